This is an optimization exercise on Yosys and OpenROAD, whose aim is small area, not a production implementation.
At most, simulation tests tie the RTL to the original design; equivalence was not proved.
The runs stand in the order in which they began. Some may have run side by side, so a run need not build on the results above it, and the first need not be the original design.
Not every run is shown, and edits may drop behaviour that the tests do not exercise.
Function not checked in run 1: the RTL went through the layout flow alone.
No activity file was given, so power comes from the tool's default toggle rates.

==> flow/config.mk <==
export PLATFORM = sky130hd
export DESIGN_NAME = Tile_PECore
export DESIGN_NICKNAME = Tile_PECore
export VERILOG_FILES = /design/flow/design.v
export SDC_FILE = /design/flow/constraint.sdc
export NUM_CORES = 4
export LEC_CHECK = 0
export CAP_MARGIN = 20
export CORE_MARGIN = 2
export CORE_UTILIZATION = 40
export SLEW_MARGIN = 20
==> flow/constraint.sdc <==
create_clock -name core_clock -period 25.0 [get_ports {clk}]
set_input_delay 5.0000 -clock core_clock [delete_from_list [all_inputs] [get_ports {clk}]]
set_output_delay 5.0000 -clock core_clock [all_outputs]
set_load 0.01 [all_outputs]
==> flow/design.v <==
module Tile_PECore (
  input [15:0] SB_T0_EAST_SB_IN_B16_0,
  input [0:0] SB_T0_EAST_SB_IN_B1_0,
  output [0:0] SB_T0_EAST_SB_OUT_B1,
  output [15:0] SB_T0_EAST_SB_OUT_B16,
  input [15:0] SB_T0_NORTH_SB_IN_B16_0,
  input [0:0] SB_T0_NORTH_SB_IN_B1_0,
  output [0:0] SB_T0_NORTH_SB_OUT_B1,
  output [15:0] SB_T0_NORTH_SB_OUT_B16,
  input [15:0] SB_T0_SOUTH_SB_IN_B16_0,
  input [0:0] SB_T0_SOUTH_SB_IN_B1_0,
  output [0:0] SB_T0_SOUTH_SB_OUT_B1,
  output [15:0] SB_T0_SOUTH_SB_OUT_B16,
  input [15:0] SB_T0_WEST_SB_IN_B16_0,
  input [0:0] SB_T0_WEST_SB_IN_B1_0,
  output [0:0] SB_T0_WEST_SB_OUT_B1,
  output [15:0] SB_T0_WEST_SB_OUT_B16,
  input [15:0] SB_T1_EAST_SB_IN_B16_0,
  input [0:0] SB_T1_EAST_SB_IN_B1_0,
  output [0:0] SB_T1_EAST_SB_OUT_B1,
  output [15:0] SB_T1_EAST_SB_OUT_B16,
  input [15:0] SB_T1_NORTH_SB_IN_B16_0,
  input [0:0] SB_T1_NORTH_SB_IN_B1_0,
  output [0:0] SB_T1_NORTH_SB_OUT_B1,
  output [15:0] SB_T1_NORTH_SB_OUT_B16,
  input [15:0] SB_T1_SOUTH_SB_IN_B16_0,
  input [0:0] SB_T1_SOUTH_SB_IN_B1_0,
  output [0:0] SB_T1_SOUTH_SB_OUT_B1,
  output [15:0] SB_T1_SOUTH_SB_OUT_B16,
  input [15:0] SB_T1_WEST_SB_IN_B16_0,
  input [0:0] SB_T1_WEST_SB_IN_B1_0,
  output [0:0] SB_T1_WEST_SB_OUT_B1,
  output [15:0] SB_T1_WEST_SB_OUT_B16,
  input [15:0] SB_T2_EAST_SB_IN_B16_0,
  input [0:0] SB_T2_EAST_SB_IN_B1_0,
  output [0:0] SB_T2_EAST_SB_OUT_B1,
  output [15:0] SB_T2_EAST_SB_OUT_B16,
  input [15:0] SB_T2_NORTH_SB_IN_B16_0,
  input [0:0] SB_T2_NORTH_SB_IN_B1_0,
  output [0:0] SB_T2_NORTH_SB_OUT_B1,
  output [15:0] SB_T2_NORTH_SB_OUT_B16,
  input [15:0] SB_T2_SOUTH_SB_IN_B16_0,
  input [0:0] SB_T2_SOUTH_SB_IN_B1_0,
  output [0:0] SB_T2_SOUTH_SB_OUT_B1,
  output [15:0] SB_T2_SOUTH_SB_OUT_B16,
  input [15:0] SB_T2_WEST_SB_IN_B16_0,
  input [0:0] SB_T2_WEST_SB_IN_B1_0,
  output [0:0] SB_T2_WEST_SB_OUT_B1,
  output [15:0] SB_T2_WEST_SB_OUT_B16,
  input [15:0] SB_T3_EAST_SB_IN_B16_0,
  input [0:0] SB_T3_EAST_SB_IN_B1_0,
  output [0:0] SB_T3_EAST_SB_OUT_B1,
  output [15:0] SB_T3_EAST_SB_OUT_B16,
  input [15:0] SB_T3_NORTH_SB_IN_B16_0,
  input [0:0] SB_T3_NORTH_SB_IN_B1_0,
  output [0:0] SB_T3_NORTH_SB_OUT_B1,
  output [15:0] SB_T3_NORTH_SB_OUT_B16,
  input [15:0] SB_T3_SOUTH_SB_IN_B16_0,
  input [0:0] SB_T3_SOUTH_SB_IN_B1_0,
  output [0:0] SB_T3_SOUTH_SB_OUT_B1,
  output [15:0] SB_T3_SOUTH_SB_OUT_B16,
  input [15:0] SB_T3_WEST_SB_IN_B16_0,
  input [0:0] SB_T3_WEST_SB_IN_B1_0,
  output [0:0] SB_T3_WEST_SB_OUT_B1,
  output [15:0] SB_T3_WEST_SB_OUT_B16,
  input [15:0] SB_T4_EAST_SB_IN_B16_0,
  input [0:0] SB_T4_EAST_SB_IN_B1_0,
  output [0:0] SB_T4_EAST_SB_OUT_B1,
  output [15:0] SB_T4_EAST_SB_OUT_B16,
  input [15:0] SB_T4_NORTH_SB_IN_B16_0,
  input [0:0] SB_T4_NORTH_SB_IN_B1_0,
  output [0:0] SB_T4_NORTH_SB_OUT_B1,
  output [15:0] SB_T4_NORTH_SB_OUT_B16,
  input [15:0] SB_T4_SOUTH_SB_IN_B16_0,
  input [0:0] SB_T4_SOUTH_SB_IN_B1_0,
  output [0:0] SB_T4_SOUTH_SB_OUT_B1,
  output [15:0] SB_T4_SOUTH_SB_OUT_B16,
  input [15:0] SB_T4_WEST_SB_IN_B16_0,
  input [0:0] SB_T4_WEST_SB_IN_B1_0,
  output [0:0] SB_T4_WEST_SB_OUT_B1,
  output [15:0] SB_T4_WEST_SB_OUT_B16,
  input  clk,
  input [31:0] config_config_addr,
  input [31:0] config_config_data,
  output [31:0] config_out_config_addr,
  output [31:0] config_out_config_data,
  output [0:0] config_out_read,
  output [0:0] config_out_write,
  input [0:0] config_read,
  input [0:0] config_write,
  output [31:0] read_config_data,
  input [31:0] read_config_data_in,
  input  reset,
  output  reset_out,
  input [3:0] stall,
  output [3:0] stall_out,
  input [15:0] tile_id
);
  assign config_out_config_addr = config_config_addr;
  assign config_out_config_data = config_config_data;
  assign config_out_read        = config_read;
  assign config_out_write       = config_write;
  assign reset_out              = reset;
  assign stall_out              = stall;
  wire [7:0]  cfg_reg  = config_config_addr[31:24];
  wire [7:0]  cfg_feat = config_config_addr[23:16];
  wire        tile_hit = (config_config_addr[15:0] == tile_id);
  wire        wr       = config_write[0] & tile_hit;
  wire [31:0] cd       = config_config_data;
  wire wr_pe   = wr & (cfg_feat == 8'd0);
  wire wr_sb1  = wr & (cfg_feat == 8'd6);
  wire wr_sb16 = wr & (cfg_feat == 8'd7);
  wire cb_reg0 = (cfg_reg == 8'd0);
  wire [15:0] in16 [0:19];
  wire        in1  [0:19];
  assign in16[0]  = SB_T0_NORTH_SB_IN_B16_0; assign in16[1]  = SB_T0_SOUTH_SB_IN_B16_0;
  assign in16[2]  = SB_T0_EAST_SB_IN_B16_0;  assign in16[3]  = SB_T0_WEST_SB_IN_B16_0;
  assign in16[4]  = SB_T1_NORTH_SB_IN_B16_0; assign in16[5]  = SB_T1_SOUTH_SB_IN_B16_0;
  assign in16[6]  = SB_T1_EAST_SB_IN_B16_0;  assign in16[7]  = SB_T1_WEST_SB_IN_B16_0;
  assign in16[8]  = SB_T2_NORTH_SB_IN_B16_0; assign in16[9]  = SB_T2_SOUTH_SB_IN_B16_0;
  assign in16[10] = SB_T2_EAST_SB_IN_B16_0;  assign in16[11] = SB_T2_WEST_SB_IN_B16_0;
  assign in16[12] = SB_T3_NORTH_SB_IN_B16_0; assign in16[13] = SB_T3_SOUTH_SB_IN_B16_0;
  assign in16[14] = SB_T3_EAST_SB_IN_B16_0;  assign in16[15] = SB_T3_WEST_SB_IN_B16_0;
  assign in16[16] = SB_T4_NORTH_SB_IN_B16_0; assign in16[17] = SB_T4_SOUTH_SB_IN_B16_0;
  assign in16[18] = SB_T4_EAST_SB_IN_B16_0;  assign in16[19] = SB_T4_WEST_SB_IN_B16_0;
  assign in1[0]  = SB_T0_NORTH_SB_IN_B1_0; assign in1[1]  = SB_T0_SOUTH_SB_IN_B1_0;
  assign in1[2]  = SB_T0_EAST_SB_IN_B1_0;  assign in1[3]  = SB_T0_WEST_SB_IN_B1_0;
  assign in1[4]  = SB_T1_NORTH_SB_IN_B1_0; assign in1[5]  = SB_T1_SOUTH_SB_IN_B1_0;
  assign in1[6]  = SB_T1_EAST_SB_IN_B1_0;  assign in1[7]  = SB_T1_WEST_SB_IN_B1_0;
  assign in1[8]  = SB_T2_NORTH_SB_IN_B1_0; assign in1[9]  = SB_T2_SOUTH_SB_IN_B1_0;
  assign in1[10] = SB_T2_EAST_SB_IN_B1_0;  assign in1[11] = SB_T2_WEST_SB_IN_B1_0;
  assign in1[12] = SB_T3_NORTH_SB_IN_B1_0; assign in1[13] = SB_T3_SOUTH_SB_IN_B1_0;
  assign in1[14] = SB_T3_EAST_SB_IN_B1_0;  assign in1[15] = SB_T3_WEST_SB_IN_B1_0;
  assign in1[16] = SB_T4_NORTH_SB_IN_B1_0; assign in1[17] = SB_T4_SOUTH_SB_IN_B1_0;
  assign in1[18] = SB_T4_EAST_SB_IN_B1_0;  assign in1[19] = SB_T4_WEST_SB_IN_B1_0;
  reg  [39:0] sb16_sel;
  reg  [39:0] sb1_sel;
  wire [15:0] out16    [0:19];
  wire        out1     [0:19];
  wire [15:0] res;
  wire        res_p;
  genvar gt, gs;
  generate
    for (gt = 0; gt < 5; gt = gt + 1) begin : g_track
      for (gs = 0; gs < 4; gs = gs + 1) begin : g_side
        localparam integer OS = (gs == 0) ? 2 : (gs == 1) ? 0 : (gs == 2) ? 1 : 3;
        localparam integer A0 = (OS == 0) ? 1 : 0;
        localparam integer A1 = (OS <= 1) ? 2 : 1;
        localparam integer A2 = (OS <= 2) ? 3 : 2;
        localparam integer K  = gt * 4 + gs;
        always @(posedge clk or posedge reset) begin
          if (reset) begin
            sb16_sel[2*K +: 2] <= 2'd0;
            sb1_sel[2*K +: 2]  <= 2'd0;
          end else begin
            if (wr_sb16 && cfg_reg == K) sb16_sel[2*K +: 2] <= cd[1:0];
            if (wr_sb1  && cfg_reg == K) sb1_sel[2*K +: 2]  <= cd[1:0];
          end
        end
        assign out16[K] = (sb16_sel[2*K +: 2] == 2'd0) ? in16[gt*4+A0] :
                          (sb16_sel[2*K +: 2] == 2'd1) ? in16[gt*4+A1] :
                          (sb16_sel[2*K +: 2] == 2'd2) ? in16[gt*4+A2] : res;
        assign out1[K]  = (sb1_sel[2*K +: 2] == 2'd0) ? in1[gt*4+A0] :
                          (sb1_sel[2*K +: 2] == 2'd1) ? in1[gt*4+A1] :
                          (sb1_sel[2*K +: 2] == 2'd2) ? in1[gt*4+A2] : res_p;
      end
    end
  endgenerate
  assign SB_T0_EAST_SB_OUT_B16  = out16[0];  assign SB_T0_NORTH_SB_OUT_B16 = out16[1];
  assign SB_T0_SOUTH_SB_OUT_B16 = out16[2];  assign SB_T0_WEST_SB_OUT_B16  = out16[3];
  assign SB_T1_EAST_SB_OUT_B16  = out16[4];  assign SB_T1_NORTH_SB_OUT_B16 = out16[5];
  assign SB_T1_SOUTH_SB_OUT_B16 = out16[6];  assign SB_T1_WEST_SB_OUT_B16  = out16[7];
  assign SB_T2_EAST_SB_OUT_B16  = out16[8];  assign SB_T2_NORTH_SB_OUT_B16 = out16[9];
  assign SB_T2_SOUTH_SB_OUT_B16 = out16[10]; assign SB_T2_WEST_SB_OUT_B16  = out16[11];
  assign SB_T3_EAST_SB_OUT_B16  = out16[12]; assign SB_T3_NORTH_SB_OUT_B16 = out16[13];
  assign SB_T3_SOUTH_SB_OUT_B16 = out16[14]; assign SB_T3_WEST_SB_OUT_B16  = out16[15];
  assign SB_T4_EAST_SB_OUT_B16  = out16[16]; assign SB_T4_NORTH_SB_OUT_B16 = out16[17];
  assign SB_T4_SOUTH_SB_OUT_B16 = out16[18]; assign SB_T4_WEST_SB_OUT_B16  = out16[19];
  assign SB_T0_EAST_SB_OUT_B1  = out1[0];  assign SB_T0_NORTH_SB_OUT_B1 = out1[1];
  assign SB_T0_SOUTH_SB_OUT_B1 = out1[2];  assign SB_T0_WEST_SB_OUT_B1  = out1[3];
  assign SB_T1_EAST_SB_OUT_B1  = out1[4];  assign SB_T1_NORTH_SB_OUT_B1 = out1[5];
  assign SB_T1_SOUTH_SB_OUT_B1 = out1[6];  assign SB_T1_WEST_SB_OUT_B1  = out1[7];
  assign SB_T2_EAST_SB_OUT_B1  = out1[8];  assign SB_T2_NORTH_SB_OUT_B1 = out1[9];
  assign SB_T2_SOUTH_SB_OUT_B1 = out1[10]; assign SB_T2_WEST_SB_OUT_B1  = out1[11];
  assign SB_T3_EAST_SB_OUT_B1  = out1[12]; assign SB_T3_NORTH_SB_OUT_B1 = out1[13];
  assign SB_T3_SOUTH_SB_OUT_B1 = out1[14]; assign SB_T3_WEST_SB_OUT_B1  = out1[15];
  assign SB_T4_EAST_SB_OUT_B1  = out1[16]; assign SB_T4_NORTH_SB_OUT_B1 = out1[17];
  assign SB_T4_SOUTH_SB_OUT_B1 = out1[18]; assign SB_T4_WEST_SB_OUT_B1  = out1[19];
  reg [24:0] cb_sel;    
  generate
    for (gt = 1; gt <= 5; gt = gt + 1) begin : g_cb
      always @(posedge clk or posedge reset) begin
        if (reset)
          cb_sel[5*(gt-1) +: 5] <= 5'd0;
        else if (wr && cfg_feat == gt && cb_reg0)
          cb_sel[5*(gt-1) +: 5] <= cd[4:0];
      end
    end
  endgenerate
  function [4:0] cb_idx(input [4:0] s);
    cb_idx = s[4] ? {3'b100, s[1:0]} : {1'b0, s[3:0]};
  endfunction
  wire [4:0]  cbi_bit0  = cb_idx(cb_sel[0 +: 5]);
  wire [4:0]  cbi_bit1  = cb_idx(cb_sel[5 +: 5]);
  wire [4:0]  cbi_bit2  = cb_idx(cb_sel[10 +: 5]);
  wire [4:0]  cbi_data0 = cb_idx(cb_sel[15 +: 5]);
  wire [4:0]  cbi_data1 = cb_idx(cb_sel[20 +: 5]);
  wire        bit0  = in1[cbi_bit0];
  wire        bit1  = in1[cbi_bit1];
  wire        bit2  = in1[cbi_bit2];
  wire [15:0] data0 = in16[cbi_data0];
  wire [15:0] data1 = in16[cbi_data1];
  wire clk_en = ~stall[0];
  reg  [15:0] inp_code;
  reg  [15:0] op_code;
  reg  [15:0] op_a_reg;
  reg  [15:0] op_b_reg;
  reg         op_d_reg, op_e_reg, op_f_reg;
  reg  [7:0]  lut;
  reg  [15:0] dbg_data;
  reg         dbg_bit;
  wire ld_ff  = wr_pe & (cfg_reg == 8'hFF);
  wire ld_a   = wr_pe & (cfg_reg == 8'hF0);
  wire ld_b   = wr_pe & (cfg_reg == 8'hF1);
  wire ld_d   = wr_pe & (cfg_reg == 8'hF3);
  wire ld_e   = wr_pe & (cfg_reg == 8'hF4);
  wire ld_f   = wr_pe & (cfg_reg == 8'hF5);
  wire ld_lut = wr_pe & (cfg_reg == 8'h00);
  wire ld_e0  = wr_pe & (cfg_reg == 8'hE0);
  wire ld_e1  = wr_pe & (cfg_reg == 8'hE1);
  wire [1:0] mode_a = inp_code[1:0];
  wire [2:0] mode_b = inp_code[4:2];
  wire [1:0] mode_d = inp_code[9:8];
  wire [1:0] mode_e = inp_code[11:10];
  wire [1:0] mode_f = inp_code[13:12];
  wire       en_acc = op_code[9];
  wire [15:0] op_a = (mode_a == 2'd2) ? data0 : op_a_reg;
  wire [15:0] op_b = (mode_b == 3'd2) ? data1 : op_b_reg;
  wire        op_d = (mode_d == 2'd2) ? bit0  : op_d_reg;
  wire        op_e = (mode_e == 2'd2) ? bit1  : op_e_reg;
  wire        op_f = (mode_f == 2'd2) ? bit2  : op_f_reg;
  wire [15:0] comp_res;
  wire        comp_res_p;
  wire        C, V;
  wire le_a = ld_a | (mode_a == 2'd3) | ((mode_a == 2'd1) & clk_en);
  wire ld_b_any = ld_b | (clk_en & en_acc);
  wire le_b = ld_b_any | (mode_b == 3'd3) | ((mode_b == 3'd1) & clk_en);
  wire le_d = ld_d | (mode_d == 2'd3) | ((mode_d == 2'd1) & clk_en);
  wire le_e = ld_e | (mode_e == 2'd3) | ((mode_e == 2'd1) & clk_en);
  wire le_f = ld_f | (mode_f == 2'd3) | ((mode_f == 2'd1) & clk_en);
  wire [15:0] val_b = ld_b ? cd[15:0] : ((en_acc & op_d) ? 16'd0 : comp_res);
  always @(posedge clk or posedge reset) begin
    if (reset) begin
      inp_code <= 16'd0;
      op_code  <= 16'd0;
      op_a_reg <= 16'd0;
      op_b_reg <= 16'd0;
      op_d_reg <= 1'b0;
      op_e_reg <= 1'b0;
      op_f_reg <= 1'b0;
      lut      <= 8'd0;
      dbg_data <= 16'd0;
      dbg_bit  <= 1'b0;
    end else begin
      if (ld_ff) begin
        inp_code <= cd[31:16];
        op_code  <= cd[15:0];
      end
      if (le_a)   op_a_reg <= ld_a ? cd[15:0] : data0;
      if (le_b)   op_b_reg <= ld_b_any ? val_b : data1;
      if (le_d)   op_d_reg <= ld_d ? cd[0] : bit0;
      if (le_e)   op_e_reg <= ld_e ? cd[0] : bit1;
      if (le_f)   op_f_reg <= ld_f ? cd[0] : bit2;
      if (ld_lut) lut      <= cd[7:0];
      if (ld_e0)  dbg_data <= cd[15:0];
      if (ld_e1)  dbg_bit  <= cd[0];
    end
  end
  wire [5:0] op        = op_code[5:0];
  wire       is_signed = op_code[6];
  reg  [15:0] add_a, add_b;
  reg         add_ci;
  wire [16:0] add_s = {1'b0, add_a} + {1'b0, add_b} + {16'd0, add_ci};
  wire [15:0] sum   = add_s[15:0];
  assign C = add_s[16];
  always @(*) begin
    add_a  = op_a;
    add_b  = op_b;
    add_ci = 1'b0;
    case (op)
      6'h00: add_ci = op_d;
      6'h01, 6'h04, 6'h05: begin add_b = ~op_b; add_ci = 1'b1; end
      6'h03: begin add_a = ~op_a; add_b = 16'd0; add_ci = 1'b1; end
      default: ;
    endcase
  end
  wire a15 = op_a[15];
  wire b15 = op_b[15];
  wire s15 = sum[15];
  wire eq  = (op_a == op_b);
  wire same_sign = ~(a15 ^ b15);
  wire lte = (same_sign & s15) | (is_signed ? (a15 & ~b15) : (~a15 & b15)) | eq;
  wire gte = (same_sign & ~s15) | (is_signed ? (~a15 & b15) : (a15 & ~b15));
  wire signed [16:0] m_a = {is_signed & a15, op_a};
  wire signed [16:0] m_b = {is_signed & b15, op_b};
  wire signed [33:0] m_full = m_a * m_b;
  wire [31:0] m = m_full[31:0];
  wire [15:0] shr_s = $signed(op_a) >>> op_b[3:0];
  wire [15:0] shr_u = op_a >> op_b[3:0];
  wire [15:0] shr = is_signed ? shr_s : shr_u;
  wire [15:0] shl = op_a << op_b[3:0];
  wire [15:0] abs_res = (s15 | ~is_signed) ? op_a : sum;
  wire mult_sovf = (a15 == b15) ? m[15] : (~m[15] & |{op_a, op_b});
  reg [15:0] res_w;
  reg        res_p_w;
  reg        ovfl;
  always @(*) begin
    res_w   = sum;
    res_p_w = C;
    ovfl    = 1'b0;
    case (op)
      6'h00: ovfl = is_signed ? (same_sign & (a15 != s15)) : C;
      6'h01: ovfl = is_signed & (~same_sign & (a15 != s15));
      6'h03: begin res_p_w = a15; res_w = abs_res; ovfl = abs_res[15]; end
      6'h04: begin res_p_w = gte; res_w = gte ? op_a : op_b; end
      6'h05: begin res_p_w = lte; res_w = lte ? op_a : op_b; end
      6'h08: res_w = op_d ? op_a : op_b;
      6'h0F: res_w = shr;
      6'h11: res_w = shl;
      6'h0B: begin res_w = m[15:0];  res_p_w = 1'b0; ovfl = is_signed ? mult_sovf : |m[31:16]; end
      6'h0C: begin res_w = m[23:8];  res_p_w = 1'b0; ovfl = is_signed ? mult_sovf : |m[31:24]; end
      6'h0D: begin res_w = m[31:16]; res_p_w = 1'b0; end
      6'h12: res_w = op_a | op_b;
      6'h13: res_w = op_a & op_b;
      6'h14: res_w = op_a ^ op_b;
      default: begin res_w = op_a; res_p_w = op_d; end
    endcase
  end
  assign comp_res   = res_w;
  assign comp_res_p = res_p_w;
  assign V = ovfl;
  wire Z = ~|comp_res;
  wire N = comp_res[15];
  wire res_lut = lut[{op_f, op_e, op_d}];
  reg  flag;
  always @(*) begin
    case (op_code[15:12])
      4'h0: flag = Z;
      4'h1: flag = ~Z;
      4'h2: flag = C;
      4'h3: flag = ~C;
      4'h4: flag = N;
      4'h5: flag = ~N;
      4'h6: flag = V;
      4'h7: flag = ~V;
      4'h8: flag = C & ~Z;
      4'h9: flag = ~C | Z;
      4'hA: flag = (N == V);
      4'hB: flag = (N != V);
      4'hC: flag = ~Z & (N == V);
      4'hD: flag = Z | (N != V);
      4'hE: flag = res_lut;
      default: flag = comp_res_p;
    endcase
  end
  assign res   = en_acc ? op_b : comp_res;
  assign res_p = flag;
  reg [31:0] pe_rd;
  always @(*) begin
    case (cfg_reg)
      8'h00: pe_rd = {24'd0, lut};
      8'hE0: pe_rd = {16'd0, dbg_data};
      8'hE1: pe_rd = {31'd0, dbg_bit};
      8'hF0: pe_rd = {16'd0, op_a_reg};
      8'hF1: pe_rd = {16'd0, op_b_reg};
      8'hF3: pe_rd = {31'd0, op_d_reg};
      8'hF4: pe_rd = {31'd0, op_e_reg};
      8'hF5: pe_rd = {31'd0, op_f_reg};
      8'hFF: pe_rd = {inp_code, op_code};
      default: pe_rd = 32'd0;
    endcase
  end
  wire [4:0] sb_ri = cb_idx(cfg_reg[4:0]);
  wire [1:0] sb16_rd = sb16_sel[2*sb_ri +: 2];
  wire [1:0] sb1_rd  = sb1_sel[2*sb_ri +: 2];
  reg [31:0] rd;
  always @(*) begin
    case (cfg_feat[2:0])
      3'd0: rd = pe_rd;
      3'd1: rd = {27'd0, cb_sel[0 +: 5]};
      3'd2: rd = {27'd0, cb_sel[5 +: 5]};
      3'd3: rd = {27'd0, cb_sel[10 +: 5]};
      3'd4: rd = {27'd0, cb_sel[15 +: 5]};
      3'd5: rd = {27'd0, cb_sel[20 +: 5]};
      3'd6: rd = {30'd0, sb1_rd};
      default: rd = {30'd0, sb16_rd};
    endcase
  end
  wire rd_en = config_read[0] & tile_hit & (cfg_feat < 8'd8);
  assign read_config_data = (rd_en ? rd : 32'd0) | read_config_data_in;
endmodule
==> flow/flow/run.sh <==
#!/bin/bash
set -euo pipefail
bash standard.sh "BUFFER_PORTS_ARGS=-buffer_cell sky130_fd_sc_hd__buf_1" finish > make_finish.log 2>&1
==> flow/standard.sh <==
#!/bin/bash
# synth_recipe.tcl (not shown) runs the flow's synth.tcl, then flattens the netlist and writes it again
# the make line also repeats each setting of config.mk as NAME=value (left out here)
make -C /OpenROAD-flow-scripts/flow DESIGN_CONFIG=/design/flow/config.mk WORK_HOME=/design/flow/orfs CLKGATE_MAP_FILE= SYNTH_SCRIPT=/design/flow/synth_recipe.tcl "${@:-finish}"
==> run notes, run 1 <==
- The number of vias per cell is about 7.2.
- The number of failing hold endpoints at the final stage is 0.
- The number of buffers added on ports is 896.
- The leading area contributor after synthesis is sky130_fd_sc_hd__mux4_2.
- The number of antenna violations at the first check in global routing is 48.
- The finished cells cover 47110 sq um.
- Sequential cells were found to cover roughly an eighth of the synthesized design area.
- The post-detailed-route count of antenna-violating nets is 0.
- The post-synthesis cell area is 41760 sq um.
- Setup repair after global routing left no endpoint under its margin.
- The placed instances occupy a cell area of 46350 sq um.
- The global-route wire length before repair is 377800 um.
- The signed area change from the synthesized netlist to the final layout is 12.81%.
- The HPWL after detailed placement is 222300 um.
- The die covers 107000 sq um.
- The library cell contributing the largest single delay on the critical path is sky130_fd_sc_hd__a221oi_1.
- The buffer type at the clock tree root is sky130_fd_sc_hd__clkbuf_16.
- The final setup skew is a little over 0.01 ns.
- Counting I/O delays and the setup requirement, the final critical path takes 22.34 ns.
- The total via count in the routed design is 47170.
- The path class of the tightest hold or removal check is reg -> reg.
- The post-route netlist has 18.48% of its cells at a drive strength greater than 1.
- After synthesis the netlist holds a flip-flop and latch count of 197.
- The total CTS buffers is 17.
- The routed wire length per instance is 43.14 um.
- The H-tree was split into 4 levels.
- The number of global-route vias before repair is 44480.
- The post-detailed-routing wire length is 282200 um.
- The clock latency on the worst-skew pair is 0.48 ns.
- The CTS tree is built.
- After synthesis, the cell types taking the most area are sky130_fd_sc_hd__mux4_2 (20%), sky130_fd_sc_hd__fa_1 (14%), sky130_fd_sc_hd__dfrtp_1 (12%).
- The total DRC errors in the routed layout is 0.
- Entering global routing, the biggest net connects 123 pins.
- The tool flagged a number of max-cap violations equal to 0.
- In the post-route analysis, the smallest setup slack over all paths is 2.658 ns.
- The kind of end point of the critical path is an output pin.
- The post-CTS setup repair buffer count is 0.
- For this configuration, the core starts out at a cell density of 40.35%.
- The placeable core region is 103500 sq um.
- The biggest cell delay along the critical path is 0.91 ns.
- The number of flops mapped to enable cells by yosys is 0.
- The count of cells resized by post-cts repair is 0.
- Adding up every negative setup slack in the final design gives 0 ns.
- The transition at the pin with the smallest max-transition slack is ~1.4 ns.
- The net count reported at finish is 5998.
- Averaged over all synthesized cells, the footprint is 9.319 sq um.
- At the worst endpoint, the required time is around 20 ns.
- For this run, the share of the core covered by cells in the final layout is 45.52%.
- The power density relative to cell area is 22.63 nW/um^2.
- The largest registers in the layout are sb16_sel: 40 flops, sb1_sel: 40 flops, cb_sel: 25 flops.
- The longest clock path from root to sink contains 2 buffers.
- The layout filler cell count is 10310.
- Pin placement for this block handled 903 I/O pins.
- The flow ran to the end and the layout has no timing, DRC or antenna violations.
- The number of rows in the core area is 118.
- The completed layout was analyzed and its total power is about 1.1 mW.
- The headroom to the max-slew limit is 6.576%.
- The final global-route overflow total is 0.
- The count of warnings emitted by yosys is 1.
- The minimum hold slack is 0.5178 ns.
- From bottom edge to top edge, the die measures 327.1 um.
- At the end of routability-driven placement, the weighted congestion stood at approximately 1.1.
- The post-synthesis cell count is 4481.
- Of all flip-flops after synthesis, the portion carrying an async set or reset was 100.0%.
- The total clock sinks is 197.
- The number of violations reported at the end of detailed-routing iteration 0 is 7547.
- The fmax is 0.04476 GHz.
- The leakage power of the design is 18.46 nW.
- The pre-CTS setup slack is 3.091 ns.
- The final count of pins violating max slew is 0.
- Buffers inserted to repair hold after CTS numbered 0.
- For the worst setup path, the data arrival time is 17.34 ns.
- The area share of the largest cell type after synthesis is 19.68%.
- Global routing consumed, over all layers together, 51.14% of the routing resources.
- The final period utilization is 89.37%.
- The floorplan step set the die width to 327.1 um.
- The number of cells in the design after placement is 6480.
- Clock-pin slew was measured on the worst setup and hold paths at 0.08 ns.
- Setup violations remaining at the end of the flow were counted as 0.
- The count of TritonRoute iterations in the first routing pass is 6.
- The number of standard cells in the layout, taps in and fillers out is roughly 6500.
- The number of distinct library cells after synthesis is 106.
- The startpoint-to-endpoint class of the critical path is in -> out.
- VDD sags by at most 48.00 uV.
- The flip-flop cell with the highest count after synthesis is sky130_fd_sc_hd__dfrtp_1.
- In this run the worst path has a maximum fanout of 21.
- The kind of launch point of the worst setup path is an input port.
## per-layer routing
layer | GRT usage (%) | share of wire [%] | vias up
li1 | - | - | 17830
met1 | 66.07 | 37 | 23910
met2 | 71.67 | 40 | 4431
met3 | 20.73 | 15 | 972
met4 | 29.81 | 7.6 | 28
met5 | 1.065 | 0.11 | -
## worst paths after layout
path / startpoint / end / slack (ns) / depth (start not counted)
worst max-delay path: SB_T3_SOUTH_SB_IN_B16_0[15] / SB_T3_SOUTH_SB_OUT_B1[0] / 2.66 / 39
worst min-delay path: op_code[7] / op_code[7] / 0.52 / 1
worst max register to register: cb_sel[17] / op_b_reg[15] / 11.60 / 35
worst min register to register: op_code[7] / op_code[7] / 0.52 / 1
max in group asynchronous: reset / sb16_sel[4] / 18.60 / 3
min in group asynchronous: reset / inp_code[14] / 4.70 / 2
## placed cells by master, fill, tap and decap left out, types with 85 or more instances in the layout
cell                        n
sky130_fd_sc_hd__a21oi_1  140
sky130_fd_sc_hd__buf_1    892
sky130_fd_sc_hd__buf_4    192
sky130_fd_sc_hd__dfrtp_1  187
sky130_fd_sc_hd__fa_1     284
sky130_fd_sc_hd__ha_1     133
sky130_fd_sc_hd__inv_1    374
sky130_fd_sc_hd__mux2_2   210
sky130_fd_sc_hd__mux2i_1  140
sky130_fd_sc_hd__mux4_2   365
sky130_fd_sc_hd__nand2_1  369
sky130_fd_sc_hd__nand3_1  110
sky130_fd_sc_hd__nor2_1   332
sky130_fd_sc_hd__nor3_1    85
sky130_fd_sc_hd__o21ai_0  155
## synthesized netlist by cell type (30+ instances only)
library cell,number
sky130_fd_sc_hd__nand2b_1,44
sky130_fd_sc_hd__mux2i_1,144
sky130_fd_sc_hd__a21oi_1,151
sky130_fd_sc_hd__a211oi_1,31
sky130_fd_sc_hd__fa_1,284
sky130_fd_sc_hd__inv_1,375
sky130_fd_sc_hd__buf_4,81
sky130_fd_sc_hd__mux4_2,365
sky130_fd_sc_hd__a22oi_1,82
sky130_fd_sc_hd__o21ai_0,155
sky130_fd_sc_hd__nand3_1,110
sky130_fd_sc_hd__buf_1,70
sky130_fd_sc_hd__buf_2,56
sky130_fd_sc_hd__clkbuf_1,251
sky130_fd_sc_hd__nand4_1,54
sky130_fd_sc_hd__nor2_1,336
sky130_fd_sc_hd__nand2_1,369
sky130_fd_sc_hd__ha_1,133
sky130_fd_sc_hd__nor3_1,88
sky130_fd_sc_hd__o22ai_1,48
sky130_fd_sc_hd__mux2_2,210
sky130_fd_sc_hd__nor4_1,38
sky130_fd_sc_hd__a21o_1,32
sky130_fd_sc_hd__and3_1,84
sky130_fd_sc_hd__dfrtp_1,197
sky130_fd_sc_hd__xnor2_1,55
sky130_fd_sc_hd__o211ai_1,30
sky130_fd_sc_hd__a221oi_1,49
## report_power, final
| group | internal (mW) | switching (mW) |
|---|---|---|
| clock network | 0.145 | 0.169 |
| registers | 0.321 | 0.00464 |
| logic | 0.117 | 0.310 |
| total | 0.583 | 0.483 |
## cell type report
class | count | area (sq um) | area share, %
clock buffers | 17 | 425.4 | 0.9030
diodes | 28 | 70.07 | 0.1487
well taps | 1380 | 1727 | 3.665
clock inverters | 15 | 241.5 | 0.5126
flip-flops and latches | 197 | 4945 | 10.50
inverters | 391 | 1478 | 3.137
multi-input cells | 3422 | 33380 | 70.85
repair buffers | 1092 | 4848 | 10.29
## cell families after synthesis
kind of cell,count (synthesis),share of synthesized area [%]
compound gates,881,15.32
flops,197,11.80
buf+inv,862,8.839
simple gates,1311,15.55
xor+xnor,84,1.762
mux,729,29.13
fa+ha+maj,417,17.60
## critical path: cells and delay by family
kind,cells,cell delay (ns)
buf+inv,10,2.30
mux,3,0.84
simple gates,7,2.07
compound gates,11,3.55
xor+xnor,1,0.29
fa+ha+maj,7,3.22
==> inputs of run 2 (changes only) <==
--- a/flow/design.v
+++ b/flow/design.v
@@ -141,2 +141,3 @@
   wire        res_p;
+  wire [15:0] nres = ~res;
   genvar gt, gs;
@@ -159,5 +160,9 @@
         end
-        assign out16[K] = (sb16_sel[2*K +: 2] == 2'd0) ? in16[gt*4+A0] :
-                          (sb16_sel[2*K +: 2] == 2'd1) ? in16[gt*4+A1] :
-                          (sb16_sel[2*K +: 2] == 2'd2) ? in16[gt*4+A2] : res;
+        wire [1:0] s16 = sb16_sel[2*K +: 2];
+        wire h0 = (s16 == 2'd0), h1 = (s16 == 2'd1), h2 = (s16 == 2'd2), nh3 = ~(s16 == 2'd3);
+        genvar gb;
+        for (gb = 0; gb < 16; gb = gb + 1) begin : g_bit
+          sb_mux_bit u_m (.a0(in16[gt*4+A0][gb]), .a1(in16[gt*4+A1][gb]), .a2(in16[gt*4+A2][gb]),
+                          .h0(h0), .h1(h1), .h2(h2), .nh3(nh3), .nr(nres[gb]), .y(out16[K][gb]));
+        end
         assign out1[K]  = (sb1_sel[2*K +: 2] == 2'd0) ? in1[gt*4+A0] :
@@ -210,4 +215,18 @@
   wire        bit2  = in1[cbi_bit2];
-  wire [15:0] data0 = in16[cbi_data0];
-  wire [15:0] data1 = in16[cbi_data1];
+  wire [15:0] data0, data1;
+  wire [19:0] oh_data0, oh_data1;
+  generate
+    for (gt = 0; gt < 20; gt = gt + 1) begin : g_cbdec
+      assign oh_data0[gt] = (cbi_data0 == gt);
+      assign oh_data1[gt] = (cbi_data1 == gt);
+    end
+    for (gt = 0; gt < 16; gt = gt + 1) begin : g_cbbit
+      wire [19:0] col;
+      for (gs = 0; gs < 20; gs = gs + 1) begin : g_col
+        assign col[gs] = in16[gs][gt];
+      end
+      cb_mux_bit u_d0 (.a(col), .h(oh_data0), .y(data0[gt]));
+      cb_mux_bit u_d1 (.a(col), .h(oh_data1), .y(data1[gt]));
+    end
+  endgenerate
   wire clk_en = ~stall[0];
@@ -303,6 +322,4 @@
   wire gte = (same_sign & ~s15) | (is_signed ? (~a15 & b15) : (a15 & ~b15));
-  wire signed [16:0] m_a = {is_signed & a15, op_a};
-  wire signed [16:0] m_b = {is_signed & b15, op_b};
-  wire signed [33:0] m_full = m_a * m_b;
-  wire [31:0] m = m_full[31:0];
+  wire [31:0] m;
+  booth_mul u_mul (.a(op_a), .b(op_b), .s(is_signed), .m(m));
   wire [15:0] shr_s = $signed(op_a) >>> op_b[3:0];
@@ -401 +418,821 @@
 endmodule
+module sb_mux_bit (
+  input  a0, a1, a2,
+  input  h0, h1, h2, nh3,
+  input  nr,
+  output y
+);
+  wire x;
+  cell_aoi222 u_x (.a1(h0), .a2(a0), .b1(h1), .b2(a1), .c1(h2), .c2(a2), .y(x));
+  cell_oai21  u_y (.a1(nh3), .a2(nr), .b1(x), .y(y));
+endmodule
+module cell_aoi222 (input a1, a2, b1, b2, c1, c2, output y);
+  assign y = ~((a1 & a2) | (b1 & b2) | (c1 & c2));
+endmodule
+module cell_oai21 (input a1, a2, b1, output y);
+  assign y = ~((a1 | a2) & b1);
+endmodule
+module cb_mux_bit (
+  input  [19:0] a,
+  input  [19:0] h,
+  output y
+);
+  wire [6:0] x;
+  wire       x03;
+  cell_aoi222 u_x0 (.a1(h[0]),  .a2(a[0]),  .b1(h[1]),  .b2(a[1]),  .c1(h[2]),  .c2(a[2]),  .y(x[0]));
+  cell_aoi222 u_x1 (.a1(h[3]),  .a2(a[3]),  .b1(h[4]),  .b2(a[4]),  .c1(h[5]),  .c2(a[5]),  .y(x[1]));
+  cell_aoi222 u_x2 (.a1(h[6]),  .a2(a[6]),  .b1(h[7]),  .b2(a[7]),  .c1(h[8]),  .c2(a[8]),  .y(x[2]));
+  cell_aoi222 u_x3 (.a1(h[9]),  .a2(a[9]),  .b1(h[10]), .b2(a[10]), .c1(h[11]), .c2(a[11]), .y(x[3]));
+  cell_aoi222 u_x4 (.a1(h[12]), .a2(a[12]), .b1(h[13]), .b2(a[13]), .c1(h[14]), .c2(a[14]), .y(x[4]));
+  cell_aoi222 u_x5 (.a1(h[15]), .a2(a[15]), .b1(h[16]), .b2(a[16]), .c1(h[17]), .c2(a[17]), .y(x[5]));
+  cell_aoi22  u_x6 (.a1(h[18]), .a2(a[18]), .b1(h[19]), .b2(a[19]), .y(x[6]));
+  cell_and4   u_a  (.a(x[0]), .b(x[1]), .c(x[2]), .d(x[3]), .y(x03));
+  cell_nand4  u_y  (.a(x03), .b(x[4]), .c(x[5]), .d(x[6]), .y(y));
+endmodule
+module cell_aoi22 (input a1, a2, b1, b2, output y);
+  assign y = ~((a1 & a2) | (b1 & b2));
+endmodule
+module cell_and4 (input a, b, c, d, output y);
+  assign y = a & b & c & d;
+endmodule
+module cell_nand4 (input a, b, c, d, output y);
+  assign y = ~(a & b & c & d);
+endmodule
+module cell_fa (input a, b, ci, output s, co);
+  assign s  = a ^ b ^ ci;
+  assign co = (a & b) | (a & ci) | (b & ci);
+endmodule
+module cell_ha (input a, b, output s, co);
+  assign s  = a ^ b;
+  assign co = a & b;
+endmodule
+module booth_enc (input b2, b1, b0,
+                  output pos1, neg1, pos2, neg2, nneg2, nz, neg, negc);
+  wire one = b1 ^ b0;
+  wire two = (b2 & ~b1 & ~b0) | (~b2 & b1 & b0);
+  assign pos1  = one & ~b2;
+  assign neg1  = one & b2;
+  assign pos2  = two & ~b2;
+  assign neg2  = two & b2;
+  assign nneg2 = ~neg2;
+  assign nz    = one | two;
+  assign neg   = b2;
+  assign negc  = b2 & (one | two);
+endmodule
+module booth_sel (input pos1, neg1, pos2, nneg2, aj, naj, ajm1, output p);
+  wire x;
+  cell_aoi222 u_x (.a1(pos1), .a2(aj), .b1(neg1), .b2(naj), .c1(pos2), .c2(ajm1), .y(x));
+  cell_oai21  u_p (.a1(nneg2), .a2(ajm1), .b1(x), .y(p));
+endmodule
+module booth_sel0 (input pos1, neg1, neg2, aj, naj, output p);
+  assign p = (pos1 & aj) | (neg1 & naj) | neg2;
+endmodule
+module booth_seln (input nz, neg, a16, output p);
+  assign p = ~(nz & (a16 ^ neg));
+endmodule
+module booth_mul (
+  input  [15:0] a,
+  input  [15:0] b,
+  input         s,
+  output [31:0] m
+);
+  wire sa = s & a[15];
+  wire sb = s & b[15];
+  wire [16:0] A = {sa, a};
+  wire [17:0] B = {sb, sb, b};
+  wire [16:0] nA = ~A;
+  wire pos1_0, neg1_0, pos2_0, neg2_0, nneg2_0, nz0, neg0, negc0;
+  booth_enc u_enc0 (.b2(B[1]), .b1(B[0]), .b0(1'b0), .pos1(pos1_0), .neg1(neg1_0), .pos2(pos2_0), .neg2(neg2_0), .nneg2(nneg2_0), .nz(nz0), .neg(neg0), .negc(negc0));
+  wire pos1_1, neg1_1, pos2_1, neg2_1, nneg2_1, nz1, neg1, negc1;
+  booth_enc u_enc1 (.b2(B[3]), .b1(B[2]), .b0(B[1]), .pos1(pos1_1), .neg1(neg1_1), .pos2(pos2_1), .neg2(neg2_1), .nneg2(nneg2_1), .nz(nz1), .neg(neg1), .negc(negc1));
+  wire pos1_2, neg1_2, pos2_2, neg2_2, nneg2_2, nz2, neg2, negc2;
+  booth_enc u_enc2 (.b2(B[5]), .b1(B[4]), .b0(B[3]), .pos1(pos1_2), .neg1(neg1_2), .pos2(pos2_2), .neg2(neg2_2), .nneg2(nneg2_2), .nz(nz2), .neg(neg2), .negc(negc2));
+  wire pos1_3, neg1_3, pos2_3, neg2_3, nneg2_3, nz3, neg3, negc3;
+  booth_enc u_enc3 (.b2(B[7]), .b1(B[6]), .b0(B[5]), .pos1(pos1_3), .neg1(neg1_3), .pos2(pos2_3), .neg2(neg2_3), .nneg2(nneg2_3), .nz(nz3), .neg(neg3), .negc(negc3));
+  wire pos1_4, neg1_4, pos2_4, neg2_4, nneg2_4, nz4, neg4, negc4;
+  booth_enc u_enc4 (.b2(B[9]), .b1(B[8]), .b0(B[7]), .pos1(pos1_4), .neg1(neg1_4), .pos2(pos2_4), .neg2(neg2_4), .nneg2(nneg2_4), .nz(nz4), .neg(neg4), .negc(negc4));
+  wire pos1_5, neg1_5, pos2_5, neg2_5, nneg2_5, nz5, neg5, negc5;
+  booth_enc u_enc5 (.b2(B[11]), .b1(B[10]), .b0(B[9]), .pos1(pos1_5), .neg1(neg1_5), .pos2(pos2_5), .neg2(neg2_5), .nneg2(nneg2_5), .nz(nz5), .neg(neg5), .negc(negc5));
+  wire pos1_6, neg1_6, pos2_6, neg2_6, nneg2_6, nz6, neg6, negc6;
+  booth_enc u_enc6 (.b2(B[13]), .b1(B[12]), .b0(B[11]), .pos1(pos1_6), .neg1(neg1_6), .pos2(pos2_6), .neg2(neg2_6), .nneg2(nneg2_6), .nz(nz6), .neg(neg6), .negc(negc6));
+  wire pos1_7, neg1_7, pos2_7, neg2_7, nneg2_7, nz7, neg7, negc7;
+  booth_enc u_enc7 (.b2(B[15]), .b1(B[14]), .b0(B[13]), .pos1(pos1_7), .neg1(neg1_7), .pos2(pos2_7), .neg2(neg2_7), .nneg2(nneg2_7), .nz(nz7), .neg(neg7), .negc(negc7));
+  wire pos1_8, neg1_8, pos2_8, neg2_8, nneg2_8, nz8, neg8, negc8;
+  booth_enc u_enc8 (.b2(B[17]), .b1(B[16]), .b0(B[15]), .pos1(pos1_8), .neg1(neg1_8), .pos2(pos2_8), .neg2(neg2_8), .nneg2(nneg2_8), .nz(nz8), .neg(neg8), .negc(negc8));
+  wire p1;
+  booth_sel0 u_p1 (.pos1(pos1_0), .neg1(neg1_0), .neg2(neg2_0), .aj(A[0]), .naj(nA[0]), .p(p1));
+  wire p2;
+  booth_sel u_p2 (.pos1(pos1_0), .neg1(neg1_0), .pos2(pos2_0), .nneg2(nneg2_0), .aj(A[1]), .naj(nA[1]), .ajm1(A[0]), .p(p2));
+  wire p3;
+  booth_sel u_p3 (.pos1(pos1_0), .neg1(neg1_0), .pos2(pos2_0), .nneg2(nneg2_0), .aj(A[2]), .naj(nA[2]), .ajm1(A[1]), .p(p3));
+  wire p4;
+  booth_sel u_p4 (.pos1(pos1_0), .neg1(neg1_0), .pos2(pos2_0), .nneg2(nneg2_0), .aj(A[3]), .naj(nA[3]), .ajm1(A[2]), .p(p4));
+  wire p5;
+  booth_sel u_p5 (.pos1(pos1_0), .neg1(neg1_0), .pos2(pos2_0), .nneg2(nneg2_0), .aj(A[4]), .naj(nA[4]), .ajm1(A[3]), .p(p5));
+  wire p6;
+  booth_sel u_p6 (.pos1(pos1_0), .neg1(neg1_0), .pos2(pos2_0), .nneg2(nneg2_0), .aj(A[5]), .naj(nA[5]), .ajm1(A[4]), .p(p6));
+  wire p7;
+  booth_sel u_p7 (.pos1(pos1_0), .neg1(neg1_0), .pos2(pos2_0), .nneg2(nneg2_0), .aj(A[6]), .naj(nA[6]), .ajm1(A[5]), .p(p7));
+  wire p8;
+  booth_sel u_p8 (.pos1(pos1_0), .neg1(neg1_0), .pos2(pos2_0), .nneg2(nneg2_0), .aj(A[7]), .naj(nA[7]), .ajm1(A[6]), .p(p8));
+  wire p9;
+  booth_sel u_p9 (.pos1(pos1_0), .neg1(neg1_0), .pos2(pos2_0), .nneg2(nneg2_0), .aj(A[8]), .naj(nA[8]), .ajm1(A[7]), .p(p9));
+  wire p10;
+  booth_sel u_p10 (.pos1(pos1_0), .neg1(neg1_0), .pos2(pos2_0), .nneg2(nneg2_0), .aj(A[9]), .naj(nA[9]), .ajm1(A[8]), .p(p10));
+  wire p11;
+  booth_sel u_p11 (.pos1(pos1_0), .neg1(neg1_0), .pos2(pos2_0), .nneg2(nneg2_0), .aj(A[10]), .naj(nA[10]), .ajm1(A[9]), .p(p11));
+  wire p12;
+  booth_sel u_p12 (.pos1(pos1_0), .neg1(neg1_0), .pos2(pos2_0), .nneg2(nneg2_0), .aj(A[11]), .naj(nA[11]), .ajm1(A[10]), .p(p12));
+  wire p13;
+  booth_sel u_p13 (.pos1(pos1_0), .neg1(neg1_0), .pos2(pos2_0), .nneg2(nneg2_0), .aj(A[12]), .naj(nA[12]), .ajm1(A[11]), .p(p13));
+  wire p14;
+  booth_sel u_p14 (.pos1(pos1_0), .neg1(neg1_0), .pos2(pos2_0), .nneg2(nneg2_0), .aj(A[13]), .naj(nA[13]), .ajm1(A[12]), .p(p14));
+  wire p15;
+  booth_sel u_p15 (.pos1(pos1_0), .neg1(neg1_0), .pos2(pos2_0), .nneg2(nneg2_0), .aj(A[14]), .naj(nA[14]), .ajm1(A[13]), .p(p15));
+  wire p16;
+  booth_sel u_p16 (.pos1(pos1_0), .neg1(neg1_0), .pos2(pos2_0), .nneg2(nneg2_0), .aj(A[15]), .naj(nA[15]), .ajm1(A[14]), .p(p16));
+  wire p17;
+  booth_sel u_p17 (.pos1(pos1_0), .neg1(neg1_0), .pos2(pos2_0), .nneg2(nneg2_0), .aj(A[16]), .naj(nA[16]), .ajm1(A[15]), .p(p17));
+  wire p18;
+  booth_seln u_p18 (.nz(nz0), .neg(neg0), .a16(A[16]), .p(p18));
+  wire p19;
+  booth_sel0 u_p19 (.pos1(pos1_1), .neg1(neg1_1), .neg2(neg2_1), .aj(A[0]), .naj(nA[0]), .p(p19));
+  wire p20;
+  booth_sel u_p20 (.pos1(pos1_1), .neg1(neg1_1), .pos2(pos2_1), .nneg2(nneg2_1), .aj(A[1]), .naj(nA[1]), .ajm1(A[0]), .p(p20));
+  wire p21;
+  booth_sel u_p21 (.pos1(pos1_1), .neg1(neg1_1), .pos2(pos2_1), .nneg2(nneg2_1), .aj(A[2]), .naj(nA[2]), .ajm1(A[1]), .p(p21));
+  wire p22;
+  booth_sel u_p22 (.pos1(pos1_1), .neg1(neg1_1), .pos2(pos2_1), .nneg2(nneg2_1), .aj(A[3]), .naj(nA[3]), .ajm1(A[2]), .p(p22));
+  wire p23;
+  booth_sel u_p23 (.pos1(pos1_1), .neg1(neg1_1), .pos2(pos2_1), .nneg2(nneg2_1), .aj(A[4]), .naj(nA[4]), .ajm1(A[3]), .p(p23));
+  wire p24;
+  booth_sel u_p24 (.pos1(pos1_1), .neg1(neg1_1), .pos2(pos2_1), .nneg2(nneg2_1), .aj(A[5]), .naj(nA[5]), .ajm1(A[4]), .p(p24));
+  wire p25;
+  booth_sel u_p25 (.pos1(pos1_1), .neg1(neg1_1), .pos2(pos2_1), .nneg2(nneg2_1), .aj(A[6]), .naj(nA[6]), .ajm1(A[5]), .p(p25));
+  wire p26;
+  booth_sel u_p26 (.pos1(pos1_1), .neg1(neg1_1), .pos2(pos2_1), .nneg2(nneg2_1), .aj(A[7]), .naj(nA[7]), .ajm1(A[6]), .p(p26));
+  wire p27;
+  booth_sel u_p27 (.pos1(pos1_1), .neg1(neg1_1), .pos2(pos2_1), .nneg2(nneg2_1), .aj(A[8]), .naj(nA[8]), .ajm1(A[7]), .p(p27));
+  wire p28;
+  booth_sel u_p28 (.pos1(pos1_1), .neg1(neg1_1), .pos2(pos2_1), .nneg2(nneg2_1), .aj(A[9]), .naj(nA[9]), .ajm1(A[8]), .p(p28));
+  wire p29;
+  booth_sel u_p29 (.pos1(pos1_1), .neg1(neg1_1), .pos2(pos2_1), .nneg2(nneg2_1), .aj(A[10]), .naj(nA[10]), .ajm1(A[9]), .p(p29));
+  wire p30;
+  booth_sel u_p30 (.pos1(pos1_1), .neg1(neg1_1), .pos2(pos2_1), .nneg2(nneg2_1), .aj(A[11]), .naj(nA[11]), .ajm1(A[10]), .p(p30));
+  wire p31;
+  booth_sel u_p31 (.pos1(pos1_1), .neg1(neg1_1), .pos2(pos2_1), .nneg2(nneg2_1), .aj(A[12]), .naj(nA[12]), .ajm1(A[11]), .p(p31));
+  wire p32;
+  booth_sel u_p32 (.pos1(pos1_1), .neg1(neg1_1), .pos2(pos2_1), .nneg2(nneg2_1), .aj(A[13]), .naj(nA[13]), .ajm1(A[12]), .p(p32));
+  wire p33;
+  booth_sel u_p33 (.pos1(pos1_1), .neg1(neg1_1), .pos2(pos2_1), .nneg2(nneg2_1), .aj(A[14]), .naj(nA[14]), .ajm1(A[13]), .p(p33));
+  wire p34;
+  booth_sel u_p34 (.pos1(pos1_1), .neg1(neg1_1), .pos2(pos2_1), .nneg2(nneg2_1), .aj(A[15]), .naj(nA[15]), .ajm1(A[14]), .p(p34));
+  wire p35;
+  booth_sel u_p35 (.pos1(pos1_1), .neg1(neg1_1), .pos2(pos2_1), .nneg2(nneg2_1), .aj(A[16]), .naj(nA[16]), .ajm1(A[15]), .p(p35));
+  wire p36;
+  booth_seln u_p36 (.nz(nz1), .neg(neg1), .a16(A[16]), .p(p36));
+  wire p37;
+  booth_sel0 u_p37 (.pos1(pos1_2), .neg1(neg1_2), .neg2(neg2_2), .aj(A[0]), .naj(nA[0]), .p(p37));
+  wire p38;
+  booth_sel u_p38 (.pos1(pos1_2), .neg1(neg1_2), .pos2(pos2_2), .nneg2(nneg2_2), .aj(A[1]), .naj(nA[1]), .ajm1(A[0]), .p(p38));
+  wire p39;
+  booth_sel u_p39 (.pos1(pos1_2), .neg1(neg1_2), .pos2(pos2_2), .nneg2(nneg2_2), .aj(A[2]), .naj(nA[2]), .ajm1(A[1]), .p(p39));
+  wire p40;
+  booth_sel u_p40 (.pos1(pos1_2), .neg1(neg1_2), .pos2(pos2_2), .nneg2(nneg2_2), .aj(A[3]), .naj(nA[3]), .ajm1(A[2]), .p(p40));
+  wire p41;
+  booth_sel u_p41 (.pos1(pos1_2), .neg1(neg1_2), .pos2(pos2_2), .nneg2(nneg2_2), .aj(A[4]), .naj(nA[4]), .ajm1(A[3]), .p(p41));
+  wire p42;
+  booth_sel u_p42 (.pos1(pos1_2), .neg1(neg1_2), .pos2(pos2_2), .nneg2(nneg2_2), .aj(A[5]), .naj(nA[5]), .ajm1(A[4]), .p(p42));
+  wire p43;
+  booth_sel u_p43 (.pos1(pos1_2), .neg1(neg1_2), .pos2(pos2_2), .nneg2(nneg2_2), .aj(A[6]), .naj(nA[6]), .ajm1(A[5]), .p(p43));
+  wire p44;
+  booth_sel u_p44 (.pos1(pos1_2), .neg1(neg1_2), .pos2(pos2_2), .nneg2(nneg2_2), .aj(A[7]), .naj(nA[7]), .ajm1(A[6]), .p(p44));
+  wire p45;
+  booth_sel u_p45 (.pos1(pos1_2), .neg1(neg1_2), .pos2(pos2_2), .nneg2(nneg2_2), .aj(A[8]), .naj(nA[8]), .ajm1(A[7]), .p(p45));
+  wire p46;
+  booth_sel u_p46 (.pos1(pos1_2), .neg1(neg1_2), .pos2(pos2_2), .nneg2(nneg2_2), .aj(A[9]), .naj(nA[9]), .ajm1(A[8]), .p(p46));
+  wire p47;
+  booth_sel u_p47 (.pos1(pos1_2), .neg1(neg1_2), .pos2(pos2_2), .nneg2(nneg2_2), .aj(A[10]), .naj(nA[10]), .ajm1(A[9]), .p(p47));
+  wire p48;
+  booth_sel u_p48 (.pos1(pos1_2), .neg1(neg1_2), .pos2(pos2_2), .nneg2(nneg2_2), .aj(A[11]), .naj(nA[11]), .ajm1(A[10]), .p(p48));
+  wire p49;
+  booth_sel u_p49 (.pos1(pos1_2), .neg1(neg1_2), .pos2(pos2_2), .nneg2(nneg2_2), .aj(A[12]), .naj(nA[12]), .ajm1(A[11]), .p(p49));
+  wire p50;
+  booth_sel u_p50 (.pos1(pos1_2), .neg1(neg1_2), .pos2(pos2_2), .nneg2(nneg2_2), .aj(A[13]), .naj(nA[13]), .ajm1(A[12]), .p(p50));
+  wire p51;
+  booth_sel u_p51 (.pos1(pos1_2), .neg1(neg1_2), .pos2(pos2_2), .nneg2(nneg2_2), .aj(A[14]), .naj(nA[14]), .ajm1(A[13]), .p(p51));
+  wire p52;
+  booth_sel u_p52 (.pos1(pos1_2), .neg1(neg1_2), .pos2(pos2_2), .nneg2(nneg2_2), .aj(A[15]), .naj(nA[15]), .ajm1(A[14]), .p(p52));
+  wire p53;
+  booth_sel u_p53 (.pos1(pos1_2), .neg1(neg1_2), .pos2(pos2_2), .nneg2(nneg2_2), .aj(A[16]), .naj(nA[16]), .ajm1(A[15]), .p(p53));
+  wire p54;
+  booth_seln u_p54 (.nz(nz2), .neg(neg2), .a16(A[16]), .p(p54));
+  wire p55;
+  booth_sel0 u_p55 (.pos1(pos1_3), .neg1(neg1_3), .neg2(neg2_3), .aj(A[0]), .naj(nA[0]), .p(p55));
+  wire p56;
+  booth_sel u_p56 (.pos1(pos1_3), .neg1(neg1_3), .pos2(pos2_3), .nneg2(nneg2_3), .aj(A[1]), .naj(nA[1]), .ajm1(A[0]), .p(p56));
+  wire p57;
+  booth_sel u_p57 (.pos1(pos1_3), .neg1(neg1_3), .pos2(pos2_3), .nneg2(nneg2_3), .aj(A[2]), .naj(nA[2]), .ajm1(A[1]), .p(p57));
+  wire p58;
+  booth_sel u_p58 (.pos1(pos1_3), .neg1(neg1_3), .pos2(pos2_3), .nneg2(nneg2_3), .aj(A[3]), .naj(nA[3]), .ajm1(A[2]), .p(p58));
+  wire p59;
+  booth_sel u_p59 (.pos1(pos1_3), .neg1(neg1_3), .pos2(pos2_3), .nneg2(nneg2_3), .aj(A[4]), .naj(nA[4]), .ajm1(A[3]), .p(p59));
+  wire p60;
+  booth_sel u_p60 (.pos1(pos1_3), .neg1(neg1_3), .pos2(pos2_3), .nneg2(nneg2_3), .aj(A[5]), .naj(nA[5]), .ajm1(A[4]), .p(p60));
+  wire p61;
+  booth_sel u_p61 (.pos1(pos1_3), .neg1(neg1_3), .pos2(pos2_3), .nneg2(nneg2_3), .aj(A[6]), .naj(nA[6]), .ajm1(A[5]), .p(p61));
+  wire p62;
+  booth_sel u_p62 (.pos1(pos1_3), .neg1(neg1_3), .pos2(pos2_3), .nneg2(nneg2_3), .aj(A[7]), .naj(nA[7]), .ajm1(A[6]), .p(p62));
+  wire p63;
+  booth_sel u_p63 (.pos1(pos1_3), .neg1(neg1_3), .pos2(pos2_3), .nneg2(nneg2_3), .aj(A[8]), .naj(nA[8]), .ajm1(A[7]), .p(p63));
+  wire p64;
+  booth_sel u_p64 (.pos1(pos1_3), .neg1(neg1_3), .pos2(pos2_3), .nneg2(nneg2_3), .aj(A[9]), .naj(nA[9]), .ajm1(A[8]), .p(p64));
+  wire p65;
+  booth_sel u_p65 (.pos1(pos1_3), .neg1(neg1_3), .pos2(pos2_3), .nneg2(nneg2_3), .aj(A[10]), .naj(nA[10]), .ajm1(A[9]), .p(p65));
+  wire p66;
+  booth_sel u_p66 (.pos1(pos1_3), .neg1(neg1_3), .pos2(pos2_3), .nneg2(nneg2_3), .aj(A[11]), .naj(nA[11]), .ajm1(A[10]), .p(p66));
+  wire p67;
+  booth_sel u_p67 (.pos1(pos1_3), .neg1(neg1_3), .pos2(pos2_3), .nneg2(nneg2_3), .aj(A[12]), .naj(nA[12]), .ajm1(A[11]), .p(p67));
+  wire p68;
+  booth_sel u_p68 (.pos1(pos1_3), .neg1(neg1_3), .pos2(pos2_3), .nneg2(nneg2_3), .aj(A[13]), .naj(nA[13]), .ajm1(A[12]), .p(p68));
+  wire p69;
+  booth_sel u_p69 (.pos1(pos1_3), .neg1(neg1_3), .pos2(pos2_3), .nneg2(nneg2_3), .aj(A[14]), .naj(nA[14]), .ajm1(A[13]), .p(p69));
+  wire p70;
+  booth_sel u_p70 (.pos1(pos1_3), .neg1(neg1_3), .pos2(pos2_3), .nneg2(nneg2_3), .aj(A[15]), .naj(nA[15]), .ajm1(A[14]), .p(p70));
+  wire p71;
+  booth_sel u_p71 (.pos1(pos1_3), .neg1(neg1_3), .pos2(pos2_3), .nneg2(nneg2_3), .aj(A[16]), .naj(nA[16]), .ajm1(A[15]), .p(p71));
+  wire p72;
+  booth_seln u_p72 (.nz(nz3), .neg(neg3), .a16(A[16]), .p(p72));
+  wire p73;
+  booth_sel0 u_p73 (.pos1(pos1_4), .neg1(neg1_4), .neg2(neg2_4), .aj(A[0]), .naj(nA[0]), .p(p73));
+  wire p74;
+  booth_sel u_p74 (.pos1(pos1_4), .neg1(neg1_4), .pos2(pos2_4), .nneg2(nneg2_4), .aj(A[1]), .naj(nA[1]), .ajm1(A[0]), .p(p74));
+  wire p75;
+  booth_sel u_p75 (.pos1(pos1_4), .neg1(neg1_4), .pos2(pos2_4), .nneg2(nneg2_4), .aj(A[2]), .naj(nA[2]), .ajm1(A[1]), .p(p75));
+  wire p76;
+  booth_sel u_p76 (.pos1(pos1_4), .neg1(neg1_4), .pos2(pos2_4), .nneg2(nneg2_4), .aj(A[3]), .naj(nA[3]), .ajm1(A[2]), .p(p76));
+  wire p77;
+  booth_sel u_p77 (.pos1(pos1_4), .neg1(neg1_4), .pos2(pos2_4), .nneg2(nneg2_4), .aj(A[4]), .naj(nA[4]), .ajm1(A[3]), .p(p77));
+  wire p78;
+  booth_sel u_p78 (.pos1(pos1_4), .neg1(neg1_4), .pos2(pos2_4), .nneg2(nneg2_4), .aj(A[5]), .naj(nA[5]), .ajm1(A[4]), .p(p78));
+  wire p79;
+  booth_sel u_p79 (.pos1(pos1_4), .neg1(neg1_4), .pos2(pos2_4), .nneg2(nneg2_4), .aj(A[6]), .naj(nA[6]), .ajm1(A[5]), .p(p79));
+  wire p80;
+  booth_sel u_p80 (.pos1(pos1_4), .neg1(neg1_4), .pos2(pos2_4), .nneg2(nneg2_4), .aj(A[7]), .naj(nA[7]), .ajm1(A[6]), .p(p80));
+  wire p81;
+  booth_sel u_p81 (.pos1(pos1_4), .neg1(neg1_4), .pos2(pos2_4), .nneg2(nneg2_4), .aj(A[8]), .naj(nA[8]), .ajm1(A[7]), .p(p81));
+  wire p82;
+  booth_sel u_p82 (.pos1(pos1_4), .neg1(neg1_4), .pos2(pos2_4), .nneg2(nneg2_4), .aj(A[9]), .naj(nA[9]), .ajm1(A[8]), .p(p82));
+  wire p83;
+  booth_sel u_p83 (.pos1(pos1_4), .neg1(neg1_4), .pos2(pos2_4), .nneg2(nneg2_4), .aj(A[10]), .naj(nA[10]), .ajm1(A[9]), .p(p83));
+  wire p84;
+  booth_sel u_p84 (.pos1(pos1_4), .neg1(neg1_4), .pos2(pos2_4), .nneg2(nneg2_4), .aj(A[11]), .naj(nA[11]), .ajm1(A[10]), .p(p84));
+  wire p85;
+  booth_sel u_p85 (.pos1(pos1_4), .neg1(neg1_4), .pos2(pos2_4), .nneg2(nneg2_4), .aj(A[12]), .naj(nA[12]), .ajm1(A[11]), .p(p85));
+  wire p86;
+  booth_sel u_p86 (.pos1(pos1_4), .neg1(neg1_4), .pos2(pos2_4), .nneg2(nneg2_4), .aj(A[13]), .naj(nA[13]), .ajm1(A[12]), .p(p86));
+  wire p87;
+  booth_sel u_p87 (.pos1(pos1_4), .neg1(neg1_4), .pos2(pos2_4), .nneg2(nneg2_4), .aj(A[14]), .naj(nA[14]), .ajm1(A[13]), .p(p87));
+  wire p88;
+  booth_sel u_p88 (.pos1(pos1_4), .neg1(neg1_4), .pos2(pos2_4), .nneg2(nneg2_4), .aj(A[15]), .naj(nA[15]), .ajm1(A[14]), .p(p88));
+  wire p89;
+  booth_sel u_p89 (.pos1(pos1_4), .neg1(neg1_4), .pos2(pos2_4), .nneg2(nneg2_4), .aj(A[16]), .naj(nA[16]), .ajm1(A[15]), .p(p89));
+  wire p90;
+  booth_seln u_p90 (.nz(nz4), .neg(neg4), .a16(A[16]), .p(p90));
+  wire p91;
+  booth_sel0 u_p91 (.pos1(pos1_5), .neg1(neg1_5), .neg2(neg2_5), .aj(A[0]), .naj(nA[0]), .p(p91));
+  wire p92;
+  booth_sel u_p92 (.pos1(pos1_5), .neg1(neg1_5), .pos2(pos2_5), .nneg2(nneg2_5), .aj(A[1]), .naj(nA[1]), .ajm1(A[0]), .p(p92));
+  wire p93;
+  booth_sel u_p93 (.pos1(pos1_5), .neg1(neg1_5), .pos2(pos2_5), .nneg2(nneg2_5), .aj(A[2]), .naj(nA[2]), .ajm1(A[1]), .p(p93));
+  wire p94;
+  booth_sel u_p94 (.pos1(pos1_5), .neg1(neg1_5), .pos2(pos2_5), .nneg2(nneg2_5), .aj(A[3]), .naj(nA[3]), .ajm1(A[2]), .p(p94));
+  wire p95;
+  booth_sel u_p95 (.pos1(pos1_5), .neg1(neg1_5), .pos2(pos2_5), .nneg2(nneg2_5), .aj(A[4]), .naj(nA[4]), .ajm1(A[3]), .p(p95));
+  wire p96;
+  booth_sel u_p96 (.pos1(pos1_5), .neg1(neg1_5), .pos2(pos2_5), .nneg2(nneg2_5), .aj(A[5]), .naj(nA[5]), .ajm1(A[4]), .p(p96));
+  wire p97;
+  booth_sel u_p97 (.pos1(pos1_5), .neg1(neg1_5), .pos2(pos2_5), .nneg2(nneg2_5), .aj(A[6]), .naj(nA[6]), .ajm1(A[5]), .p(p97));
+  wire p98;
+  booth_sel u_p98 (.pos1(pos1_5), .neg1(neg1_5), .pos2(pos2_5), .nneg2(nneg2_5), .aj(A[7]), .naj(nA[7]), .ajm1(A[6]), .p(p98));
+  wire p99;
+  booth_sel u_p99 (.pos1(pos1_5), .neg1(neg1_5), .pos2(pos2_5), .nneg2(nneg2_5), .aj(A[8]), .naj(nA[8]), .ajm1(A[7]), .p(p99));
+  wire p100;
+  booth_sel u_p100 (.pos1(pos1_5), .neg1(neg1_5), .pos2(pos2_5), .nneg2(nneg2_5), .aj(A[9]), .naj(nA[9]), .ajm1(A[8]), .p(p100));
+  wire p101;
+  booth_sel u_p101 (.pos1(pos1_5), .neg1(neg1_5), .pos2(pos2_5), .nneg2(nneg2_5), .aj(A[10]), .naj(nA[10]), .ajm1(A[9]), .p(p101));
+  wire p102;
+  booth_sel u_p102 (.pos1(pos1_5), .neg1(neg1_5), .pos2(pos2_5), .nneg2(nneg2_5), .aj(A[11]), .naj(nA[11]), .ajm1(A[10]), .p(p102));
+  wire p103;
+  booth_sel u_p103 (.pos1(pos1_5), .neg1(neg1_5), .pos2(pos2_5), .nneg2(nneg2_5), .aj(A[12]), .naj(nA[12]), .ajm1(A[11]), .p(p103));
+  wire p104;
+  booth_sel u_p104 (.pos1(pos1_5), .neg1(neg1_5), .pos2(pos2_5), .nneg2(nneg2_5), .aj(A[13]), .naj(nA[13]), .ajm1(A[12]), .p(p104));
+  wire p105;
+  booth_sel u_p105 (.pos1(pos1_5), .neg1(neg1_5), .pos2(pos2_5), .nneg2(nneg2_5), .aj(A[14]), .naj(nA[14]), .ajm1(A[13]), .p(p105));
+  wire p106;
+  booth_sel u_p106 (.pos1(pos1_5), .neg1(neg1_5), .pos2(pos2_5), .nneg2(nneg2_5), .aj(A[15]), .naj(nA[15]), .ajm1(A[14]), .p(p106));
+  wire p107;
+  booth_sel u_p107 (.pos1(pos1_5), .neg1(neg1_5), .pos2(pos2_5), .nneg2(nneg2_5), .aj(A[16]), .naj(nA[16]), .ajm1(A[15]), .p(p107));
+  wire p108;
+  booth_seln u_p108 (.nz(nz5), .neg(neg5), .a16(A[16]), .p(p108));
+  wire p109;
+  booth_sel0 u_p109 (.pos1(pos1_6), .neg1(neg1_6), .neg2(neg2_6), .aj(A[0]), .naj(nA[0]), .p(p109));
+  wire p110;
+  booth_sel u_p110 (.pos1(pos1_6), .neg1(neg1_6), .pos2(pos2_6), .nneg2(nneg2_6), .aj(A[1]), .naj(nA[1]), .ajm1(A[0]), .p(p110));
+  wire p111;
+  booth_sel u_p111 (.pos1(pos1_6), .neg1(neg1_6), .pos2(pos2_6), .nneg2(nneg2_6), .aj(A[2]), .naj(nA[2]), .ajm1(A[1]), .p(p111));
+  wire p112;
+  booth_sel u_p112 (.pos1(pos1_6), .neg1(neg1_6), .pos2(pos2_6), .nneg2(nneg2_6), .aj(A[3]), .naj(nA[3]), .ajm1(A[2]), .p(p112));
+  wire p113;
+  booth_sel u_p113 (.pos1(pos1_6), .neg1(neg1_6), .pos2(pos2_6), .nneg2(nneg2_6), .aj(A[4]), .naj(nA[4]), .ajm1(A[3]), .p(p113));
+  wire p114;
+  booth_sel u_p114 (.pos1(pos1_6), .neg1(neg1_6), .pos2(pos2_6), .nneg2(nneg2_6), .aj(A[5]), .naj(nA[5]), .ajm1(A[4]), .p(p114));
+  wire p115;
+  booth_sel u_p115 (.pos1(pos1_6), .neg1(neg1_6), .pos2(pos2_6), .nneg2(nneg2_6), .aj(A[6]), .naj(nA[6]), .ajm1(A[5]), .p(p115));
+  wire p116;
+  booth_sel u_p116 (.pos1(pos1_6), .neg1(neg1_6), .pos2(pos2_6), .nneg2(nneg2_6), .aj(A[7]), .naj(nA[7]), .ajm1(A[6]), .p(p116));
+  wire p117;
+  booth_sel u_p117 (.pos1(pos1_6), .neg1(neg1_6), .pos2(pos2_6), .nneg2(nneg2_6), .aj(A[8]), .naj(nA[8]), .ajm1(A[7]), .p(p117));
+  wire p118;
+  booth_sel u_p118 (.pos1(pos1_6), .neg1(neg1_6), .pos2(pos2_6), .nneg2(nneg2_6), .aj(A[9]), .naj(nA[9]), .ajm1(A[8]), .p(p118));
+  wire p119;
+  booth_sel u_p119 (.pos1(pos1_6), .neg1(neg1_6), .pos2(pos2_6), .nneg2(nneg2_6), .aj(A[10]), .naj(nA[10]), .ajm1(A[9]), .p(p119));
+  wire p120;
+  booth_sel u_p120 (.pos1(pos1_6), .neg1(neg1_6), .pos2(pos2_6), .nneg2(nneg2_6), .aj(A[11]), .naj(nA[11]), .ajm1(A[10]), .p(p120));
+  wire p121;
+  booth_sel u_p121 (.pos1(pos1_6), .neg1(neg1_6), .pos2(pos2_6), .nneg2(nneg2_6), .aj(A[12]), .naj(nA[12]), .ajm1(A[11]), .p(p121));
+  wire p122;
+  booth_sel u_p122 (.pos1(pos1_6), .neg1(neg1_6), .pos2(pos2_6), .nneg2(nneg2_6), .aj(A[13]), .naj(nA[13]), .ajm1(A[12]), .p(p122));
+  wire p123;
+  booth_sel u_p123 (.pos1(pos1_6), .neg1(neg1_6), .pos2(pos2_6), .nneg2(nneg2_6), .aj(A[14]), .naj(nA[14]), .ajm1(A[13]), .p(p123));
+  wire p124;
+  booth_sel u_p124 (.pos1(pos1_6), .neg1(neg1_6), .pos2(pos2_6), .nneg2(nneg2_6), .aj(A[15]), .naj(nA[15]), .ajm1(A[14]), .p(p124));
+  wire p125;
+  booth_sel u_p125 (.pos1(pos1_6), .neg1(neg1_6), .pos2(pos2_6), .nneg2(nneg2_6), .aj(A[16]), .naj(nA[16]), .ajm1(A[15]), .p(p125));
+  wire p126;
+  booth_seln u_p126 (.nz(nz6), .neg(neg6), .a16(A[16]), .p(p126));
+  wire p127;
+  booth_sel0 u_p127 (.pos1(pos1_7), .neg1(neg1_7), .neg2(neg2_7), .aj(A[0]), .naj(nA[0]), .p(p127));
+  wire p128;
+  booth_sel u_p128 (.pos1(pos1_7), .neg1(neg1_7), .pos2(pos2_7), .nneg2(nneg2_7), .aj(A[1]), .naj(nA[1]), .ajm1(A[0]), .p(p128));
+  wire p129;
+  booth_sel u_p129 (.pos1(pos1_7), .neg1(neg1_7), .pos2(pos2_7), .nneg2(nneg2_7), .aj(A[2]), .naj(nA[2]), .ajm1(A[1]), .p(p129));
+  wire p130;
+  booth_sel u_p130 (.pos1(pos1_7), .neg1(neg1_7), .pos2(pos2_7), .nneg2(nneg2_7), .aj(A[3]), .naj(nA[3]), .ajm1(A[2]), .p(p130));
+  wire p131;
+  booth_sel u_p131 (.pos1(pos1_7), .neg1(neg1_7), .pos2(pos2_7), .nneg2(nneg2_7), .aj(A[4]), .naj(nA[4]), .ajm1(A[3]), .p(p131));
+  wire p132;
+  booth_sel u_p132 (.pos1(pos1_7), .neg1(neg1_7), .pos2(pos2_7), .nneg2(nneg2_7), .aj(A[5]), .naj(nA[5]), .ajm1(A[4]), .p(p132));
+  wire p133;
+  booth_sel u_p133 (.pos1(pos1_7), .neg1(neg1_7), .pos2(pos2_7), .nneg2(nneg2_7), .aj(A[6]), .naj(nA[6]), .ajm1(A[5]), .p(p133));
+  wire p134;
+  booth_sel u_p134 (.pos1(pos1_7), .neg1(neg1_7), .pos2(pos2_7), .nneg2(nneg2_7), .aj(A[7]), .naj(nA[7]), .ajm1(A[6]), .p(p134));
+  wire p135;
+  booth_sel u_p135 (.pos1(pos1_7), .neg1(neg1_7), .pos2(pos2_7), .nneg2(nneg2_7), .aj(A[8]), .naj(nA[8]), .ajm1(A[7]), .p(p135));
+  wire p136;
+  booth_sel u_p136 (.pos1(pos1_7), .neg1(neg1_7), .pos2(pos2_7), .nneg2(nneg2_7), .aj(A[9]), .naj(nA[9]), .ajm1(A[8]), .p(p136));
+  wire p137;
+  booth_sel u_p137 (.pos1(pos1_7), .neg1(neg1_7), .pos2(pos2_7), .nneg2(nneg2_7), .aj(A[10]), .naj(nA[10]), .ajm1(A[9]), .p(p137));
+  wire p138;
+  booth_sel u_p138 (.pos1(pos1_7), .neg1(neg1_7), .pos2(pos2_7), .nneg2(nneg2_7), .aj(A[11]), .naj(nA[11]), .ajm1(A[10]), .p(p138));
+  wire p139;
+  booth_sel u_p139 (.pos1(pos1_7), .neg1(neg1_7), .pos2(pos2_7), .nneg2(nneg2_7), .aj(A[12]), .naj(nA[12]), .ajm1(A[11]), .p(p139));
+  wire p140;
+  booth_sel u_p140 (.pos1(pos1_7), .neg1(neg1_7), .pos2(pos2_7), .nneg2(nneg2_7), .aj(A[13]), .naj(nA[13]), .ajm1(A[12]), .p(p140));
+  wire p141;
+  booth_sel u_p141 (.pos1(pos1_7), .neg1(neg1_7), .pos2(pos2_7), .nneg2(nneg2_7), .aj(A[14]), .naj(nA[14]), .ajm1(A[13]), .p(p141));
+  wire p142;
+  booth_sel u_p142 (.pos1(pos1_7), .neg1(neg1_7), .pos2(pos2_7), .nneg2(nneg2_7), .aj(A[15]), .naj(nA[15]), .ajm1(A[14]), .p(p142));
+  wire p143;
+  booth_sel u_p143 (.pos1(pos1_7), .neg1(neg1_7), .pos2(pos2_7), .nneg2(nneg2_7), .aj(A[16]), .naj(nA[16]), .ajm1(A[15]), .p(p143));
+  wire p144;
+  booth_seln u_p144 (.nz(nz7), .neg(neg7), .a16(A[16]), .p(p144));
+  wire p145;
+  booth_sel0 u_p145 (.pos1(pos1_8), .neg1(neg1_8), .neg2(neg2_8), .aj(A[0]), .naj(nA[0]), .p(p145));
+  wire p146;
+  booth_sel u_p146 (.pos1(pos1_8), .neg1(neg1_8), .pos2(pos2_8), .nneg2(nneg2_8), .aj(A[1]), .naj(nA[1]), .ajm1(A[0]), .p(p146));
+  wire p147;
+  booth_sel u_p147 (.pos1(pos1_8), .neg1(neg1_8), .pos2(pos2_8), .nneg2(nneg2_8), .aj(A[2]), .naj(nA[2]), .ajm1(A[1]), .p(p147));
+  wire p148;
+  booth_sel u_p148 (.pos1(pos1_8), .neg1(neg1_8), .pos2(pos2_8), .nneg2(nneg2_8), .aj(A[3]), .naj(nA[3]), .ajm1(A[2]), .p(p148));
+  wire p149;
+  booth_sel u_p149 (.pos1(pos1_8), .neg1(neg1_8), .pos2(pos2_8), .nneg2(nneg2_8), .aj(A[4]), .naj(nA[4]), .ajm1(A[3]), .p(p149));
+  wire p150;
+  booth_sel u_p150 (.pos1(pos1_8), .neg1(neg1_8), .pos2(pos2_8), .nneg2(nneg2_8), .aj(A[5]), .naj(nA[5]), .ajm1(A[4]), .p(p150));
+  wire p151;
+  booth_sel u_p151 (.pos1(pos1_8), .neg1(neg1_8), .pos2(pos2_8), .nneg2(nneg2_8), .aj(A[6]), .naj(nA[6]), .ajm1(A[5]), .p(p151));
+  wire p152;
+  booth_sel u_p152 (.pos1(pos1_8), .neg1(neg1_8), .pos2(pos2_8), .nneg2(nneg2_8), .aj(A[7]), .naj(nA[7]), .ajm1(A[6]), .p(p152));
+  wire p153;
+  booth_sel u_p153 (.pos1(pos1_8), .neg1(neg1_8), .pos2(pos2_8), .nneg2(nneg2_8), .aj(A[8]), .naj(nA[8]), .ajm1(A[7]), .p(p153));
+  wire p154;
+  booth_sel u_p154 (.pos1(pos1_8), .neg1(neg1_8), .pos2(pos2_8), .nneg2(nneg2_8), .aj(A[9]), .naj(nA[9]), .ajm1(A[8]), .p(p154));
+  wire p155;
+  booth_sel u_p155 (.pos1(pos1_8), .neg1(neg1_8), .pos2(pos2_8), .nneg2(nneg2_8), .aj(A[10]), .naj(nA[10]), .ajm1(A[9]), .p(p155));
+  wire p156;
+  booth_sel u_p156 (.pos1(pos1_8), .neg1(neg1_8), .pos2(pos2_8), .nneg2(nneg2_8), .aj(A[11]), .naj(nA[11]), .ajm1(A[10]), .p(p156));
+  wire p157;
+  booth_sel u_p157 (.pos1(pos1_8), .neg1(neg1_8), .pos2(pos2_8), .nneg2(nneg2_8), .aj(A[12]), .naj(nA[12]), .ajm1(A[11]), .p(p157));
+  wire p158;
+  booth_sel u_p158 (.pos1(pos1_8), .neg1(neg1_8), .pos2(pos2_8), .nneg2(nneg2_8), .aj(A[13]), .naj(nA[13]), .ajm1(A[12]), .p(p158));
+  wire p159;
+  booth_sel u_p159 (.pos1(pos1_8), .neg1(neg1_8), .pos2(pos2_8), .nneg2(nneg2_8), .aj(A[14]), .naj(nA[14]), .ajm1(A[13]), .p(p159));
+  wire p160;
+  booth_sel u_p160 (.pos1(pos1_8), .neg1(neg1_8), .pos2(pos2_8), .nneg2(nneg2_8), .aj(A[15]), .naj(nA[15]), .ajm1(A[14]), .p(p160));
+  wire s161, c162;
+  cell_ha u_s161 (.a(negc0), .b(p1), .s(s161), .co(c162));
+  wire s163, c164;
+  cell_ha u_s163 (.a(p2), .b(c162), .s(s163), .co(c164));
+  wire s165, c166;
+  cell_fa u_s165 (.a(negc1), .b(p19), .ci(p3), .s(s165), .co(c166));
+  wire s167, c168;
+  cell_ha u_s167 (.a(s165), .b(c164), .s(s167), .co(c168));
+  wire s169, c170;
+  cell_fa u_s169 (.a(p20), .b(p4), .ci(c166), .s(s169), .co(c170));
+  wire s171, c172;
+  cell_ha u_s171 (.a(c168), .b(s169), .s(s171), .co(c172));
+  wire s173, c174;
+  cell_fa u_s173 (.a(negc2), .b(p21), .ci(p37), .s(s173), .co(c174));
+  wire s175, c176;
+  cell_fa u_s175 (.a(p5), .b(s173), .ci(c170), .s(s175), .co(c176));
+  wire s177, c178;
+  cell_ha u_s177 (.a(c172), .b(s175), .s(s177), .co(c178));
+  wire s179, c180;
+  cell_fa u_s179 (.a(p22), .b(p38), .ci(p6), .s(s179), .co(c180));
+  wire s181, c182;
+  cell_fa u_s181 (.a(c174), .b(s179), .ci(c176), .s(s181), .co(c182));
+  wire s183, c184;
+  cell_ha u_s183 (.a(c178), .b(s181), .s(s183), .co(c184));
+  wire s185, c186;
+  cell_fa u_s185 (.a(negc3), .b(p23), .ci(p39), .s(s185), .co(c186));
+  wire s187, c188;
+  cell_fa u_s187 (.a(p55), .b(p7), .ci(c180), .s(s187), .co(c188));
+  wire s189, c190;
+  cell_fa u_s189 (.a(s185), .b(s187), .ci(c182), .s(s189), .co(c190));
+  wire s191, c192;
+  cell_ha u_s191 (.a(c184), .b(s189), .s(s191), .co(c192));
+  wire s193, c194;
+  cell_fa u_s193 (.a(p24), .b(p40), .ci(p56), .s(s193), .co(c194));
+  wire s195, c196;
+  cell_fa u_s195 (.a(p8), .b(c186), .ci(s193), .s(s195), .co(c196));
+  wire s197, c198;
+  cell_fa u_s197 (.a(c188), .b(s195), .ci(c190), .s(s197), .co(c198));
+  wire s199, c200;
+  cell_ha u_s199 (.a(c192), .b(s197), .s(s199), .co(c200));
+  wire s201, c202;
+  cell_fa u_s201 (.a(negc4), .b(p25), .ci(p41), .s(s201), .co(c202));
+  wire s203, c204;
+  cell_fa u_s203 (.a(p57), .b(p73), .ci(p9), .s(s203), .co(c204));
+  wire s205, c206;
+  cell_fa u_s205 (.a(c194), .b(s201), .ci(s203), .s(s205), .co(c206));
+  wire s207, c208;
+  cell_fa u_s207 (.a(c196), .b(s205), .ci(c198), .s(s207), .co(c208));
+  wire s209, c210;
+  cell_ha u_s209 (.a(c200), .b(s207), .s(s209), .co(c210));
+  wire s211, c212;
+  cell_fa u_s211 (.a(p10), .b(p26), .ci(p42), .s(s211), .co(c212));
+  wire s213, c214;
+  cell_fa u_s213 (.a(p58), .b(p74), .ci(c202), .s(s213), .co(c214));
+  wire s215, c216;
+  cell_fa u_s215 (.a(c204), .b(s211), .ci(s213), .s(s215), .co(c216));
+  wire s217, c218;
+  cell_fa u_s217 (.a(c206), .b(s215), .ci(c208), .s(s217), .co(c218));
+  wire s219, c220;
+  cell_ha u_s219 (.a(c210), .b(s217), .s(s219), .co(c220));
+  wire s221, c222;
+  cell_fa u_s221 (.a(negc5), .b(p11), .ci(p27), .s(s221), .co(c222));
+  wire s223, c224;
+  cell_fa u_s223 (.a(p43), .b(p59), .ci(p75), .s(s223), .co(c224));
+  wire s225, c226;
+  cell_fa u_s225 (.a(p91), .b(c212), .ci(s221), .s(s225), .co(c226));
+  wire s227, c228;
+  cell_fa u_s227 (.a(s223), .b(c214), .ci(s225), .s(s227), .co(c228));
+  wire s229, c230;
+  cell_fa u_s229 (.a(c216), .b(s227), .ci(c218), .s(s229), .co(c230));
+  wire s231, c232;
+  cell_ha u_s231 (.a(c220), .b(s229), .s(s231), .co(c232));
+  wire s233, c234;
+  cell_fa u_s233 (.a(p12), .b(p28), .ci(p44), .s(s233), .co(c234));
+  wire s235, c236;
+  cell_fa u_s235 (.a(p60), .b(p76), .ci(p92), .s(s235), .co(c236));
+  wire s237, c238;
+  cell_fa u_s237 (.a(c222), .b(c224), .ci(s233), .s(s237), .co(c238));
+  wire s239, c240;
+  cell_fa u_s239 (.a(s235), .b(c226), .ci(s237), .s(s239), .co(c240));
+  wire s241, c242;
+  cell_fa u_s241 (.a(c228), .b(s239), .ci(c230), .s(s241), .co(c242));
+  wire s243, c244;
+  cell_ha u_s243 (.a(c232), .b(s241), .s(s243), .co(c244));
+  wire s245, c246;
+  cell_fa u_s245 (.a(negc6), .b(p109), .ci(p13), .s(s245), .co(c246));
+  wire s247, c248;
+  cell_fa u_s247 (.a(p29), .b(p45), .ci(p61), .s(s247), .co(c248));
+  wire s249, c250;
+  cell_fa u_s249 (.a(p77), .b(p93), .ci(c234), .s(s249), .co(c250));
+  wire s251, c252;
+  cell_fa u_s251 (.a(c236), .b(s245), .ci(s247), .s(s251), .co(c252));
+  wire s253, c254;
+  cell_fa u_s253 (.a(s249), .b(c238), .ci(s251), .s(s253), .co(c254));
+  wire s255, c256;
+  cell_fa u_s255 (.a(c240), .b(s253), .ci(c242), .s(s255), .co(c256));
+  wire s257, c258;
+  cell_ha u_s257 (.a(c244), .b(s255), .s(s257), .co(c258));
+  wire s259, c260;
+  cell_fa u_s259 (.a(p110), .b(p14), .ci(p30), .s(s259), .co(c260));
+  wire s261, c262;
+  cell_fa u_s261 (.a(p46), .b(p62), .ci(p78), .s(s261), .co(c262));
+  wire s263, c264;
+  cell_fa u_s263 (.a(p94), .b(c246), .ci(c248), .s(s263), .co(c264));
+  wire s265, c266;
+  cell_fa u_s265 (.a(s259), .b(s261), .ci(c250), .s(s265), .co(c266));
+  wire s267, c268;
+  cell_fa u_s267 (.a(s263), .b(c252), .ci(s265), .s(s267), .co(c268));
+  wire s269, c270;
+  cell_fa u_s269 (.a(c254), .b(s267), .ci(c256), .s(s269), .co(c270));
+  wire s271, c272;
+  cell_ha u_s271 (.a(c258), .b(s269), .s(s271), .co(c272));
+  wire s273, c274;
+  cell_fa u_s273 (.a(negc7), .b(p111), .ci(p127), .s(s273), .co(c274));
+  wire s275, c276;
+  cell_fa u_s275 (.a(p15), .b(p31), .ci(p47), .s(s275), .co(c276));
+  wire s277, c278;
+  cell_fa u_s277 (.a(p63), .b(p79), .ci(p95), .s(s277), .co(c278));
+  wire s279, c280;
+  cell_fa u_s279 (.a(c260), .b(c262), .ci(s273), .s(s279), .co(c280));
+  wire s281, c282;
+  cell_fa u_s281 (.a(s275), .b(s277), .ci(c264), .s(s281), .co(c282));
+  wire s283, c284;
+  cell_fa u_s283 (.a(s279), .b(c266), .ci(s281), .s(s283), .co(c284));
+  wire s285, c286;
+  cell_fa u_s285 (.a(c268), .b(s283), .ci(c270), .s(s285), .co(c286));
+  wire s287, c288;
+  cell_ha u_s287 (.a(c272), .b(s285), .s(s287), .co(c288));
+  wire s289, c290;
+  cell_fa u_s289 (.a(p112), .b(p128), .ci(p16), .s(s289), .co(c290));
+  wire s291, c292;
+  cell_fa u_s291 (.a(p32), .b(p48), .ci(p64), .s(s291), .co(c292));
+  wire s293, c294;
+  cell_fa u_s293 (.a(p80), .b(p96), .ci(c274), .s(s293), .co(c294));
+  wire s295, c296;
+  cell_fa u_s295 (.a(c276), .b(c278), .ci(s289), .s(s295), .co(c296));
+  wire s297, c298;
+  cell_fa u_s297 (.a(s291), .b(s293), .ci(c280), .s(s297), .co(c298));
+  wire s299, c300;
+  cell_fa u_s299 (.a(s295), .b(c282), .ci(s297), .s(s299), .co(c300));
+  wire s301, c302;
+  cell_fa u_s301 (.a(c284), .b(s299), .ci(c286), .s(s301), .co(c302));
+  wire s303, c304;
+  cell_ha u_s303 (.a(c288), .b(s301), .s(s303), .co(c304));
+  wire s305, c306;
+  cell_fa u_s305 (.a(negc8), .b(p113), .ci(p129), .s(s305), .co(c306));
+  wire s307, c308;
+  cell_fa u_s307 (.a(p145), .b(p17), .ci(p33), .s(s307), .co(c308));
+  wire s309, c310;
+  cell_fa u_s309 (.a(p49), .b(p65), .ci(p81), .s(s309), .co(c310));
+  wire s311, c312;
+  cell_fa u_s311 (.a(p97), .b(c290), .ci(c292), .s(s311), .co(c312));
+  wire s313, c314;
+  cell_fa u_s313 (.a(s305), .b(s307), .ci(s309), .s(s313), .co(c314));
+  wire s315, c316;
+  cell_fa u_s315 (.a(c294), .b(s311), .ci(c296), .s(s315), .co(c316));
+  wire s317, c318;
+  cell_fa u_s317 (.a(s313), .b(c298), .ci(s315), .s(s317), .co(c318));
+  wire s319, c320;
+  cell_fa u_s319 (.a(c300), .b(s317), .ci(c302), .s(s319), .co(c320));
+  wire s321, c322;
+  cell_ha u_s321 (.a(c304), .b(s319), .s(s321), .co(c322));
+  wire i323;
+  assign i323 = ~p114;
+  wire s324, c325;
+  cell_fa u_s324 (.a(p130), .b(p146), .ci(p18), .s(s324), .co(c325));
+  wire s326, c327;
+  cell_fa u_s326 (.a(p34), .b(p50), .ci(p66), .s(s326), .co(c327));
+  wire s328, c329;
+  cell_fa u_s328 (.a(p82), .b(p98), .ci(i323), .s(s328), .co(c329));
+  wire s330, c331;
+  cell_fa u_s330 (.a(c306), .b(c308), .ci(c310), .s(s330), .co(c331));
+  wire s332, c333;
+  cell_fa u_s332 (.a(s324), .b(s326), .ci(s328), .s(s332), .co(c333));
+  wire s334, c335;
+  cell_fa u_s334 (.a(c312), .b(s330), .ci(c314), .s(s334), .co(c335));
+  wire s336, c337;
+  cell_fa u_s336 (.a(s332), .b(c316), .ci(s334), .s(s336), .co(c337));
+  wire s338, c339;
+  cell_fa u_s338 (.a(c318), .b(s336), .ci(c320), .s(s338), .co(c339));
+  wire s340, c341;
+  cell_ha u_s340 (.a(c322), .b(s338), .s(s340), .co(c341));
+  wire i342;
+  assign i342 = ~p114;
+  wire s343, c344;
+  cell_fa u_s343 (.a(p115), .b(p131), .ci(p147), .s(s343), .co(c344));
+  wire s345, c346;
+  cell_fa u_s345 (.a(p35), .b(p51), .ci(p67), .s(s345), .co(c346));
+  wire s347, c348;
+  cell_fa u_s347 (.a(p83), .b(p99), .ci(i342), .s(s347), .co(c348));
+  wire s349, c350;
+  cell_fa u_s349 (.a(c325), .b(c327), .ci(s343), .s(s349), .co(c350));
+  wire s351, c352;
+  cell_fa u_s351 (.a(s345), .b(c329), .ci(s347), .s(s351), .co(c352));
+  wire s353, c354;
+  cell_fa u_s353 (.a(c331), .b(s349), .ci(c333), .s(s353), .co(c354));
+  wire s355, c356;
+  cell_fa u_s355 (.a(s351), .b(c335), .ci(s353), .s(s355), .co(c356));
+  wire s357, c358;
+  cell_fa u_s357 (.a(c337), .b(s355), .ci(c339), .s(s357), .co(c358));
+  wire s359, c360;
+  cell_ha u_s359 (.a(c341), .b(s357), .s(s359), .co(c360));
+  wire s361, c362;
+  cell_fa u_s361 (.a(p100), .b(p114), .ci(p116), .s(s361), .co(c362));
+  wire s363, c364;
+  cell_fa u_s363 (.a(p132), .b(p148), .ci(p36), .s(s363), .co(c364));
+  wire s365, c366;
+  cell_fa u_s365 (.a(p52), .b(p68), .ci(p84), .s(s365), .co(c366));
+  wire s367, c368;
+  cell_fa u_s367 (.a(c344), .b(c346), .ci(s361), .s(s367), .co(c368));
+  wire s369, c370;
+  cell_fa u_s369 (.a(s363), .b(s365), .ci(c348), .s(s369), .co(c370));
+  wire s371, c372;
+  cell_fa u_s371 (.a(c350), .b(s367), .ci(s369), .s(s371), .co(c372));
+  wire s373, c374;
+  cell_fa u_s373 (.a(c352), .b(c354), .ci(s371), .s(s373), .co(c374));
+  wire s375, c376;
+  cell_fa u_s375 (.a(c356), .b(s373), .ci(c358), .s(s375), .co(c376));
+  wire s377, c378;
+  cell_ha u_s377 (.a(c360), .b(s375), .s(s377), .co(c378));
+  wire i379;
+  assign i379 = ~p101;
+  wire s380, c381;
+  cell_fa u_s380 (.a(p117), .b(p133), .ci(p149), .s(s380), .co(c381));
+  wire s382, c383;
+  cell_fa u_s382 (.a(p53), .b(p69), .ci(p85), .s(s382), .co(c383));
+  wire s384, c385;
+  cell_fa u_s384 (.a(i379), .b(c362), .ci(c364), .s(s384), .co(c385));
+  wire s386, c387;
+  cell_fa u_s386 (.a(c366), .b(s380), .ci(s382), .s(s386), .co(c387));
+  wire s388, c389;
+  cell_fa u_s388 (.a(s384), .b(c368), .ci(c370), .s(s388), .co(c389));
+  wire s390, c391;
+  cell_fa u_s390 (.a(s386), .b(c372), .ci(s388), .s(s390), .co(c391));
+  wire s392, c393;
+  cell_fa u_s392 (.a(c374), .b(s390), .ci(c376), .s(s392), .co(c393));
+  wire s394, c395;
+  cell_ha u_s394 (.a(c378), .b(s392), .s(s394), .co(c395));
+  wire s396, c397;
+  cell_fa u_s396 (.a(p101), .b(p102), .ci(p118), .s(s396), .co(c397));
+  wire s398, c399;
+  cell_fa u_s398 (.a(p134), .b(p150), .ci(p54), .s(s398), .co(c399));
+  wire s400, c401;
+  cell_fa u_s400 (.a(p70), .b(p86), .ci(c381), .s(s400), .co(c401));
+  wire s402, c403;
+  cell_fa u_s402 (.a(c383), .b(s396), .ci(s398), .s(s402), .co(c403));
+  wire s404, c405;
+  cell_fa u_s404 (.a(c385), .b(s400), .ci(c387), .s(s404), .co(c405));
+  wire s406, c407;
+  cell_fa u_s406 (.a(s402), .b(c389), .ci(s404), .s(s406), .co(c407));
+  wire s408, c409;
+  cell_fa u_s408 (.a(c391), .b(s406), .ci(c393), .s(s408), .co(c409));
+  wire s410, c411;
+  cell_ha u_s410 (.a(c395), .b(s408), .s(s410), .co(c411));
+  wire i412;
+  assign i412 = ~p103;
+  wire s413, c414;
+  cell_fa u_s413 (.a(p119), .b(p135), .ci(p151), .s(s413), .co(c414));
+  wire s415, c416;
+  cell_fa u_s415 (.a(p71), .b(p87), .ci(i412), .s(s415), .co(c416));
+  wire s417, c418;
+  cell_fa u_s417 (.a(c397), .b(c399), .ci(s413), .s(s417), .co(c418));
+  wire s419, c420;
+  cell_fa u_s419 (.a(s415), .b(c401), .ci(c403), .s(s419), .co(c420));
+  wire s421, c422;
+  cell_fa u_s421 (.a(s417), .b(c405), .ci(s419), .s(s421), .co(c422));
+  wire s423, c424;
+  cell_fa u_s423 (.a(c407), .b(s421), .ci(c409), .s(s423), .co(c424));
+  wire s425, c426;
+  cell_ha u_s425 (.a(c411), .b(s423), .s(s425), .co(c426));
+  wire s427, c428;
+  cell_fa u_s427 (.a(p103), .b(p104), .ci(p120), .s(s427), .co(c428));
+  wire s429, c430;
+  cell_fa u_s429 (.a(p136), .b(p152), .ci(p72), .s(s429), .co(c430));
+  wire s431, c432;
+  cell_fa u_s431 (.a(p88), .b(c414), .ci(s427), .s(s431), .co(c432));
+  wire s433, c434;
+  cell_fa u_s433 (.a(s429), .b(c416), .ci(c418), .s(s433), .co(c434));
+  wire s435, c436;
+  cell_fa u_s435 (.a(s431), .b(c420), .ci(s433), .s(s435), .co(c436));
+  wire s437, c438;
+  cell_fa u_s437 (.a(c422), .b(s435), .ci(c424), .s(s437), .co(c438));
+  wire s439, c440;
+  cell_ha u_s439 (.a(c426), .b(s437), .s(s439), .co(c440));
+  wire i441;
+  assign i441 = ~p105;
+  wire s442, c443;
+  cell_fa u_s442 (.a(p121), .b(p137), .ci(p153), .s(s442), .co(c443));
+  wire s444, c445;
+  cell_fa u_s444 (.a(p89), .b(i441), .ci(c428), .s(s444), .co(c445));
+  wire s446, c447;
+  cell_fa u_s446 (.a(c430), .b(s442), .ci(s444), .s(s446), .co(c447));
+  wire s448, c449;
+  cell_fa u_s448 (.a(c432), .b(c434), .ci(s446), .s(s448), .co(c449));
+  wire s450, c451;
+  cell_fa u_s450 (.a(c436), .b(s448), .ci(c438), .s(s450), .co(c451));
+  wire s452, c453;
+  cell_ha u_s452 (.a(c440), .b(s450), .s(s452), .co(c453));
+  wire s454, c455;
+  cell_fa u_s454 (.a(p105), .b(p106), .ci(p122), .s(s454), .co(c455));
+  wire s456, c457;
+  cell_fa u_s456 (.a(p138), .b(p154), .ci(p90), .s(s456), .co(c457));
+  wire s458, c459;
+  cell_fa u_s458 (.a(c443), .b(s454), .ci(s456), .s(s458), .co(c459));
+  wire s460, c461;
+  cell_fa u_s460 (.a(c445), .b(s458), .ci(c447), .s(s460), .co(c461));
+  wire s462, c463;
+  cell_fa u_s462 (.a(c449), .b(s460), .ci(c451), .s(s462), .co(c463));
+  wire s464, c465;
+  cell_ha u_s464 (.a(c453), .b(s462), .s(s464), .co(c465));
+  wire i466;
+  assign i466 = ~p107;
+  wire s467, c468;
+  cell_fa u_s467 (.a(p123), .b(p139), .ci(p155), .s(s467), .co(c468));
+  wire s469, c470;
+  cell_fa u_s469 (.a(i466), .b(c455), .ci(c457), .s(s469), .co(c470));
+  wire s471, c472;
+  cell_fa u_s471 (.a(s467), .b(s469), .ci(c459), .s(s471), .co(c472));
+  wire s473, c474;
+  cell_fa u_s473 (.a(s471), .b(c461), .ci(c463), .s(s473), .co(c474));
+  wire s475, c476;
+  cell_ha u_s475 (.a(c465), .b(s473), .s(s475), .co(c476));
+  wire s477, c478;
+  cell_fa u_s477 (.a(p107), .b(p108), .ci(p124), .s(s477), .co(c478));
+  wire s479, c480;
+  cell_fa u_s479 (.a(p140), .b(p156), .ci(c468), .s(s479), .co(c480));
+  wire s481, c482;
+  cell_fa u_s481 (.a(s477), .b(c470), .ci(s479), .s(s481), .co(c482));
+  wire s483, c484;
+  cell_fa u_s483 (.a(c472), .b(s481), .ci(c474), .s(s483), .co(c484));
+  wire s485, c486;
+  cell_ha u_s485 (.a(c476), .b(s483), .s(s485), .co(c486));
+  wire i487;
+  assign i487 = ~p125;
+  wire s488, c489;
+  cell_fa u_s488 (.a(p141), .b(p157), .ci(i487), .s(s488), .co(c489));
+  wire s490, c491;
+  cell_fa u_s490 (.a(c478), .b(s488), .ci(c480), .s(s490), .co(c491));
+  wire s492, c493;
+  cell_fa u_s492 (.a(c482), .b(s490), .ci(c484), .s(s492), .co(c493));
+  wire s494, c495;
+  cell_ha u_s494 (.a(c486), .b(s492), .s(s494), .co(c495));
+  wire s496, c497;
+  cell_fa u_s496 (.a(p125), .b(p126), .ci(p142), .s(s496), .co(c497));
+  wire s498, c499;
+  cell_fa u_s498 (.a(p158), .b(s496), .ci(c489), .s(s498), .co(c499));
+  wire s500, c501;
+  cell_fa u_s500 (.a(s498), .b(c491), .ci(c493), .s(s500), .co(c501));
+  wire s502, c503;
+  cell_ha u_s502 (.a(c495), .b(s500), .s(s502), .co(c503));
+  wire i504;
+  assign i504 = ~p143;
+  wire s505, c506;
+  cell_fa u_s505 (.a(p159), .b(i504), .ci(c497), .s(s505), .co(c506));
+  wire s507, c508;
+  cell_fa u_s507 (.a(s505), .b(c499), .ci(c501), .s(s507), .co(c508));
+  wire s509, c510;
+  cell_ha u_s509 (.a(c503), .b(s507), .s(s509), .co(c510));
+  wire s511, c512;
+  cell_fa u_s511 (.a(p143), .b(p144), .ci(p160), .s(s511), .co(c512));
+  wire s513, c514;
+  cell_fa u_s513 (.a(s511), .b(c506), .ci(c508), .s(s513), .co(c514));
+  wire s515, c516;
+  cell_ha u_s515 (.a(c510), .b(s513), .s(s515), .co(c516));
+  assign m[0] = s161;   
+  assign m[1] = s163;   
+  assign m[2] = s167;   
+  assign m[3] = s171;   
+  assign m[4] = s177;   
+  assign m[5] = s183;   
+  assign m[6] = s191;   
+  assign m[7] = s199;   
+  assign m[8] = s209;   
+  assign m[9] = s219;   
+  assign m[10] = s231;   
+  assign m[11] = s243;   
+  assign m[12] = s257;   
+  assign m[13] = s271;   
+  assign m[14] = s287;   
+  assign m[15] = s303;   
+  assign m[16] = s321;   
+  assign m[17] = s340;   
+  assign m[18] = s359;   
+  assign m[19] = s377;   
+  assign m[20] = s394;   
+  assign m[21] = s410;   
+  assign m[22] = s425;   
+  assign m[23] = s439;   
+  assign m[24] = s452;   
+  assign m[25] = s464;   
+  assign m[26] = s475;   
+  assign m[27] = s485;   
+  assign m[28] = s494;   
+  assign m[29] = s502;   
+  assign m[30] = s509;   
+  assign m[31] = s515;   
+endmodule
--- a/flow/config.mk
+++ b/flow/config.mk
@@ -11 +11,3 @@
 export SLEW_MARGIN = 20
+export SYNTH_HIERARCHICAL = 1
+export SYNTH_MINIMUM_KEEP_SIZE = 0
==> run 2 against run 1 <==
Compared with the run above: the run now fails in global routing (5_1_grt); synthesized area is 22% lower; synthesized cell count is 18% lower.
==> run notes, run 2 <==
- The flow did not finish.
- The flow halted during global routing (5_1_grt).
- The tool reported: "[ERROR GRT-0116] Global routing finished with congestion. Check the congestion regions in the DRC Viewer".
- The post-synthesis average cell area is 8.915 sq um (-4.3%).
- The final global-route overflow total is 92.
- The number of buffers added to fix hold violations after cts is 0 (unchanged).
- The number of global-route vias before repair is 49870.
- The total cell area at the placement stage came to 41700 sq um (-10%).
- The final weighted congestion in routability-driven placement is 1.180 (+8.5%).
- The effective utilization at floorplan came to 40.43% (+0.084 points).
- The first global-routing pass estimated 402500 um of wire.
- The pre-CTS setup slack came to -1.716 ns (-4.807 ns).
- The floorplan die height is 289.3 um (-12%).
- The number of buffers on the longest clock path is 2 (unchanged).
- The die width is 289.3 um (-12%).
- The total number of H-tree levels is 4 (unchanged).
- The total clock sinks is 197 (unchanged).
- In the global route stage, overall resource usage came out at 68.69%.
- The largest net degree at the start of global routing is 144.
- The number of cells in the design after placement was 6068 (-6.4%).
- The post-synthesis cell area is 32570 sq um (-22%).
- The count of warnings emitted by yosys is 7 (+6).
- The total CTS buffers is 17 (unchanged).
- The number of buffers added on ports came to 896 (unchanged).
- The top-level I/O count came to 903 (unchanged).
- The post-synthesis cell count is 3653 (-18%).
- The HPWL after detailed placement was 215100 um (-3.2%).
- The buffer type at the clock tree root is sky130_fd_sc_hd__clkbuf_16.
- The number of rows in the core area was 104 (-12%).
==> run 2: worst max path at each step <==
| stage | start | end | slack, ns | cells past startpoint |
|---|---|---|---|---|
| after CTS | SB_T0_NORTH_SB_IN_B16_0[0] | SB_T2_WEST_SB_OUT_B1[0] | -1.38 | 59 |
| after global placement | SB_T0_WEST_SB_IN_B16_0[2] | SB_T4_NORTH_SB_OUT_B1[0] | -1.34 | 55 |
| after floorplan | SB_T0_WEST_SB_IN_B16_0[1] | SB_T0_EAST_SB_OUT_B1[0] | -0.45 | 56 |
| after detailed placement | SB_T0_EAST_SB_IN_B16_0[1] | SB_T2_WEST_SB_OUT_B1[0] | -1.72 | 56 |
==> run 2: metrics by stage <==
step	hold slack (ns)	TNS, ns
CTS	0.5162	-40.14
detailed placement	0.4967	-54.09
global placement	0.4900	-33.62
floorplan	0.4800	-9.009
==> run 2: power groups by stage <==
stage	registers, mW	logic [mW]	clock network, mW
after CTS	0.319	0.321	0.295
after detailed placement	0.325	0.315	0
after global placement	0.325	0.315	0
after floorplan	0.325	0.101	0
==> run 2: what timing repair did <==
action	4_1_cts
cloned	2
gates resized for setup	120
buffers inserted	20
endpoints found under the setup margin	80
pin swaps	22
==> run 2: per-layer routing <==
metal	track usage [%]	overflow
met1	73.37	12
met2	84.73	46
met4	55.44	29
met5	21.59	1
met3	54.65	4
==> inputs of run 3 (changes only) <==
--- a/flow/design.v
+++ b/flow/design.v
@@ -301,5 +301,23 @@
   reg         add_ci;
-  wire [16:0] add_s = {1'b0, add_a} + {1'b0, add_b} + {16'd0, add_ci};
-  wire [15:0] sum   = add_s[15:0];
-  assign C = add_s[16];
+  wire [15:0] sum;
+  wire [8:0]  add_c;
+  wire [7:0]  hs0, hs1;
+  wire [8:0]  hc0, hc1;
+  assign add_c[0] = add_ci;
+  genvar ga;
+  generate
+    for (ga = 0; ga < 8; ga = ga + 1) begin : g_add
+      cell_fa u_fa (.a(add_a[ga]), .b(add_b[ga]), .ci(add_c[ga]), .s(sum[ga]), .co(add_c[ga+1]));
+    end
+    assign hs0[0] = add_a[8] ^ add_b[8];
+    assign hc0[1] = add_a[8] & add_b[8];
+    assign hs1[0] = ~(add_a[8] ^ add_b[8]);
+    assign hc1[1] = add_a[8] | add_b[8];
+    for (ga = 1; ga < 8; ga = ga + 1) begin : g_addh
+      cell_fa u_fa0 (.a(add_a[8+ga]), .b(add_b[8+ga]), .ci(hc0[ga]), .s(hs0[ga]), .co(hc0[ga+1]));
+      cell_fa u_fa1 (.a(add_a[8+ga]), .b(add_b[8+ga]), .ci(hc1[ga]), .s(hs1[ga]), .co(hc1[ga+1]));
+    end
+  endgenerate
+  assign sum[15:8] = add_c[8] ? hs1 : hs0;
+  assign C = add_c[8] ? hc1[8] : hc0[8];
   always @(*) begin
@@ -322,8 +340,13 @@
   wire gte = (same_sign & ~s15) | (is_signed ? (~a15 & b15) : (a15 & ~b15));
+  wire        sh_left  = (op == 6'h11);
+  wire        shift_op = (op == 6'h0F) | sh_left;
+  wire [3:0]  sh_k     = op_b[3:0] ^ {4{~sh_left}};
+  wire [15:0] mb;
+  generate
+    for (ga = 0; ga < 16; ga = ga + 1) begin : g_mb
+      assign mb[ga] = shift_op ? (sh_k == ga) : op_b[ga];
+    end
+  endgenerate
   wire [31:0] m;
-  booth_mul u_mul (.a(op_a), .b(op_b), .s(is_signed), .m(m));
-  wire [15:0] shr_s = $signed(op_a) >>> op_b[3:0];
-  wire [15:0] shr_u = op_a >> op_b[3:0];
-  wire [15:0] shr = is_signed ? shr_s : shr_u;
-  wire [15:0] shl = op_a << op_b[3:0];
+  booth_mul u_mul (.a(op_a), .b(mb), .sa_en(is_signed), .sb_en(is_signed & ~shift_op), .m(m));
   wire [15:0] abs_res = (s15 | ~is_signed) ? op_a : sum;
@@ -344,4 +367,4 @@
       6'h08: res_w = op_d ? op_a : op_b;
-      6'h0F: res_w = shr;
-      6'h11: res_w = shl;
+      6'h0F: res_w = m[30:15];
+      6'h11: res_w = m[15:0];
       6'h0B: begin res_w = m[15:0];  res_p_w = 1'b0; ovfl = is_signed ? mult_sovf : |m[31:16]; end
@@ -384,35 +407,52 @@
   assign res_p = flag;
-  reg [31:0] pe_rd;
-  always @(*) begin
-    case (cfg_reg)
-      8'h00: pe_rd = {24'd0, lut};
-      8'hE0: pe_rd = {16'd0, dbg_data};
-      8'hE1: pe_rd = {31'd0, dbg_bit};
-      8'hF0: pe_rd = {16'd0, op_a_reg};
-      8'hF1: pe_rd = {16'd0, op_b_reg};
-      8'hF3: pe_rd = {31'd0, op_d_reg};
-      8'hF4: pe_rd = {31'd0, op_e_reg};
-      8'hF5: pe_rd = {31'd0, op_f_reg};
-      8'hFF: pe_rd = {inp_code, op_code};
-      default: pe_rd = 32'd0;
-    endcase
-  end
-  wire [4:0] sb_ri = cb_idx(cfg_reg[4:0]);
-  wire [1:0] sb16_rd = sb16_sel[2*sb_ri +: 2];
-  wire [1:0] sb1_rd  = sb1_sel[2*sb_ri +: 2];
-  reg [31:0] rd;
-  always @(*) begin
-    case (cfg_feat[2:0])
-      3'd0: rd = pe_rd;
-      3'd1: rd = {27'd0, cb_sel[0 +: 5]};
-      3'd2: rd = {27'd0, cb_sel[5 +: 5]};
-      3'd3: rd = {27'd0, cb_sel[10 +: 5]};
-      3'd4: rd = {27'd0, cb_sel[15 +: 5]};
-      3'd5: rd = {27'd0, cb_sel[20 +: 5]};
-      3'd6: rd = {30'd0, sb1_rd};
-      default: rd = {30'd0, sb16_rd};
-    endcase
-  end
-  wire rd_en = config_read[0] & tile_hit & (cfg_feat < 8'd8);
-  assign read_config_data = (rd_en ? rd : 32'd0) | read_config_data_in;
+  wire       rd_en = config_read[0] & tile_hit & (cfg_feat[7:3] == 5'd0);
+  wire [7:0] fh;
+  generate
+    for (gt = 0; gt < 8; gt = gt + 1) begin : g_fh
+      assign fh[gt] = rd_en & (cfg_feat[2:0] == gt);
+    end
+  endgenerate
+  wire r_lut = fh[0] & (cfg_reg == 8'h00);
+  wire r_e0  = fh[0] & (cfg_reg == 8'hE0);
+  wire r_e1  = fh[0] & (cfg_reg == 8'hE1);
+  wire r_f0  = fh[0] & (cfg_reg == 8'hF0);
+  wire r_f1  = fh[0] & (cfg_reg == 8'hF1);
+  wire r_f3  = fh[0] & (cfg_reg == 8'hF3);
+  wire r_f4  = fh[0] & (cfg_reg == 8'hF4);
+  wire r_f5  = fh[0] & (cfg_reg == 8'hF5);
+  wire r_ff  = fh[0] & (cfg_reg == 8'hFF);
+  wire [4:0]  sb_ri = cb_idx(cfg_reg[4:0]);
+  wire [19:0] oh_ri;
+  wire [19:0] sbr16_0, sbr16_1, sbr1_0, sbr1_1;
+  wire [1:0]  sb16_rd, sb1_rd;
+  generate
+    for (gt = 0; gt < 20; gt = gt + 1) begin : g_ri
+      assign oh_ri[gt] = (sb_ri == gt);
+      assign sbr16_0[gt] = sb16_sel[2*gt];
+      assign sbr16_1[gt] = sb16_sel[2*gt+1];
+      assign sbr1_0[gt]  = sb1_sel[2*gt];
+      assign sbr1_1[gt]  = sb1_sel[2*gt+1];
+    end
+  endgenerate
+  cb_mux_bit u_rd16_0 (.a(sbr16_0), .h(oh_ri), .y(sb16_rd[0]));
+  cb_mux_bit u_rd16_1 (.a(sbr16_1), .h(oh_ri), .y(sb16_rd[1]));
+  cb_mux_bit u_rd1_0  (.a(sbr1_0),  .h(oh_ri), .y(sb1_rd[0]));
+  cb_mux_bit u_rd1_1  (.a(sbr1_1),  .h(oh_ri), .y(sb1_rd[1]));
+  wire [31:0] rd = {24'd0, {8{r_lut}} & lut}
+                 | {16'd0, {16{r_e0}} & dbg_data}
+                 | {31'd0, r_e1 & dbg_bit}
+                 | {16'd0, {16{r_f0}} & op_a_reg}
+                 | {16'd0, {16{r_f1}} & op_b_reg}
+                 | {31'd0, r_f3 & op_d_reg}
+                 | {31'd0, r_f4 & op_e_reg}
+                 | {31'd0, r_f5 & op_f_reg}
+                 | ({32{r_ff}} & {inp_code, op_code})
+                 | {27'd0, {5{fh[1]}} & cb_sel[0 +: 5]}
+                 | {27'd0, {5{fh[2]}} & cb_sel[5 +: 5]}
+                 | {27'd0, {5{fh[3]}} & cb_sel[10 +: 5]}
+                 | {27'd0, {5{fh[4]}} & cb_sel[15 +: 5]}
+                 | {27'd0, {5{fh[5]}} & cb_sel[20 +: 5]}
+                 | {30'd0, {2{fh[6]}} & sb1_rd}
+                 | {30'd0, {2{fh[7]}} & sb16_rd};
+  assign read_config_data = rd | read_config_data_in;
 endmodule
@@ -495,7 +535,8 @@
   input  [15:0] b,
-  input         s,
+  input         sa_en,
+  input         sb_en,
   output [31:0] m
 );
-  wire sa = s & a[15];
-  wire sb = s & b[15];
+  wire sa = sa_en & a[15];
+  wire sb = sb_en & b[15];
   wire [16:0] A = {sa, a};
@@ -842,397 +883,435 @@
   wire s161, c162;
-  cell_ha u_s161 (.a(negc0), .b(p1), .s(s161), .co(c162));
+  cell_ha u_s161 (.a(negc1), .b(p19), .s(s161), .co(c162));
   wire s163, c164;
-  cell_ha u_s163 (.a(p2), .b(c162), .s(s163), .co(c164));
+  cell_ha u_s163 (.a(p20), .b(p4), .s(s163), .co(c164));
   wire s165, c166;
-  cell_fa u_s165 (.a(negc1), .b(p19), .ci(p3), .s(s165), .co(c166));
+  cell_fa u_s165 (.a(negc2), .b(p21), .ci(p37), .s(s165), .co(c166));
   wire s167, c168;
-  cell_ha u_s167 (.a(s165), .b(c164), .s(s167), .co(c168));
+  cell_ha u_s167 (.a(p5), .b(c164), .s(s167), .co(c168));
   wire s169, c170;
-  cell_fa u_s169 (.a(p20), .b(p4), .ci(c166), .s(s169), .co(c170));
+  cell_fa u_s169 (.a(p22), .b(p38), .ci(p6), .s(s169), .co(c170));
   wire s171, c172;
-  cell_ha u_s171 (.a(c168), .b(s169), .s(s171), .co(c172));
+  cell_ha u_s171 (.a(c166), .b(s169), .s(s171), .co(c172));
   wire s173, c174;
-  cell_fa u_s173 (.a(negc2), .b(p21), .ci(p37), .s(s173), .co(c174));
+  cell_fa u_s173 (.a(negc3), .b(p23), .ci(p39), .s(s173), .co(c174));
   wire s175, c176;
-  cell_fa u_s175 (.a(p5), .b(s173), .ci(c170), .s(s175), .co(c176));
+  cell_fa u_s175 (.a(p55), .b(p7), .ci(c170), .s(s175), .co(c176));
   wire s177, c178;
-  cell_ha u_s177 (.a(c172), .b(s175), .s(s177), .co(c178));
+  cell_ha u_s177 (.a(s173), .b(c172), .s(s177), .co(c178));
   wire s179, c180;
-  cell_fa u_s179 (.a(p22), .b(p38), .ci(p6), .s(s179), .co(c180));
+  cell_fa u_s179 (.a(p24), .b(p40), .ci(p56), .s(s179), .co(c180));
   wire s181, c182;
-  cell_fa u_s181 (.a(c174), .b(s179), .ci(c176), .s(s181), .co(c182));
+  cell_fa u_s181 (.a(p8), .b(c174), .ci(s179), .s(s181), .co(c182));
   wire s183, c184;
-  cell_ha u_s183 (.a(c178), .b(s181), .s(s183), .co(c184));
+  cell_ha u_s183 (.a(c176), .b(s181), .s(s183), .co(c184));
   wire s185, c186;
-  cell_fa u_s185 (.a(negc3), .b(p23), .ci(p39), .s(s185), .co(c186));
+  cell_fa u_s185 (.a(negc4), .b(p25), .ci(p41), .s(s185), .co(c186));
   wire s187, c188;
-  cell_fa u_s187 (.a(p55), .b(p7), .ci(c180), .s(s187), .co(c188));
+  cell_fa u_s187 (.a(p57), .b(p73), .ci(p9), .s(s187), .co(c188));
   wire s189, c190;
-  cell_fa u_s189 (.a(s185), .b(s187), .ci(c182), .s(s189), .co(c190));
+  cell_fa u_s189 (.a(c180), .b(s185), .ci(s187), .s(s189), .co(c190));
   wire s191, c192;
-  cell_ha u_s191 (.a(c184), .b(s189), .s(s191), .co(c192));
+  cell_ha u_s191 (.a(c182), .b(s189), .s(s191), .co(c192));
   wire s193, c194;
-  cell_fa u_s193 (.a(p24), .b(p40), .ci(p56), .s(s193), .co(c194));
+  cell_fa u_s193 (.a(p10), .b(p26), .ci(p42), .s(s193), .co(c194));
   wire s195, c196;
-  cell_fa u_s195 (.a(p8), .b(c186), .ci(s193), .s(s195), .co(c196));
+  cell_fa u_s195 (.a(p58), .b(p74), .ci(c186), .s(s195), .co(c196));
   wire s197, c198;
-  cell_fa u_s197 (.a(c188), .b(s195), .ci(c190), .s(s197), .co(c198));
+  cell_fa u_s197 (.a(c188), .b(s193), .ci(s195), .s(s197), .co(c198));
   wire s199, c200;
-  cell_ha u_s199 (.a(c192), .b(s197), .s(s199), .co(c200));
+  cell_ha u_s199 (.a(c190), .b(c192), .s(s199), .co(c200));
   wire s201, c202;
-  cell_fa u_s201 (.a(negc4), .b(p25), .ci(p41), .s(s201), .co(c202));
+  cell_fa u_s201 (.a(negc5), .b(p11), .ci(p27), .s(s201), .co(c202));
   wire s203, c204;
-  cell_fa u_s203 (.a(p57), .b(p73), .ci(p9), .s(s203), .co(c204));
+  cell_fa u_s203 (.a(p43), .b(p59), .ci(p75), .s(s203), .co(c204));
   wire s205, c206;
-  cell_fa u_s205 (.a(c194), .b(s201), .ci(s203), .s(s205), .co(c206));
+  cell_fa u_s205 (.a(p91), .b(c194), .ci(s201), .s(s205), .co(c206));
   wire s207, c208;
-  cell_fa u_s207 (.a(c196), .b(s205), .ci(c198), .s(s207), .co(c208));
+  cell_fa u_s207 (.a(s203), .b(c196), .ci(s205), .s(s207), .co(c208));
   wire s209, c210;
-  cell_ha u_s209 (.a(c200), .b(s207), .s(s209), .co(c210));
+  cell_ha u_s209 (.a(c198), .b(s207), .s(s209), .co(c210));
   wire s211, c212;
-  cell_fa u_s211 (.a(p10), .b(p26), .ci(p42), .s(s211), .co(c212));
+  cell_fa u_s211 (.a(p12), .b(p28), .ci(p44), .s(s211), .co(c212));
   wire s213, c214;
-  cell_fa u_s213 (.a(p58), .b(p74), .ci(c202), .s(s213), .co(c214));
+  cell_fa u_s213 (.a(p60), .b(p76), .ci(p92), .s(s213), .co(c214));
   wire s215, c216;
-  cell_fa u_s215 (.a(c204), .b(s211), .ci(s213), .s(s215), .co(c216));
+  cell_fa u_s215 (.a(c202), .b(c204), .ci(s211), .s(s215), .co(c216));
   wire s217, c218;
-  cell_fa u_s217 (.a(c206), .b(s215), .ci(c208), .s(s217), .co(c218));
+  cell_fa u_s217 (.a(s213), .b(c206), .ci(s215), .s(s217), .co(c218));
   wire s219, c220;
-  cell_ha u_s219 (.a(c210), .b(s217), .s(s219), .co(c220));
+  cell_ha u_s219 (.a(c208), .b(s217), .s(s219), .co(c220));
   wire s221, c222;
-  cell_fa u_s221 (.a(negc5), .b(p11), .ci(p27), .s(s221), .co(c222));
+  cell_fa u_s221 (.a(negc6), .b(p109), .ci(p13), .s(s221), .co(c222));
   wire s223, c224;
-  cell_fa u_s223 (.a(p43), .b(p59), .ci(p75), .s(s223), .co(c224));
+  cell_fa u_s223 (.a(p29), .b(p45), .ci(p61), .s(s223), .co(c224));
   wire s225, c226;
-  cell_fa u_s225 (.a(p91), .b(c212), .ci(s221), .s(s225), .co(c226));
+  cell_fa u_s225 (.a(p77), .b(p93), .ci(c212), .s(s225), .co(c226));
   wire s227, c228;
-  cell_fa u_s227 (.a(s223), .b(c214), .ci(s225), .s(s227), .co(c228));
+  cell_fa u_s227 (.a(c214), .b(s221), .ci(s223), .s(s227), .co(c228));
   wire s229, c230;
-  cell_fa u_s229 (.a(c216), .b(s227), .ci(c218), .s(s229), .co(c230));
+  cell_fa u_s229 (.a(s225), .b(c216), .ci(s227), .s(s229), .co(c230));
   wire s231, c232;
-  cell_ha u_s231 (.a(c220), .b(s229), .s(s231), .co(c232));
+  cell_ha u_s231 (.a(c218), .b(s229), .s(s231), .co(c232));
   wire s233, c234;
-  cell_fa u_s233 (.a(p12), .b(p28), .ci(p44), .s(s233), .co(c234));
+  cell_fa u_s233 (.a(p110), .b(p14), .ci(p30), .s(s233), .co(c234));
   wire s235, c236;
-  cell_fa u_s235 (.a(p60), .b(p76), .ci(p92), .s(s235), .co(c236));
+  cell_fa u_s235 (.a(p46), .b(p62), .ci(p78), .s(s235), .co(c236));
   wire s237, c238;
-  cell_fa u_s237 (.a(c222), .b(c224), .ci(s233), .s(s237), .co(c238));
+  cell_fa u_s237 (.a(p94), .b(c222), .ci(c224), .s(s237), .co(c238));
   wire s239, c240;
-  cell_fa u_s239 (.a(s235), .b(c226), .ci(s237), .s(s239), .co(c240));
+  cell_fa u_s239 (.a(s233), .b(s235), .ci(c226), .s(s239), .co(c240));
   wire s241, c242;
-  cell_fa u_s241 (.a(c228), .b(s239), .ci(c230), .s(s241), .co(c242));
+  cell_fa u_s241 (.a(s237), .b(c228), .ci(s239), .s(s241), .co(c242));
   wire s243, c244;
-  cell_ha u_s243 (.a(c232), .b(s241), .s(s243), .co(c244));
+  cell_ha u_s243 (.a(c230), .b(c232), .s(s243), .co(c244));
   wire s245, c246;
-  cell_fa u_s245 (.a(negc6), .b(p109), .ci(p13), .s(s245), .co(c246));
+  cell_fa u_s245 (.a(negc7), .b(p111), .ci(p127), .s(s245), .co(c246));
   wire s247, c248;
-  cell_fa u_s247 (.a(p29), .b(p45), .ci(p61), .s(s247), .co(c248));
+  cell_fa u_s247 (.a(p15), .b(p31), .ci(p47), .s(s247), .co(c248));
   wire s249, c250;
-  cell_fa u_s249 (.a(p77), .b(p93), .ci(c234), .s(s249), .co(c250));
+  cell_fa u_s249 (.a(p63), .b(p79), .ci(p95), .s(s249), .co(c250));
   wire s251, c252;
-  cell_fa u_s251 (.a(c236), .b(s245), .ci(s247), .s(s251), .co(c252));
+  cell_fa u_s251 (.a(c234), .b(c236), .ci(s245), .s(s251), .co(c252));
   wire s253, c254;
-  cell_fa u_s253 (.a(s249), .b(c238), .ci(s251), .s(s253), .co(c254));
+  cell_fa u_s253 (.a(s247), .b(s249), .ci(c238), .s(s253), .co(c254));
   wire s255, c256;
-  cell_fa u_s255 (.a(c240), .b(s253), .ci(c242), .s(s255), .co(c256));
+  cell_fa u_s255 (.a(s251), .b(c240), .ci(s253), .s(s255), .co(c256));
   wire s257, c258;
-  cell_ha u_s257 (.a(c244), .b(s255), .s(s257), .co(c258));
+  cell_ha u_s257 (.a(c242), .b(s255), .s(s257), .co(c258));
   wire s259, c260;
-  cell_fa u_s259 (.a(p110), .b(p14), .ci(p30), .s(s259), .co(c260));
+  cell_fa u_s259 (.a(p112), .b(p128), .ci(p16), .s(s259), .co(c260));
   wire s261, c262;
-  cell_fa u_s261 (.a(p46), .b(p62), .ci(p78), .s(s261), .co(c262));
+  cell_fa u_s261 (.a(p32), .b(p48), .ci(p64), .s(s261), .co(c262));
   wire s263, c264;
-  cell_fa u_s263 (.a(p94), .b(c246), .ci(c248), .s(s263), .co(c264));
+  cell_fa u_s263 (.a(p80), .b(p96), .ci(c246), .s(s263), .co(c264));
   wire s265, c266;
-  cell_fa u_s265 (.a(s259), .b(s261), .ci(c250), .s(s265), .co(c266));
+  cell_fa u_s265 (.a(c248), .b(c250), .ci(s259), .s(s265), .co(c266));
   wire s267, c268;
-  cell_fa u_s267 (.a(s263), .b(c252), .ci(s265), .s(s267), .co(c268));
+  cell_fa u_s267 (.a(s261), .b(s263), .ci(c252), .s(s267), .co(c268));
   wire s269, c270;
-  cell_fa u_s269 (.a(c254), .b(s267), .ci(c256), .s(s269), .co(c270));
+  cell_fa u_s269 (.a(s265), .b(c254), .ci(s267), .s(s269), .co(c270));
   wire s271, c272;
-  cell_ha u_s271 (.a(c258), .b(s269), .s(s271), .co(c272));
+  cell_ha u_s271 (.a(c256), .b(s269), .s(s271), .co(c272));
   wire s273, c274;
-  cell_fa u_s273 (.a(negc7), .b(p111), .ci(p127), .s(s273), .co(c274));
+  cell_fa u_s273 (.a(negc8), .b(p113), .ci(p129), .s(s273), .co(c274));
   wire s275, c276;
-  cell_fa u_s275 (.a(p15), .b(p31), .ci(p47), .s(s275), .co(c276));
+  cell_fa u_s275 (.a(p145), .b(p17), .ci(p33), .s(s275), .co(c276));
   wire s277, c278;
-  cell_fa u_s277 (.a(p63), .b(p79), .ci(p95), .s(s277), .co(c278));
+  cell_fa u_s277 (.a(p49), .b(p65), .ci(p81), .s(s277), .co(c278));
   wire s279, c280;
-  cell_fa u_s279 (.a(c260), .b(c262), .ci(s273), .s(s279), .co(c280));
+  cell_fa u_s279 (.a(p97), .b(c260), .ci(c262), .s(s279), .co(c280));
   wire s281, c282;
-  cell_fa u_s281 (.a(s275), .b(s277), .ci(c264), .s(s281), .co(c282));
+  cell_fa u_s281 (.a(s273), .b(s275), .ci(s277), .s(s281), .co(c282));
   wire s283, c284;
-  cell_fa u_s283 (.a(s279), .b(c266), .ci(s281), .s(s283), .co(c284));
+  cell_fa u_s283 (.a(c264), .b(s279), .ci(c266), .s(s283), .co(c284));
   wire s285, c286;
-  cell_fa u_s285 (.a(c268), .b(s283), .ci(c270), .s(s285), .co(c286));
+  cell_fa u_s285 (.a(s281), .b(c268), .ci(s283), .s(s285), .co(c286));
   wire s287, c288;
-  cell_ha u_s287 (.a(c272), .b(s285), .s(s287), .co(c288));
-  wire s289, c290;
-  cell_fa u_s289 (.a(p112), .b(p128), .ci(p16), .s(s289), .co(c290));
-  wire s291, c292;
-  cell_fa u_s291 (.a(p32), .b(p48), .ci(p64), .s(s291), .co(c292));
-  wire s293, c294;
-  cell_fa u_s293 (.a(p80), .b(p96), .ci(c274), .s(s293), .co(c294));
-  wire s295, c296;
-  cell_fa u_s295 (.a(c276), .b(c278), .ci(s289), .s(s295), .co(c296));
-  wire s297, c298;
-  cell_fa u_s297 (.a(s291), .b(s293), .ci(c280), .s(s297), .co(c298));
-  wire s299, c300;
-  cell_fa u_s299 (.a(s295), .b(c282), .ci(s297), .s(s299), .co(c300));
-  wire s301, c302;
-  cell_fa u_s301 (.a(c284), .b(s299), .ci(c286), .s(s301), .co(c302));
-  wire s303, c304;
-  cell_ha u_s303 (.a(c288), .b(s301), .s(s303), .co(c304));
-  wire s305, c306;
-  cell_fa u_s305 (.a(negc8), .b(p113), .ci(p129), .s(s305), .co(c306));
+  cell_ha u_s287 (.a(c270), .b(s285), .s(s287), .co(c288));
+  wire i289 = ~p114;
+  wire s290, c291;
+  cell_fa u_s290 (.a(p130), .b(p146), .ci(p18), .s(s290), .co(c291));
+  wire s292, c293;
+  cell_fa u_s292 (.a(p34), .b(p50), .ci(p66), .s(s292), .co(c293));
+  wire s294, c295;
+  cell_fa u_s294 (.a(p82), .b(p98), .ci(i289), .s(s294), .co(c295));
+  wire s296, c297;
+  cell_fa u_s296 (.a(c274), .b(c276), .ci(c278), .s(s296), .co(c297));
+  wire s298, c299;
+  cell_fa u_s298 (.a(s290), .b(s292), .ci(s294), .s(s298), .co(c299));
+  wire s300, c301;
+  cell_fa u_s300 (.a(c280), .b(s296), .ci(c282), .s(s300), .co(c301));
+  wire s302, c303;
+  cell_fa u_s302 (.a(s298), .b(c284), .ci(s300), .s(s302), .co(c303));
+  wire s304, c305;
+  cell_ha u_s304 (.a(c286), .b(s302), .s(s304), .co(c305));
+  wire i306 = ~p114;
   wire s307, c308;
-  cell_fa u_s307 (.a(p145), .b(p17), .ci(p33), .s(s307), .co(c308));
+  cell_fa u_s307 (.a(p115), .b(p131), .ci(p147), .s(s307), .co(c308));
   wire s309, c310;
-  cell_fa u_s309 (.a(p49), .b(p65), .ci(p81), .s(s309), .co(c310));
+  cell_fa u_s309 (.a(p35), .b(p51), .ci(p67), .s(s309), .co(c310));
   wire s311, c312;
-  cell_fa u_s311 (.a(p97), .b(c290), .ci(c292), .s(s311), .co(c312));
+  cell_fa u_s311 (.a(p83), .b(p99), .ci(i306), .s(s311), .co(c312));
   wire s313, c314;
-  cell_fa u_s313 (.a(s305), .b(s307), .ci(s309), .s(s313), .co(c314));
+  cell_fa u_s313 (.a(c291), .b(c293), .ci(s307), .s(s313), .co(c314));
   wire s315, c316;
-  cell_fa u_s315 (.a(c294), .b(s311), .ci(c296), .s(s315), .co(c316));
+  cell_fa u_s315 (.a(s309), .b(c295), .ci(s311), .s(s315), .co(c316));
   wire s317, c318;
-  cell_fa u_s317 (.a(s313), .b(c298), .ci(s315), .s(s317), .co(c318));
+  cell_fa u_s317 (.a(c297), .b(s313), .ci(c299), .s(s317), .co(c318));
   wire s319, c320;
-  cell_fa u_s319 (.a(c300), .b(s317), .ci(c302), .s(s319), .co(c320));
+  cell_fa u_s319 (.a(s315), .b(c301), .ci(s317), .s(s319), .co(c320));
   wire s321, c322;
-  cell_ha u_s321 (.a(c304), .b(s319), .s(s321), .co(c322));
-  wire i323;
-  assign i323 = ~p114;
-  wire s324, c325;
-  cell_fa u_s324 (.a(p130), .b(p146), .ci(p18), .s(s324), .co(c325));
-  wire s326, c327;
-  cell_fa u_s326 (.a(p34), .b(p50), .ci(p66), .s(s326), .co(c327));
-  wire s328, c329;
-  cell_fa u_s328 (.a(p82), .b(p98), .ci(i323), .s(s328), .co(c329));
-  wire s330, c331;
-  cell_fa u_s330 (.a(c306), .b(c308), .ci(c310), .s(s330), .co(c331));
-  wire s332, c333;
-  cell_fa u_s332 (.a(s324), .b(s326), .ci(s328), .s(s332), .co(c333));
-  wire s334, c335;
-  cell_fa u_s334 (.a(c312), .b(s330), .ci(c314), .s(s334), .co(c335));
-  wire s336, c337;
-  cell_fa u_s336 (.a(s332), .b(c316), .ci(s334), .s(s336), .co(c337));
-  wire s338, c339;
-  cell_fa u_s338 (.a(c318), .b(s336), .ci(c320), .s(s338), .co(c339));
+  cell_ha u_s321 (.a(c303), .b(s319), .s(s321), .co(c322));
+  wire s323, c324;
+  cell_fa u_s323 (.a(p100), .b(p114), .ci(p116), .s(s323), .co(c324));
+  wire s325, c326;
+  cell_fa u_s325 (.a(p132), .b(p148), .ci(p36), .s(s325), .co(c326));
+  wire s327, c328;
+  cell_fa u_s327 (.a(p52), .b(p68), .ci(p84), .s(s327), .co(c328));
+  wire s329, c330;
+  cell_fa u_s329 (.a(c308), .b(c310), .ci(s323), .s(s329), .co(c330));
+  wire s331, c332;
+  cell_fa u_s331 (.a(s325), .b(s327), .ci(c312), .s(s331), .co(c332));
+  wire s333, c334;
+  cell_fa u_s333 (.a(c314), .b(s329), .ci(s331), .s(s333), .co(c334));
+  wire s335, c336;
+  cell_fa u_s335 (.a(c316), .b(c318), .ci(s333), .s(s335), .co(c336));
+  wire s337, c338;
+  cell_ha u_s337 (.a(c320), .b(s335), .s(s337), .co(c338));
+  wire i339 = ~p101;
   wire s340, c341;
-  cell_ha u_s340 (.a(c322), .b(s338), .s(s340), .co(c341));
-  wire i342;
-  assign i342 = ~p114;
-  wire s343, c344;
-  cell_fa u_s343 (.a(p115), .b(p131), .ci(p147), .s(s343), .co(c344));
-  wire s345, c346;
-  cell_fa u_s345 (.a(p35), .b(p51), .ci(p67), .s(s345), .co(c346));
-  wire s347, c348;
-  cell_fa u_s347 (.a(p83), .b(p99), .ci(i342), .s(s347), .co(c348));
-  wire s349, c350;
-  cell_fa u_s349 (.a(c325), .b(c327), .ci(s343), .s(s349), .co(c350));
-  wire s351, c352;
-  cell_fa u_s351 (.a(s345), .b(c329), .ci(s347), .s(s351), .co(c352));
-  wire s353, c354;
-  cell_fa u_s353 (.a(c331), .b(s349), .ci(c333), .s(s353), .co(c354));
-  wire s355, c356;
-  cell_fa u_s355 (.a(s351), .b(c335), .ci(s353), .s(s355), .co(c356));
-  wire s357, c358;
-  cell_fa u_s357 (.a(c337), .b(s355), .ci(c339), .s(s357), .co(c358));
-  wire s359, c360;
-  cell_ha u_s359 (.a(c341), .b(s357), .s(s359), .co(c360));
-  wire s361, c362;
-  cell_fa u_s361 (.a(p100), .b(p114), .ci(p116), .s(s361), .co(c362));
-  wire s363, c364;
-  cell_fa u_s363 (.a(p132), .b(p148), .ci(p36), .s(s363), .co(c364));
-  wire s365, c366;
-  cell_fa u_s365 (.a(p52), .b(p68), .ci(p84), .s(s365), .co(c366));
-  wire s367, c368;
-  cell_fa u_s367 (.a(c344), .b(c346), .ci(s361), .s(s367), .co(c368));
+  cell_fa u_s340 (.a(p117), .b(p133), .ci(p149), .s(s340), .co(c341));
+  wire s342, c343;
+  cell_fa u_s342 (.a(p53), .b(p69), .ci(p85), .s(s342), .co(c343));
+  wire s344, c345;
+  cell_fa u_s344 (.a(i339), .b(c324), .ci(c326), .s(s344), .co(c345));
+  wire s346, c347;
+  cell_fa u_s346 (.a(c328), .b(s340), .ci(s342), .s(s346), .co(c347));
+  wire s348, c349;
+  cell_fa u_s348 (.a(s344), .b(c330), .ci(c332), .s(s348), .co(c349));
+  wire s350, c351;
+  cell_fa u_s350 (.a(s346), .b(c334), .ci(s348), .s(s350), .co(c351));
+  wire s352, c353;
+  cell_ha u_s352 (.a(c336), .b(s350), .s(s352), .co(c353));
+  wire s354, c355;
+  cell_fa u_s354 (.a(p101), .b(p102), .ci(p118), .s(s354), .co(c355));
+  wire s356, c357;
+  cell_fa u_s356 (.a(p134), .b(p150), .ci(p54), .s(s356), .co(c357));
+  wire s358, c359;
+  cell_fa u_s358 (.a(p70), .b(p86), .ci(c341), .s(s358), .co(c359));
+  wire s360, c361;
+  cell_fa u_s360 (.a(c343), .b(s354), .ci(s356), .s(s360), .co(c361));
+  wire s362, c363;
+  cell_fa u_s362 (.a(c345), .b(s358), .ci(c347), .s(s362), .co(c363));
+  wire s364, c365;
+  cell_fa u_s364 (.a(s360), .b(c349), .ci(s362), .s(s364), .co(c365));
+  wire s366, c367;
+  cell_ha u_s366 (.a(c351), .b(s364), .s(s366), .co(c367));
+  wire i368 = ~p103;
   wire s369, c370;
-  cell_fa u_s369 (.a(s363), .b(s365), .ci(c348), .s(s369), .co(c370));
+  cell_fa u_s369 (.a(p119), .b(p135), .ci(p151), .s(s369), .co(c370));
   wire s371, c372;
-  cell_fa u_s371 (.a(c350), .b(s367), .ci(s369), .s(s371), .co(c372));
+  cell_fa u_s371 (.a(p71), .b(p87), .ci(i368), .s(s371), .co(c372));
   wire s373, c374;
-  cell_fa u_s373 (.a(c352), .b(c354), .ci(s371), .s(s373), .co(c374));
+  cell_fa u_s373 (.a(c355), .b(c357), .ci(s369), .s(s373), .co(c374));
   wire s375, c376;
-  cell_fa u_s375 (.a(c356), .b(s373), .ci(c358), .s(s375), .co(c376));
+  cell_fa u_s375 (.a(s371), .b(c359), .ci(c361), .s(s375), .co(c376));
   wire s377, c378;
-  cell_ha u_s377 (.a(c360), .b(s375), .s(s377), .co(c378));
-  wire i379;
-  assign i379 = ~p101;
-  wire s380, c381;
-  cell_fa u_s380 (.a(p117), .b(p133), .ci(p149), .s(s380), .co(c381));
-  wire s382, c383;
-  cell_fa u_s382 (.a(p53), .b(p69), .ci(p85), .s(s382), .co(c383));
-  wire s384, c385;
-  cell_fa u_s384 (.a(i379), .b(c362), .ci(c364), .s(s384), .co(c385));
-  wire s386, c387;
-  cell_fa u_s386 (.a(c366), .b(s380), .ci(s382), .s(s386), .co(c387));
-  wire s388, c389;
-  cell_fa u_s388 (.a(s384), .b(c368), .ci(c370), .s(s388), .co(c389));
-  wire s390, c391;
-  cell_fa u_s390 (.a(s386), .b(c372), .ci(s388), .s(s390), .co(c391));
-  wire s392, c393;
-  cell_fa u_s392 (.a(c374), .b(s390), .ci(c376), .s(s392), .co(c393));
+  cell_fa u_s377 (.a(s373), .b(c363), .ci(s375), .s(s377), .co(c378));
+  wire s379, c380;
+  cell_ha u_s379 (.a(c365), .b(s377), .s(s379), .co(c380));
+  wire s381, c382;
+  cell_fa u_s381 (.a(p103), .b(p104), .ci(p120), .s(s381), .co(c382));
+  wire s383, c384;
+  cell_fa u_s383 (.a(p136), .b(p152), .ci(p72), .s(s383), .co(c384));
+  wire s385, c386;
+  cell_fa u_s385 (.a(p88), .b(c370), .ci(s381), .s(s385), .co(c386));
+  wire s387, c388;
+  cell_fa u_s387 (.a(s383), .b(c372), .ci(c374), .s(s387), .co(c388));
+  wire s389, c390;
+  cell_fa u_s389 (.a(s385), .b(c376), .ci(s387), .s(s389), .co(c390));
+  wire s391, c392;
+  cell_ha u_s391 (.a(c378), .b(s389), .s(s391), .co(c392));
+  wire i393 = ~p105;
   wire s394, c395;
-  cell_ha u_s394 (.a(c378), .b(s392), .s(s394), .co(c395));
+  cell_fa u_s394 (.a(p121), .b(p137), .ci(p153), .s(s394), .co(c395));
   wire s396, c397;
-  cell_fa u_s396 (.a(p101), .b(p102), .ci(p118), .s(s396), .co(c397));
+  cell_fa u_s396 (.a(p89), .b(i393), .ci(c382), .s(s396), .co(c397));
   wire s398, c399;
-  cell_fa u_s398 (.a(p134), .b(p150), .ci(p54), .s(s398), .co(c399));
+  cell_fa u_s398 (.a(c384), .b(s394), .ci(s396), .s(s398), .co(c399));
   wire s400, c401;
-  cell_fa u_s400 (.a(p70), .b(p86), .ci(c381), .s(s400), .co(c401));
+  cell_fa u_s400 (.a(c386), .b(c388), .ci(s398), .s(s400), .co(c401));
   wire s402, c403;
-  cell_fa u_s402 (.a(c383), .b(s396), .ci(s398), .s(s402), .co(c403));
+  cell_ha u_s402 (.a(c390), .b(s400), .s(s402), .co(c403));
   wire s404, c405;
-  cell_fa u_s404 (.a(c385), .b(s400), .ci(c387), .s(s404), .co(c405));
+  cell_fa u_s404 (.a(p105), .b(p106), .ci(p122), .s(s404), .co(c405));
   wire s406, c407;
-  cell_fa u_s406 (.a(s402), .b(c389), .ci(s404), .s(s406), .co(c407));
+  cell_fa u_s406 (.a(p138), .b(p154), .ci(p90), .s(s406), .co(c407));
   wire s408, c409;
-  cell_fa u_s408 (.a(c391), .b(s406), .ci(c393), .s(s408), .co(c409));
+  cell_fa u_s408 (.a(c395), .b(s404), .ci(s406), .s(s408), .co(c409));
   wire s410, c411;
-  cell_ha u_s410 (.a(c395), .b(s408), .s(s410), .co(c411));
-  wire i412;
-  assign i412 = ~p103;
-  wire s413, c414;
-  cell_fa u_s413 (.a(p119), .b(p135), .ci(p151), .s(s413), .co(c414));
+  cell_fa u_s410 (.a(c397), .b(s408), .ci(c399), .s(s410), .co(c411));
+  wire s412, c413;
+  cell_ha u_s412 (.a(c401), .b(s410), .s(s412), .co(c413));
+  wire i414 = ~p107;
   wire s415, c416;
-  cell_fa u_s415 (.a(p71), .b(p87), .ci(i412), .s(s415), .co(c416));
+  cell_fa u_s415 (.a(p123), .b(p139), .ci(p155), .s(s415), .co(c416));
   wire s417, c418;
-  cell_fa u_s417 (.a(c397), .b(c399), .ci(s413), .s(s417), .co(c418));
+  cell_fa u_s417 (.a(i414), .b(c405), .ci(c407), .s(s417), .co(c418));
   wire s419, c420;
-  cell_fa u_s419 (.a(s415), .b(c401), .ci(c403), .s(s419), .co(c420));
+  cell_fa u_s419 (.a(s415), .b(s417), .ci(c409), .s(s419), .co(c420));
   wire s421, c422;
-  cell_fa u_s421 (.a(s417), .b(c405), .ci(s419), .s(s421), .co(c422));
+  cell_ha u_s421 (.a(s419), .b(c411), .s(s421), .co(c422));
   wire s423, c424;
-  cell_fa u_s423 (.a(c407), .b(s421), .ci(c409), .s(s423), .co(c424));
+  cell_fa u_s423 (.a(p107), .b(p108), .ci(p124), .s(s423), .co(c424));
   wire s425, c426;
-  cell_ha u_s425 (.a(c411), .b(s423), .s(s425), .co(c426));
+  cell_fa u_s425 (.a(p140), .b(p156), .ci(c416), .s(s425), .co(c426));
   wire s427, c428;
-  cell_fa u_s427 (.a(p103), .b(p104), .ci(p120), .s(s427), .co(c428));
+  cell_fa u_s427 (.a(s423), .b(c418), .ci(s425), .s(s427), .co(c428));
   wire s429, c430;
-  cell_fa u_s429 (.a(p136), .b(p152), .ci(p72), .s(s429), .co(c430));
-  wire s431, c432;
-  cell_fa u_s431 (.a(p88), .b(c414), .ci(s427), .s(s431), .co(c432));
-  wire s433, c434;
-  cell_fa u_s433 (.a(s429), .b(c416), .ci(c418), .s(s433), .co(c434));
-  wire s435, c436;
-  cell_fa u_s435 (.a(s431), .b(c420), .ci(s433), .s(s435), .co(c436));
-  wire s437, c438;
-  cell_fa u_s437 (.a(c422), .b(s435), .ci(c424), .s(s437), .co(c438));
-  wire s439, c440;
-  cell_ha u_s439 (.a(c426), .b(s437), .s(s439), .co(c440));
-  wire i441;
-  assign i441 = ~p105;
+  cell_ha u_s429 (.a(c420), .b(s427), .s(s429), .co(c430));
+  wire i431 = ~p125;
+  wire s432, c433;
+  cell_fa u_s432 (.a(p141), .b(p157), .ci(i431), .s(s432), .co(c433));
+  wire s434, c435;
+  cell_fa u_s434 (.a(c424), .b(s432), .ci(c426), .s(s434), .co(c435));
+  wire s436, c437;
+  cell_ha u_s436 (.a(c428), .b(s434), .s(s436), .co(c437));
+  wire s438, c439;
+  cell_fa u_s438 (.a(p125), .b(p126), .ci(p142), .s(s438), .co(c439));
+  wire s440, c441;
+  cell_fa u_s440 (.a(p158), .b(s438), .ci(c433), .s(s440), .co(c441));
   wire s442, c443;
-  cell_fa u_s442 (.a(p121), .b(p137), .ci(p153), .s(s442), .co(c443));
-  wire s444, c445;
-  cell_fa u_s444 (.a(p89), .b(i441), .ci(c428), .s(s444), .co(c445));
-  wire s446, c447;
-  cell_fa u_s446 (.a(c430), .b(s442), .ci(s444), .s(s446), .co(c447));
-  wire s448, c449;
-  cell_fa u_s448 (.a(c432), .b(c434), .ci(s446), .s(s448), .co(c449));
-  wire s450, c451;
-  cell_fa u_s450 (.a(c436), .b(s448), .ci(c438), .s(s450), .co(c451));
-  wire s452, c453;
-  cell_ha u_s452 (.a(c440), .b(s450), .s(s452), .co(c453));
-  wire s454, c455;
-  cell_fa u_s454 (.a(p105), .b(p106), .ci(p122), .s(s454), .co(c455));
-  wire s456, c457;
-  cell_fa u_s456 (.a(p138), .b(p154), .ci(p90), .s(s456), .co(c457));
-  wire s458, c459;
-  cell_fa u_s458 (.a(c443), .b(s454), .ci(s456), .s(s458), .co(c459));
-  wire s460, c461;
-  cell_fa u_s460 (.a(c445), .b(s458), .ci(c447), .s(s460), .co(c461));
-  wire s462, c463;
-  cell_fa u_s462 (.a(c449), .b(s460), .ci(c451), .s(s462), .co(c463));
-  wire s464, c465;
-  cell_ha u_s464 (.a(c453), .b(s462), .s(s464), .co(c465));
-  wire i466;
-  assign i466 = ~p107;
+  cell_ha u_s442 (.a(s440), .b(c435), .s(s442), .co(c443));
+  wire i444 = ~p143;
+  wire s445, c446;
+  cell_fa u_s445 (.a(p159), .b(i444), .ci(c439), .s(s445), .co(c446));
+  wire s447, c448;
+  cell_ha u_s447 (.a(s445), .b(c441), .s(s447), .co(c448));
+  wire s449, c450;
+  cell_fa u_s449 (.a(p143), .b(p144), .ci(p160), .s(s449), .co(c450));
+  wire s451, c452;
+  cell_ha u_s451 (.a(s449), .b(c446), .s(s451), .co(c452));
+  wire s453, c454;
+  cell_ha u_s453 (.a(negc0), .b(p1), .s(s453), .co(c454));
+  wire s455, c456;
+  cell_ha u_s455 (.a(p2), .b(c454), .s(s455), .co(c456));
+  wire s457, c458;
+  cell_fa u_s457 (.a(p3), .b(s161), .ci(c456), .s(s457), .co(c458));
+  wire s459, c460;
+  cell_fa u_s459 (.a(c162), .b(s163), .ci(c458), .s(s459), .co(c460));
+  wire s461, c462;
+  cell_fa u_s461 (.a(s165), .b(s167), .ci(c460), .s(s461), .co(c462));
+  wire s463, c464;
+  cell_fa u_s463 (.a(c168), .b(s171), .ci(c462), .s(s463), .co(c464));
+  wire s465, c466;
+  cell_fa u_s465 (.a(s175), .b(s177), .ci(c464), .s(s465), .co(c466));
   wire s467, c468;
-  cell_fa u_s467 (.a(p123), .b(p139), .ci(p155), .s(s467), .co(c468));
+  cell_fa u_s467 (.a(c178), .b(s183), .ci(c466), .s(s467), .co(c468));
   wire s469, c470;
-  cell_fa u_s469 (.a(i466), .b(c455), .ci(c457), .s(s469), .co(c470));
+  cell_fa u_s469 (.a(c184), .b(s191), .ci(c468), .s(s469), .co(c470));
   wire s471, c472;
-  cell_fa u_s471 (.a(s467), .b(s469), .ci(c459), .s(s471), .co(c472));
+  cell_fa u_s471 (.a(s197), .b(s199), .ci(c470), .s(s471), .co(c472));
   wire s473, c474;
-  cell_fa u_s473 (.a(s471), .b(c461), .ci(c463), .s(s473), .co(c474));
+  cell_ha u_s473 (.a(c200), .b(s209), .s(s473), .co(c474));
   wire s475, c476;
-  cell_ha u_s475 (.a(c465), .b(s473), .s(s475), .co(c476));
+  cell_fa u_s475 (.a(c210), .b(s219), .ci(c474), .s(s475), .co(c476));
   wire s477, c478;
-  cell_fa u_s477 (.a(p107), .b(p108), .ci(p124), .s(s477), .co(c478));
+  cell_fa u_s477 (.a(c220), .b(s231), .ci(c476), .s(s477), .co(c478));
   wire s479, c480;
-  cell_fa u_s479 (.a(p140), .b(p156), .ci(c468), .s(s479), .co(c480));
+  cell_fa u_s479 (.a(s241), .b(s243), .ci(c478), .s(s479), .co(c480));
   wire s481, c482;
-  cell_fa u_s481 (.a(s477), .b(c470), .ci(s479), .s(s481), .co(c482));
+  cell_fa u_s481 (.a(c244), .b(s257), .ci(c480), .s(s481), .co(c482));
   wire s483, c484;
-  cell_fa u_s483 (.a(c472), .b(s481), .ci(c474), .s(s483), .co(c484));
+  cell_fa u_s483 (.a(c258), .b(s271), .ci(c482), .s(s483), .co(c484));
   wire s485, c486;
-  cell_ha u_s485 (.a(c476), .b(s483), .s(s485), .co(c486));
-  wire i487;
-  assign i487 = ~p125;
-  wire s488, c489;
-  cell_fa u_s488 (.a(p141), .b(p157), .ci(i487), .s(s488), .co(c489));
-  wire s490, c491;
-  cell_fa u_s490 (.a(c478), .b(s488), .ci(c480), .s(s490), .co(c491));
-  wire s492, c493;
-  cell_fa u_s492 (.a(c482), .b(s490), .ci(c484), .s(s492), .co(c493));
-  wire s494, c495;
-  cell_ha u_s494 (.a(c486), .b(s492), .s(s494), .co(c495));
-  wire s496, c497;
-  cell_fa u_s496 (.a(p125), .b(p126), .ci(p142), .s(s496), .co(c497));
-  wire s498, c499;
-  cell_fa u_s498 (.a(p158), .b(s496), .ci(c489), .s(s498), .co(c499));
-  wire s500, c501;
-  cell_fa u_s500 (.a(s498), .b(c491), .ci(c493), .s(s500), .co(c501));
+  cell_fa u_s485 (.a(c272), .b(s287), .ci(c484), .s(s485), .co(c486));
+  wire s487 = ~(c200 ^ s209);
+  wire c488 = c200 | s209;
+  wire s489, c490;
+  cell_fa u_s489 (.a(c210), .b(s219), .ci(c488), .s(s489), .co(c490));
+  wire s491, c492;
+  cell_fa u_s491 (.a(c220), .b(s231), .ci(c490), .s(s491), .co(c492));
+  wire s493, c494;
+  cell_fa u_s493 (.a(s241), .b(s243), .ci(c492), .s(s493), .co(c494));
+  wire s495, c496;
+  cell_fa u_s495 (.a(c244), .b(s257), .ci(c494), .s(s495), .co(c496));
+  wire s497, c498;
+  cell_fa u_s497 (.a(c258), .b(s271), .ci(c496), .s(s497), .co(c498));
+  wire s499, c500;
+  cell_fa u_s499 (.a(c272), .b(s287), .ci(c498), .s(s499), .co(c500));
+  wire k501 = c472 ? c500 : c486;
   wire s502, c503;
-  cell_ha u_s502 (.a(c495), .b(s500), .s(s502), .co(c503));
-  wire i504;
-  assign i504 = ~p143;
-  wire s505, c506;
-  cell_fa u_s505 (.a(p159), .b(i504), .ci(c497), .s(s505), .co(c506));
-  wire s507, c508;
-  cell_fa u_s507 (.a(s505), .b(c499), .ci(c501), .s(s507), .co(c508));
-  wire s509, c510;
-  cell_ha u_s509 (.a(c503), .b(s507), .s(s509), .co(c510));
-  wire s511, c512;
-  cell_fa u_s511 (.a(p143), .b(p144), .ci(p160), .s(s511), .co(c512));
-  wire s513, c514;
-  cell_fa u_s513 (.a(s511), .b(c506), .ci(c508), .s(s513), .co(c514));
-  wire s515, c516;
-  cell_ha u_s515 (.a(c510), .b(s513), .s(s515), .co(c516));
-  assign m[0] = s161;   
-  assign m[1] = s163;   
-  assign m[2] = s167;   
-  assign m[3] = s171;   
-  assign m[4] = s177;   
-  assign m[5] = s183;   
-  assign m[6] = s191;   
-  assign m[7] = s199;   
-  assign m[8] = s209;   
-  assign m[9] = s219;   
-  assign m[10] = s231;   
-  assign m[11] = s243;   
-  assign m[12] = s257;   
-  assign m[13] = s271;   
-  assign m[14] = s287;   
-  assign m[15] = s303;   
-  assign m[16] = s321;   
-  assign m[17] = s340;   
-  assign m[18] = s359;   
-  assign m[19] = s377;   
-  assign m[20] = s394;   
-  assign m[21] = s410;   
-  assign m[22] = s425;   
-  assign m[23] = s439;   
-  assign m[24] = s452;   
-  assign m[25] = s464;   
-  assign m[26] = s475;   
-  assign m[27] = s485;   
-  assign m[28] = s494;   
-  assign m[29] = s502;   
-  assign m[30] = s509;   
-  assign m[31] = s515;   
+  cell_ha u_s502 (.a(c288), .b(s304), .s(s502), .co(c503));
+  wire s504, c505;
+  cell_fa u_s504 (.a(c305), .b(s321), .ci(c503), .s(s504), .co(c505));
+  wire s506, c507;
+  cell_fa u_s506 (.a(c322), .b(s337), .ci(c505), .s(s506), .co(c507));
+  wire s508, c509;
+  cell_fa u_s508 (.a(c338), .b(s352), .ci(c507), .s(s508), .co(c509));
+  wire s510, c511;
+  cell_fa u_s510 (.a(c353), .b(s366), .ci(c509), .s(s510), .co(c511));
+  wire s512, c513;
+  cell_fa u_s512 (.a(c367), .b(s379), .ci(c511), .s(s512), .co(c513));
+  wire s514, c515;
+  cell_fa u_s514 (.a(c380), .b(s391), .ci(c513), .s(s514), .co(c515));
+  wire s516 = ~(c288 ^ s304);
+  wire c517 = c288 | s304;
+  wire s518, c519;
+  cell_fa u_s518 (.a(c305), .b(s321), .ci(c517), .s(s518), .co(c519));
+  wire s520, c521;
+  cell_fa u_s520 (.a(c322), .b(s337), .ci(c519), .s(s520), .co(c521));
+  wire s522, c523;
+  cell_fa u_s522 (.a(c338), .b(s352), .ci(c521), .s(s522), .co(c523));
+  wire s524, c525;
+  cell_fa u_s524 (.a(c353), .b(s366), .ci(c523), .s(s524), .co(c525));
+  wire s526, c527;
+  cell_fa u_s526 (.a(c367), .b(s379), .ci(c525), .s(s526), .co(c527));
+  wire s528, c529;
+  cell_fa u_s528 (.a(c380), .b(s391), .ci(c527), .s(s528), .co(c529));
+  wire k530 = k501 ? c529 : c515;
+  wire s531, c532;
+  cell_ha u_s531 (.a(c392), .b(s402), .s(s531), .co(c532));
+  wire s533, c534;
+  cell_fa u_s533 (.a(c403), .b(s412), .ci(c532), .s(s533), .co(c534));
+  wire s535, c536;
+  cell_fa u_s535 (.a(s421), .b(c413), .ci(c534), .s(s535), .co(c536));
+  wire s537, c538;
+  cell_fa u_s537 (.a(s429), .b(c422), .ci(c536), .s(s537), .co(c538));
+  wire s539, c540;
+  cell_fa u_s539 (.a(c430), .b(s436), .ci(c538), .s(s539), .co(c540));
+  wire s541, c542;
+  cell_fa u_s541 (.a(s442), .b(c437), .ci(c540), .s(s541), .co(c542));
+  wire s543, c544;
+  cell_fa u_s543 (.a(s447), .b(c443), .ci(c542), .s(s543), .co(c544));
+  wire s545, c546;
+  cell_fa u_s545 (.a(s451), .b(c448), .ci(c544), .s(s545), .co(c546));
+  wire s547 = ~(c392 ^ s402);
+  wire c548 = c392 | s402;
+  wire s549, c550;
+  cell_fa u_s549 (.a(c403), .b(s412), .ci(c548), .s(s549), .co(c550));
+  wire s551, c552;
+  cell_fa u_s551 (.a(s421), .b(c413), .ci(c550), .s(s551), .co(c552));
+  wire s553, c554;
+  cell_fa u_s553 (.a(s429), .b(c422), .ci(c552), .s(s553), .co(c554));
+  wire s555, c556;
+  cell_fa u_s555 (.a(c430), .b(s436), .ci(c554), .s(s555), .co(c556));
+  wire s557, c558;
+  cell_fa u_s557 (.a(s442), .b(c437), .ci(c556), .s(s557), .co(c558));
+  wire s559, c560;
+  cell_fa u_s559 (.a(s447), .b(c443), .ci(c558), .s(s559), .co(c560));
+  wire s561, c562;
+  cell_fa u_s561 (.a(s451), .b(c448), .ci(c560), .s(s561), .co(c562));
+  assign m[0] = s453;
+  assign m[1] = s455;
+  assign m[2] = s457;
+  assign m[3] = s459;
+  assign m[4] = s461;
+  assign m[5] = s463;
+  assign m[6] = s465;
+  assign m[7] = s467;
+  assign m[8] = s469;
+  assign m[9] = s471;
+  assign m[10] = (c472 ? s487 : s473);
+  assign m[11] = (c472 ? s489 : s475);
+  assign m[12] = (c472 ? s491 : s477);
+  assign m[13] = (c472 ? s493 : s479);
+  assign m[14] = (c472 ? s495 : s481);
+  assign m[15] = (c472 ? s497 : s483);
+  assign m[16] = (c472 ? s499 : s485);
+  assign m[17] = (k501 ? s516 : s502);
+  assign m[18] = (k501 ? s518 : s504);
+  assign m[19] = (k501 ? s520 : s506);
+  assign m[20] = (k501 ? s522 : s508);
+  assign m[21] = (k501 ? s524 : s510);
+  assign m[22] = (k501 ? s526 : s512);
+  assign m[23] = (k501 ? s528 : s514);
+  assign m[24] = (k530 ? s547 : s531);
+  assign m[25] = (k530 ? s549 : s533);
+  assign m[26] = (k530 ? s551 : s535);
+  assign m[27] = (k530 ? s553 : s537);
+  assign m[28] = (k530 ? s555 : s539);
+  assign m[29] = (k530 ? s557 : s541);
+  assign m[30] = (k530 ? s559 : s543);
+  assign m[31] = (k530 ? s561 : s545);
 endmodule
==> flow/flow/run.sh (replaced) <==
#!/bin/bash
# The standard layout, with three changes to how it is made:
#  - the port buffers use the smallest buffer cell (every port still gets its own buffer);
#  - synthesis buffers are removed at floorplan (REMOVE_ABC_BUFFERS) instead of at a
#    timing-driven global placement (GPL_TIMING_DRIVEN is 0 in config.mk).
set -euo pipefail
bash standard.sh "BUFFER_PORTS_ARGS=-buffer_cell sky130_fd_sc_hd__buf_1" REMOVE_ABC_BUFFERS=1 finish > make_finish.log 2>&1
--- a/flow/config.mk
+++ b/flow/config.mk
@@ -8,4 +8,8 @@
 export CAP_MARGIN = 20
+export CELL_PAD_IN_SITES_DETAIL_PLACEMENT = 1
+export CELL_PAD_IN_SITES_GLOBAL_PLACEMENT = 1
 export CORE_MARGIN = 2
-export CORE_UTILIZATION = 40
+export CORE_UTILIZATION = 30
+export GPL_TIMING_DRIVEN = 0
+export PLACE_DENSITY = 0.42
 export SLEW_MARGIN = 20
==> run 3 against run 2 <==
Compared with the run above: now clean on timing, DRC and antenna; synthesized cell count decreased by 7.9%; synthesized area fell by 3.9%.
==> run notes, run 3 <==
- The critical path is of the in -> out type.
- The floorplan die height is 326.9 um (+13%).
- The transition at the pin with the smallest max-transition slack is ~1.4 ns.
- The largest registers in the layout are sb16_sel: 40 flops, sb1_sel: 40 flops, cb_sel: 25 flops.
- Of the total power, the clock network draws 34.5%.
- The final global-route overflow total is 0.
- The worst path required time is 20.00 ns.
- The final count of pins violating max slew came to 0.
- The effective utilization at floorplan came to 30.23% (-10 points).
- In the final layout, the share of cells above drive strength 1 is ~14%.
- The total number of H-tree levels came to 4 (unchanged).
- The headroom to the max-slew limit is under 10%.
- The number of cells in the design after placement is 5526 (-8.9%).
- The number of buffers added to fix hold violations after cts is 0 (unchanged).
- Net switching is around two fifths of the power.
- Sequential cells burn 35.9% of the power.
- The CTS tree is built.
- The total clock sinks came to 197 (unchanged).
- The count of warnings emitted by yosys is 7 (unchanged).
- The run finished with no timing, DRC or antenna violations.
- CTS placed an instance of sky130_fd_sc_hd__clkbuf_16 at the clock tree root.
- The finished layout cell area is 37750 sq um.
- Across the run, the number of max-cap violations was 0.
- The final setup skew is 0.01297 ns.
- The post-detailed-route count of antenna-violating nets is 0.
- The number of standard cells in the layout, taps in and fillers out is 5613.
- The top-level I/O count is 903 (unchanged).
- Data on the critical path arrives at its endpoint at 19.50 ns.
- Setup slack on the worst reg-to-reg path comes out at 10.54 ns.
- The number of buffers on the longest clock path is 2 (unchanged).
- The final period utilization is 97.98%.
- STA classifies the critical path startpoint as an input port.
- Setup repair after global routing left no endpoint under its margin.
- The number of buffers added on ports is 896 (unchanged).
- The total cell area at the placement stage is 36910 sq um (-11%).
- Per report_power, the combinational group accounts for 29.6% of the total.
- The post-detailed-routing wire length is 235900 um.
- Detailed routing inserted a total of 41360 vias.
- The kind of end point of the critical path is an output pin.
- The post-route setup TNS is 0 ns.
- After clock tree synthesis, the clock-pin slew on the worst setup and hold paths is 0.07 ns.
- The number of cells on the worst hold path is 1.
- The analysis attributes to cell leakage a power of between 10 and 15 nW.
- The signed area change from the synthesized netlist to the final layout is 20.67%.
- For this run, the post-layout net count is 4885.
- The post-synthesis average cell area was 9.298 sq um (+4.3%).
- After detailed routing, the number of remaining DRC violations is 0.
- The number of rows in the core area is 118 (+13%).
- For this design the total switching power over the nets is 0.3418 mW.
- The global-route wire length before repair is between 300000 and 400000 um.
- The slowest stage of the critical path is the sky130_fd_sc_hd__nor2_2 cell.
- Leaving out fill and tap cells, the most frequent cells in the layout are sky130_fd_sc_hd__buf_1 (892), sky130_fd_sc_hd__a222oi_1 (694), sky130_fd_sc_hd__o21ai_1 (466).
- The startpoint of the most critical register-to-register path is cb_sel[21].
- Cell internal power was estimated by the tool at 0.5451 mW.
- Dividing the detail-routed wire length by the instance count gives 42.04 um.
- The area of the die is roughly 110000 sq um.
- The largest single stage delay on the critical path is 0.74 ns.
- The number of cells on the worst reg-to-reg path is 37.
- The number of failing hold endpoints at the final stage is 0.
- The count of TritonRoute iterations in the first routing pass is 15.
- At the later pin of the worst-skew pair, clock insertion delay measures roughly 0.51 ns.
- The most common library cell in the layout ignoring fill and taps is sky130_fd_sc_hd__buf_1.
- The post-synthesis cell count is 3365 (-7.9%).
- For the finished layout, the period the worst path requires is 24.50 ns.
- The HPWL after detailed placement is 188600 um (-12%).
- The total setup violations reported at the end of the flow is 0.
- The library cell appearing most often on the critical path is sky130_fd_sc_hd__fa_1.
- Global routing consumed, over all layers together, between 40 and 50% of the routing resources.
- The number of violations reported at the end of detailed-routing iteration 0 is 10310.
- The minimum hold slack is 0.5112 ns.
- The number of vias per cell is 7.369.
- The final weighted congestion in routability-driven placement is 1.000 (-15%).
- The worst hold path startpoint is dbg_data[14].
- Static timing analysis puts the maximum clock frequency at 0.04082 GHz.
- The post-synthesis cell area is 31290 sq um (-3.9%).
- Entering global routing, the biggest net connects between 90 and 100 pins.
- The total CTS buffers is 17 (unchanged).
- After layout, the design draws a total of between 0.8 and 0.9 mW.
- The number of antenna violations at the first check in global routing is 61.
- The placeable core region is 103500 sq um.
- The worst min-delay path endpoint is dbg_data[14].
- The die width is 326.9 um (+13%).
- Dividing total power by cell area gives a power density of 23.49 nW/um^2.
- The number of global-route vias before repair was 39700.
- Of all nets on the critical path, the largest fanout is 20.
- The endpoint identified for the worst register-to-register timing path is op_b_reg[9].
- The worst IR drop on VDD is 53.72 uV.
- The tightest min-delay check is of the reg -> reg type.
run 3: power by group through the flow:
stage          sequential (mW)  combinational [mW]  clock, mW
6_report                 0.318               0.263      0.306
5_1_grt                  0.318               0.268      0.321
4_1_cts                  0.318               0.251      0.310
3_5_place_dp             0.325               0.250          0
3_3_place_gp             0.325               0.248          0
2_1_floorplan            0.325              0.0824          0
run 3: critical path: cells and delay by family:
| family | cells | cell delay, ns |
|---|---|---|
| adders and majority gates | 11 | 4.33 |
| AOI/OAI and AO/OA | 10 | 3.66 |
| muxes | 5 | 2.58 |
| and+or+nand+nor | 7 | 2.51 |
| buffers and inverters | 6 | 1.08 |
| xor gates and xnor gates | 1 | 0.25 |
run 3: worst max-delay path by stage:
stage                                     from                        to  slack (ns)  cells after the start
global route        SB_T0_NORTH_SB_IN_B16_0[0]  SB_T3_SOUTH_SB_OUT_B1[0]        0.08                     40
finish              SB_T0_NORTH_SB_IN_B16_0[0]  SB_T4_NORTH_SB_OUT_B1[0]        0.50                     40
detailed placement  SB_T0_NORTH_SB_IN_B16_0[3]   SB_T3_EAST_SB_OUT_B1[0]        0.09                     40
CTS                 SB_T0_NORTH_SB_IN_B16_0[3]   SB_T3_EAST_SB_OUT_B1[0]         0.1                     39
global placement    SB_T0_NORTH_SB_IN_B16_0[2]  SB_T2_WEST_SB_OUT_B16[9]       -3.13                     34
floorplan            SB_T1_EAST_SB_IN_B16_0[2]   SB_T0_EAST_SB_OUT_B1[0]        3.82                     38
run 3: final cells by class:
| class | count | area, sq um |
|---|---|---|
| Fill cell | 12350 | 65740 |
| Multi-Input combinational cell | 2889 | 25500 |
| Sequential cell | 197 | 4933 |
| Timing Repair Buffer | 975 | 4512 |
| Tap cell | 1380 | 1727 |
| Clock buffer | 20 | 446.7 |
| Inverter | 90 | 347.8 |
| Clock inverter | 12 | 162.7 |
| Antenna cell | 50 | 125.1 |
run 3: what timing repair did:
item                                    4_1_cts  5_1_grt
buffers inserted                              0        0
endpoints found under the setup margin        0       20
resized for setup                             0        1
run 3: layer usage:
metal | part of all wire (%) | global-route usage (%)
met1 | 41 | 58.09
met2 | 44 | 64.08
met3 | 12 | 10.63
met4 | 3.7 | 14.58
met5 | 0.013 | 0
run 3: metrics by stage:
| stage | util [%] | worst slack, ns |
|---|---|---|
| after global routing | 36.47 | 0.08451 |
| final | 36.48 | 0.5044 |
| after CTS | 36.26 | 0.09547 |
| after detailed placement | 35.67 | 0.09417 |
| after global placement | 34.04 | -3.127 |
| after floorplan | - | 3.824 |
==> inputs of run 4 (changes only) <==
==> flow/flow/run.sh (replaced) <==
#!/bin/bash
# The standard layout, with these changes to how it is made:
#  - the port buffers use the smallest buffer cell (every port still gets its own buffer);
#  - synthesis buffers are removed at floorplan (REMOVE_ABC_BUFFERS) instead of at a
#    timing-driven global placement (GPL_TIMING_DRIVEN is 0 in config.mk);
#  - clock tree synthesis without dummy loads.
set -euo pipefail
bash standard.sh "BUFFER_PORTS_ARGS=-buffer_cell sky130_fd_sc_hd__buf_1" REMOVE_ABC_BUFFERS=1 \
  "CTS_ARGS=-sink_clustering_enable -repair_clock_nets -dont_use_dummy_load" \
  finish > make_finish.log 2>&1
--- a/flow/config.mk
+++ b/flow/config.mk
@@ -14,2 +14,3 @@
 export PLACE_DENSITY = 0.42
+export SETUP_SLACK_MARGIN = 0.5
 export SLEW_MARGIN = 20
==> run 4 against run 3 <==
Compared with the run above: still clean on timing, DRC and antenna; maximum frequency grew 1.7%; cell count shrank 0.29%; synthesized area is the same; critical path depth is the same; clock skew grew 0.014 ns; sequential cell count is the same; global-route usage is essentially flat; register-to-register slack gained 0.53 ns; sequential power is essentially flat; critical endpoint is now SB_T3_WEST_SB_OUT_B1[0].
==> run notes, run 4 <==
- The run finished with no timing, DRC or antenna violations.
- The transition at the pin with the smallest max-transition slack is 1.346 ns (-0.02857 ns).
- The number of cells on the worst hold path is 1 (unchanged).
- The clock latency on the worst-skew pair is 0.51 ns (about the same).
- The pre-CTS setup slack is 0.09417 ns (unchanged).
- The total number of H-tree levels was 4 (unchanged).
- The post-detailed-route count of antenna-violating nets is 0 (unchanged).
- The destination of the critical timing path is SB_T3_WEST_SB_OUT_B1[0].
- The total track usage was 42.23% (about the same).
- The final setup skew is 0.02732 ns (+0.01435 ns).
- The total DRC errors in the routed layout is 0 (unchanged).
- The kind of end point of the critical path is an output pin.
- The effective utilization at floorplan came to 30.23% (unchanged).
- The HPWL after detailed placement is 188600 um (unchanged).
- The arrival time of data at the critical path endpoint is 19.07 ns (-0.43 ns).
- In this run the most critical hold path is launched from dbg_data[14].
- The top routing layer in use is met5.
- The critical path starts at SB_T0_NORTH_SB_IN_B16_0[3].
- In this run the worst hold path is classified as reg -> reg.
- The post-synthesis cell area is 31290 sq um (unchanged).
- The clock transition at the register clock pins on the worst setup and hold paths after CTS is 0.06 ns (about the same).
- The count of warnings emitted by yosys is 7 (unchanged).
- The worst setup slack after layout was 0.9253 ns (+0.4209 ns).
- The routed wire length per instance came to 42.22 um (+0.43%).
- The total clock sinks came to 197 (unchanged).
- The net count reported at finish is 4884 (-0.020%).
- The number of failing hold endpoints at the final stage was 0 (unchanged).
- The floorplan die height is 326.9 um (unchanged).
- The CTS tree is built.
- The number of cells on the worst reg-to-reg path came to 34 (-8.1%).
- The final global-route overflow total is 0 (unchanged).
- The detailed-route wire length on metal 1 is 96000 um (-0.47%).
- The register cell area after layout is 4933 sq um (unchanged).
- The fraction of layout instances using a drive strength above 1 is 13.44% (-0.19 points).
- The startpoint of the most critical register-to-register path is cb_sel[16].
- In the layout the commonest cells are sky130_fd_sc_hd__buf_1 (892), sky130_fd_sc_hd__a222oi_1 (694), sky130_fd_sc_hd__o21ai_1 (466).
- The kind of launch point of the worst setup path is an input port.
- The number of violations reported at the end of detailed-routing iteration 0 is 10270 (-0.41%).
- The signed area change from the synthesized netlist to the final layout is 20.28%.
- The leakage power of the design came to 13.39 nW (-0.64%).
- The total setup violations reported at the end of the flow is 0 (unchanged).
- The count of TritonRoute iterations in the first routing pass is 17 (+2).
- The final period utilization was 96.30% (-1.7 points).
- The clock period minus final worst setup slack is 24.07 ns (-0.4209 ns).
- The endpoint identified for the worst register-to-register timing path is op_b_reg[9].
- The power density relative to cell area came to 21.98 nW/um^2 (-6.4%).
- The total via count in the routed design is 41320 (-0.11%).
- The die width is 326.9 um (unchanged).
- The worst path required time came to 20.00 ns (about the same).
- The total CTS buffers came to 17 (unchanged).
- Setup repair after global routing left no endpoint under its margin.
- The fmax is 0.04154 GHz (+1.7%).
- The number of vias per cell is 7.382 (+0.18%).
- The internal reg-to-reg setup slack is 11.07 ns (+0.53 ns).
- The number of buffers on the longest clock path was 2 (unchanged).
- The headroom to the max-slew limit is 9.905% (+1.9 points).
- The number of antenna violations at the first check in global routing came to 62 (+1.6%).
- The number of global-route vias before repair is 39630 (-0.17%).
- The global-route wire length before repair is 325300 um (about the same).
- The largest fanout of any net on the critical path came to 19 (-5.0%).
- The library cell appearing most often on the critical path is sky130_fd_sc_hd__fa_1.
- The routed length on met3 is 28440 um (+2.1%).
- The post-synthesis average cell area is 9.298 sq um (unchanged).
- The number of rows in the core area was 118 (unchanged).
- The post-route setup TNS is 0 ns (unchanged).
- The placeable core region was 103500 sq um (unchanged).
- The wire length on met2 is 103200 um (+0.20%).
- The final count of pins violating max slew is 0 (unchanged).
- The post-synthesis cell count was 3365 (unchanged).
- The post-detailed-routing wire length came to 236300 um (+0.14%).
- The number of buffers added on ports is 896 (unchanged).
- The cell sitting at the root of the clock tree is a sky130_fd_sc_hd__clkbuf_16.
- The area of the die is 106900 sq um (unchanged).
- The worst IR drop on VDD came to 53.33 uV (-0.72%).
- The top-level I/O count is 903 (unchanged).
- The library cell used most frequently in the layout, excluding fill and tap cells, is sky130_fd_sc_hd__buf_1.
- The largest net degree at the start of global routing is 92 (unchanged).
- The startpoint-to-endpoint class of the critical path is in -> out.
- The share of the core filled with cells is 36.36% (-0.12 points).
- The largest registers in the layout are sb16_sel: 40 flops, sb1_sel: 40 flops, cb_sel: 25 flops.
- For this design, the slowest cell found on the critical path is sky130_fd_sc_hd__a222oi_1.
- The layout filler cell count was 12360 (+0.032%).
- The biggest cell delay along the critical path came to 0.66 ns (-0.08 ns).
- The area of combinational cells with multiple inputs is 25580 sq um (+0.31%).
- The number of buffers added to fix hold violations after cts was 0 (unchanged).
- The final weighted congestion in routability-driven placement came to 1.000 (unchanged).
- The number of maximum-capacitance constraint violations is 0 (unchanged).
==> run 4: power breakdown <==
| part | total (mW) | internal, mW | switching [mW] |
|---|---|---|---|
| Sequential | 0.319 | 0.319 | 0.0000000204 |
| Clock | 0.245 | 0.118 | 0.127 |
| Combinational | 0.263 | 0.0727 | 0.190 |
==> run 4: routing by layer <==
| metal | vias to the layer above | GRT usage, % |
|---|---|---|
| met4 | 4 | 14.16 |
| li1 | 16350 | - |
| met5 | - | 0 |
| met3 | 417 | 10.68 |
| met2 | 3241 | 64.22 |
| met1 | 21300 | 58.14 |
==> run 4: how the worst min path moves through the flow <==
stage / to / slack (ns)
detailed placement: dbg_bit / 0.49
CTS: op_code[11] / 0.51
global placement: dbg_data[13] / 0.49
global route: dbg_data[15] / 0.52
floorplan: dbg_bit / 0.47
finish: dbg_data[14] / 0.51
==> run 4: area by class of cell <==
cell class	instances	share of cell area, %
multi-input combinational	2889	67.97
sequential	197	13.11
timing repair buffer	974	11.94
tap	1380	4.588
clock buffer	17	1.130
inverter	90	0.9243
antenna	50	0.3325
==> run 4: stage by stage <==
| stage | hold WS (ns) | instances | cell area (sq um) | total power [mW] |
|---|---|---|---|---|
| 2_1_floorplan | 0.4707 | 3176 | 30140 | 0.4072 |
| 3_3_place_gp | 0.4882 | 5452 | 35230 | 0.5728 |
| 3_5_place_dp | 0.4909 | 5526 | 36910 | 0.5745 |
| 4_1_cts | 0.5084 | 5543 | 37370 | 0.8195 |
| 5_1_grt | 0.5199 | 5593 | 37620 | 0.8464 |
| 6_report | 0.5072 | 5597 | 37630 | 0.8270 |
==> run 4: worst max-delay path: cells and delay by family <==
kind	cells	cell delay, ns
fa+ha+maj	12	4.58
simple gates	7	2.66
xor+xnor	1	0.17
compound gates	10	3.73
mux	4	1.92
buf+inv	6	0.99
==> run 4: what timing repair did <==
| action | 4_1_cts | 5_1_grt |
|---|---|---|
| endpoints found under the setup margin | 20 | 20 |
| buffers inserted | 0 | 0 |
| resized for setup | 7 | 14 |
| pin swaps | 0 | 0 |
==> inputs of run 5 (changes only) <==
--- a/flow/design.v
+++ b/flow/design.v
@@ -479,3 +479,3 @@
 );
-  wire [6:0] x;
+  wire [5:0] x;
   wire       x03;
@@ -487,8 +487,8 @@
   cell_aoi222 u_x5 (.a1(h[15]), .a2(a[15]), .b1(h[16]), .b2(a[16]), .c1(h[17]), .c2(a[17]), .y(x[5]));
-  cell_aoi22  u_x6 (.a1(h[18]), .a2(a[18]), .b1(h[19]), .b2(a[19]), .y(x[6]));
   cell_and4   u_a  (.a(x[0]), .b(x[1]), .c(x[2]), .d(x[3]), .y(x03));
-  cell_nand4  u_y  (.a(x03), .b(x[4]), .c(x[5]), .d(x[6]), .y(y));
+  cb_mux_tail u_y  (.x03(x03), .x4(x[4]), .x5(x[5]), .h18(h[18]), .a18(a[18]), .h19(h[19]), .a19(a[19]), .y(y));
 endmodule
-module cell_aoi22 (input a1, a2, b1, b2, output y);
-  assign y = ~((a1 & a2) | (b1 & b2));
+module cb_mux_tail (input x03, x4, x5, h18, a18, h19, a19, output y);
+  wire x6 = ~((h18 & a18) | (h19 & a19));
+  assign y = ~(x03 & x4 & x5 & x6);
 endmodule
--- a/flow/config.mk
+++ b/flow/config.mk
@@ -7,3 +7,3 @@
 export LEC_CHECK = 0
-export CAP_MARGIN = 20
+export CAP_MARGIN = 3
 export CELL_PAD_IN_SITES_DETAIL_PLACEMENT = 1
@@ -15,3 +15,3 @@
 export SETUP_SLACK_MARGIN = 0.5
-export SLEW_MARGIN = 20
+export SLEW_MARGIN = 3
 export SYNTH_HIERARCHICAL = 1
==> run 5 against run 4 <==
Compared with the run above: the layout now fails its checks (max-capacitance violations, max-slew violations); synthesized cell count unchanged; clock-buffer cell count unchanged; highest routed layer unchanged; core utilization shrank 0.41 points; worst setup slack improved by 0.074 ns; register-to-register slack lost 0.26 ns; non-clock buffer count decreased by 7; wire length is 0.42% lower; first-iteration DRC count fell by 2.2%.
==> run notes, run 5 <==
- The flow ran to the end, but the layout failed its checks.
- The reasons given for failing layout checks are max-capacitance violations, max-slew violations.
- The worst hold path belongs to the class reg -> reg.
- The clock period minus final worst setup slack is 24.00 ns (-0.07400 ns).
- The post-synthesis cell area is 31110 sq um (-0.58%).
- The largest individual stage delay along the critical path comes from the cell sky130_fd_sc_hd__mux2i_1.
- The die width came to 326.0 um (-0.28%).
- The overall power of the completed layout is 0.8233 mW (-0.44%).
- The placeable core region came to 103200 sq um (-0.29%).
- In this run the most critical hold path is launched from dbg_data[0].
- The total DRC errors in the routed layout was 0 (unchanged).
- The effective utilization at floorplan was 30.14% (-0.088 points).
- The post-route setup TNS came to 0 ns (unchanged).
- The post-synthesis average cell area is 9.244 sq um (-0.58%).
- The floorplan die height is 326.0 um (-0.28%).
- The net switching fraction of the power came to 38.22% (-0.19 points).
- The post-detailed-routing wire length is 235300 um (-0.42%).
- The met1 track demand over resource in global routing is 57.31% (-0.83 points).
- The global-route track usage on met2 is 63.68% (-0.54 points).
- The net count reported at finish came to 4877 (-0.14%).
- The clock transition at the register clock pins on the worst setup and hold paths after CTS is 0.06 ns (about the same).
- The proportion of power drawn by flip-flops and latches is 38.7% (+0.2 points).
- The kind of launch point of the worst setup path is an input port.
- The power density relative to cell area is 22.19 nW/um^2 (+0.97%).
- The pre-CTS setup slack is -0.3540 ns (-0.4482 ns).
- The terminus of the critical flop-to-flop path is op_b_reg[10].
- The setup path with the least slack is of type in -> out.
- The internal reg-to-reg setup slack is 10.81 ns (-0.26 ns).
- The final weighted congestion in routability-driven placement was 1.020 (+2.0%).
- The share of the core filled with cells is 35.95% (-0.41 points).
- The largest net degree at the start of global routing is 111 (+21%).
- The total CTS buffers was 17 (unchanged).
- The global-route wire length before repair is 323700 um (-0.49%).
- The largest fanout of any net on the critical path is 30 (+11).
- The number of cells in the design after placement is 5506 (-0.36%).
- The number of global-route vias before repair was 39700 (+0.18%).
- The area growth from synthesis to layout is 19.28%.
- The number of rows in the core area came to 118 (unchanged).
- The fraction of layout instances using a drive strength above 1 came to 10.91% (-2.5 points).
- The number of cells on the worst reg-to-reg path came to 38 (+12%).
- The number of buffers added on ports is 896 (unchanged).
- In the final layout, the registers with the most flip-flops are sb16_sel: 40 flops, sb1_sel: 40 flops, cb_sel: 25 flops.
- The count of TritonRoute iterations in the first routing pass was 15 (-2).
- The total clock sinks was 197 (unchanged).
- The transition at the pin with the smallest max-transition slack is 1.504 ns (+0.1574 ns).
- The root buffer cell chosen for the clock tree is sky130_fd_sc_hd__clkbuf_16.
- The top-level I/O count is 903 (unchanged).
- The total via count in the routed design is 41020 (-0.72%).
- The worst setup path is captured at an output pin.
- The post-synthesis cell count came to 3365 (unchanged).
- The leakage power of the design is 13.31 nW (-0.58%).
- Setup repair after global routing left no endpoint under its margin.
- The final global-route overflow total came to 0 (unchanged).
- Leaving out fill and tap cells, the most frequent cell in the layout is sky130_fd_sc_hd__buf_1.
- The area of the die is 106300 sq um (-0.57%).
- The final period utilization is 96.00% (-0.30 points).
- The worst IR drop on VDD is 48.76 uV (-8.6%).
- The routed wire length per instance is 42.11 um (-0.24%).
- The number of maximum-capacitance constraint violations is 5 (+5).
- The total cell area at the placement stage was 36170 sq um (-2.0%).
- The fmax was 0.04167 GHz (+0.31%).
- The cell that appears most often on the critical path is sky130_fd_sc_hd__fa_1.
- The final setup skew came to 0.02978 ns (+0.002462 ns).
- The total setup violations reported at the end of the flow was 0 (unchanged).
- The count of warnings emitted by yosys came to 7 (unchanged).
- The number of standard cells in the layout, taps in and fillers out was 5587 (-0.18%).
- The switching power is 0.3147 mW (-0.93%).
- The number of cells on the worst hold path came to 1 (unchanged).
- The biggest cell delay along the critical path is 0.79 ns (+0.13 ns).
- The layout filler cell count is 12350 (-0.057%).
- The power share of the clock group is 29.6% (about the same).
- The total internal power is 0.5086 mW (-0.14%).
- The number of violations reported at the end of detailed-routing iteration 0 is 10050 (-2.2%).
- The headroom to the max-slew limit came to -0.4635% (-10 points).
- The arrival time of data at the critical path endpoint was 19.00 ns (-0.07 ns).
- The finished layout cell area was 37100 sq um (-1.4%).
- The worst path required time is 20.00 ns (about the same).
- The HPWL after detailed placement came to 188500 um (about the same).
- The number of failing hold endpoints at the final stage is 0 (unchanged).
- The CTS tree is built.
- The met3 usage in global routing is 11.90% (+1.2 points).
- The number of buffers on the longest clock path was 2 (unchanged).
- The minimum hold slack is 0.5079 ns (+0.0007000 ns).
- The final count of pins violating max slew is 34 (+34).
- The total number of H-tree levels came to 4 (unchanged).
- The worst setup slack after layout was 0.9993 ns (+0.07400 ns).
- For hold timing, the worst endpoint is dbg_data[0].
- In this run the critical register-to-register path is launched from cb_sel[21].
- The number of vias per cell is 7.342 (-0.54%).
- The post-detailed-route count of antenna-violating nets is 0 (unchanged).
- The part of the power in combinational logic is 31.7% (about the same).
- The peak-usage layer in the global routing report is met2.
- The number of antenna violations at the first check in global routing was 56 (-9.7%).
- The total track usage is 42.10% (-0.13 points).
- The clock latency on the worst-skew pair is 0.51 ns (about the same).
- Leaving out fill and tap cells, the most frequent cells in the layout are sky130_fd_sc_hd__buf_1 (894), sky130_fd_sc_hd__a222oi_1 (694), sky130_fd_sc_hd__o21ai_1 (467).
run 5: cell types whose count changed in the layout (fill, tap and decap cells not counted), sizes merged:
cell,previous run,this run
buf,973,967
clkinv,4,1
diode,50,47
inv,86,89
clkbuf,18,17
run 5: how the worst max path moves through the flow:
stage          depth (start not counted)                         from                   endpoint  slack, ns
3_5_place_dp                          40   SB_T2_SOUTH_SB_IN_B16_0[2]   SB_T0_SOUTH_SB_OUT_B1[0]      -0.35
2_1_floorplan                         38    SB_T1_EAST_SB_IN_B16_0[2]    SB_T0_EAST_SB_OUT_B1[0]       3.82
5_1_grt                               40   SB_T0_NORTH_SB_IN_B16_0[3]   SB_T3_NORTH_SB_OUT_B1[0]       0.50
3_3_place_gp                          36   SB_T0_NORTH_SB_IN_B16_0[2]  SB_T2_WEST_SB_OUT_B16[12]      -2.94
6_report                              38  SB_T2_SOUTH_SB_IN_B16_0[15]   SB_T3_NORTH_SB_OUT_B1[0]        1.0
4_1_cts                               39   SB_T2_SOUTH_SB_IN_B16_0[2]   SB_T0_SOUTH_SB_OUT_B1[0]       0.66
run 5: power groups by stage:
stage | Combinational (mW) | Sequential [mW] | Clock [mW]
6_report | 0.261 | 0.319 | 0.243
5_1_grt | 0.266 | 0.318 | 0.258
4_1_cts | 0.249 | 0.319 | 0.249
3_5_place_dp | 0.248 | 0.325 | 0
3_3_place_gp | 0.247 | 0.325 | 0
2_1_floorplan | 0.0820 | 0.325 | 0
run 5: layout make-up:
| class | count | area, sq um | area share [%] |
|---|---|---|---|
| multi-input combinational | 2889 | 25230 | 68.01 |
| sequential | 197 | 4931 | 13.29 |
| timing repair buffer | 967 | 4320 | 11.64 |
| tap | 1380 | 1727 | 4.654 |
| clock buffer | 17 | 425.4 | 1.147 |
| inverter | 90 | 347.8 | 0.9375 |
| antenna | 47 | 117.6 | 0.3170 |
run 5: repair_timing:
item | in CTS | in global routing
resized for setup | 21 | 23
cloned | 0 | 0
hold buffers | 0 | 0
endpoints found under the setup margin | 20 | 20
setup buffers | 11 | 3
pin swaps | 4 | 2
run 5: routing by layer:
layer	vias up	wire length (um)	part of all wire, %
met4	14	9132	3.9
met1	21090	95190	40
met3	439	29370	12
met2	3135	101400	43
met5	-	155	0.066
li1	16340	-	-
run 5: critical path: cells and delay by family:
family	cells	cell delay, ns
muxes	4	2.48
buffers and inverters	6	1.62
AOI/OAI and AO/OA	11	3.33
adders and majority gates	12	4.87
and+or+nand+nor	5	1.65
==> inputs of run 6 (changes only) <==
--- a/flow/config.mk
+++ b/flow/config.mk
@@ -7,3 +7,3 @@
 export LEC_CHECK = 0
-export CAP_MARGIN = 3
+export CAP_MARGIN = 20
 export CELL_PAD_IN_SITES_DETAIL_PLACEMENT = 1
@@ -15,3 +15,3 @@
 export SETUP_SLACK_MARGIN = 0.5
-export SLEW_MARGIN = 3
+export SLEW_MARGIN = 20
 export SYNTH_HIERARCHICAL = 1
==> run 6 against run 5 <==
Compared with the run above: core utilization grew 0.41 points; cell area increased by 1.1%; combinational power about the same; now clean on timing, DRC and antenna.
==> run notes, run 6 <==
- The run finished with no timing, DRC or antenna violations.
- The final count of pins violating max slew is 0 (-100%).
- The clock transition at the register clock pins on the worst setup and hold paths after CTS is 0.06 ns (about the same).
- The power share of the clock group is 29.6% (about the same).
- The kind of cell with the highest combined delay along the critical path is adder cells.
- The placeable core region was 103200 sq um (unchanged).
- The fraction of layout instances using a drive strength above 1 came to 12.34% (+1.4 points).
- The post-detailed-route count of antenna-violating nets is 0 (unchanged).
- The headroom to the max-slew limit is 15.71% (+16 points).
- The power density relative to cell area was 22.00 nW/um^2 (-0.86%).
- The post-detailed-routing wire length is 235600 um (+0.13%).
- The part of the power in combinational logic was 31.8% (about the same).
- The overall power of the completed layout is 0.8256 mW (+0.28%).
- The share of the core filled with cells came to 36.37% (+0.41 points).
- The fmax is 0.04165 GHz (about the same).
- The library cells used most frequently in the layout, excluding fill and tap cells, are sky130_fd_sc_hd__buf_1 (892), sky130_fd_sc_hd__a222oi_1 (694), sky130_fd_sc_hd__o21ai_1 (468).
- The number of rows in the core area is 118 (unchanged).
- The number of standard cells in the layout, taps in and fillers out is 5594 (+0.13%).
- The total clock sinks came to 197 (unchanged).
- The effective utilization at floorplan was 30.14% (unchanged).
- The top-level I/O count came to 903 (unchanged).
- The number of failing hold endpoints at the final stage is 0 (unchanged).
- The number of antenna violations at the first check in global routing came to 63 (+13%).
- The worst IR drop on VDD is 56.88 uV (+17%).
- The number of violations reported at the end of detailed-routing iteration 0 is 10470 (+4.2%).
- The count of warnings emitted by yosys is 7 (unchanged).
- The CTS tree is built.
- The total CTS buffers is 17 (unchanged).
- Leaving out fill and tap cells, the most frequent cell in the layout is sky130_fd_sc_hd__buf_1.
- The clock period minus final worst setup slack is 24.01 ns (+0.009447 ns).
- The final period utilization came to 96.04% (about the same).
- The library cell contributing the largest single delay on the critical path is sky130_fd_sc_hd__a222oi_1.
- The total number of H-tree levels is 4 (unchanged).
- The routed wire length per instance was 42.12 um (about the same).
- The transition at the pin with the smallest max-transition slack is 1.256 ns (-0.2479 ns).
- The net switching fraction of the power is 38.32% (+0.10 points).
- The number of buffers added on ports is 896 (unchanged).
- In the final layout, the registers with the most flip-flops are sb16_sel: 40 flops, sb1_sel: 40 flops, cb_sel: 25 flops.
- The clock latency on the worst-skew pair is 0.52 ns (about the same).
- The number of buffers added to fix hold violations after cts is 0 (unchanged).
- The leakage power of the design came to 13.39 nW (+0.58%).
- The total setup violations reported at the end of the flow is 0 (unchanged).
- The kind of launch point of the worst setup path is an input port.
- The final weighted congestion in routability-driven placement was 1.020 (unchanged).
- The final global-route overflow total was 0 (unchanged).
- The buffer type at the clock tree root is sky130_fd_sc_hd__clkbuf_16.
- The arrival time of data at the critical path endpoint came to 19.01 ns (about the same).
- The final setup skew was 0.03862 ns (+0.008838 ns).
- Compared with the post-synthesis result, the final layout area differs by 20.65%.
- The post-synthesis cell area is 31110 sq um (unchanged).
- The largest net degree at the start of global routing is 89 (-20%).
- The library cell appearing most often on the critical path is sky130_fd_sc_hd__fa_1.
- The area of the die is 106300 sq um (unchanged).
- The floorplan die height is 326.0 um (unchanged).
- The die width came to 326.0 um (unchanged).
- The post-synthesis average cell area came to 9.244 sq um (unchanged).
- The number of buffers on the longest clock path is 2 (unchanged).
- Setup repair after global routing left no endpoint under its margin.
- The worst min-delay path category is reg -> reg.
- The number of cells in the design after placement was 5524 (+0.33%).
- The biggest cell delay along the critical path was 0.69 ns (-0.10 ns).
- The total DRC errors in the routed layout is 0 (unchanged).
- The total track usage is 42.21% (+0.11 points).
- The total internal power is 0.5092 mW (+0.12%).
- The count of TritonRoute iterations in the first routing pass came to 15 (unchanged).
- The switching power is 0.3164 mW (+0.54%).
- The number of buffer and inverter instances along the worst setup path was 5 (-1).
- The proportion of power drawn by flip-flops and latches is 38.6% (about the same).
- The number of global-route vias before repair is 39670 (-0.093%).
- The post-synthesis cell count was 3365 (unchanged).
- The worst setup path is captured at an output pin.
- The startpoint-to-endpoint class of the critical path is in -> out.
- The global-route wire length before repair is 324300 um (+0.18%).
- The net count reported at finish is 4881 (+0.082%).
- The largest fanout of any net on the critical path was 20 (-33%).
- The total via count in the routed design is 41170 (+0.37%).
- The number of vias per cell was 7.360 (+0.25%).
- The worst path required time is 20.00 ns (about the same).
- The HPWL after detailed placement is 189500 um (+0.52%).
- The number of maximum-capacitance constraint violations came to 0 (-5).
[run 6: area by class of cell]
class,instances,area [sq um]
Timing Repair inverter,1,5.005
Clock buffer,17,425.4
Sequential cell,197,4933
Tap cell,1380,1727
Antenna cell,50,125.1
Fill cell,12290,65670
Timing Repair Buffer,970,4529
Multi-Input combinational cell,2889,25430
Inverter,90,351.6
[run 6: repair_timing]
action                                  in CTS  in global routing
endpoints found under the setup margin      20                 20
buffers inserted                             0                  0
gates cloned                                 0                  1
gates resized for setup                     10                 20
[run 6: worst register-to-register path, delay by kind of cell (launching register included)]
family	cells	cell delay [ns]
buffers and inverters	5	2.34
AND/OR/NAND/NOR	4	1.57
flip-flops	1	0.72
multiplexers	3	1.65
adder cells (fa/ha/maj)	12	4.86
AO/OA/AOI/OAI	10	2.60
[run 6: metrics by stage]
| stage | hold WS, ns | TNS [ns] | instance area [sq um] | setup slack (ns) |
|---|---|---|---|---|
| after floorplan | 0.4707 | 0 | 29960 | 3.824 |
| after global placement | 0.4825 | -436.26 | 35050 | -2.945 |
| after detailed placement | 0.4955 | -1.122 | 36770 | -0.1016 |
| after CTS | 0.5082 | 0 | 37240 | 0.5787 |
| after global routing | 0.5265 | 0 | 37510 | 0.5077 |
| final | 0.5052 | 0 | 37530 | 0.9899 |
[run 6: power by group through the flow]
stage / combinational (mW) / sequential, mW / clock, mW
after floorplan: 0.0820 / 0.325 / 0
after global placement: 0.247 / 0.325 / 0
after detailed placement: 0.249 / 0.325 / 0
after CTS: 0.250 / 0.319 / 0.249
after global routing: 0.267 / 0.318 / 0.258
final: 0.263 / 0.319 / 0.244
[run 6: path summary, 6_finish.rpt]
path                                             from                        to  slack (ns)  cells past startpoint
setup / recovery           SB_T0_NORTH_SB_IN_B16_0[3]  SB_T0_SOUTH_SB_OUT_B1[0]        0.99                     40
hold / removal                            dbg_data[0]               dbg_data[0]        0.51                      1
setup reg to reg                           cb_sel[15]               op_b_reg[9]       11.10                     34
min in group asynchronous                       reset               sb1_sel[22]        4.54                      2
hold reg to reg                           dbg_data[0]               dbg_data[0]        0.51                      1
max in group asynchronous                       reset                op_code[9]       19.10                      4
[run 6: metal layers]
| metal | vias up | global-route usage (%) | routed length (um) |
|---|---|---|---|
| li1 | 16340 | - | - |
| met3 | 465 | 11.40 | 28160 |
| met1 | 21170 | 57.79 | 96150 |
| met2 | 3182 | 63.75 | 101700 |
| met4 | 20 | 14.51 | 9477 |
| met5 | - | 0 | 107 |

-- what the ideal ports hide --
How much do the figures lean on ideal ports? The routed layouts below were timed once more, with nothing changed but the port constraints.
Step 1 assumes that a clkbuf_16 drives the clock port and a buf_2 every other input.
Step 2 times the ports against the registers' clock, not the clock port: input delays grow and output delays shrink by t, the midpoint of the rising clock arrivals with the driver on.
a / b / c = no drivers / after step 1 / after step 2; a / b = the first two.
run	t, ns	slack for setup (ns)	hold slack, ns	cell pins on the clock port's net
run 1	0.536	2.658 / 2.538 / 2.538	0.518 / 0.518 / 0.518	1
run 3	0.569	0.504 / 0.450 / 0.450	0.511 / 0.511 / 0.511	1
run 4	0.566	0.925 / 0.897 / 0.897	0.507 / 0.507 / 0.507	1
run 5	0.564	0.999 / 0.920 / 0.920	0.508 / 0.508 / 0.508	1
run 6	0.561	0.990 / 0.961 / 0.961	0.505 / 0.505 / 0.505	1
For run 1, which loses most, drivers alone change the setup slack by -0.120 ns; drivers and shift together by -0.120 ns.
